Source: an optimization exercise on an open RTL-to-GDS flow (aim: small area). Production flows keep margins and buffers that such runs may drop.
In this exercise RTL edits were held to simulation tests only and were not proved equivalent to the original.
Order is by start time. A run may have started before the one above it ended, and the first run may already hold edits.
Not every run is shown, and edits may drop behaviour that the tests do not exercise.
In runs 11 to 13 the design's own scripts or RTL, not TritonCTS, make the clock network.
The clock port is modelled as an ideal driver, which makes a skipped or thinned clock tree look cheaper than it is; a real chip needs a root buffer or a tree.
No activity file was given, so power comes from the tool's default toggle rates.

**run.sh**
```bash
#!/bin/bash
# synth_recipe.tcl (not shown) runs the flow's synth.tcl, then flattens the netlist and writes it again
# the make line also repeats each setting of config.mk as NAME=value (left out here)
make -C /OpenROAD-flow-scripts/flow DESIGN_CONFIG=/design/flow/config.mk WORK_HOME=/design/flow/orfs CLKGATE_MAP_FILE= SYNTH_SCRIPT=/design/flow/synth_recipe.tcl finish
```
**config.mk**
```make
export PLATFORM = sky130hd
export DESIGN_NAME = TOP_Final
export DESIGN_NICKNAME = TOP_Final
export VERILOG_FILES = /design/flow/design.v
export SDC_FILE = /design/flow/constraint.sdc
export NUM_CORES = 4
export LEC_CHECK = 0
export CAP_MARGIN = 20
export CORE_MARGIN = 2
export CORE_UTILIZATION = 40
export SLEW_MARGIN = 20
```
**constraint.sdc**
```tcl
create_clock -name core_clock -period 100.0 [get_ports {i_clk}]
set_input_delay 20.0000 -clock core_clock [delete_from_list [all_inputs] [get_ports {i_clk}]]
set_output_delay 20.0000 -clock core_clock [all_outputs]
set_load 0.01 [all_outputs]
```
**design.v**
```verilog
`timescale 1ns / 1ps
module clock_divider_1kHz(
    input i_clk,
    input i_reset,
    output o_clk
    );
    reg r_clk;
    reg[31:0] r_counter;
    assign o_clk = (r_counter == 4 - 1) & ~r_clk;
    always @(posedge i_clk or posedge i_reset) begin
        if(i_reset) begin
            r_clk <= 0;
            r_counter <= 0;
        end
        else begin
            if(r_counter == 4 - 1) begin  
                r_counter <= 0;
                r_clk <= ~r_clk;
            end
            else begin
                r_counter <= r_counter + 1;
            end
        end
    end
endmodule
`timescale 1ns / 1ps
module clock_divider_10Hz(
    input i_clk,
    input i_reset,
    output o_clk
    );
    reg r_clk;
    reg[31:0] r_counter;
    assign o_clk = (r_counter == 100 - 1) & ~r_clk;
    always @(posedge i_clk or posedge i_reset) begin
        if(i_reset) begin
            r_clk <= 0;
            r_counter <= 0;
        end
        else begin
            if(r_counter == 100 - 1) begin  
                r_counter <= 0;
                r_clk <= ~r_clk;
            end
            else begin
                r_counter <= r_counter + 1;
            end
        end
    end
endmodule
`timescale 1ns / 1ps
module counter_FND(
    input i_clk,
    input i_reset,
    input i_en,
    output[1:0] o_counter
    );
    reg[1:0] r_counter;
    assign o_counter = r_counter;
    always @(posedge i_clk or posedge i_reset)begin
        if(i_reset)begin
            r_counter <= 0;
        end
        else if(i_en) begin
            r_counter <= r_counter + 1;
        end
    end
endmodule
`timescale 1ns / 1ps
module counter_data(
    input i_clk,
    input i_reset,
    input i_en,
    output[13:0] o_counter
    );
    reg[13:0] r_counter;
    assign o_counter = r_counter;
    always @(posedge i_clk or posedge i_reset)begin
        if(i_reset)begin
            r_counter <= 0;
        end
        else if(i_en) begin
            r_counter <= r_counter + 1;
        end
    end
endmodule
`timescale 1ns / 1ps
module decoder_2x4(
    input[1:0] i_digitSelect,
    output[3:0] o_digit
    );
    reg[3:0] r_digit;
    assign o_digit = r_digit;
    always @(i_digitSelect) begin
        r_digit = 4'b1111;
        case(i_digitSelect)
            2'h0 : r_digit = 4'b1110;
            2'h1 : r_digit = 4'b1101;
            2'h2 : r_digit = 4'b1011;
            2'h3 : r_digit = 4'b0111;
        endcase
    end
endmodule
`timescale 1ns / 1ps
module digit_divider(
    input[13:0] i_value,   
    output[3:0] o_1000, o_100, o_10, o_1
    );
    assign o_1    = i_value % 10;
    assign o_10   = i_value / 10 % 10;
    assign o_100  = i_value / 100 % 10;
    assign o_1000 = i_value / 1000 % 10;
endmodule
`timescale 1ns / 1ps
module mux_4x1(
    input [3:0] i_1000, i_100, i_10, i_1,
    input [1:0] i_counter,
    output [3:0] o_value
    );
    reg [3:0] r_value;
    assign o_value = r_value;
    always @(*) begin
        case(i_counter)
            2'h0 : r_value = i_1;
            2'h1 : r_value = i_10;
            2'h2 : r_value = i_100;
            2'h3 : r_value = i_1000;
        endcase
    end
endmodule
`timescale 1ns / 1ps
module BCD_to_FND_decoder(
    input [3:0] i_value,
    output [7:0] o_font
    );
    reg[7:0] r_font;
    assign o_font = r_font;
    always @(i_value) begin
        case(i_value)
            4'h0 : r_font = 8'hc0;
            4'h1 : r_font = 8'hf9;
            4'h2 : r_font = 8'ha4;
            4'h3 : r_font = 8'hb0;
            4'h4 : r_font = 8'h99;
            4'h5 : r_font = 8'h92;
            4'h6 : r_font = 8'h82;
            4'h7 : r_font = 8'hf8;
            4'h8 : r_font = 8'h80;
            4'h9 : r_font = 8'h90;
            4'ha : r_font = 8'h7f;
            default : r_font = 8'hff;
        endcase
    end
endmodule
`timescale 1ns / 1ps
module TOP_Final(
    input i_clk,
    input i_reset,
    output[3:0] o_digit,
    output [7:0] o_font
    );
    wire w_clk_to_counter_FND;   
    wire [1:0] w_counter_to_2_4_decoder;   
    wire w_clk_to_counter_data;   
    wire [13:0] w_counter_to_digit_divider;   
    wire [3:0] w_1000, w_100, w_10, w_1;   
    wire [3:0] w_MUX_to_BCD_to_decoder;   
    clock_divider_1kHz clock_divider_1kHz_dut(
        .i_clk(i_clk),
        .i_reset(i_reset),
        .o_clk(w_clk_to_counter_FND)   
    );
    counter_FND counter_FND_dut(
        .i_clk(i_clk),
        .i_en(w_clk_to_counter_FND),
        .i_reset(i_reset),
        .o_counter(w_counter_to_2_4_decoder)   
    );    
    decoder_2x4 decoder_2x4_dut(
        .i_digitSelect(w_counter_to_2_4_decoder),   
        .o_digit(o_digit)
    );
    clock_divider_10Hz clock_divider_10Hz_dut(
        .i_clk(i_clk),
        .i_reset(i_reset),
        .o_clk(w_clk_to_counter_data)   
    );
    counter_data counter_data_dut(
        .i_clk(i_clk),
        .i_en(w_clk_to_counter_data),
        .i_reset(i_reset),
        .o_counter(w_counter_to_digit_divider)   
    );
    digit_divider digit_divider_dut(
        .i_value(w_counter_to_digit_divider),   
        .o_1000(w_1000),   
        .o_100(w_100),
        .o_10(w_10),
        .o_1(w_1)
    );
    mux_4x1 mux_4x1_dut(
        .i_1000(w_1000),  
        .i_100(w_100), 
        .i_10(w_10),
        .i_1(w_1),
        .i_counter(w_counter_to_2_4_decoder),   
        .o_value(w_MUX_to_BCD_to_decoder)   
    );
    BCD_to_FND_decoder BCD_to_FND_decoder_dut(
        .i_value(w_MUX_to_BCD_to_decoder),   
        .o_font(o_font)
    );
endmodule
```
==> notes.md, run 1 <==
drt wl/cell=between 15 and 20 um; Post-synth top cells=nor2_1 (405), nand2_1 (343), a21oi_1 (266); Worst path slowest cell=o311ai_2; drt first pass iters=6; largest net degree at the start of global routing=70; Die Y=roughly 270 um; worst stage delay on the critical path=750 ps; Data required, critical path=around 80,000 ps; GP Congestion=a little under 1; Fillers=roughly 7,000; Die W=between 200 and 300 um; Remaining DRCs=0; Hold EP=clock_divider_1kHz_dut.r_clk; final setup fails=0; Clock Sinks=82; ranking of synthesized cells by area=ha_1 (11%), dfrtp_1 (7.5%), xnor2_1 (7.4%); Antenna diodes=0; sequential element share of the synthesized area=0.0753; post-synth top area share=0.107; # nets final=4,053; clk_skew=between 20 and 25 ps; setup TNS=0 ps; asr flop ratio synth=1.00; number of global-route vias before repair=~27,000; Total GRT Usage=0.247; Worst-Margin Slew=~1100 ps; crit path DAT=74,010 ps; netlist area before placement=approximately 27,000 um2; WHS Path Cells=1; syn avg cell area=between 7 and 8 um2; Via Count=roughly 30,000; initial antenna violation count=1; DPL Wire Length=a little over 70 mm; Min-Delay Path Class=flop to flop; Die Footprint=70,200 um2; leading area contributor after synthesis=ha_1; Warnings, synthesis=7; CTS tree=done; Clock Root Buffer=clkbuf_16; routed vias/inst=6.29; EDFF count, synth=0; Area Growth Syn to Fin=5.21%; max_cap viols=0; clock slew seen by the registers of the worst setup and hold paths=about 90 ps; cell with the most instances after synthesis=nor2_1; Tcrit/Tclk final=0.940; final WL=89.5 mm; Non-Filler Instances=about 4,700; Final Slew Violations=0; Min Clock Period, post-route=about 94,000 ps; Reg2Reg Depth=13; Starting Density=0.405; type of element launching the critical path=flop; CTS buffer count=9; Hold Vio Cnt, Final=0; Ports=14; kind of end point of the critical path=output pin; critical path's most frequent cell=ha_1; H-tree Lvls=3; # port buffers=13; Reg-to-Reg Start=clock_divider_10Hz_dut.r_counter[6]; status=no timing/DRC/antenna violations; Routed Antenna Nets=0; Fmax=~11 MHz; dpl cells=approximately 4,700; CORE AREA=67,300 um2; row cnt=95; Yosys cell types=149; min-delay src=clock_divider_1kHz_dut.r_clk; Mapped Cells=roughly 3,900; critical path peak fanout=37; share of layout cells above drive strength 1=0.0782; ys flop type=dfrtp_1; GRT overflow=0; latest clock arrival within the worst-skew pair=380 ps; reg2reg end=clock_divider_10Hz_dut.r_counter[31]; relative slew slack=0.270; Initial DRC Count=about 2,400; Clock Tree Buf Depth=2; R2R Setup Slk=97,010 ps; global-route wire length before repair=144 mm; Worst Path Class, Setup=flop to output pin; flops & latches, synth=82
-- area by class of cell --
type / instances / area, um2 / area share
Clock buffer: 9 / 225 / 0.00785
Sequential cell: 82 / 2050 / 0.0716
Clock inverter: 7 / 71.3 / 0.00249
Tap cell: 873 / 1090 / 0.0381
Inverter: 114 / 432 / 0.0151
Timing Repair Buffer: 49 / 429 / 0.0150
Multi-Input combinational cell: 3561 / 24400 / 0.850
-- layer usage --
metal	part of all wire	wire [um]	GRT usage
met5	0.00012	11	0
met4	0.022	1950	0.0644
met3	0.066	5950	0.0239
met2	0.44	39700	0.400
met1	0.47	41900	0.348
-- worst max-delay path: cells and delay by family, from the launching register on --
kind / cells / cell delay [ps]
adders and majority gates: 31 / 9700
xor gates and xnor gates: 1 / 220
muxes: 18 / 5810
DFF: 1 / 420
AOI/OAI and AO/OA: 115 / 26450
buffers and inverters: 17 / 3330
and+or+nand+nor: 116 / 27540
-- logic make-up (layout without fill, tap and decap cells) --
family	after synthesis	after routing	synth area share
and+or+nand+nor	1676	1676	0.321
AOI/OAI and AO/OA	1194	1194	0.307
xor gates and xnor gates	306	306	0.0986
adders and majority gates	239	239	0.109
buffers and inverters	233	179	0.0368
muxes	128	128	0.0510
DFF	82	82	0.0753
other	1	18	0.000138
-- flip-flops by register name, summed over array words and instances, names as in the netlist --
register                          flops
clock_divider_10Hz_dut.r_counter     32
counter_FND_dut.r_counter             2
clock_divider_10Hz_dut.r_clk          1
counter_data_dut.r_counter           14
clock_divider_1kHz_dut.r_clk          1
clock_divider_1kHz_dut.r_counter     32
-- stage by stage --
stage                     hold slack [ps]  area [um2]  worst slack [ps]   util
after CTS                             477       28500              3130  0.424
after global routing                  505       28700             -8.52  0.426
final                                 473       28700              5990  0.426
after floorplan                       443       27300             15900      -
after detailed placement              465       28200              3730  0.419
after global placement                458       28200              5420  0.419
-- timing repair --
action	CTS	global route
setup buffers	0	7
setup endpoints to repair	0	8
gates resized for setup	0	21
hold buffers	0	0
-- cell usage in the layout, fill, tap and decap left out, drive strengths merged, types with 27 or more instances in the layout --
master	Yosys	final
nor2	410	410
nand2	345	345
a21oi	267	267
o21ai	265	265
ha	234	234
xnor2	230	230
nand3	156	156
nor3	154	154
inv	113	116
dfrtp	82	82
o21a	82	82
nand2b	80	80
xor2	76	76
nand4	75	75
mux2i	75	75
nor4	63	63
or3	59	59
a211oi	58	58
a21o	57	57
nor2b	56	56
mux2	53	53
o211ai	52	52
or2	51	51
and2	47	47
and3	46	46
o31ai	44	44
a31oi	40	40
or4	38	38
buf	53	36
o21bai	30	30
o211a	27	27
-- how the worst max path moves through the flow --
| stage | start | to | cells after the start |
|---|---|---|---|
| detailed placement | counter_FND_dut.r_counter[1] | o_font[4] | 292 |
| global route | counter_FND_dut.r_counter[1] | o_font[4] | 300 |
| CTS | counter_FND_dut.r_counter[1] | o_font[4] | 292 |
| floorplan | counter_FND_dut.r_counter[0] | o_font[4] | 319 |
| global placement | counter_FND_dut.r_counter[1] | o_font[4] | 293 |
| finish | counter_FND_dut.r_counter[0] | o_font[4] | 298 |
Power of run 1 is not shown: the default activity estimate is doubtful for this run.
==> run 2: changes to the inputs <==
==> design.v (replaced) <==
`timescale 1ns / 1ps
module TOP_Final(
    input i_clk,
    input i_reset,
    output [3:0] o_digit,
    output [7:0] o_font
    );
    reg [4:0] u;
    reg [4:0] x;
    reg [3:0] d0, d1, d2, d3;
    reg       f;
    wire blk  = &u[2:0];
    wire inc  = blk & (x == 5'd24);
    wire c1   = inc & (d0 == 4'd9);
    wire c2   = c1 & (d1 == 4'd9);
    wire c3   = c2 & (d2 == 4'd9);
    wire c4   = c3 & (d3 == 4'd9);
    wire wrap = inc & f & (d3 == 4'd6) & (d2 == 4'd3) & (d1 == 4'd8) & (d0 == 4'd3);
    always @(posedge i_clk or posedge i_reset) begin
        if (i_reset) begin
            u  <= 5'd4;
            x  <= 5'd0;
            d0 <= 4'd0;
            d1 <= 4'd0;
            d2 <= 4'd0;
            d3 <= 4'd0;
            f  <= 1'b0;
        end else begin
            u <= u + 5'd1;
            x <= (x == 5'd24) ? 5'd0 : x + 5'd1;
            if (wrap) begin
                d0 <= 4'd0;
                d1 <= 4'd0;
                d2 <= 4'd0;
                d3 <= 4'd0;
                f  <= 1'b0;
            end else begin
                if (inc) d0 <= c1 ? 4'd0 : d0 + 4'd1;
                if (c1)  d1 <= c2 ? 4'd0 : d1 + 4'd1;
                if (c2)  d2 <= c3 ? 4'd0 : d2 + 4'd1;
                if (c3)  d3 <= c4 ? 4'd0 : d3 + 4'd1;
                if (c4)  f  <= 1'b1;
            end
        end
    end
    wire [1:0] s = u[4:3];
    assign o_digit = ~(4'b0001 << s);
    reg [3:0] dig;
    always @(*) begin
        case (s)
            2'd0: dig = d0;
            2'd1: dig = d1;
            2'd2: dig = d2;
            default: dig = d3;
        endcase
    end
    reg [7:0] font;
    always @(*) begin
        case (dig)
            4'd0: font = 8'hc0;
            4'd1: font = 8'hf9;
            4'd2: font = 8'ha4;
            4'd3: font = 8'hb0;
            4'd4: font = 8'h99;
            4'd5: font = 8'h92;
            4'd6: font = 8'h82;
            4'd7: font = 8'hf8;
            4'd8: font = 8'h80;
            4'd9: font = 8'h90;
            default: font = 8'hff;
        endcase
    end
    assign o_font = font;
endmodule
==> run 2 against run 1 <==
Against the previous run: area after synthesis down 93%; sequential share of layout area up 26 points; clock-buffer cell count down 5; clock skew down 17 ps; highest routed layer is now met4.
==> notes.md, run 2 <==
CORE AREA=~4400 um2; Worst Slack Setup Final=about 77,000 ps; setup TNS=0 ps; Reg-to-Reg Start=x[0]; CP bufs+invs=2; initial antenna violation count=0; Clock Root Buffer=clkbuf_8; Min Clock Period, post-route=between 20,000 and 25,000 ps; Yosys cell types=48; Fmax=43.9 MHz; clock slew seen by the registers of the worst setup and hold paths=around 90 ps; final setup fails=0; final WL=3.68 mm; Initial DRC Count=38; clk_skew=4.11 ps; Most Crowded Layer GR=met2; worst stage delay on the critical path=approximately 760 ps; Die Y=between 70 and 80 um; post_cts resized=0; CTS tree=done; ys flop type=dfrtp_1; Mapped Cells=~190; CP Cell Sequence=mux4_1 -> inv_1 -> ha_1 -> nor2_1 -> o21ai_2 -> o21a_1 -> clkdlybuf4s50_1; R2R Setup Slk=97,880 ps; Tcrit/Tclk final=0.228; Worst path slowest cell=mux4_1; most frequent cells in the layout=dfrtp_1 (26), ha_1 (19), nand2_1 (16), inv_1 (15), nand3_1 (14); grt met2 use=0.263; critical path peak fanout=11; Ports=14; Hold WS=around 460 ps; type of element launching the critical path=flop; Final Slew Violations=0; post-synth top area share=0.351; # nets final=220; drt wl/cell=around 15 um; Worst-Margin Slew=~580 ps; GR Layer Usage met3=0.0208; postcts setup bufs=0; DPL Wire Length=between 2 and 3 mm; max_cap viols=0; row cnt=24; M1 GR Usage=0.199; H-tree Lvls=1; relative slew slack=0.613; status=no timing/DRC/antenna violations; reg2reg end=d3[2]; Starting Density=0.420; syn avg cell area=9.80 um2; Clock Tree Buf Depth=2; Min-Delay Path Class=flop to flop; Routed Antenna Nets=0; Die W=slightly above 70 um; Hold EP=u[0]; ranking of synthesized cells by area=dfrtp_1 (35%), ha_1 (13%), mux4_1 (4.3%); share of layout cells above drive strength 1=0.0707; setup slack at placement=between 70,000 and 80,000 ps; drt first pass iters=4; min-delay src=u[0]; Post-synth top cells=dfrtp_1 (26), ha_1 (19), inv_1 (16), nand2_1 (16), nand3_1 (14); latest clock arrival within the worst-skew pair=280 ps; EDFF count, synth=0; Hold Vio Cnt, Final=0; largest net degree at the start of global routing=28; CTS buffer count=3; Reg2Reg Depth=6; leading area contributor after synthesis=dfrtp_1; fin util=0.462; global-route wire length before repair=approximately 6.5 mm; Data required, critical path=roughly 80,000 ps; WHS Path Cells=1; kind of end point of the critical path=output pin; Die Footprint=about 5200 um2; sequential element share of the synthesized area=0.365; CP top delay family=multiplexers; number of global-route vias before repair=1,446; Largest regs=u: 5 flops, x: 5 flops; crit path DAT=~2800 ps; # port buffers=12; most common cell after layout, fill and taps aside=dfrtp_1; GP Congestion=0.840; Total GRT Usage=0.158; Antenna diodes=0; Worst Path Class, Setup=flop to output pin; Warnings, synthesis=1; Via Count=between 1,000 and 1,500; netlist area before placement=1850 um2; routed vias/inst=5.59; flops & latches, synth=27; cts hold-fix bufs=0; Clock Sinks=27; RSZ-0062 raised after global routing=no; Remaining DRCs=0; cell with the most instances after synthesis=dfrtp_1; Area Growth Syn to Fin=9.99%; GRT overflow=0; asr flop ratio synth=1.00
run 2: cell count changes after synthesis, moves of 139 or more:
cell / previous run / this run
nor2_1: 405 / 10
nand2_1: 343 / 16
a21oi_1: 266 / 13
xnor2_1: 230 / 2
o21ai_0: 229 / 9
ha_1: 234 / 19
nor3_1: 145 / 0
nand3_1: 153 / 14
run 2: worst register-to-register path: cells and delay by family (launching register included):
kind / cells / cell delay [ps]
and+or+nand+nor: 3 / 1200
buffers and inverters: 1 / 70
adders and majority gates: 1 / 200
DFF: 1 / 420
AOI/OAI and AO/OA: 1 / 160
run 2: per-layer routing:
metal  vias to the layer above  wire length, um
met5                         -                0
met4                         0               78
met3                         7              117
met2                        28             1760
met1                       674             1720
li1                        689                -
run 2: area by class of cell:
class                      count  area (um2)
clock buffer                   4        45.0
sequential                    27         677
multi-input combinational    139        1070
fill                         408        2380
inverter                      16        60.1
tap                           52        65.1
timing repair buffer          12         120
run 2: kinds of logic (layout without fill, tap and decap cells):
logic type                 count (synthesis)  count (layout)  synth area share
DFF                                       27              27             0.365
AOI/OAI and AO/OA                         37              37             0.128
muxes                                     10              10            0.0878
adders and majority gates                 19              19             0.128
xor gates and xnor gates                   3               3            0.0142
and+or+nand+nor                           69              69             0.218
other                                      1               1           0.00202
buffers and inverters                     23              32            0.0567
run 2: worst max-delay path by stage:
stage | start | end | cells past startpoint
final | u[3] | o_font[0] | 7
after detailed placement | u[3] | o_font[0] | 7
after CTS | u[3] | o_font[0] | 7
after global placement | u[3] | o_font[0] | 7
after global routing | u[3] | o_font[0] | 7
after floorplan | u[3] | o_font[1] | 5
run 2: through the flow:
step / instances / area, um2
floorplan: 189 / 1850
global placement: 246 / 1990
detailed placement: 246 / 1990
CTS: 250 / 2040
global route: 250 / 2040
finish: 250 / 2040
Power of run 2 is not shown: the default activity estimate is doubtful for this run.
==> run 3: changes to the inputs <==
==> design.v (replaced) <==
`timescale 1ns / 1ps
module TOP_Final(
    input i_clk,
    input i_reset,
    output [3:0] o_digit,
    output [7:0] o_font
    );
    reg [2:0] b;
    reg [1:0] s;
    reg [4:0] x;
    reg [3:0] d0, d1, d2, d3;
    reg       f;
    wire t   = ~b[1] & b[0];
    wire e   = t & b[2];
    wire inc = e & x[0] & x[2] & x[4];
    reg fx;
    always @(*) begin
        case ({x[4], x[3], x[2], x[1]})
            4'b0010, 4'b0100, 4'b1000, 4'b1001, 4'b1011,
            4'b1101, 4'b1110, 4'b1111: fx = 1'b1;
            default: fx = 1'b0;
        endcase
    end
    wire a0 = inc & d0[0];
    wire c1 = a0 & d0[3];
    wire a1 = c1 & d1[0];
    wire c2 = a1 & d1[3];
    wire a2 = c2 & d2[0];
    wire c3 = a2 & d2[3];
    wire a3 = c3 & d3[0];
    wire c4 = a3 & d3[3];
    wire wrap = a0 & d0[1] & f & d3[2] & d3[1] & d2[1] & d2[0] & d1[3];
    always @(posedge i_clk or posedge i_reset) begin
        if (i_reset) begin
            b  <= 3'b000;
            s  <= 2'd0;
            x  <= 5'b01010;
            d0 <= 4'd0;
            d1 <= 4'd0;
            d2 <= 4'd0;
            d3 <= 4'd0;
            f  <= 1'b0;
        end else begin
            b <= {b[1:0], ~(b[2] ^ t)};
            s <= {s[1] ^ (s[0] & e), s[0] ^ e};
            x <= {x[3:0], fx};
            d0[0] <= d0[0] ^ inc;
            d0[1] <= d0[1] ^ (a0 & ~d0[3]);
            d0[2] <= d0[2] ^ (a0 & d0[1] & ~wrap);
            d0[3] <= a0 ? (d0[1] & d0[2]) : d0[3];
            d1[0] <= d1[0] ^ c1;
            d1[1] <= d1[1] ^ (a1 & ~d1[3]);
            d1[2] <= d1[2] ^ (a1 & d1[1]);
            d1[3] <= a1 ? (d1[1] & d1[2]) : (d1[3] & ~wrap);
            d2[0] <= (d2[0] ^ c2) & ~wrap;
            d2[1] <= (d2[1] ^ (a2 & ~d2[3])) & ~wrap;
            d2[2] <= d2[2] ^ (a2 & d2[1]);
            d2[3] <= a2 ? (d2[1] & d2[2]) : d2[3];
            d3[0] <= d3[0] ^ c3;
            d3[1] <= (d3[1] ^ (a3 & ~d3[3])) & ~wrap;
            d3[2] <= (d3[2] ^ (a3 & d3[1])) & ~wrap;
            d3[3] <= a3 ? (d3[1] & d3[2]) : d3[3];
            f <= f ? ~wrap : c4;
        end
    end
    assign o_digit = {~(s[1] & s[0]), ~(s[1] & ~s[0]), ~(~s[1] & s[0]), ~(~s[1] & ~s[0])};
    reg [3:0] q;
    always @(*) begin
        case (s)
            2'd0: q = d0;
            2'd1: q = d1;
            2'd2: q = d2;
            default: q = d3;
        endcase
    end
    wire one  = ~q[3] & ~q[2] & ~q[1] & q[0];
    wire four = q[2] & ~q[1] & ~q[0];
    assign o_font[0] = one | four;
    assign o_font[1] = q[2] & (q[1] ^ q[0]);
    assign o_font[2] = ~q[2] & q[1] & ~q[0];
    assign o_font[3] = one | four | (q[2] & q[1] & q[0]);
    assign o_font[4] = q[0] | (q[2] & ~q[1]);
    assign o_font[5] = (~q[2] & q[1]) | (~q[3] & ~q[2] & q[0]) | (q[1] & q[0]);
    assign o_font[6] = (~q[3] & ~q[2] & ~q[1]) | (q[2] & q[1] & q[0]);
    assign o_font[7] = 1'b1;
endmodule
--- a/config.mk
+++ b/config.mk
@@ -9,3 +9,6 @@
 export CORE_MARGIN = 2
 export CORE_UTILIZATION = 40
+export CTS_BUF_LIST = sky130_fd_sc_hd__clkbuf_16
+export CTS_CLUSTER_DIAMETER = 200
+export CTS_CLUSTER_SIZE = 40
 export SLEW_MARGIN = 20
==> run 3 against run 2 <==
Against the previous run: global-route usage decreased by 1.2 points; critical path type unchanged; critical endpoint is now o_font[3]; die area shrank 29%; synthesized cell count decreased by 42%; register-to-register slack worse by 700 ps; critical path depth shrank 2; clock-buffer cell count shrank 1; via count decreased by 41%; area after synthesis down 31%; cell area decreased by 26%.
==> notes.md, run 3 <==
Reg2Reg Depth=13; GRT overflow=0; main combinational cell family by area after synthesis=simple AND/OR/NAND/NOR gates; setup slack at placement=around 78,000 ps; flops & latches, synth=27; CP Capture Point=o_font[3]; sequential element share of the synthesized area=0.529; postcts setup bufs=0; Fmax=44.7 MHz; most frequent cells in the layout=dfrtp_1 (25), clkdlybuf4s50_1 (12), nor2_1 (8), inv_1 (8), ha_1 (8); dpl cell area=1430 um2; syn avg cell area=about 12 um2; mux cell area share after synthesis=0.0811; Worst Path Class, Setup=flop to output pin; Reg-to-Reg Start=b[0]; relative slew slack=0.522; status=no timing/DRC/antenna violations; setup TNS=0 ps; H-tree Lvls=1; Worst-Margin Slew=712 ps; R2R Setup Slk=a little under 100,000 ps; Largest Register=x; global-route wire length before repair=3.82 mm; asr flop ratio synth=1.00; Die W=~61 um; Starting Density=0.420; area of the multi-input gates=~550 um2; # port buffers=12; CTS tree=done; complex-gate fraction of the synthesized area=0.0488; Routed Antenna Nets=0; initial antenna violation count=0; most common cell after layout, fill and taps aside=dfrtp_1; row cnt=20; Yosys cell types=31; max_cap viols=0; final WL=between 2 and 2.5 mm; RSZ-0062 raised after global routing=no; cell with the most instances after synthesis=dfrtp_1; Leakage=just over 0.0007 uW; Pwr Density=between 10 and 15 nW/um2; share of layout cells above drive strength 1=0.0894; Synth Area in Adders=0.0781; Final Slew Violations=0; DPL Wire Length=~1.7 mm; crit path DAT=between 2000 and 2500 ps; drt wl/cell=13.2 um; Clock Root Buffer=clkbuf_16; Warnings, synthesis=1; IR drop worst, VDD=~8.4 uV; Data required, critical path=80,000 ps; EDFF count, synth=0; Tcrit/Tclk final=0.224; reg2reg end=d3[1]; Remaining DRCs=0; Post-synth top cells=dfrtp_1 (25), ha_1 (8), inv_1 (8), nor2_1 (8); critical path peak fanout=9; CORE AREA=3050 um2; GP Congestion=a little under 0.8; type of element launching the critical path=flop; Initial DRC Count=20; Hold WS=roughly 370 ps; leading area contributor after synthesis=dfrtp_1; Mapped Cells=110; post-synth top area share=0.488; clk_skew=1.29 ps; Worst Slack Setup Final=approximately 78,000 ps; max reg flops=5; kind of end point of the critical path=output pin; Min-Delay Path Class=flop to flop; Antenna diodes=0; # nets final=approximately 130; Die Footprint=~3700 um2; total power=approximately 20 uW; Storage cell area=678 um2; Min Clock Period, post-route=~22,000 ps; netlist area before placement=between 1000 and 1500 um2; drt first pass iters=4; post_cts resized=0; Hold Vio Cnt, Final=0; Final Cell Area=1510 um2; Clock Sinks=27; final setup fails=0; Fillers=309; number of global-route vias before repair=811; fraction of the mapped netlist area in simple logic gates=0.143; largest net degree at the start of global routing=28; post-synthesis xor/xnor area fraction=0.0752; ranking of synthesized cells by area=dfrtp_1 (49%), ha_1 (7.8%), mux4_2 (5.3%); latest clock arrival within the worst-skew pair=roughly 260 ps; CTS buffer count=3; Die Y=a little over 60 um; routed vias/inst=~4.9; Total GRT Usage=0.146; Ports=14; Clock Tree Buf Depth=2; beginning of the critical path=s[1]; cts hold-fix bufs=0; clock slew seen by the registers of the worst setup and hold paths=60 ps; Area Growth Syn to Fin=18.0%; Via Count=between 800 and 900; ys flop type=dfrtp_1
## run 3: final cells by class
cell class              count  share of cell area
multi-input cells          72               0.363
clock buffers               3              0.0497
inverters                   8              0.0199
clock inverters             1             0.00248
flip-flops and latches     27               0.449
well taps                  44              0.0364
repair buffers             12              0.0795
## run 3: cells by family (layout without fill, tap and decap cells)
group,count (synthesis),in the layout
DFF,27,27
and+or+nand+nor,36,36
muxes,5,5
buffers and inverters,11,24
AOI/OAI and AO/OA,11,11
adders and majority gates,8,8
other,1,1
xor gates and xnor gates,11,11
## run 3: per-layer routing
layer,vias to the layer above,wire (um),track usage
li1,394,-,-
met1,399,974,0.187
met2,17,1070,0.226
met3,9,74,0.0320
met4,0,86,0.0901
met5,-,0,0
## run 3: power by group
group | total (uW) | switching [uW] | internal (uW)
logic | 0.260 | 0.222 | 0.0378
clock network | 8.84 | 3.49 | 5.35
registers | 10.9 | 0 | 10.9
total | 20.0 | 3.71 | 16.3
## run 3: how the worst min path moves through the flow
stage | from | endpoint | cells past startpoint
floorplan | b[0] | b[1] | 0
global placement | b[0] | b[1] | 0
detailed placement | x[0] | x[1] | 0
CTS | b[0] | b[1] | 0
global route | b[0] | b[1] | 0
finish | b[0] | b[1] | 0
## run 3: worst max-delay path, cell delays in order, from the launching register on
cell and delay [ps]:
dfrtp_1 530, mux4_2 640, nor2_1 130, mux2i_1 100
o21ai_1 150, clkdlybuf4s50_1 560
## run 3: metrics by stage
step	utilization	cells
floorplan	-	110
global placement	0.469	163
detailed placement	0.469	163
CTS	0.495	167
global route	0.495	167
finish	0.495	167
==> run 4: changes to the inputs <==
--- a/config.mk
+++ b/config.mk
@@ -9,6 +9,4 @@
 export CORE_MARGIN = 2
 export CORE_UTILIZATION = 40
-export CTS_BUF_LIST = sky130_fd_sc_hd__clkbuf_16
-export CTS_CLUSTER_DIAMETER = 200
-export CTS_CLUSTER_SIZE = 40
+export CTS_BUF_LIST = sky130_fd_sc_hd__clkbuf_8
 export SLEW_MARGIN = 20
==> run 4 against run 3 <==
Against the previous run: sequential share of layout area grew 1.0 points; critical path depth is the same; register-to-register slack gained 30 ps; cell area shrank 2.2%; via count shrank 2.3%; worst hold slack gained 5.6 ps; critical path type unchanged; largest power group unchanged; highest routed layer unchanged.
==> notes.md, run 4 <==
Clock Tree Buf Depth=2; dpl cells=between 150 and 200; Fmax=~45 MHz; routed vias/inst=4.79; Remaining DRCs=0; Fillers=between 300 and 400; Ports=14; ys flop type=dfrtp_1; Largest Register=x; cts hold-fix bufs=0; GP Congestion=around 0.79; EDFF count, synth=0; status=no timing/DRC/antenna violations; Die Footprint=between 3000 and 4000 um2; Worst Path Class, Setup=flop to output pin; final WL=2.17 mm; Total GRT Usage=0.141; Data required, critical path=approximately 80,000 ps; Worst-Margin Slew=around 700 ps; initial antenna violation count=0; Mapped Cells=110; max_cap viols=0; # nets final=134; Post-synth top cells=dfrtp_1 (25), ha_1 (8), inv_1 (8), nor2_1 (8); final setup fails=0; share of layout cells above drive strength 1=0.0894; relative slew slack=0.524; asr flop ratio synth=1.00; Warnings, synthesis=1; Non-Filler Instances=between 150 and 200; drt wl/cell=13.0 um; Pwr Density=around 12 nW/um2; CTS buffer count=3; leading area contributor after synthesis=dfrtp_1; Area Growth Syn to Fin=15.3%; netlist area before placement=roughly 1300 um2; flops & latches, synth=27; ranking of synthesized cells by area=dfrtp_1 (49%), ha_1 (7.8%), mux4_2 (5.3%); dpl cell area=around 1400 um2; crit path DAT=2390 ps; H-tree Lvls=1; Die Y=around 61 um; global-route wire length before repair=around 3.7 mm; Via Count=800; Clock Root Buffer=clkbuf_8; IR drop worst, VDD=7.87 uV; critical path peak fanout=9; Clock Sinks=27; largest net degree at the start of global routing=28; # port buffers=12; kind of end point of the critical path=output pin; post-synth top area share=0.488; Final Cell Area=between 1000 and 1500 um2; Min Clock Period, post-route=between 20,000 and 25,000 ps; Hold Vio Cnt, Final=0; clk_skew=approximately 1.4 ps; row cnt=20; cell with the most instances after synthesis=dfrtp_1; Starting Density=0.420; setup TNS=0 ps; CTS tree=done; number of global-route vias before repair=793; Final Slew Violations=0; type of element launching the critical path=flop; Tcrit/Tclk final=0.224; CORE AREA=between 3000 and 4000 um2; sequential element share of the synthesized area=0.529; DPL Wire Length=1.65 mm; Min-Delay Path Class=flop to flop; most frequent cells in the layout=dfrtp_1 (25), clkdlybuf4s50_1 (12), nor2_1 (8), inv_1 (8), ha_1 (8); Yosys cell types=31; Antenna diodes=0; clock slew seen by the registers of the worst setup and hold paths=~90 ps; Leakage=between 0.0007 and 0.0008 uW; Initial DRC Count=22; Routed Antenna Nets=0; Die W=60.6 um; GRT overflow=0; RSZ-0062 raised after global routing=no; most common cell after layout, fill and taps aside=dfrtp_1; post_cts resized=0; syn avg cell area=~12 um2; postcts setup bufs=0; latest clock arrival within the worst-skew pair=between 200 and 300 ps; drt first pass iters=4; max reg flops=5
## run 4: cell counts after synthesis
Identical to the previous run, type by type.
## run 4: layout make-up
type                       count  area [um2]  share of cell area
clock inverter                 1        3.75             0.00254
clock buffer                   3        41.3              0.0279
multi-input combinational     72         549               0.372
tap                           44        55.1              0.0373
inverter                       8        30.0              0.0203
sequential                    27         678               0.459
timing repair buffer          12         120              0.0813
## run 4: worst paths after layout
path | to | start | cells past startpoint | slack, ps
min in group asynchronous | x[4] | i_reset | 2 | 20100
hold / removal | b[1] | b[0] | 0 | 380
setup reg to reg | d3[1] | b[0] | 13 | 97210
hold reg to reg | b[1] | b[0] | 0 | 380
max in group asynchronous | x[1] | i_reset | 2 | 79530
setup / recovery | o_font[3] | s[1] | 5 | 77610
## run 4: metrics by stage
stage	hold slack (ps)	total power, uW	setup slack, ps	util
2_1_floorplan	347	11.3	78470	-
3_3_place_gp	358	11.4	77950	0.469
3_5_place_dp	359	11.4	77890	0.469
4_1_cts	386	17.3	77590	0.484
5_1_grt	399	17.8	77480	0.484
6_report	379	17.1	77610	0.484
## run 4: metal layers
metal | routed length, um | GRT usage | part of all wire
met1 | 973 | 0.185 | 0.45
met2 | 1110 | 0.229 | 0.51
met3 | 72 | 0.0256 | 0.033
met4 | 19 | 0.0652 | 0.0087
met5 | 0 | 0 | 0
## run 4: critical path: stages (launching register included)
cell and delay [ps]:
dfrtp_1 540, mux4_1 660, nor2_1 110, mux2i_1 100, o21ai_1 150, clkdlybuf4s50_1 560
## run 4: cell families after synthesis
family / count (synthesis) / share of synthesized area
other: 1 / 0.00293
adder cells (fa/ha/maj): 8 / 0.0781
buffers and inverters: 11 / 0.0420
AND/OR/NAND/NOR: 36 / 0.143
multiplexers: 5 / 0.0811
XOR/XNOR: 11 / 0.0752
AO/OA/AOI/OAI: 11 / 0.0488
flip-flops: 27 / 0.529
## run 4: power by group
part	total [uW]	switching [uW]	internal, uW
clock	5.93	3.19	2.75
sequential	10.9	0	10.9
combinational	0.264	0.226	0.0378
==> run 5: changes to the inputs <==
==> flow/run.sh (new file) <==
#!/bin/bash
# The standard ORFS layout (standard.sh), with the port buffers made of the
# smallest buffer cell instead of the one buffer_ports picks by default.
set -euo pipefail
cd "$(dirname "$0")/.."
bash standard.sh "BUFFER_PORTS_ARGS=-buffer_cell sky130_fd_sc_hd__buf_1" finish > standard_flow.log 2>&1
==> standard.sh (new file) <==
#!/bin/bash
# synth_recipe.tcl (not shown) runs the flow's synth.tcl, then flattens the netlist and writes it again
# the make line also repeats each setting of config.mk as NAME=value (left out here)
make -C /OpenROAD-flow-scripts/flow DESIGN_CONFIG=/design/flow/config.mk WORK_HOME=/design/flow/orfs CLKGATE_MAP_FILE= SYNTH_SCRIPT=/design/flow/synth_recipe.tcl "${@:-finish}"
removed: run.sh
==> run 5 against run 4 <==
Against the previous run: largest cell class unchanged; non-clock buffer count unchanged; cell count did not move; via count is 2.3% higher; sequential power is essentially flat; setup slack gained 320 ps; still clean; critical endpoint is now o_font[1]; clock skew rose by 2.8 ps; register-to-register slack got worse by 50 ps; global-route usage grew 0.89 points; clock power is 3% higher.
==> notes.md, run 5 <==
share of layout cells above drive strength 1=0.0894; DPL Wire Length=between 1.5 and 2 mm; clk_skew=between 4 and 5 ps; flops & latches, synth=27; Final Slew Violations=0; type of element launching the critical path=flop; CP Cell Sequence=mux4_2 -> ha_1 -> and2_2 -> buf_1; Final Cell Area=between 1000 and 1500 um2; Reg2Reg Depth=13; Hold Vio Cnt, Final=0; final setup fails=0; Worst path slowest cell=mux4_2; Worst Slack Setup Final=77,930 ps; Data required, critical path=80,000 ps; Hold EP=b[1]; relative slew slack=0.525; drt wl/cell=around 13 um; Clock Sinks=27; Clock Root Buffer=clkbuf_8; most frequent cells in the layout=dfrtp_1 (25), buf_1 (12), nor2_1 (8), inv_1 (8), ha_1 (8); Yosys cell types=31; largest net degree at the start of global routing=28; IR drop worst, VDD=about 6.6 uV; Largest Register=x; Die Y=~60 um; Antenna diodes=0; CTS tree=done; Remaining DRCs=0; setup TNS=0 ps; post_cts resized=0; most common cell after layout, fill and taps aside=dfrtp_1; Die Footprint=between 3000 and 4000 um2; Worst Path Class, Setup=flop to output pin; Clock Tree Buf Depth=2; Starting Density=0.420; Min Clock Period, post-route=22,070 ps; drt first pass iters=4; Gate power share=0.014; # nets final=roughly 130; Fmax=45.3 MHz; critical path peak fanout=9; fin util=0.459; CP top delay family=multiplexers; clock slew seen by the registers of the worst setup and hold paths=90 ps; Ports=14; GP Congestion=0.764; beginning of the critical path=s[1]; CORE AREA=between 3000 and 4000 um2; # port buffers=12; row cnt=20; postcts setup bufs=0; final WL=approximately 2.2 mm; Clk network pwr share=0.354; cell with the most instances after synthesis=dfrtp_1; leading area contributor after synthesis=dfrtp_1; kind of end point of the critical path=output pin; Pwr Density=~12 nW/um2; syn avg cell area=between 10 and 15 um2; Worst-Margin Slew=about 700 ps; EDFF count, synth=0; max reg flops=5; dpl cell area=around 1400 um2; GRT overflow=0; routed vias/inst=slightly below 5; Tcrit/Tclk final=0.221; Reg-to-Reg Start=b[0]; ranking of synthesized cells by area=dfrtp_1 (49%), ha_1 (7.8%), mux4_2 (5.3%); RSZ-0062 raised after global routing=no; max_cap viols=0; H-tree Lvls=1; Initial DRC Count=27; post-synth top area share=0.488; global-route wire length before repair=around 3.9 mm; P_sw=about 3.6 uW; reg2reg end=d3[1]; P_int=approximately 14 uW; worst stage delay on the critical path=around 630 ps; Sw Ratio=0.207; min-delay src=b[0]; asr flop ratio synth=1.00; Routed Antenna Nets=0; WHS Path Cells=0; latest clock arrival within the worst-skew pair=270 ps; Total GRT Usage=0.150; number of global-route vias before repair=between 800 and 900; setup slack at placement=78,220 ps; Min-Delay Path Class=flop to flop; cts hold-fix bufs=0; Via Count=818; Area Growth Syn to Fin=9.47%; netlist area before placement=1280 um2; Leakage=0.000679 uW; ys flop type=dfrtp_1; Hold WS=380 ps; crit path DAT=about 2100 ps; CP bufs+invs=1; Fillers=313; status=no timing/DRC/antenna violations; Warnings, synthesis=1; CTS buffer count=3; Seq pwr share=0.632; Post-synth top cells=dfrtp_1 (25), ha_1 (8), inv_1 (8), nor2_1 (8); Die W=between 60 and 70 um; Mapped Cells=110; initial antenna violation count=0; R2R Setup Slk=a little under 100,000 ps; sequential element share of the synthesized area=0.529
==> run 5: changes by cell type in the layout (fill, tap and decap cells not counted), sizes merged <==
cell / previous run / this run
clkdlybuf4s50: 12 / 0
buf: 0 / 12
==> run 5: kinds of logic after synthesis <==
kind of cell | count (synthesis) | share of synthesized area
AO/OA/AOI/OAI | 11 | 0.0488
XOR/XNOR | 11 | 0.0752
adder cells (fa/ha/maj) | 8 | 0.0781
buffers and inverters | 11 | 0.0420
flip-flops | 27 | 0.529
multiplexers | 5 | 0.0811
other | 1 | 0.00293
AND/OR/NAND/NOR | 36 | 0.143
==> run 5: power groups by stage <==
stage	sequential, uW	combinational (uW)	clock [uW]
global route	10.9	0.300	6.66
floorplan	11.1	0.207	0
finish	10.9	0.238	6.11
CTS	10.9	0.253	6.19
detailed placement	11.1	0.252	0
global placement	11.1	0.243	0
==> run 5: per-stage QoR <==
stage          total power [uW]  cells
2_1_floorplan              11.3    110
3_3_place_gp               11.4    163
3_5_place_dp               11.4    163
4_1_cts                    17.4    167
5_1_grt                    17.9    167
6_report                   17.3    167
==> run 5: worst reg2reg max path, stage by stage (launching register included) <==
cell and delay, ps:
dfrtp_1 380, nor2b_1 130, ha_1 210, and4_1 210, ha_1 250, and2_1 190
ha_1 230, and2_1 180, ha_1 220, and2_1 170, ha_1 200, nor2b_1 140
xnor2_1 130, nor2_1 50
==> run 5: worst max path at each step <==
| stage | end | cells past startpoint | slack [ps] |
|---|---|---|---|
| 5_1_grt | o_font[1] | 4 | 77830 |
| 6_report | o_font[1] | 4 | 77930 |
| 3_5_place_dp | o_font[1] | 4 | 78220 |
| 2_1_floorplan | o_font[1] | 4 | 78470 |
| 4_1_cts | o_font[1] | 4 | 77920 |
| 3_3_place_gp | o_font[1] | 4 | 78300 |
==> run 5: per-layer routing <==
layer | up-vias | share of wire | track usage
li1 | 393 | - | -
met3 | 5 | 0.045 | 0.0362
met4 | 0 | 0.017 | 0.0652
met1 | 401 | 0.46 | 0.187
met2 | 19 | 0.48 | 0.249
met5 | - | 0 | 0
==> run 5: layout make-up <==
cell class	count	area, um2	area share
Timing Repair Buffer	12	45.0	0.0321
Clock buffer	3	41.3	0.0294
Inverter	8	30.0	0.0214
Multi-Input combinational cell	72	549	0.392
Clock inverter	1	3.75	0.00268
Tap cell	44	55.1	0.0393
Sequential cell	27	678	0.483
==> run 6: changes to the inputs <==
==> design.v (replaced) <==
`timescale 1ns / 1ps
module TOP_Final(
    input i_clk,
    input i_reset,
    output [3:0] o_digit,
    output [7:0] o_font
    );
    reg [2:0] b;
    reg [1:0] s;
    reg [4:0] x;
    reg [3:0] d0, d1, d2, d3;
    reg       f;
    wire [2:0] b_n;
    wire [1:0] s_n;
    wire [3:0] d0_n, d1_n, d2_n, d3_n;
    wire       f_n;
    wire       fx;
    always @(posedge i_clk or posedge i_reset) begin
        if (i_reset) begin
            b  <= 3'b000;
            s  <= 2'b00;
            x  <= 5'b01010;
            d0 <= 4'd0;
            d1 <= 4'd0;
            d2 <= 4'd0;
            d3 <= 4'd0;
            f  <= 1'b0;
        end else begin
            b  <= b_n;
            s  <= s_n;
            x  <= {x[3:0], fx};
            d0 <= d0_n;
            d1 <= d1_n;
            d2 <= d2_n;
            d3 <= d3_n;
            f  <= f_n;
        end
    end
    wire t, e, k, inc, fu, fv;
    g_nor2b  g_t  (.a(b[1]), .bn(b[0]), .y(t));           
    g_xnor2  g_b0 (.a(b[2]), .b(t), .y(b_n[0]));
    assign b_n[2:1] = b[1:0];
    g_and2   g_e  (.a(b[2]), .b(t), .y(e));               
    g_xor2   g_s0 (.a(s[0]), .b(e), .y(s_n[0]));
    g_nand2  g_k  (.a(s[0]), .b(e), .y(k));
    g_xnor2  g_s1 (.a(s[1]), .b(k), .y(s_n[1]));
    g_a21oi  g_fu (.a1(x[2]), .a2(x[3]), .b1(x[1]), .y(fu));
    g_o21ai  g_fv (.a1(x[2]), .a2(x[3]), .b1(fu), .y(fv));
    g_xnor2  g_fx (.a(x[4]), .b(fv), .y(fx));
    g_and4   g_in (.a(e), .b(x[0]), .c(x[2]), .d(x[4]), .y(inc));
    g_or2    g_o0 (.a(s[1]), .b(s[0]), .y(o_digit[0]));
    g_nand2b g_o1 (.an(s[1]), .b(s[0]), .y(o_digit[1]));
    g_nand2b g_o2 (.an(s[0]), .b(s[1]), .y(o_digit[2]));
    g_nand2  g_o3 (.a(s[1]), .b(s[0]), .y(o_digit[3]));
    wire a0, w1, w2, wrap, wrap_b;
    g_nand4  g_w1 (.a(a0), .b(d0[1]), .c(f), .d(d3[2]), .y(w1));
    g_nand4  g_w2 (.a(d3[1]), .b(d2[1]), .c(d2[0]), .d(d1[3]), .y(w2));
    g_nor2   g_w  (.a(w1), .b(w2), .y(wrap));
    g_inv    g_wb (.a(wrap), .y(wrap_b));
    wire h01, k02, p0, cb1;
    g_ha     g_00 (.a(d0[0]), .b(inc), .s(d0_n[0]), .co(a0));
    g_xnor2  g_01 (.a(d0[1]), .b(a0), .y(h01));
    g_nor2   g_02 (.a(h01), .b(d0[3]), .y(d0_n[1]));
    g_nand3  g_03 (.a(a0), .b(d0[1]), .c(wrap_b), .y(k02));
    g_xnor2  g_04 (.a(d0[2]), .b(k02), .y(d0_n[2]));
    g_nor2b  g_05 (.a(k02), .bn(d0[2]), .y(p0));
    g_nand2  g_06 (.a(a0), .b(d0[3]), .y(cb1));           
    g_a21o   g_07 (.a1(d0[3]), .a2(cb1), .b1(p0), .y(d0_n[3]));
    wire a1, h11, k12, p1, cb2;
    g_xnor2  g_10 (.a(d1[0]), .b(cb1), .y(d1_n[0]));
    g_nor2b  g_1a (.a(cb1), .bn(d1[0]), .y(a1));
    g_xnor2  g_11 (.a(d1[1]), .b(a1), .y(h11));
    g_nor2   g_12 (.a(h11), .b(d1[3]), .y(d1_n[1]));
    g_nand2  g_13 (.a(a1), .b(d1[1]), .y(k12));
    g_xnor2  g_14 (.a(d1[2]), .b(k12), .y(d1_n[2]));
    g_nor2b  g_15 (.a(k12), .bn(d1[2]), .y(p1));
    g_nand2  g_16 (.a(a1), .b(d1[3]), .y(cb2));
    g_a31o   g_17 (.a1(d1[3]), .a2(cb2), .a3(wrap_b), .b1(p1), .y(d1_n[3]));
    wire a2, h20, h21, k22, p2, cb3;
    g_xor2   g_20 (.a(d2[0]), .b(cb2), .y(h20));
    g_nor2   g_2w (.a(h20), .b(wrap), .y(d2_n[0]));
    g_nor2b  g_2a (.a(cb2), .bn(d2[0]), .y(a2));
    g_xnor2  g_21 (.a(d2[1]), .b(a2), .y(h21));
    g_nor3   g_22 (.a(h21), .b(d2[3]), .c(wrap), .y(d2_n[1]));
    g_nand2  g_23 (.a(a2), .b(d2[1]), .y(k22));
    g_xnor2  g_24 (.a(d2[2]), .b(k22), .y(d2_n[2]));
    g_nor2b  g_25 (.a(k22), .bn(d2[2]), .y(p2));
    g_nand2  g_26 (.a(a2), .b(d2[3]), .y(cb3));
    g_a21o   g_27 (.a1(d2[3]), .a2(cb3), .b1(p2), .y(d2_n[3]));
    wire a3, h31, k32, h32, p3, cb4, fb;
    g_xnor2  g_30 (.a(d3[0]), .b(cb3), .y(d3_n[0]));
    g_nor2b  g_3a (.a(cb3), .bn(d3[0]), .y(a3));
    g_xnor2  g_31 (.a(d3[1]), .b(a3), .y(h31));
    g_nor3   g_32 (.a(h31), .b(d3[3]), .c(wrap), .y(d3_n[1]));
    g_nand2  g_33 (.a(a3), .b(d3[1]), .y(k32));
    g_xor2   g_34 (.a(d3[2]), .b(k32), .y(h32));
    g_nor2   g_3w (.a(h32), .b(wrap), .y(d3_n[2]));
    g_nor2b  g_35 (.a(k32), .bn(d3[2]), .y(p3));
    g_nand2  g_36 (.a(a3), .b(d3[3]), .y(cb4));
    g_a21o   g_37 (.a1(d3[3]), .a2(cb4), .b1(p3), .y(d3_n[3]));
    g_nand2  g_f0 (.a(f), .b(wrap_b), .y(fb));
    g_nand2  g_f1 (.a(fb), .b(cb4), .y(f_n));
    wire [3:0] m;
    g_mux4 g_m0 (.a0(d0[0]), .a1(d1[0]), .a2(d2[0]), .a3(d3[0]), .s0(s[0]), .s1(s[1]), .y(m[0]));
    g_mux4 g_m1 (.a0(d0[1]), .a1(d1[1]), .a2(d2[1]), .a3(d3[1]), .s0(s[0]), .s1(s[1]), .y(m[1]));
    g_mux4 g_m2 (.a0(d0[2]), .a1(d1[2]), .a2(d2[2]), .a3(d3[2]), .s0(s[0]), .s1(s[1]), .y(m[2]));
    g_mux4 g_m3 (.a0(d0[3]), .a1(d1[3]), .a2(d2[3]), .a3(d3[3]), .s0(s[0]), .s1(s[1]), .y(m[3]));
    wire n0, n1, n2, n3, n4, n5, n6, n7, n8;
    g_inv    g_d0 (.a(m[0]), .y(n0));
    g_inv    g_d1 (.a(m[1]), .y(n1));
    g_nor2   g_d2 (.a(n0), .b(n1), .y(n2));
    g_o21ai  g_d3 (.a1(m[0]), .a2(m[1]), .b1(m[2]), .y(n3));
    g_nor2   g_d4 (.a(n3), .b(n2), .y(o_font[1]));
    g_nor2   g_d5 (.a(m[2]), .b(m[0]), .y(n4));
    g_nor2   g_d6 (.a(m[2]), .b(n1), .y(n5));
    g_nor4   g_d7 (.a(m[3]), .b(n4), .c(n5), .d(o_font[1]), .y(o_font[3]));
    g_nor2   g_d8 (.a(m[2]), .b(m[3]), .y(n6));
    g_inv    g_d9 (.a(n6), .y(n7));
    g_nor3   g_da (.a(m[0]), .b(n1), .c(n7), .y(o_font[2]));
    g_a211oi g_db (.a1(n7), .a2(m[0]), .b1(m[1]), .c1(n4), .y(o_font[0]));
    g_nor2   g_dc (.a(n6), .b(n2), .y(n8));
    g_nor2   g_dd (.a(n5), .b(n8), .y(o_font[6]));
    g_a21oi  g_de (.a1(n0), .a2(n1), .b1(n8), .y(o_font[5]));
    g_a21oi  g_df (.a1(n0), .a2(m[1]), .b1(n4), .y(o_font[4]));
    assign o_font[7] = 1'b1;
endmodule
module g_inv   (input a, output y);                 assign y = ~a;                 endmodule
module g_nand2 (input a, input b, output y);        assign y = ~(a & b);           endmodule
module g_nor2  (input a, input b, output y);        assign y = ~(a | b);           endmodule
module g_and2  (input a, input b, output y);        assign y = a & b;              endmodule
module g_or2   (input a, input b, output y);        assign y = a | b;              endmodule
module g_xor2  (input a, input b, output y);        assign y = a ^ b;              endmodule
module g_xnor2 (input a, input b, output y);        assign y = ~(a ^ b);           endmodule
module g_nor2b (input a, input bn, output y);       assign y = ~a & bn;            endmodule
module g_nand2b(input an, input b, output y);       assign y = an | ~b;            endmodule
module g_nand3 (input a, input b, input c, output y); assign y = ~(a & b & c);     endmodule
module g_nor3  (input a, input b, input c, output y); assign y = ~(a | b | c);     endmodule
module g_nand4 (input a, input b, input c, input d, output y); assign y = ~(a & b & c & d); endmodule
module g_nor4  (input a, input b, input c, input d, output y); assign y = ~(a | b | c | d); endmodule
module g_and4  (input a, input b, input c, input d, output y); assign y = a & b & c & d;    endmodule
module g_a21o  (input a1, input a2, input b1, output y);  assign y = (a1 & a2) | b1;        endmodule
module g_a31o  (input a1, input a2, input a3, input b1, output y); assign y = (a1 & a2 & a3) | b1; endmodule
module g_a21oi (input a1, input a2, input b1, output y);  assign y = ~((a1 & a2) | b1);     endmodule
module g_o21ai (input a1, input a2, input b1, output y);  assign y = ~((a1 | a2) & b1);     endmodule
module g_a211oi(input a1, input a2, input b1, input c1, output y); assign y = ~((a1 & a2) | b1 | c1); endmodule
module g_ha    (input a, input b, output s, output co); assign s = a ^ b; assign co = a & b; endmodule
module g_mux4  (input a0, input a1, input a2, input a3, input s0, input s1, output y);
    assign y = s1 ? (s0 ? a3 : a2) : (s0 ? a1 : a0);
endmodule
==> flow/run.sh (replaced) <==
#!/bin/bash
# The standard ORFS layout (standard.sh) with three changes:
#  - before floorplanning, every logic cell is set to the smallest drive of its own
#    family (flow/downsize.tcl); the resizer later upsizes any cell that needs it;
#  - the port buffers use the smallest buffer cell;
#  - after clock tree synthesis the tree's root buffer is removed, so the clock port
#    drives the leaf clock buffers directly (flow/post_cts.tcl).
set -euo pipefail
cd "$(dirname "$0")/.."
W="$PWD"
bash standard.sh "BUFFER_PORTS_ARGS=-buffer_cell sky130_fd_sc_hd__buf_1" \
  "PRE_FLOORPLAN_TCL=$W/flow/downsize.tcl" "POST_CTS_TCL=$W/flow/post_cts.tcl" \
  finish > "$W/standard_flow.log" 2>&1
==> flow/downsize.tcl (new file) <==
# Replace every cell by the smallest-area cell of its own family (same name but the drive suffix).
proc ds_downsize {} {
  set n 0; set saved 0.0
  foreach inst [get_cells *] {
    set lc [get_lib_cells -of_objects $inst]
    set name [get_name $lc]
    if {![regexp {^(sky130_fd_sc_hd__[a-z0-9]+)_([0-9]+)$} $name -> base drv]} continue
    if {[regexp {__(df|sdf|edf|sedf|dl)} $base] || [string match "*clkbuf*" $base] || [string match "*clkinv*" $base] || [string match "*tap*" $base] || [string match "*fill*" $base] || [string match "*decap*" $base] || [string match "*conb*" $base]} continue
    set best $name; set barea [get_property $lc area]
    foreach c [get_lib_cells ${base}_*] {
      set cn [get_name $c]
      if {![regexp "^${base}_\[0-9\]+\$" $cn]} continue
      if {[get_property $c dont_use]} continue
      set a [get_property $c area]
      if {$a < $barea - 1e-6} { set best $cn; set barea $a }
    }
    if {$best ne $name} {
      set saved [expr {$saved + [get_property $lc area] - $barea}]
      replace_cell $inst [get_lib_cells $best]
      incr n
    }
  }
  puts "downsize: replaced $n cells, saved $saved um2"
}

ds_downsize
==> flow/post_cts.tcl (new file) <==
# Remove the clock tree's root buffer: the clock port then drives the few leaf clock
# buffers directly (the leaf buffers still drive every register).
proc pc_remove_root {} {
  set block [ord::get_db_block]
  set clk [$block findNet i_clk]
  set roots {}
  foreach it [$clk getITerms] {
    set inst [$it getInst]
    if {[string match "sky130_fd_sc_hd__clkbuf_*" [[$inst getMaster] getName]]} { lappend roots $inst }
  }
  if {[llength $roots] != 1} { puts "post_cts: [llength $roots] buffers on i_clk, nothing removed"; return }
  set root [lindex $roots 0]
  set out [[$root findITerm X] getNet]
  set loads {}
  foreach it [$out getITerms] {
    if {[$it getInst] ne $root} { lappend loads $it }
  }
  if {[llength $loads] > 4} { puts "post_cts: root drives [llength $loads] pins, nothing removed"; return }
  foreach it $loads { $it disconnect; $it connect $clk }
  odb::dbInst_destroy $root
  odb::dbNet_destroy $out
  puts "post_cts: removed root clock buffer, i_clk now drives [llength $loads] pins"
}
pc_remove_root
--- a/config.mk
+++ b/config.mk
@@ -8,5 +8,7 @@
 export CAP_MARGIN = 20
 export CORE_MARGIN = 2
-export CORE_UTILIZATION = 40
+export CORE_UTILIZATION = 30
 export CTS_BUF_LIST = sky130_fd_sc_hd__clkbuf_8
 export SLEW_MARGIN = 20
+export SYNTH_HIERARCHICAL = 1
+export SYNTH_MINIMUM_KEEP_SIZE = 0
==> run 6 against run 5 <==
Against the previous run: still clean; sequential power is essentially flat; die area grew 24%; non-clock buffer count is the same; clock-buffer cell count shrank 1; maximum frequency grew 0.15%; worst hold slack gained 2.4 ps; first-iteration DRC count grew 48%; synthesized cell count shrank 2.7%; setup slack gained 34 ps; power shrank 5.4%; global-route usage shrank 4.1 points.
==> notes.md, run 6 <==
status=no timing/DRC/antenna violations; Die W=approximately 68 um; Mapped Cells=between 100 and 150; CP top delay family=multiplexers; clock slew seen by the registers of the worst setup and hold paths=100 ps; Data required, critical path=~80,000 ps; Warnings, synthesis=7; Hold WS=roughly 380 ps; Final Slew Violations=0; routed vias/inst=between 4 and 5; Initial DRC Count=40; global-route wire length before repair=3.74 mm; # nets final=around 130; clk_skew=about 2.9 ps; Worst path slowest cell=mux4_2; Routed Antenna Nets=0; row cnt=23; crit path DAT=around 2000 ps; Seq pwr share=0.669; Fmax=approximately 45 MHz; relative slew slack=0.375; Worst-Margin Slew=slightly above 900 ps; Clock Sinks=27; GP Congestion=~0.84; Pwr Density=approximately 12 nW/um2; number of global-route vias before repair=767; setup slack at placement=just under 80,000 ps; drt wl/cell=around 13 um; P_int=13.0 uW; drt first pass iters=4; Hold Vio Cnt, Final=0; Sw Ratio=0.204; DPL Wire Length=1.75 mm; kind of end point of the critical path=output pin; largest net degree at the start of global routing=28; setup TNS=0 ps; P_sw=3.33 uW; Leakage=a little under 0.0006 uW; Remaining DRCs=0; R2R Setup Slk=97,160 ps; Total GRT Usage=0.109; most frequent cells in the layout=dfrtp_1 (25), xnor2_1 (12), nor2_1 (12), buf_1 (12), nand2_1 (11); share of layout cells above drive strength 1=0.0744; initial antenna violation count=0; Min-Delay Path Class=flop to flop; Largest Register=x; IR drop worst, VDD=4.86 uV; Ports=14; Tcrit/Tclk final=0.220; GRT overflow=0; Final Cell Area=1350 um2; Die Y=between 60 and 70 um; critical path peak fanout=10; most common cell after layout, fill and taps aside=dfrtp_1; Worst Path Class, Setup=flop to output pin; CP Cell Sequence=mux4_2 -> o21ai_1 -> nor2_1 -> nor4_1 -> buf_1; Fillers=roughly 380; CTS tree=done; Die Footprint=4560 um2; max reg flops=5; worst stage delay on the critical path=roughly 610 ps; Starting Density=0.307; Min Clock Period, post-route=between 20,000 and 25,000 ps; CORE AREA=roughly 3900 um2; final WL=between 2 and 2.5 mm; final setup fails=0; dpl cell area=approximately 1300 um2; Antenna diodes=0; type of element launching the critical path=flop; Via Count=around 810; latest clock arrival within the worst-skew pair=approximately 150 ps; RSZ-0062 raised after global routing=no; Gate power share=0.014; # port buffers=12; max_cap viols=0; CP bufs+invs=1; Clk network pwr share=0.317; Worst Slack Setup Final=between 70,000 and 80,000 ps
[run 6: layer usage]
metal | vias to the layer above | track usage | part of all wire | routed length [um]
met3 | 5 | 0.0300 | 0.038 | 86
met2 | 15 | 0.179 | 0.48 | 1110
met5 | - | 0 | 0 | 0
met4 | 0 | 0.0408 | 0.021 | 48
li1 | 382 | - | - | -
met1 | 410 | 0.138 | 0.46 | 1040
[run 6: area by class of cell]
type,count,area [um2],share of cell area
sequential,27,678,0.502
timing repair buffer,12,45.0,0.0333
clock inverter,1,8.76,0.00648
tap,50,62.6,0.0463
multi-input combinational,74,510,0.378
clock buffer,2,27.5,0.0204
inverter,5,18.8,0.0139
[run 6: worst paths after layout]
kind,end,from,cells after the start
max reg2reg,d3[2],b[1],13
min reg2reg,b[1],b[0],0
max in group asynchronous,d3[3],i_reset,2
min,b[1],b[0],0
min in group asynchronous,x[4],i_reset,2
max,o_font[3],s[0],5
[run 6: through the flow]
stage | std cells | util | total power (uW)
3_5_place_dp | 168 | 0.334 | 11.4
5_1_grt | 171 | 0.343 | 16.9
2_1_floorplan | 107 | - | 11.3
6_report | 171 | 0.343 | 16.3
3_3_place_gp | 168 | 0.334 | 11.4
[run 6: power by group through the flow]
stage	Combinational (uW)	Sequential, uW	Clock (uW)
2_1_floorplan	0.190	11.1	0
3_3_place_gp	0.235	11.1	0
3_5_place_dp	0.254	11.1	0
5_1_grt	0.280	10.9	5.75
6_report	0.232	10.9	5.17
==> run 7: changes to the inputs <==
--- a/design.v
+++ b/design.v
@@ -6,9 +6,16 @@
     output [7:0] o_font
     );
-    reg [2:0] b;
+    reg       b0, b2;
     reg [1:0] s;
-    reg [4:0] x;
-    reg [3:0] d0, d1, d2, d3;
-    reg       f;
+    reg       x0, x2, x4;
+    reg [3:0] d0;
+    reg       d1_0, d1_2, d1_3, d2_2, d2_3, d3_0, d3_3;
+    reg       b1, x1, x3;
+    reg       d1_1, d2_0, d2_1, d3_1, d3_2, f;
+    wire [2:0] b = {b2, b1, b0};
+    wire [4:0] x = {x4, x3, x2, x1, x0};
+    wire [3:0] d1 = {d1_3, d1_2, d1_1, d1_0};
+    wire [3:0] d2 = {d2_3, d2_2, d2_1, d2_0};
+    wire [3:0] d3 = {d3_3, d3_2, d3_1, d3_0};
     wire [2:0] b_n;
     wire [1:0] s_n;
@@ -18,27 +25,49 @@
     always @(posedge i_clk or posedge i_reset) begin
         if (i_reset) begin
-            b  <= 3'b000;
+            b0 <= 1'b0;
+            b2 <= 1'b0;
             s  <= 2'b00;
-            x  <= 5'b01010;
+            x0 <= 1'b0;
+            x2 <= 1'b1;
+            x4 <= 1'b1;
             d0 <= 4'd0;
-            d1 <= 4'd0;
-            d2 <= 4'd0;
-            d3 <= 4'd0;
-            f  <= 1'b0;
+            d1_0 <= 1'b0;
+            d1_2 <= 1'b0;
+            d1_3 <= 1'b0;
+            d2_2 <= 1'b0;
+            d2_3 <= 1'b0;
+            d3_0 <= 1'b0;
+            d3_3 <= 1'b0;
         end else begin
-            b  <= b_n;
+            b0 <= b_n[0];
+            b2 <= b1;
             s  <= s_n;
-            x  <= {x[3:0], fx};
+            x0 <= fx;
+            x2 <= x1;
+            x4 <= x3;
             d0 <= d0_n;
-            d1 <= d1_n;
-            d2 <= d2_n;
-            d3 <= d3_n;
-            f  <= f_n;
+            d1_0 <= d1_n[0];
+            d1_2 <= d1_n[2];
+            d1_3 <= d1_n[3];
+            d2_2 <= d2_n[2];
+            d2_3 <= d2_n[3];
+            d3_0 <= d3_n[0];
+            d3_3 <= d3_n[3];
         end
+    end
+    always @(posedge i_clk) begin
+        b1   <= b0;
+        x1   <= x0;
+        x3   <= x2;
+        d1_1 <= d1_n[1];
+        d2_0 <= d2_n[0];
+        d2_1 <= d2_n[1];
+        d3_1 <= d3_n[1];
+        d3_2 <= d3_n[2];
+        f    <= f_n;
     end
     wire t, e, k, inc, fu, fv;
     g_nor2b  g_t  (.a(b[1]), .bn(b[0]), .y(t));           
     g_xnor2  g_b0 (.a(b[2]), .b(t), .y(b_n[0]));
-    assign b_n[2:1] = b[1:0];
     g_and2   g_e  (.a(b[2]), .b(t), .y(e));               
     g_xor2   g_s0 (.a(s[0]), .b(e), .y(s_n[0]));
@@ -48,14 +77,14 @@
     g_o21ai  g_fv (.a1(x[2]), .a2(x[3]), .b1(fu), .y(fv));
     g_xnor2  g_fx (.a(x[4]), .b(fv), .y(fx));
-    g_and4   g_in (.a(e), .b(x[0]), .c(x[2]), .d(x[4]), .y(inc));
+    g_and4   g_in (.a(e), .b(x[1]), .c(x[2]), .d(x[3]), .y(inc));
     g_or2    g_o0 (.a(s[1]), .b(s[0]), .y(o_digit[0]));
     g_nand2b g_o1 (.an(s[1]), .b(s[0]), .y(o_digit[1]));
     g_nand2b g_o2 (.an(s[0]), .b(s[1]), .y(o_digit[2]));
     g_nand2  g_o3 (.a(s[1]), .b(s[0]), .y(o_digit[3]));
-    wire a0, w1, w2, wrap, wrap_b;
+    wire a0, w1, w2, clr, wrap_b;
     g_nand4  g_w1 (.a(a0), .b(d0[1]), .c(f), .d(d3[2]), .y(w1));
     g_nand4  g_w2 (.a(d3[1]), .b(d2[1]), .c(d2[0]), .d(d1[3]), .y(w2));
-    g_nor2   g_w  (.a(w1), .b(w2), .y(wrap));
-    g_inv    g_wb (.a(wrap), .y(wrap_b));
+    g_or2    g_wb (.a(w1), .b(w2), .y(wrap_b));
+    g_o21bai g_cl (.a1(w1), .a2(w2), .b1n(i_reset), .y(clr));
     wire h01, k02, p0, cb1;
     g_ha     g_00 (.a(d0[0]), .b(inc), .s(d0_n[0]), .co(a0));
@@ -71,5 +100,5 @@
     g_nor2b  g_1a (.a(cb1), .bn(d1[0]), .y(a1));
     g_xnor2  g_11 (.a(d1[1]), .b(a1), .y(h11));
-    g_nor2   g_12 (.a(h11), .b(d1[3]), .y(d1_n[1]));
+    g_nor3   g_12 (.a(h11), .b(d1[3]), .c(i_reset), .y(d1_n[1]));
     g_nand2  g_13 (.a(a1), .b(d1[1]), .y(k12));
     g_xnor2  g_14 (.a(d1[2]), .b(k12), .y(d1_n[2]));
@@ -79,8 +108,8 @@
     wire a2, h20, h21, k22, p2, cb3;
     g_xor2   g_20 (.a(d2[0]), .b(cb2), .y(h20));
-    g_nor2   g_2w (.a(h20), .b(wrap), .y(d2_n[0]));
+    g_nor2   g_2w (.a(h20), .b(clr), .y(d2_n[0]));
     g_nor2b  g_2a (.a(cb2), .bn(d2[0]), .y(a2));
     g_xnor2  g_21 (.a(d2[1]), .b(a2), .y(h21));
-    g_nor3   g_22 (.a(h21), .b(d2[3]), .c(wrap), .y(d2_n[1]));
+    g_nor3   g_22 (.a(h21), .b(d2[3]), .c(clr), .y(d2_n[1]));
     g_nand2  g_23 (.a(a2), .b(d2[1]), .y(k22));
     g_xnor2  g_24 (.a(d2[2]), .b(k22), .y(d2_n[2]));
@@ -92,13 +121,13 @@
     g_nor2b  g_3a (.a(cb3), .bn(d3[0]), .y(a3));
     g_xnor2  g_31 (.a(d3[1]), .b(a3), .y(h31));
-    g_nor3   g_32 (.a(h31), .b(d3[3]), .c(wrap), .y(d3_n[1]));
+    g_nor3   g_32 (.a(h31), .b(d3[3]), .c(clr), .y(d3_n[1]));
     g_nand2  g_33 (.a(a3), .b(d3[1]), .y(k32));
     g_xor2   g_34 (.a(d3[2]), .b(k32), .y(h32));
-    g_nor2   g_3w (.a(h32), .b(wrap), .y(d3_n[2]));
+    g_nor2   g_3w (.a(h32), .b(clr), .y(d3_n[2]));
     g_nor2b  g_35 (.a(k32), .bn(d3[2]), .y(p3));
     g_nand2  g_36 (.a(a3), .b(d3[3]), .y(cb4));
     g_a21o   g_37 (.a1(d3[3]), .a2(cb4), .b1(p3), .y(d3_n[3]));
     g_nand2  g_f0 (.a(f), .b(wrap_b), .y(fb));
-    g_nand2  g_f1 (.a(fb), .b(cb4), .y(f_n));
+    g_a21oi  g_f1 (.a1(fb), .a2(cb4), .b1(i_reset), .y(f_n));
     wire [3:0] m;
     g_mux4 g_m0 (.a0(d0[0]), .a1(d1[0]), .a2(d2[0]), .a3(d3[0]), .s0(s[0]), .s1(s[1]), .y(m[0]));
@@ -144,4 +173,5 @@
 module g_o21ai (input a1, input a2, input b1, output y);  assign y = ~((a1 | a2) & b1);     endmodule
 module g_a211oi(input a1, input a2, input b1, input c1, output y); assign y = ~((a1 & a2) | b1 | c1); endmodule
+module g_o21bai(input a1, input a2, input b1n, output y); assign y = ~((a1 | a2) & ~b1n); endmodule
 module g_ha    (input a, input b, output s, output co); assign s = a ^ b; assign co = a & b; endmodule
 module g_mux4  (input a0, input a1, input a2, input a3, input s0, input s1, output y);
==> run 7 against run 6 <==
Against the previous run: worst hold slack worse by 54 ps; global-route usage is 0.12 points lower; critical path depth stayed put; cell count is 1.2% lower; first-iteration DRC count is 35% lower; sequential share of layout area is 1.8 points lower; die area is 2.8% lower; cell area is 3.1% lower; clock-buffer cell count stayed put; critical path type unchanged; critical endpoint unchanged.
==> notes.md, run 7 <==
status=no timing/DRC/antenna violations; GRT overflow=0; Largest regs=d0: 4 flops, s: 2 flops; Total GRT Usage=0.108; share of layout cells above drive strength 1=0.0744; row cnt=22; critical path peak fanout=10; Hold WS=329 ps; RSZ-0062 raised after global routing=no; drt wl/cell=approximately 12 um; Antenna diodes=0; clock slew seen by the registers of the worst setup and hold paths=approximately 90 ps; Routed Antenna Nets=0; fin util=0.352; DPL Wire Length=approximately 1.7 mm; Final Slew Violations=0; Die Y=approximately 67 um; Die W=about 67 um; max_cap viols=0; DRT met1 WL=about 970 um; Tcrit/Tclk final=0.220; Data required, critical path=80,000 ps; CORE AREA=about 3700 um2; type of element launching the critical path=flop; kind of end point of the critical path=output pin; Storage cell area=633 um2; most frequent cells in the layout=dfrtp_1 (16), xnor2_1 (12), buf_1 (12), nor2_1 (10), nand2_1 (10); max reg flops=4; Hold Vio Cnt, Final=0; CTS tree=done; Worst Path Class, Setup=flop to output pin; Starting Density=0.316; relative slew slack=0.546; number of global-route vias before repair=~790; Worst-Margin Slew=a little under 700 ps; initial antenna violation count=0; Min Clock Period, post-route=roughly 22,000 ps; Initial DRC Count=26; Clock Sinks=27; WL met2=~1000 um; Via Count=773; Min-Delay Path Class=flop to flop; crit path DAT=~2000 ps; DR WL met3=between 40 and 50 um; DR top layer=met4; most common cell after layout, fill and taps aside=dfrtp_1; setup TNS=0 ps; largest net degree at the start of global routing=19; Remaining DRCs=0; Fillers=about 380; drt first pass iters=2; final WL=about 2.1 mm; # nets final=about 130; Reg2Reg Depth=13; latest clock arrival within the worst-skew pair=about 150 ps; Fmax=between 40 and 50 MHz; Warnings, synthesis=7; final setup fails=0; GP Congestion=0.807; # port buffers=12; Die Footprint=4430 um2; clk_skew=~3.4 ps; Ports=14; routed vias/inst=4.57; WHS Path Cells=0; global-route wire length before repair=between 3 and 4 mm; Largest Register=d0; Mapped Cells=107; area of the multi-input gates=about 520 um2
## run 7: critical path, stage by stage (launching register included)
cell and delay (ps):
dfrtp_1 590, mux4_2 610, o21ai_1 150, nor2_1 80
nor4_1 260, buf_1 180
## run 7: layout make-up
cell class                 count  area share
clock inverter                 1     0.00382
timing repair buffer          12      0.0344
multi-input combinational     75       0.400
inverter                       4      0.0115
tap                           48      0.0459
sequential                    27       0.484
clock buffer                   2      0.0210
## run 7: per-stage QoR
| stage | setup slack [ps] | cells | instance area [um2] |
|---|---|---|---|
| after global routing | 77790 | 169 | 1310 |
| final | 77980 | 169 | 1310 |
| after floorplan | 78250 | 107 | 1170 |
| after global placement | 78240 | 166 | 1280 |
| after detailed placement | 78150 | 166 | 1280 |
## run 7: path summary, 6_finish.rpt
kind                            startpoint        end  slack [ps]
worst max-delay path                  s[0]  o_font[3]       77980
worst min-delay path                    x1         x2         330
worst max register to register          b0       d3_2       97130
worst min register to register          x1         x2         330
max in group asynchronous          i_reset       d2_2       79590
min in group asynchronous          i_reset       d1_2       19980
## run 7: per-layer routing
metal,global-route usage,vias to the layer above
met5,0,-
met4,0.0612,0
met3,0.0101,3
met2,0.191,11
met1,0.128,371
li1,-,388
Power of run 7 is not shown: the default activity estimate is doubtful for this run.
==> run 8: changes to the inputs <==
==> design.v (replaced) <==
`timescale 1ns / 1ps
module TOP_Final(
    input i_clk,
    input i_reset,
    output [3:0] o_digit,
    output [7:0] o_font
    );
    reg       b0, b2;
    reg [1:0] s;
    reg       x0, x2, x4;
    reg [3:0] d0;
    reg       d1_0, d1_2, d1_3, d2_2, d2_3, d3_0, d3_3;
    reg       b1, x1, x3;
    reg       d1_1, d2_0, d2_1, d3_1, d3_2, f;
    wire n__000_, n__001_, n__002_, n__003_, n__004_, n__005_, n__006_, n__007_, n__008_, n__009_, n__010_, n__011_, n__012_, n__013_, n__014_, n__015_, n__016_, n__017_, n__018_, n__019_, n__020_, n__021_, n__022_, n__023_, n__024_, n__025_, n__026_, n__027_, n__028_, n__029_, n__030_, n__031_, n__032_, n__033_, n__034_, n__035_, n__036_, n__037_, n__038_, n__039_, n__040_, n__041_, n__042_, n__043_, n__044_, n__045_, n__046_, n__047_, n__048_, n__049_, n__050_, n__051_, n__052_, n__053_, n__054_, n__055_, n__056_, n__057_, n__058_, n__059_, n__060_, n__061_, n__062_, n__063_, n__064_, n__065_, n__066_, n__067_, n__068_, n__069_, n__070_, n__071_, n__072_, n__073_, n__074_, n__075_, n__076_, n__077_, n__078_, n__079_, n__080_, n__081_, n_f_n, n_fx;
    always @(posedge i_clk or posedge i_reset) begin
        if (i_reset) begin
            b0 <= 1'b0;
            b2 <= 1'b0;
            s[0] <= 1'b0;
            s[1] <= 1'b0;
            x0 <= 1'b0;
            x2 <= 1'b1;
            x4 <= 1'b1;
            d0[0] <= 1'b0;
            d0[1] <= 1'b0;
            d0[2] <= 1'b0;
            d0[3] <= 1'b0;
            d1_0 <= 1'b0;
            d1_2 <= 1'b0;
            d1_3 <= 1'b0;
            d2_2 <= 1'b0;
            d2_3 <= 1'b0;
            d3_0 <= 1'b0;
            d3_3 <= 1'b0;
        end else begin
            b0 <= n__010_;
            b2 <= b1;
            s[0] <= n__009_;
            s[1] <= n__007_;
            x0 <= n_fx;
            x2 <= x1;
            x4 <= x3;
            d0[0] <= n__003_;
            d0[1] <= n__002_;
            d0[2] <= n__019_;
            d0[3] <= n__012_;
            d1_0 <= n__008_;
            d1_2 <= n__001_;
            d1_3 <= n__005_;
            d2_2 <= n__014_;
            d2_3 <= n__015_;
            d3_0 <= n__017_;
            d3_3 <= n__011_;
        end
    end
    always @(posedge i_clk) begin
        b1 <= b0;
        x1 <= x0;
        x3 <= x2;
        d1_1 <= n__004_;
        d2_0 <= n__006_;
        d2_1 <= n__013_;
        d3_1 <= n__018_;
        d3_2 <= n__016_;
        f <= n_f_n;
    end
    g_clkinv c1 (.A(d0[3]), .Y(n__053_));
    g_clkinv c2 (.A(d2_3), .Y(n__054_));
    g_clkinv c3 (.A(d3_3), .Y(n__055_));
    g_clkinv c4 (.A(i_reset), .Y(n__000_));
    g_clkinv c5 (.A(f), .Y(n__056_));
    g_clkinv c6 (.A(b1), .Y(n__057_));
    g_or2 c7 (.A(s[0]), .B(s[1]), .X(o_digit[0]));
    g_nand2b c8 (.A_N(s[0]), .B(s[1]), .Y(o_digit[2]));
    g_o22ai c9 (.A1(d0[0]), .A2(o_digit[0]), .B1(o_digit[2]), .B2(d2_0), .Y(n__058_));
    g_nand2 c10 (.A(s[0]), .B(s[1]), .Y(o_digit[3]));
    g_clkinv c11 (.A(o_digit[3]), .Y(n__059_));
    g_nand2b c12 (.A_N(s[1]), .B(s[0]), .Y(o_digit[1]));
    g_o22ai c13 (.A1(d3_0), .A2(o_digit[3]), .B1(o_digit[1]), .B2(d1_0), .Y(n__060_));
    g_or2 c14 (.A(n__058_), .B(n__060_), .X(n__061_));
    g_nor2 c15 (.A(d2_1), .B(o_digit[2]), .Y(n__062_));
    g_o22ai c16 (.A1(d3_1), .A2(o_digit[3]), .B1(o_digit[1]), .B2(d1_1), .Y(n__063_));
    g_nor2 c17 (.A(n__062_), .B(n__063_), .Y(n__064_));
    g_o21ai c18 (.A1(d0[1]), .A2(o_digit[0]), .B1(n__064_), .Y(n__065_));
    g_and2 c19 (.A(n__061_), .B(n__065_), .X(n__066_));
    g_o22ai c20 (.A1(d2_2), .A2(o_digit[2]), .B1(o_digit[3]), .B2(d3_2), .Y(n__067_));
    g_o22ai c21 (.A1(d0[2]), .A2(o_digit[0]), .B1(o_digit[1]), .B2(d1_2), .Y(n__068_));
    g_nor2 c22 (.A(n__067_), .B(n__068_), .Y(n__069_));
    g_nand2 c23 (.A(n__066_), .B(n__069_), .Y(n__070_));
    g_o22ai c24 (.A1(d3_3), .A2(o_digit[3]), .B1(o_digit[1]), .B2(d1_3), .Y(n__071_));
    g_o22ai c25 (.A1(d0[3]), .A2(o_digit[0]), .B1(o_digit[2]), .B2(d2_3), .Y(n__072_));
    g_nor2 c26 (.A(n__071_), .B(n__072_), .Y(n__073_));
    g_nor2 c27 (.A(n__069_), .B(n__073_), .Y(n__074_));
    g_nand2 c28 (.A(n__065_), .B(n__074_), .Y(n__075_));
    g_nand2 c29 (.A(n__061_), .B(n__070_), .Y(o_font[4]));
    g_nand2 c30 (.A(n__070_), .B(n__075_), .Y(n__076_));
    g_nand2 c31 (.A(o_font[4]), .B(n__076_), .Y(n__077_));
    g_clkinv c32 (.A(n__077_), .Y(o_font[0]));
    g_nand2b c33 (.A_N(n__066_), .B(n__074_), .Y(n__078_));
    g_nor2b c34 (.A(n__078_), .B_N(n__061_), .Y(o_font[2]));
    g_nor2 c35 (.A(n__061_), .B(n__065_), .Y(n__079_));
    g_nor3b c36 (.A(n__066_), .B(n__079_), .C_N(n__069_), .Y(o_font[1]));
    g_nand2 c37 (.A(n__069_), .B(n__079_), .Y(n__080_));
    g_a21oi c38 (.A1(n__077_), .A2(n__080_), .B1(n__073_), .Y(o_font[3]));
    g_and3 c39 (.A(n__057_), .B(b0), .C(b2), .X(n__081_));
    g_and2 c40 (.A(x2), .B(x3), .X(n__020_));
    g_and4 c41 (.A(d0[0]), .B(x1), .C(n__081_), .D(n__020_), .X(n__021_));
    g_nand2 c42 (.A(d0[1]), .B(n__021_), .Y(n__022_));
    g_nand2 c43 (.A(d1_3), .B(d2_0), .Y(n__023_));
    g_nand4 c44 (.A(d3_2), .B(d2_1), .C(d3_1), .D(f), .Y(n__024_));
    g_nor2 c45 (.A(n__023_), .B(n__024_), .Y(n__025_));
    g_nand3 c46 (.A(d0[1]), .B(n__021_), .C(n__025_), .Y(n__026_));
    g_nand2 c47 (.A(n__000_), .B(n__026_), .Y(n__027_));
    g_and3 c48 (.A(d0[3]), .B(d1_0), .C(n__021_), .X(n__028_));
    g_nor2b c49 (.A(n__023_), .B_N(n__028_), .Y(n__029_));
    g_and3 c50 (.A(d2_3), .B(d3_0), .C(n__029_), .X(n__030_));
    g_nand3 c51 (.A(d3_3), .B(n__000_), .C(n__030_), .Y(n__031_));
    g_o21ai c52 (.A1(n__056_), .A2(n__027_), .B1(n__031_), .Y(n_f_n));
    g_nand3 c53 (.A(d3_2), .B(d3_1), .C(n__030_), .Y(n__032_));
    g_o21ai c54 (.A1(n__055_), .A2(n__030_), .B1(n__032_), .Y(n__011_));
    g_a21oi c55 (.A1(d3_1), .A2(n__030_), .B1(d3_2), .Y(n__033_));
    g_nor3b c56 (.A(n__033_), .B(n__027_), .C_N(n__032_), .Y(n__016_));
    g_xnor2 c57 (.A(d3_1), .B(n__030_), .Y(n__034_));
    g_nor3 c58 (.A(d3_3), .B(n__027_), .C(n__034_), .Y(n__018_));
    g_a21oi c59 (.A1(d2_3), .A2(n__029_), .B1(d3_0), .Y(n__035_));
    g_nor2 c60 (.A(n__030_), .B(n__035_), .Y(n__017_));
    g_nand2 c61 (.A(d2_1), .B(n__029_), .Y(n__036_));
    g_nand3 c62 (.A(d2_2), .B(d2_1), .C(n__029_), .Y(n__037_));
    g_o21ai c63 (.A1(n__054_), .A2(n__029_), .B1(n__037_), .Y(n__015_));
    g_xnor2 c64 (.A(d2_2), .B(n__036_), .Y(n__014_));
    g_o21ai c65 (.A1(d2_1), .A2(n__029_), .B1(n__054_), .Y(n__038_));
    g_nor3b c66 (.A(n__027_), .B(n__038_), .C_N(n__036_), .Y(n__013_));
    g_a21oi c67 (.A1(d1_3), .A2(n__028_), .B1(d2_0), .Y(n__039_));
    g_nor3 c68 (.A(n__027_), .B(n__029_), .C(n__039_), .Y(n__006_));
    g_nand2 c69 (.A(d1_1), .B(n__028_), .Y(n__040_));
    g_nand3 c70 (.A(d1_2), .B(d1_1), .C(n__028_), .Y(n__041_));
    g_nand2 c71 (.A(d1_3), .B(n__026_), .Y(n__042_));
    g_o21ai c72 (.A1(n__028_), .A2(n__042_), .B1(n__041_), .Y(n__005_));
    g_xnor2 c73 (.A(d1_2), .B(n__040_), .Y(n__001_));
    g_o21ai c74 (.A1(d1_1), .A2(n__028_), .B1(n__000_), .Y(n__043_));
    g_nor3b c75 (.A(d1_3), .B(n__043_), .C_N(n__040_), .Y(n__004_));
    g_a21oi c76 (.A1(d0[3]), .A2(n__021_), .B1(d1_0), .Y(n__044_));
    g_nor2 c77 (.A(n__028_), .B(n__044_), .Y(n__008_));
    g_nor2 c78 (.A(n__022_), .B(n__025_), .Y(n__045_));
    g_nand2 c79 (.A(d0[2]), .B(n__045_), .Y(n__046_));
    g_o21ai c80 (.A1(n__053_), .A2(n__021_), .B1(n__046_), .Y(n__012_));
    g_xor2 c81 (.A(d0[2]), .B(n__045_), .X(n__019_));
    g_o21ai c82 (.A1(d0[1]), .A2(n__021_), .B1(n__053_), .Y(n__047_));
    g_a21oi c83 (.A1(d0[1]), .A2(n__021_), .B1(n__047_), .Y(n__002_));
    g_nor2 c84 (.A(x2), .B(x3), .Y(n__048_));
    g_nor3 c85 (.A(x1), .B(n__020_), .C(n__048_), .Y(n__049_));
    g_xor2 c86 (.A(x4), .B(n__049_), .X(n_fx));
    g_a21oi c87 (.A1(s[0]), .A2(n__081_), .B1(s[1]), .Y(n__050_));
    g_a21oi c88 (.A1(n__059_), .A2(n__081_), .B1(n__050_), .Y(n__007_));
    g_a21oi c89 (.A1(n__057_), .A2(b0), .B1(b2), .Y(n__051_));
    g_or2 c90 (.A(n__081_), .B(n__051_), .X(n__010_));
    g_nand2 c91 (.A(n__075_), .B(n__080_), .Y(o_font[6]));
    g_o21ai c92 (.A1(n__061_), .A2(n__065_), .B1(n__078_), .Y(o_font[5]));
    g_a31oi c93 (.A1(x1), .A2(n__081_), .A3(n__020_), .B1(d0[0]), .Y(n__052_));
    g_nor2 c94 (.A(n__021_), .B(n__052_), .Y(n__003_));
    g_xor2 c95 (.A(s[0]), .B(n__081_), .X(n__009_));
    assign o_font[7] = 1'h1;
endmodule
module g_a21oi(input A1, input A2, input B1, output Y); assign Y = (~A1&~B1) | (~A2&~B1); endmodule
module g_a31oi(input A1, input A2, input A3, input B1, output Y); assign Y = (~A1&~B1) | (~A2&~B1) | (~A3&~B1); endmodule
module g_and2(input A, input B, output X); assign X = (A&B); endmodule
module g_and3(input A, input B, input C, output X); assign X = (A&B&C); endmodule
module g_and4(input A, input B, input C, input D, output X); assign X = (A&B&C&D); endmodule
module g_clkinv(input A, output Y); assign Y = (~A); endmodule
module g_nand2(input A, input B, output Y); assign Y = (~A) | (~B); endmodule
module g_nand2b(input A_N, input B, output Y); assign Y = (A_N) | (~B); endmodule
module g_nand3(input A, input B, input C, output Y); assign Y = (~A) | (~B) | (~C); endmodule
module g_nand4(input A, input B, input C, input D, output Y); assign Y = (~A) | (~B) | (~C) | (~D); endmodule
module g_nor2(input A, input B, output Y); assign Y = (~A&~B); endmodule
module g_nor2b(input A, input B_N, output Y); assign Y = (~A&B_N); endmodule
module g_nor3(input A, input B, input C, output Y); assign Y = (~A&~B&~C); endmodule
module g_nor3b(input A, input B, input C_N, output Y); assign Y = (~A&~B&C_N); endmodule
module g_o21ai(input A1, input A2, input B1, output Y); assign Y = (~A1&~A2) | (~B1); endmodule
module g_o22ai(input A1, input A2, input B1, input B2, output Y); assign Y = (~B1&~B2) | (~A1&~A2); endmodule
module g_or2(input A, input B, output X); assign X = (A) | (B); endmodule
module g_xnor2(input A, input B, output Y); assign Y = (~A&~B) | (A&B); endmodule
module g_xor2(input A, input B, output X); assign X = (A&~B) | (~A&B); endmodule
==> run 8 against run 7 <==
Against the previous run: register-to-register slack better by 360 ps; clock skew up 2.3 ps; flip-flop and latch count stayed put; synthesized cell count grew 17%; die area is 2.8% lower.
==> notes.md, run 8 <==
Routed Antenna Nets=0; dpl cell area=1240 um2; most common cell after layout, fill and taps aside=dfrtp_1; largest net degree at the start of global routing=19; Seq pwr share=0.679; RSZ-0062 raised after global routing=no; number of global-route vias before repair=893; WL met2=about 1.1 mm; Hold Vio Cnt, Final=0; # port buffers=12; Mapped Cells=125; DPL Wire Length=about 1.8 mm; global-route wire length before repair=between 4 and 5 mm; DRT met1 WL=1.15 mm; Gate power share=0.015; GP Congestion=~0.76; total power=16.0 uW; Remaining DRCs=0; IR drop worst, VDD=around 6.2 uV; Worst Path Class, Setup=flop to output pin; clk_skew=approximately 5.7 ps; Sw Ratio=0.196; Min-Delay Path Class=flop to flop; Die Footprint=4310 um2; min-delay src=x3; DR WL met3=~87 um; DR top layer=met4; final setup fails=0; CTS tree=done; crit path DAT=around 2000 ps; Via Count=between 900 and 1,000; Largest regs=d0: 4 flops, s: 2 flops; Pwr Density=12.5 nW/um2; Die Y=around 66 um; Fmax=~46 MHz; Leakage=0.000552 uW; Total GRT Usage=0.120; Reg-to-Reg Start=x2; Final Slew Violations=0; Initial DRC Count=58; Warnings, synthesis=7; Data required, critical path=around 80,000 ps; row cnt=22; Die W=approximately 66 um; status=no timing/DRC/antenna violations; P_sw=around 3.1 uW; Worst-Margin Slew=a little under 700 ps; Tcrit/Tclk final=0.220; # nets final=142; Starting Density=0.311; max reg flops=4; Min Clock Period, post-route=~22,000 ps; Largest Register=d0; GRT overflow=0; setup TNS=0 ps; share of layout cells above drive strength 1=0.0360; Final Cell Area=1280 um2; relative slew slack=0.536; kind of end point of the critical path=output pin; drt first pass iters=4; type of element launching the critical path=flop; P_int=~13 uW; routed vias/inst=~5.0; Clock Sinks=27; Antenna diodes=0; Ports=14; initial antenna violation count=0; critical path peak fanout=6; Clk network pwr share=0.306; final WL=between 2 and 2.5 mm; latest clock arrival within the worst-skew pair=about 150 ps; most frequent cells in the layout=dfrtp_1 (16), nand2_1 (15), nor2_1 (12), buf_1 (12), o21ai_1 (10); beginning of the critical path=s[0]; CORE AREA=roughly 3700 um2; clock slew seen by the registers of the worst setup and hold paths=90 ps; max_cap viols=0; drt wl/cell=~13 um
## run 8: metal layers
metal,up-vias,track usage
met2,19,0.203
met4,0,0.0104
met3,4,0.0274
met1,450,0.161
met5,-,0
li1,455,-
## run 8: critical path, stage by stage (launching register included)
cell	delay (ps)
dfrtp_1	440
or2_1	310
o22ai_1	130
or2_1	190
and2_1	190
nand2_1	80
nand2_1	100
nand2_1	80
a21oi_1	120
buf_1	160
## run 8: worst paths after layout
| kind | end | slack (ps) | cells past startpoint |
|---|---|---|---|
| max | o_font[3] | 78050 | 9 |
| min | x4 | 330 | 0 |
| max reg2reg | d3_2 | 97490 | 7 |
| min reg2reg | x4 | 330 | 0 |
| max in group asynchronous | d2_3 | 79630 | 2 |
| min in group asynchronous | d3_0 | 19930 | 2 |
## run 8: metrics by stage
stage               std cells  utilization  setup WS [ps]  hold WS [ps]
floorplan                 125            -          78370           305
global placement          184        0.339          78290           312
detailed placement        184        0.339          78240           321
global route              187        0.349          77790           346
finish                    187        0.349          78050           331
## run 8: area by class of cell
cell class	count	area, um2
flip-flops and latches	27	633
multi-input cells	88	469
fillers	372	2380
repair buffers	12	45.0
well taps	48	60.1
clock inverters	1	7.51
clock buffers	2	27.5
inverters	9	33.8
## run 8: power by group through the flow
stage	logic, uW	clock network, uW	registers (uW)
floorplan	0.179	0	11.1
global route	0.293	5.62	10.9
global placement	0.241	0	11.1
detailed placement	0.254	0	11.1
finish	0.237	4.89	10.9
==> run 9: changes to the inputs <==
==> design.v (replaced) <==
`timescale 1ns / 1ps
module TOP_Final(
    input i_clk,
    input i_reset,
    output [3:0] o_digit,
    output [7:0] o_font
    );
    reg       b0, b2;
    reg [1:0] s;
    reg       x0, x2, x4;
    reg [3:0] d0;
    reg       d1_0, d1_2, d1_3, d2_2, d2_3, d3_0, d3_3;
    reg       b1, x1, x3;
    reg       d1_1, d2_0, d2_1, d3_1, d3_2, f;
    wire n__000_, n__001_, n__002_, n__003_, n__004_, n__005_, n__006_, n__007_, n__008_, n__009_, n__010_, n__011_, n__012_, n__013_, n__014_, n__015_, n__016_, n__017_, n__018_, n__019_, n__020_, n__021_, n__022_, n__023_, n__024_, n__025_, n__026_, n__027_, n__028_, n__029_, n__030_, n__031_, n__032_, n__033_, n__034_, n__035_, n__036_, n__037_, n__038_, n__039_, n__040_, n__041_, n__042_, n__043_, n__044_, n__045_, n__046_, n__047_, n__048_, n__049_, n__050_, n__051_, n__052_, n__053_, n__054_, n__055_, n__056_, n__057_, n__058_, n__059_, n__060_, n__061_, n__062_, n__063_, n__064_, n__065_, n__066_, n__067_, n__068_, n__069_, n__070_, n__071_, n__072_, n__073_, n__074_, n__075_, n__076_, n__077_, n__078_, n_f_n, n_fx;
    always @(posedge i_clk or posedge i_reset) begin
        if (i_reset) begin
            b0 <= 1'b0;
            b2 <= 1'b0;
            s[0] <= 1'b0;
            s[1] <= 1'b0;
            x0 <= 1'b0;
            x2 <= 1'b1;
            x4 <= 1'b1;
            d0[0] <= 1'b0;
            d0[1] <= 1'b0;
            d0[2] <= 1'b0;
            d0[3] <= 1'b0;
            d1_0 <= 1'b0;
            d1_2 <= 1'b0;
            d1_3 <= 1'b0;
            d2_2 <= 1'b0;
            d2_3 <= 1'b0;
            d3_0 <= 1'b0;
            d3_3 <= 1'b0;
        end else begin
            b0 <= n__010_;
            b2 <= b1;
            s[0] <= n__009_;
            s[1] <= n__007_;
            x0 <= n_fx;
            x2 <= x1;
            x4 <= x3;
            d0[0] <= n__003_;
            d0[1] <= n__002_;
            d0[2] <= n__019_;
            d0[3] <= n__012_;
            d1_0 <= n__008_;
            d1_2 <= n__001_;
            d1_3 <= n__005_;
            d2_2 <= n__014_;
            d2_3 <= n__015_;
            d3_0 <= n__017_;
            d3_3 <= n__011_;
        end
    end
    always @(posedge i_clk) begin
        b1 <= b0;
        x1 <= x0;
        x3 <= x2;
        d1_1 <= n__004_;
        d2_0 <= n__006_;
        d2_1 <= n__013_;
        d3_1 <= n__018_;
        d3_2 <= n__016_;
        f <= n_f_n;
    end
    g_clkinv c1 (.A(s[0]), .Y(n__051_));
    g_clkinv c2 (.A(d0[3]), .Y(n__052_));
    g_clkinv c3 (.A(d2_3), .Y(n__053_));
    g_clkinv c4 (.A(d3_3), .Y(n__054_));
    g_clkinv c5 (.A(i_reset), .Y(n__000_));
    g_clkinv c6 (.A(f), .Y(n__055_));
    g_nand2 c7 (.A(n__051_), .B(s[1]), .Y(o_digit[2]));
    g_or2 c8 (.A(s[0]), .B(s[1]), .X(o_digit[0]));
    g_o22ai c9 (.A1(d2_0), .A2(o_digit[2]), .B1(o_digit[0]), .B2(d0[0]), .Y(n__056_));
    g_nand2b c10 (.A_N(s[1]), .B(s[0]), .Y(o_digit[1]));
    g_nand2 c11 (.A(s[0]), .B(s[1]), .Y(o_digit[3]));
    g_o22ai c12 (.A1(d1_0), .A2(o_digit[1]), .B1(o_digit[3]), .B2(d3_0), .Y(n__057_));
    g_nor2 c13 (.A(n__056_), .B(n__057_), .Y(n__058_));
    g_o22ai c14 (.A1(d1_1), .A2(o_digit[1]), .B1(o_digit[3]), .B2(d3_1), .Y(n__059_));
    g_o22ai c15 (.A1(d2_1), .A2(o_digit[2]), .B1(o_digit[0]), .B2(d0[1]), .Y(n__060_));
    g_nor2 c16 (.A(n__059_), .B(n__060_), .Y(n__061_));
    g_nor2 c17 (.A(n__058_), .B(n__061_), .Y(n__062_));
    g_o22ai c18 (.A1(d2_2), .A2(o_digit[2]), .B1(o_digit[3]), .B2(d3_2), .Y(n__063_));
    g_o22ai c19 (.A1(d0[2]), .A2(o_digit[0]), .B1(o_digit[1]), .B2(d1_2), .Y(n__064_));
    g_nor2 c20 (.A(n__063_), .B(n__064_), .Y(n__065_));
    g_nand2 c21 (.A(n__062_), .B(n__065_), .Y(n__066_));
    g_o22ai c22 (.A1(d1_3), .A2(o_digit[1]), .B1(o_digit[3]), .B2(d3_3), .Y(n__067_));
    g_o22ai c23 (.A1(d2_3), .A2(o_digit[2]), .B1(o_digit[0]), .B2(d0[3]), .Y(n__068_));
    g_nor2 c24 (.A(n__067_), .B(n__068_), .Y(n__069_));
    g_o22ai c25 (.A1(n__063_), .A2(n__064_), .B1(n__067_), .B2(n__068_), .Y(n__070_));
    g_nor2 c26 (.A(n__061_), .B(n__070_), .Y(n__071_));
    g_nand2 c27 (.A(n__058_), .B(n__071_), .Y(n__072_));
    g_o21ai c28 (.A1(n__056_), .A2(n__057_), .B1(n__066_), .Y(o_font[4]));
    g_nand2 c29 (.A(n__066_), .B(n__072_), .Y(o_font[0]));
    g_nand2 c30 (.A(n__058_), .B(n__061_), .Y(n__073_));
    g_o21ai c31 (.A1(n__062_), .A2(n__070_), .B1(n__073_), .Y(o_font[5]));
    g_nor4 c32 (.A(n__058_), .B(n__059_), .C(n__060_), .D(n__070_), .Y(o_font[2]));
    g_nand2 c33 (.A(n__065_), .B(n__073_), .Y(n__074_));
    g_nor2 c34 (.A(n__062_), .B(n__074_), .Y(o_font[1]));
    g_nand3 c35 (.A(n__058_), .B(n__061_), .C(n__065_), .Y(n__075_));
    g_a31oi c36 (.A1(n__066_), .A2(n__072_), .A3(n__075_), .B1(n__069_), .Y(o_font[3]));
    g_nand2 c37 (.A(x2), .B(x3), .Y(n__076_));
    g_nor2b c38 (.A(b1), .B_N(b0), .Y(n__077_));
    g_nand2 c39 (.A(b2), .B(n__077_), .Y(n__078_));
    g_nor2 c40 (.A(n__076_), .B(n__078_), .Y(n__020_));
    g_and3 c41 (.A(d0[0]), .B(x1), .C(n__020_), .X(n__021_));
    g_nand2 c42 (.A(d0[1]), .B(n__021_), .Y(n__022_));
    g_nand2 c43 (.A(d1_3), .B(d2_0), .Y(n__023_));
    g_nand3 c44 (.A(d3_2), .B(d2_1), .C(d3_1), .Y(n__024_));
    g_nor3 c45 (.A(n__055_), .B(n__023_), .C(n__024_), .Y(n__025_));
    g_nand3 c46 (.A(d0[1]), .B(n__021_), .C(n__025_), .Y(n__026_));
    g_nand2 c47 (.A(n__000_), .B(n__026_), .Y(n__027_));
    g_and3 c48 (.A(d0[3]), .B(d1_0), .C(n__021_), .X(n__028_));
    g_nor2b c49 (.A(n__023_), .B_N(n__028_), .Y(n__029_));
    g_and3 c50 (.A(d2_3), .B(d3_0), .C(n__029_), .X(n__030_));
    g_nand3 c51 (.A(d3_3), .B(n__000_), .C(n__030_), .Y(n__031_));
    g_o21ai c52 (.A1(n__055_), .A2(n__027_), .B1(n__031_), .Y(n_f_n));
    g_nand3 c53 (.A(d3_2), .B(d3_1), .C(n__030_), .Y(n__032_));
    g_o21ai c54 (.A1(n__054_), .A2(n__030_), .B1(n__032_), .Y(n__011_));
    g_a21oi c55 (.A1(d3_1), .A2(n__030_), .B1(d3_2), .Y(n__033_));
    g_nor3b c56 (.A(n__033_), .B(n__027_), .C_N(n__032_), .Y(n__016_));
    g_xnor2 c57 (.A(d3_1), .B(n__030_), .Y(n__034_));
    g_nor3 c58 (.A(d3_3), .B(n__027_), .C(n__034_), .Y(n__018_));
    g_a21oi c59 (.A1(d2_3), .A2(n__029_), .B1(d3_0), .Y(n__035_));
    g_nor2 c60 (.A(n__030_), .B(n__035_), .Y(n__017_));
    g_nand2 c61 (.A(d2_1), .B(n__029_), .Y(n__036_));
    g_nand3 c62 (.A(d2_2), .B(d2_1), .C(n__029_), .Y(n__037_));
    g_o21ai c63 (.A1(n__053_), .A2(n__029_), .B1(n__037_), .Y(n__015_));
    g_xnor2 c64 (.A(d2_2), .B(n__036_), .Y(n__014_));
    g_o21ai c65 (.A1(d2_1), .A2(n__029_), .B1(n__053_), .Y(n__038_));
    g_nor3b c66 (.A(n__027_), .B(n__038_), .C_N(n__036_), .Y(n__013_));
    g_a21oi c67 (.A1(d1_3), .A2(n__028_), .B1(d2_0), .Y(n__039_));
    g_nor3 c68 (.A(n__027_), .B(n__029_), .C(n__039_), .Y(n__006_));
    g_nand2 c69 (.A(d1_3), .B(n__026_), .Y(n__040_));
    g_and2 c70 (.A(d1_1), .B(n__028_), .X(n__041_));
    g_o2bb2ai c71 (.A1_N(d1_2), .A2_N(n__041_), .B1(n__040_), .B2(n__028_), .Y(n__005_));
    g_xor2 c72 (.A(d1_2), .B(n__041_), .X(n__001_));
    g_o21ai c73 (.A1(d1_1), .A2(n__028_), .B1(n__000_), .Y(n__042_));
    g_nor3 c74 (.A(d1_3), .B(n__041_), .C(n__042_), .Y(n__004_));
    g_a21oi c75 (.A1(d0[3]), .A2(n__021_), .B1(d1_0), .Y(n__043_));
    g_nor2 c76 (.A(n__028_), .B(n__043_), .Y(n__008_));
    g_nor2 c77 (.A(n__022_), .B(n__025_), .Y(n__044_));
    g_nand2 c78 (.A(d0[2]), .B(n__044_), .Y(n__045_));
    g_o21ai c79 (.A1(n__052_), .A2(n__021_), .B1(n__045_), .Y(n__012_));
    g_xor2 c80 (.A(d0[2]), .B(n__044_), .X(n__019_));
    g_o21ai c81 (.A1(d0[1]), .A2(n__021_), .B1(n__052_), .Y(n__046_));
    g_a21oi c82 (.A1(d0[1]), .A2(n__021_), .B1(n__046_), .Y(n__002_));
    g_a21oi c83 (.A1(x2), .A2(x3), .B1(x1), .Y(n__047_));
    g_o21ai c84 (.A1(x2), .A2(x3), .B1(n__047_), .Y(n__048_));
    g_xnor2 c85 (.A(x4), .B(n__048_), .Y(n_fx));
    g_o21ai c86 (.A1(n__051_), .A2(n__078_), .B1(s[1]), .Y(n__049_));
    g_o21ai c87 (.A1(o_digit[1]), .A2(n__078_), .B1(n__049_), .Y(n__007_));
    g_xnor2 c88 (.A(b2), .B(n__077_), .Y(n__010_));
    g_o21ai c89 (.A1(n__061_), .A2(n__070_), .B1(n__075_), .Y(o_font[6]));
    g_a21oi c90 (.A1(x1), .A2(n__020_), .B1(d0[0]), .Y(n__050_));
    g_nor2 c91 (.A(n__021_), .B(n__050_), .Y(n__003_));
    g_xnor2 c92 (.A(s[0]), .B(n__078_), .Y(n__009_));
    assign o_font[7] = 1'h1;
endmodule
module g_a21oi(input A1, input A2, input B1, output Y); assign Y = (~A1&~B1) | (~A2&~B1); endmodule
module g_a31oi(input A1, input A2, input A3, input B1, output Y); assign Y = (~A1&~B1) | (~A2&~B1) | (~A3&~B1); endmodule
module g_and2(input A, input B, output X); assign X = (A&B); endmodule
module g_and3(input A, input B, input C, output X); assign X = (A&B&C); endmodule
module g_clkinv(input A, output Y); assign Y = (~A); endmodule
module g_nand2(input A, input B, output Y); assign Y = (~A) | (~B); endmodule
module g_nand2b(input A_N, input B, output Y); assign Y = (A_N) | (~B); endmodule
module g_nand3(input A, input B, input C, output Y); assign Y = (~A) | (~B) | (~C); endmodule
module g_nor2(input A, input B, output Y); assign Y = (~A&~B); endmodule
module g_nor2b(input A, input B_N, output Y); assign Y = (~A&B_N); endmodule
module g_nor3(input A, input B, input C, output Y); assign Y = (~A&~B&~C); endmodule
module g_nor3b(input A, input B, input C_N, output Y); assign Y = (~A&~B&C_N); endmodule
module g_nor4(input A, input B, input C, input D, output Y); assign Y = (~A&~B&~C&~D); endmodule
module g_o21ai(input A1, input A2, input B1, output Y); assign Y = (~A1&~A2) | (~B1); endmodule
module g_o22ai(input A1, input A2, input B1, input B2, output Y); assign Y = (~B1&~B2) | (~A1&~A2); endmodule
module g_o2bb2ai(input A1_N, input A2_N, input B1, input B2, output Y); assign Y = (~B1&~B2) | (A1_N&A2_N); endmodule
module g_or2(input A, input B, output X); assign X = (A) | (B); endmodule
module g_xnor2(input A, input B, output Y); assign Y = (~A&~B) | (A&B); endmodule
module g_xor2(input A, input B, output X); assign X = (A&~B) | (~A&B); endmodule
==> run 9 against run 8 <==
Against the previous run: synthesized cell count fell by 2.4%; cell count decreased by 1.6%; largest cell class unchanged; global-route usage hardly changed; setup slack better by 37 ps; critical path type unchanged; clock skew decreased by 2.9 ps.
==> notes.md, run 9 <==
Ports=14; Reg2Reg Depth=9; DPL Wire Length=between 1.5 and 2 mm; routed vias/inst=approximately 4.8; Hold Vio Cnt, Final=0; final WL=2.27 mm; most common cell after layout, fill and taps aside=dfrtp_1; drt first pass iters=4; # port buffers=12; largest net degree at the start of global routing=19; Tcrit/Tclk final=0.219; Reg-to-Reg Start=b0; clk_skew=2.79 ps; Worst Path Class, Setup=flop to output pin; max_cap viols=0; R2R Setup Slk=97,340 ps; final setup fails=0; RSZ-0062 raised after global routing=no; Largest Register=d0; Clock Sinks=27; Fillers=between 300 and 400; clock slew seen by the registers of the worst setup and hold paths=80 ps; Die W=approximately 65 um; critical path peak fanout=5; Die Y=~65 um; latest clock arrival within the worst-skew pair=between 100 and 150 ps; Worst path slowest cell=dfrtp_1; worst stage delay on the critical path=roughly 430 ps; CORE AREA=~3600 um2; max reg flops=4; relative slew slack=0.548; GRT overflow=0; min-delay src=x3; Largest regs=d0: 4 flops, s: 2 flops; Via Count=between 800 and 900; Die Footprint=about 4200 um2; # nets final=~140; number of global-route vias before repair=a little over 900; initial antenna violation count=0; CP Cell Sequence=or2_1 -> o22ai_1 -> nor2_1 -> nor2_1 -> nand2_1 -> a31oi_1 -> buf_1; kind of end point of the critical path=output pin; Hold EP=x4; Final Slew Violations=0; Mapped Cells=122; Antenna diodes=0; Min-Delay Path Class=flop to flop; critical path's most frequent cell=nor2_1; row cnt=22; Min Clock Period, post-route=approximately 22,000 ps; most frequent cells in the layout=dfrtp_1 (16), nand2_1 (15), o21ai_1 (13), nor2_1 (12), buf_1 (12); setup TNS=0 ps; WHS Path Cells=0; Fmax=between 40 and 50 MHz; global-route wire length before repair=~4 mm; dpl cells=around 180; type of element launching the critical path=flop; crit path DAT=approximately 1900 ps; fin util=0.345; status=no timing/DRC/antenna violations; Routed Antenna Nets=0; Initial DRC Count=45; reg2reg end=d3_2; drt wl/cell=around 12 um; Worst-Margin Slew=about 680 ps; Remaining DRCs=0; Total GRT Usage=0.120; Non-Filler Instances=184; share of layout cells above drive strength 1=0.0294; CTS tree=done; Data required, critical path=roughly 80,000 ps; Starting Density=0.309; Warnings, synthesis=7; GP Congestion=0.866
-- run 9: area by class of cell --
class / instances / area [um2] / area share
Timing Repair Buffer: 12 / 45.0 / 0.0359
Clock inverter: 1 / 3.75 / 0.00299
Tap cell: 48 / 60.1 / 0.0479
Multi-Input combinational cell: 87 / 459 / 0.366
Clock buffer: 2 / 27.5 / 0.0219
Inverter: 7 / 26.3 / 0.0209
Sequential cell: 27 / 633 / 0.504
-- run 9: worst max-delay path, delay by kind of cell (launching register included) --
| kind | cells | cell delay, ps |
|---|---|---|
| AND/OR/NAND/NOR | 4 | 770 |
| flip-flops | 1 | 430 |
| buffers and inverters | 1 | 170 |
| AO/OA/AOI/OAI | 2 | 410 |
-- run 9: how the worst max path moves through the flow --
| stage | start | end | slack, ps | cells past startpoint |
|---|---|---|---|---|
| after floorplan | s[0] | o_font[3] | 78510 | 6 |
| after global placement | s[0] | o_font[3] | 78450 | 7 |
| after detailed placement | s[0] | o_font[3] | 78260 | 7 |
| after global routing | s[0] | o_font[3] | 77910 | 7 |
| final | s[0] | o_font[3] | 78090 | 7 |
-- run 9: layer usage --
layer / up-vias / global-route usage / part of all wire
li1: 449 / - / -
met1: 417 / 0.144 / 0.47
met2: 23 / 0.210 / 0.47
met3: 3 / 0.0171 / 0.038
met4: 0 / 0.0547 / 0.021
met5: - / 0 / 0
-- run 9: metrics by stage --
stage | setup slack [ps] | cell area (um2) | hold slack (ps)
2_1_floorplan | 78510 | 1120 | 317
3_3_place_gp | 78450 | 1220 | 327
3_5_place_dp | 78260 | 1220 | 334
5_1_grt | 77910 | 1250 | 362
6_report | 78090 | 1250 | 347
Power of run 9 is not shown: the default activity estimate is doubtful for this run.
==> run 10: changes to the inputs <==
==> design.v (replaced) <==
`timescale 1ns / 1ps
module TOP_Final(
    input i_clk,
    input i_reset,
    output [3:0] o_digit,
    output [7:0] o_font
    );
    reg       b0, b2;
    reg [1:0] s;
    reg       x0, x2, x4;
    reg [3:0] d0;
    reg       b1, x1, x3;
    reg       d1_1, d2_0, d2_1, d3_1, d3_2, f;
    reg       d1_0, d1_2, d1_3, d2_2, d2_3, d3_0, d3_3;
    wire n__000_, n__001_, n__002_, n__003_, n__004_, n__005_, n__006_, n__007_, n__008_, n__009_, n__010_, n__011_, n__012_, n__013_, n__014_, n__015_, n__016_, n__017_, n__018_, n__019_, n__020_, n__021_, n__022_, n__023_, n__024_, n__025_, n__026_, n__027_, n__028_, n__029_, n__030_, n__031_, n__032_, n__033_, n__034_, n__035_, n__036_, n__037_, n__038_, n__039_, n__040_, n__041_, n__042_, n__043_, n__044_, n__045_, n__046_, n__047_, n__048_, n__049_, n__050_, n__051_, n__052_, n__053_, n__054_, n__055_, n__056_, n__057_, n__058_, n__059_, n__060_, n__061_, n__062_, n__063_, n__064_, n__065_, n__066_, n__067_, n__068_, n__069_, n__070_, n__071_, n__072_, n__073_, n__074_, n__075_, n__076_, n__077_, n__078_, n__079_, n__080_, n__081_, n_f_n, n_fx;
    always @(posedge i_clk or posedge i_reset) begin
        if (i_reset) begin
            b0 <= 1'b0;
            b2 <= 1'b0;
            s[0] <= 1'b0;
            s[1] <= 1'b0;
            x0 <= 1'b0;
            x2 <= 1'b1;
            x4 <= 1'b1;
            d0[0] <= 1'b0;
            d0[1] <= 1'b0;
            d0[2] <= 1'b0;
            d0[3] <= 1'b0;
        end else begin
            b0 <= n__016_;
            b2 <= b1;
            s[0] <= n__014_;
            s[1] <= n__013_;
            x0 <= n_fx;
            x2 <= x1;
            x4 <= x3;
            d0[0] <= n__011_;
            d0[1] <= n__010_;
            d0[2] <= n__008_;
            d0[3] <= n__017_;
        end
    end
    always @(posedge i_clk) begin
        b1 <= b0;
        x1 <= x0;
        x3 <= x2;
        d1_1 <= n__009_;
        d2_0 <= n__012_;
        d2_1 <= n__015_;
        d3_1 <= n__019_;
        d3_2 <= n__018_;
        f <= n_f_n;
        d1_0 <= n__000_;
        d1_2 <= n__001_;
        d1_3 <= n__002_;
        d2_2 <= n__003_;
        d2_3 <= n__004_;
        d3_0 <= n__005_;
        d3_3 <= n__006_;
    end
    g_clkinv c1 (.A(s[0]), .Y(n__052_));
    g_clkinv c2 (.A(d0[3]), .Y(n__053_));
    g_clkinv c3 (.A(i_reset), .Y(n__007_));
    g_clkinv c4 (.A(f), .Y(n__054_));
    g_nand2 c5 (.A(s[0]), .B(s[1]), .Y(o_digit[3]));
    g_or2 c6 (.A(s[0]), .B(s[1]), .X(o_digit[0]));
    g_o22ai c7 (.A1(d3_1), .A2(o_digit[3]), .B1(o_digit[0]), .B2(d0[1]), .Y(n__055_));
    g_nand2 c8 (.A(n__052_), .B(s[1]), .Y(o_digit[2]));
    g_nand2b c9 (.A_N(s[1]), .B(s[0]), .Y(o_digit[1]));
    g_o22ai c10 (.A1(d2_1), .A2(o_digit[2]), .B1(o_digit[1]), .B2(d1_1), .Y(n__056_));
    g_nor2 c11 (.A(n__055_), .B(n__056_), .Y(n__057_));
    g_o22ai c12 (.A1(d0[0]), .A2(o_digit[0]), .B1(o_digit[1]), .B2(d1_0), .Y(n__058_));
    g_o22ai c13 (.A1(d3_0), .A2(o_digit[3]), .B1(o_digit[2]), .B2(d2_0), .Y(n__059_));
    g_nor2 c14 (.A(n__058_), .B(n__059_), .Y(n__060_));
    g_nand2 c15 (.A(n__057_), .B(n__060_), .Y(n__061_));
    g_nor2 c16 (.A(n__057_), .B(n__060_), .Y(n__062_));
    g_o22ai c17 (.A1(d0[2]), .A2(o_digit[0]), .B1(o_digit[2]), .B2(d2_2), .Y(n__063_));
    g_o22ai c18 (.A1(d3_2), .A2(o_digit[3]), .B1(o_digit[1]), .B2(d1_2), .Y(n__064_));
    g_nor2 c19 (.A(n__063_), .B(n__064_), .Y(n__065_));
    g_nand2 c20 (.A(n__061_), .B(n__065_), .Y(n__066_));
    g_nor2 c21 (.A(n__062_), .B(n__066_), .Y(o_font[1]));
    g_o22ai c22 (.A1(d3_3), .A2(o_digit[3]), .B1(o_digit[1]), .B2(d1_3), .Y(n__067_));
    g_o22ai c23 (.A1(d0[3]), .A2(o_digit[0]), .B1(o_digit[2]), .B2(d2_3), .Y(n__068_));
    g_nor2 c24 (.A(n__067_), .B(n__068_), .Y(n__069_));
    g_nand3 c25 (.A(n__057_), .B(n__060_), .C(n__065_), .Y(n__070_));
    g_nand2 c26 (.A(n__062_), .B(n__065_), .Y(n__071_));
    g_o22ai c27 (.A1(n__063_), .A2(n__064_), .B1(n__067_), .B2(n__068_), .Y(n__072_));
    g_nor2 c28 (.A(n__057_), .B(n__072_), .Y(n__073_));
    g_nand2 c29 (.A(n__060_), .B(n__073_), .Y(n__074_));
    g_o21ai c30 (.A1(n__058_), .A2(n__059_), .B1(n__071_), .Y(o_font[4]));
    g_nand2 c31 (.A(n__071_), .B(n__074_), .Y(o_font[0]));
    g_a31oi c32 (.A1(n__070_), .A2(n__071_), .A3(n__074_), .B1(n__069_), .Y(o_font[3]));
    g_nand2 c33 (.A(x2), .B(x3), .Y(n__075_));
    g_nor2b c34 (.A(b1), .B_N(b0), .Y(n__076_));
    g_nand2 c35 (.A(b2), .B(n__076_), .Y(n__077_));
    g_nor2 c36 (.A(n__075_), .B(n__077_), .Y(n__078_));
    g_and3 c37 (.A(d0[0]), .B(x1), .C(n__078_), .X(n__079_));
    g_nand2 c38 (.A(d0[1]), .B(n__079_), .Y(n__080_));
    g_nand2 c39 (.A(d2_0), .B(d1_3), .Y(n__081_));
    g_nand4 c40 (.A(d2_1), .B(d3_1), .C(d3_2), .D(f), .Y(n__020_));
    g_nor2 c41 (.A(n__081_), .B(n__020_), .Y(n__021_));
    g_o31ai c42 (.A1(n__080_), .A2(n__081_), .A3(n__020_), .B1(n__007_), .Y(n__022_));
    g_and3 c43 (.A(d0[3]), .B(d1_0), .C(n__079_), .X(n__023_));
    g_nor2b c44 (.A(n__081_), .B_N(n__023_), .Y(n__024_));
    g_and3 c45 (.A(d3_0), .B(d2_3), .C(n__024_), .X(n__025_));
    g_nand2 c46 (.A(d3_3), .B(n__007_), .Y(n__026_));
    g_nand3 c47 (.A(d3_3), .B(n__007_), .C(n__025_), .Y(n__027_));
    g_o21ai c48 (.A1(n__054_), .A2(n__022_), .B1(n__027_), .Y(n_f_n));
    g_a21oi c49 (.A1(d3_1), .A2(n__025_), .B1(d3_2), .Y(n__028_));
    g_and3 c50 (.A(d3_1), .B(d3_2), .C(n__025_), .X(n__029_));
    g_nor3 c51 (.A(n__022_), .B(n__028_), .C(n__029_), .Y(n__018_));
    g_xnor2 c52 (.A(d3_1), .B(n__025_), .Y(n__030_));
    g_nor3 c53 (.A(d3_3), .B(n__022_), .C(n__030_), .Y(n__019_));
    g_and2 c54 (.A(d2_1), .B(n__024_), .X(n__031_));
    g_nor2 c55 (.A(d2_1), .B(n__024_), .Y(n__032_));
    g_nor4 c56 (.A(d2_3), .B(n__022_), .C(n__031_), .D(n__032_), .Y(n__015_));
    g_a21oi c57 (.A1(d1_3), .A2(n__023_), .B1(d2_0), .Y(n__033_));
    g_nor3 c58 (.A(n__022_), .B(n__024_), .C(n__033_), .Y(n__012_));
    g_and2 c59 (.A(d1_1), .B(n__023_), .X(n__034_));
    g_o21ai c60 (.A1(d1_1), .A2(n__023_), .B1(n__007_), .Y(n__035_));
    g_nor3 c61 (.A(d1_3), .B(n__034_), .C(n__035_), .Y(n__009_));
    g_nor2 c62 (.A(n__080_), .B(n__021_), .Y(n__036_));
    g_nand2 c63 (.A(d0[2]), .B(n__036_), .Y(n__037_));
    g_o21ai c64 (.A1(n__053_), .A2(n__079_), .B1(n__037_), .Y(n__017_));
    g_xor2 c65 (.A(d0[2]), .B(n__036_), .X(n__008_));
    g_o21ai c66 (.A1(d0[1]), .A2(n__079_), .B1(n__053_), .Y(n__038_));
    g_a21oi c67 (.A1(d0[1]), .A2(n__079_), .B1(n__038_), .Y(n__010_));
    g_a21oi c68 (.A1(x2), .A2(x3), .B1(x1), .Y(n__039_));
    g_o21ai c69 (.A1(x2), .A2(x3), .B1(n__039_), .Y(n__040_));
    g_xnor2 c70 (.A(x4), .B(n__040_), .Y(n_fx));
    g_o21ai c71 (.A1(n__052_), .A2(n__077_), .B1(s[1]), .Y(n__041_));
    g_o21ai c72 (.A1(o_digit[1]), .A2(n__077_), .B1(n__041_), .Y(n__013_));
    g_xnor2 c73 (.A(b2), .B(n__076_), .Y(n__016_));
    g_o21ai c74 (.A1(n__057_), .A2(n__072_), .B1(n__070_), .Y(o_font[6]));
    g_o21ai c75 (.A1(n__062_), .A2(n__072_), .B1(n__061_), .Y(o_font[5]));
    g_a21oi c76 (.A1(x1), .A2(n__078_), .B1(d0[0]), .Y(n__042_));
    g_nor2 c77 (.A(n__079_), .B(n__042_), .Y(n__011_));
    g_xnor2 c78 (.A(s[0]), .B(n__077_), .Y(n__014_));
    g_a21oi c79 (.A1(d0[3]), .A2(n__079_), .B1(d1_0), .Y(n__043_));
    g_nor3 c80 (.A(i_reset), .B(n__023_), .C(n__043_), .Y(n__000_));
    g_nand2 c81 (.A(d1_2), .B(n__034_), .Y(n__044_));
    g_o21ai c82 (.A1(d1_2), .A2(n__034_), .B1(n__007_), .Y(n__045_));
    g_a21oi c83 (.A1(d1_2), .A2(n__034_), .B1(n__045_), .Y(n__001_));
    g_nor2 c84 (.A(n__022_), .B(n__023_), .Y(n__046_));
    g_nand2 c85 (.A(d1_3), .B(n__046_), .Y(n__047_));
    g_o21ai c86 (.A1(i_reset), .A2(n__044_), .B1(n__047_), .Y(n__002_));
    g_nand2 c87 (.A(d2_2), .B(n__031_), .Y(n__048_));
    g_xnor2 c88 (.A(d2_2), .B(n__031_), .Y(n__049_));
    g_nor2 c89 (.A(i_reset), .B(n__049_), .Y(n__003_));
    g_nand2b c90 (.A_N(n__024_), .B(d2_3), .Y(n__050_));
    g_a21oi c91 (.A1(n__048_), .A2(n__050_), .B1(i_reset), .Y(n__004_));
    g_a21oi c92 (.A1(d2_3), .A2(n__024_), .B1(d3_0), .Y(n__051_));
    g_nor3 c93 (.A(i_reset), .B(n__025_), .C(n__051_), .Y(n__005_));
    g_o2bb2ai c94 (.A1_N(n__007_), .A2_N(n__029_), .B1(n__025_), .B2(n__026_), .Y(n__006_));
    g_nor2b c95 (.A(n__060_), .B_N(o_font[5]), .Y(o_font[2]));
    assign o_font[7] = 1'h1;
endmodule
module g_a21oi(input A1, input A2, input B1, output Y); assign Y = (~A1&~B1) | (~A2&~B1); endmodule
module g_a31oi(input A1, input A2, input A3, input B1, output Y); assign Y = (~A1&~B1) | (~A2&~B1) | (~A3&~B1); endmodule
module g_and2(input A, input B, output X); assign X = (A&B); endmodule
module g_and3(input A, input B, input C, output X); assign X = (A&B&C); endmodule
module g_clkinv(input A, output Y); assign Y = (~A); endmodule
module g_nand2(input A, input B, output Y); assign Y = (~A) | (~B); endmodule
module g_nand2b(input A_N, input B, output Y); assign Y = (A_N) | (~B); endmodule
module g_nand3(input A, input B, input C, output Y); assign Y = (~A) | (~B) | (~C); endmodule
module g_nand4(input A, input B, input C, input D, output Y); assign Y = (~A) | (~B) | (~C) | (~D); endmodule
module g_nor2(input A, input B, output Y); assign Y = (~A&~B); endmodule
module g_nor2b(input A, input B_N, output Y); assign Y = (~A&B_N); endmodule
module g_nor3(input A, input B, input C, output Y); assign Y = (~A&~B&~C); endmodule
module g_nor4(input A, input B, input C, input D, output Y); assign Y = (~A&~B&~C&~D); endmodule
module g_o21ai(input A1, input A2, input B1, output Y); assign Y = (~A1&~A2) | (~B1); endmodule
module g_o22ai(input A1, input A2, input B1, input B2, output Y); assign Y = (~B1&~B2) | (~A1&~A2); endmodule
module g_o2bb2ai(input A1_N, input A2_N, input B1, input B2, output Y); assign Y = (~B1&~B2) | (A1_N&A2_N); endmodule
module g_o31ai(input A1, input A2, input A3, input B1, output Y); assign Y = (~A1&~A2&~A3) | (~B1); endmodule
module g_or2(input A, input B, output X); assign X = (A) | (B); endmodule
module g_xnor2(input A, input B, output Y); assign Y = (~A&~B) | (A&B); endmodule
module g_xor2(input A, input B, output X); assign X = (A&~B) | (~A&B); endmodule
==> run 10 against run 9 <==
Against the previous run: setup slack improved by 72 ps; highest routed layer is now met3; first-iteration DRC count rose by 38%; critical endpoint unchanged; cell area fell by 1.6%; cell count rose by 1.6%; routed wire length fell by 1.4%; worst hold slack barely moved.
==> notes.md, run 10 <==
status=no timing/DRC/antenna violations; Clock Sinks=27; area of the multi-input gates=480 um2; Ports=14; CP Cell Sequence=or2_1 -> o22ai_1 -> nor2_1 -> nor2_1 -> nand2_1 -> a31oi_1 -> buf_1; # port buffers=12; number of global-route vias before repair=~900; type of element launching the critical path=flop; worst stage delay on the critical path=about 430 ps; Routed Antenna Nets=0; crit path DAT=1840 ps; CORE AREA=between 3000 and 4000 um2; Fillers=between 300 and 400; global-route wire length before repair=3.95 mm; Storage cell area=around 600 um2; clock slew seen by the registers of the worst setup and hold paths=80 ps; Hold Vio Cnt, Final=0; max reg flops=4; row cnt=22; latest clock arrival within the worst-skew pair=150 ps; Die Y=64.6 um; Pwr Density=~13 nW/um2; Warnings, synthesis=7; Tcrit/Tclk final=0.218; relative slew slack=0.507; dpl cell area=approximately 1200 um2; largest net degree at the start of global routing=16; CP top delay family=simple AND/OR/NAND/NOR gates; Final Cell Area=1230 um2; Total GRT Usage=0.116; max_cap viols=0; Final Slew Violations=0; GRT overflow=0; GP Congestion=about 0.76; clk_skew=~4.4 ps; CTS tree=done; critical path peak fanout=5; Worst path slowest cell=dfrtp_1; share of layout cells above drive strength 1=0.0360; Die Footprint=4170 um2; drt wl/cell=approximately 12 um; Initial DRC Count=62; final setup fails=0; critical path's most frequent cell=nor2_1; DPL Wire Length=between 1.5 and 2 mm; drt first pass iters=4; total power=roughly 16 uW; IR drop worst, VDD=roughly 9.6 uV; initial antenna violation count=0; Data required, critical path=roughly 80,000 ps; Antenna diodes=0; routed vias/inst=just under 5; Largest Register=d0; Fmax=about 46 MHz; Worst Slack Setup Final=between 70,000 and 80,000 ps; CP bufs+invs=1; RSZ-0062 raised after global routing=no; Die W=approximately 65 um; Starting Density=0.305; Remaining DRCs=0; Hold WS=347 ps; Worst-Margin Slew=~730 ps; setup TNS=0 ps; setup slack at placement=roughly 78,000 ps; Min-Delay Path Class=flop to flop; kind of end point of the critical path=output pin; Leakage=between 0.0004 and 0.0005 uW; most frequent cells in the layout=nand2_1 (16), dfxtp_1 (16), nor2_1 (14), o21ai_1 (12), buf_1 (12); Via Count=907; Min Clock Period, post-route=21,840 ps; Worst Path Class, Setup=flop to output pin; Mapped Cells=around 130; final WL=2.24 mm; Largest regs=d0: 4 flops, s: 2 flops; # nets final=around 140
run 10: metrics by stage:
stage,util,cells
floorplan,-,125
global placement,0.333,184
detailed placement,0.333,184
global route,0.342,187
finish,0.342,187
run 10: final cells by class:
class / count / share of cell area
tap: 48 / 0.0486
sequential: 27 / 0.484
multi-input combinational: 92 / 0.389
inverter: 5 / 0.0152
clock inverter: 1 / 0.00405
clock buffer: 2 / 0.0223
timing repair buffer: 12 / 0.0365
run 10: worst paths after layout:
kind                         start   endpoint  slack, ps  cells after the start
max reg2reg                     b0       d3_2      97420                      9
min                             x0         x1        350                      0
min in group asynchronous  i_reset         x0      19990                      2
min reg2reg                     x0         x1        350                      0
max                           s[0]  o_font[3]      78160                      7
max in group asynchronous  i_reset         x2      79690                      2
run 10: per-layer routing:
layer / vias up / global-route usage / share of wire
met1: 437 / 0.144 / 0.47
met4: 0 / 0.00798 / 0
met5: - / 0 / 0
li1: 460 / - / -
met3: 0 / 0.0313 / 0.038
met2: 10 / 0.208 / 0.50
run 10: report_power, final:
part	internal [uW]	switching, uW
clock network	1.93	2.69
registers	10.8	0.00000000000000520
logic	0.0293	0.222
==> run 11: changes to the inputs <==
==> design.v (replaced) <==
`timescale 1ns / 1ps
module TOP_Final(
    input i_clk,
    input i_reset,
    output [3:0] o_digit,
    output [7:0] o_font
    );
    reg       b0, b2;
    reg [1:0] s;
    reg       x0, x2, x4;
    reg [3:0] d0;
    reg       b1, x1, x3;
    reg       d1_1, d2_0, d2_1, d3_1, d3_2, f;
    reg       d1_0, d1_2, d1_3, d2_2, d2_3, d3_0, d3_3;
    wire n__000_, n__001_, n__002_, n__003_, n__004_, n__005_, n__006_, n__007_, n__008_, n__009_, n__010_, n__011_, n__012_, n__013_, n__014_, n__015_, n__016_, n__017_, n__018_, n__019_, n__020_, n__021_, n__022_, n__023_, n__024_, n__025_, n__026_, n__027_, n__028_, n__029_, n__030_, n__031_, n__032_, n__033_, n__034_, n__035_, n__036_, n__037_, n__038_, n__039_, n__040_, n__041_, n__042_, n__043_, n__044_, n__045_, n__046_, n__047_, n__048_, n__049_, n__050_, n__051_, n__052_, n__053_, n__054_, n__055_, n__056_, n__057_, n__058_, n__059_, n__060_, n__061_, n__062_, n__063_, n__064_, n__065_, n__066_, n__067_, n__068_, n__069_, n__070_, n__071_, n__072_, n__073_, n__074_, n__075_, n__076_, n__077_, n__078_, n_f_n, n_fx;
    always @(posedge i_clk or posedge i_reset) begin
        if (i_reset) begin
            b0 <= 1'b0;
            b2 <= 1'b0;
            s[0] <= 1'b0;
            s[1] <= 1'b0;
            x0 <= 1'b0;
            x2 <= 1'b1;
            x4 <= 1'b1;
            d0[0] <= 1'b0;
            d0[1] <= 1'b0;
            d0[2] <= 1'b0;
            d0[3] <= 1'b0;
        end else begin
            b0 <= n__016_;
            b2 <= b1;
            s[0] <= n__014_;
            s[1] <= n__013_;
            x0 <= n_fx;
            x2 <= x1;
            x4 <= x3;
            d0[0] <= n__011_;
            d0[1] <= n__010_;
            d0[2] <= n__008_;
            d0[3] <= n__017_;
        end
    end
    always @(posedge i_clk) begin
        b1 <= b0;
        x1 <= x0;
        x3 <= x2;
        d1_1 <= n__009_;
        d2_0 <= n__012_;
        d2_1 <= n__015_;
        d3_1 <= n__019_;
        d3_2 <= n__018_;
        f <= n_f_n;
        d1_0 <= n__000_;
        d1_2 <= n__001_;
        d1_3 <= n__002_;
        d2_2 <= n__003_;
        d2_3 <= n__004_;
        d3_0 <= n__005_;
        d3_3 <= n__006_;
    end
    g_clkinv c1 (.A(s[0]), .Y(n__049_));
    g_clkinv c2 (.A(d0[3]), .Y(n__050_));
    g_clkinv c3 (.A(i_reset), .Y(n__007_));
    g_clkinv c4 (.A(f), .Y(n__051_));
    g_or2 c5 (.A(s[0]), .B(s[1]), .X(o_digit[0]));
    g_nand2 c6 (.A(s[0]), .B(s[1]), .Y(o_digit[3]));
    g_o22ai c7 (.A1(d0[1]), .A2(o_digit[0]), .B1(o_digit[3]), .B2(d3_1), .Y(n__052_));
    g_nand2b c8 (.A_N(s[1]), .B(s[0]), .Y(o_digit[1]));
    g_nand2 c9 (.A(n__049_), .B(s[1]), .Y(o_digit[2]));
    g_o22ai c10 (.A1(d1_1), .A2(o_digit[1]), .B1(o_digit[2]), .B2(d2_1), .Y(n__053_));
    g_nor2 c11 (.A(n__052_), .B(n__053_), .Y(n__054_));
    g_o22ai c12 (.A1(d3_0), .A2(o_digit[3]), .B1(o_digit[2]), .B2(d2_0), .Y(n__055_));
    g_o22ai c13 (.A1(d0[0]), .A2(o_digit[0]), .B1(o_digit[1]), .B2(d1_0), .Y(n__056_));
    g_nor2 c14 (.A(n__055_), .B(n__056_), .Y(n__057_));
    g_nand2 c15 (.A(n__054_), .B(n__057_), .Y(n__058_));
    g_nor2 c16 (.A(n__054_), .B(n__057_), .Y(n__059_));
    g_o22ai c17 (.A1(d3_2), .A2(o_digit[3]), .B1(o_digit[2]), .B2(d2_2), .Y(n__060_));
    g_o22ai c18 (.A1(d0[2]), .A2(o_digit[0]), .B1(o_digit[1]), .B2(d1_2), .Y(n__061_));
    g_nor2 c19 (.A(n__060_), .B(n__061_), .Y(n__062_));
    g_nand2 c20 (.A(n__058_), .B(n__062_), .Y(n__063_));
    g_nor2 c21 (.A(n__059_), .B(n__063_), .Y(o_font[1]));
    g_o22ai c22 (.A1(d0[3]), .A2(o_digit[0]), .B1(o_digit[2]), .B2(d2_3), .Y(n__064_));
    g_o22ai c23 (.A1(d3_3), .A2(o_digit[3]), .B1(o_digit[1]), .B2(d1_3), .Y(n__065_));
    g_nor2 c24 (.A(n__064_), .B(n__065_), .Y(n__066_));
    g_nand3 c25 (.A(n__054_), .B(n__057_), .C(n__062_), .Y(n__067_));
    g_nand2 c26 (.A(n__059_), .B(n__062_), .Y(n__068_));
    g_o22ai c27 (.A1(n__060_), .A2(n__061_), .B1(n__064_), .B2(n__065_), .Y(n__069_));
    g_nor2 c28 (.A(n__054_), .B(n__069_), .Y(n__070_));
    g_nand2 c29 (.A(n__057_), .B(n__070_), .Y(n__071_));
    g_o21ai c30 (.A1(n__055_), .A2(n__056_), .B1(n__068_), .Y(o_font[4]));
    g_nand2 c31 (.A(n__068_), .B(n__071_), .Y(o_font[0]));
    g_a31oi c32 (.A1(n__067_), .A2(n__068_), .A3(n__071_), .B1(n__066_), .Y(o_font[3]));
    g_nand2 c33 (.A(x2), .B(x3), .Y(n__072_));
    g_nor2b c34 (.A(b1), .B_N(b0), .Y(n__073_));
    g_nand2 c35 (.A(b2), .B(n__073_), .Y(n__074_));
    g_nor2 c36 (.A(n__072_), .B(n__074_), .Y(n__075_));
    g_and3 c37 (.A(d0[0]), .B(x1), .C(n__075_), .X(n__076_));
    g_nand2 c38 (.A(d0[1]), .B(n__076_), .Y(n__077_));
    g_nand3 c39 (.A(d2_0), .B(d2_1), .C(d1_3), .Y(n__078_));
    g_nand3 c40 (.A(d3_1), .B(d3_2), .C(f), .Y(n__020_));
    g_nor2 c41 (.A(n__078_), .B(n__020_), .Y(n__021_));
    g_o31ai c42 (.A1(n__077_), .A2(n__078_), .A3(n__020_), .B1(n__007_), .Y(n__022_));
    g_and3 c43 (.A(d0[3]), .B(d1_0), .C(n__076_), .X(n__023_));
    g_and3 c44 (.A(d2_0), .B(d1_3), .C(n__023_), .X(n__024_));
    g_and3 c45 (.A(d3_0), .B(d2_3), .C(n__024_), .X(n__025_));
    g_nand3 c46 (.A(d3_3), .B(n__007_), .C(n__025_), .Y(n__026_));
    g_o21ai c47 (.A1(n__051_), .A2(n__022_), .B1(n__026_), .Y(n_f_n));
    g_a21oi c48 (.A1(d3_1), .A2(n__025_), .B1(d3_2), .Y(n__027_));
    g_nand3 c49 (.A(d3_1), .B(d3_2), .C(n__025_), .Y(n__028_));
    g_nor3b c50 (.A(n__022_), .B(n__027_), .C_N(n__028_), .Y(n__018_));
    g_xnor2 c51 (.A(d3_1), .B(n__025_), .Y(n__029_));
    g_nor3 c52 (.A(d3_3), .B(n__022_), .C(n__029_), .Y(n__019_));
    g_xnor2 c53 (.A(d2_1), .B(n__024_), .Y(n__030_));
    g_nor3 c54 (.A(d2_3), .B(n__022_), .C(n__030_), .Y(n__015_));
    g_a21oi c55 (.A1(d1_3), .A2(n__023_), .B1(d2_0), .Y(n__031_));
    g_nor3 c56 (.A(n__022_), .B(n__024_), .C(n__031_), .Y(n__012_));
    g_o21ai c57 (.A1(d1_1), .A2(n__023_), .B1(n__007_), .Y(n__032_));
    g_a211oi c58 (.A1(d1_1), .A2(n__023_), .B1(n__032_), .C1(d1_3), .Y(n__009_));
    g_nor2 c59 (.A(n__077_), .B(n__021_), .Y(n__033_));
    g_nand2 c60 (.A(d0[2]), .B(n__033_), .Y(n__034_));
    g_o21ai c61 (.A1(n__050_), .A2(n__076_), .B1(n__034_), .Y(n__017_));
    g_xor2 c62 (.A(d0[2]), .B(n__033_), .X(n__008_));
    g_o21ai c63 (.A1(d0[1]), .A2(n__076_), .B1(n__050_), .Y(n__035_));
    g_a21oi c64 (.A1(d0[1]), .A2(n__076_), .B1(n__035_), .Y(n__010_));
    g_a21oi c65 (.A1(x2), .A2(x3), .B1(x1), .Y(n__036_));
    g_o21ai c66 (.A1(x2), .A2(x3), .B1(n__036_), .Y(n__037_));
    g_xnor2 c67 (.A(x4), .B(n__037_), .Y(n_fx));
    g_o21ai c68 (.A1(n__049_), .A2(n__074_), .B1(s[1]), .Y(n__038_));
    g_o21ai c69 (.A1(o_digit[1]), .A2(n__074_), .B1(n__038_), .Y(n__013_));
    g_xnor2 c70 (.A(b2), .B(n__073_), .Y(n__016_));
    g_o21ai c71 (.A1(n__054_), .A2(n__069_), .B1(n__067_), .Y(o_font[6]));
    g_o21ai c72 (.A1(n__059_), .A2(n__069_), .B1(n__058_), .Y(o_font[5]));
    g_a21oi c73 (.A1(x1), .A2(n__075_), .B1(d0[0]), .Y(n__039_));
    g_nor2 c74 (.A(n__076_), .B(n__039_), .Y(n__011_));
    g_xnor2 c75 (.A(s[0]), .B(n__074_), .Y(n__014_));
    g_a21oi c76 (.A1(d0[3]), .A2(n__076_), .B1(d1_0), .Y(n__040_));
    g_nor3 c77 (.A(i_reset), .B(n__023_), .C(n__040_), .Y(n__000_));
    g_and3 c78 (.A(d1_1), .B(d1_2), .C(n__023_), .X(n__041_));
    g_a21oi c79 (.A1(d1_1), .A2(n__023_), .B1(d1_2), .Y(n__042_));
    g_nor3 c80 (.A(i_reset), .B(n__041_), .C(n__042_), .Y(n__001_));
    g_nor2 c81 (.A(n__022_), .B(n__023_), .Y(n__043_));
    g_a22o c82 (.A1(n__007_), .A2(n__041_), .B1(n__043_), .B2(d1_3), .X(n__002_));
    g_and3 c83 (.A(d2_1), .B(d2_2), .C(n__024_), .X(n__044_));
    g_a21oi c84 (.A1(d2_1), .A2(n__024_), .B1(d2_2), .Y(n__045_));
    g_nor3 c85 (.A(i_reset), .B(n__044_), .C(n__045_), .Y(n__003_));
    g_nor2b c86 (.A(n__024_), .B_N(d2_3), .Y(n__046_));
    g_o21a c87 (.A1(n__044_), .A2(n__046_), .B1(n__007_), .X(n__004_));
    g_a21oi c88 (.A1(d2_3), .A2(n__024_), .B1(d3_0), .Y(n__047_));
    g_nor3 c89 (.A(i_reset), .B(n__025_), .C(n__047_), .Y(n__005_));
    g_nand2b c90 (.A_N(n__025_), .B(d3_3), .Y(n__048_));
    g_a21oi c91 (.A1(n__028_), .A2(n__048_), .B1(i_reset), .Y(n__006_));
    g_nor2b c92 (.A(n__057_), .B_N(o_font[5]), .Y(o_font[2]));
    assign o_font[7] = 1'h1;
endmodule
module g_a211oi(input A1, input A2, input B1, input C1, output Y); assign Y = (~A1&~B1&~C1) | (~A2&~B1&~C1); endmodule
module g_a21oi(input A1, input A2, input B1, output Y); assign Y = (~A1&~B1) | (~A2&~B1); endmodule
module g_a22o(input A1, input A2, input B1, input B2, output X); assign X = (B1&B2) | (A1&A2); endmodule
module g_a31oi(input A1, input A2, input A3, input B1, output Y); assign Y = (~A1&~B1) | (~A2&~B1) | (~A3&~B1); endmodule
module g_and3(input A, input B, input C, output X); assign X = (A&B&C); endmodule
module g_clkinv(input A, output Y); assign Y = (~A); endmodule
module g_nand2(input A, input B, output Y); assign Y = (~A) | (~B); endmodule
module g_nand2b(input A_N, input B, output Y); assign Y = (A_N) | (~B); endmodule
module g_nand3(input A, input B, input C, output Y); assign Y = (~A) | (~B) | (~C); endmodule
module g_nor2(input A, input B, output Y); assign Y = (~A&~B); endmodule
module g_nor2b(input A, input B_N, output Y); assign Y = (~A&B_N); endmodule
module g_nor3(input A, input B, input C, output Y); assign Y = (~A&~B&~C); endmodule
module g_nor3b(input A, input B, input C_N, output Y); assign Y = (~A&~B&C_N); endmodule
module g_o21a(input A1, input A2, input B1, output X); assign X = (A1&B1) | (A2&B1); endmodule
module g_o21ai(input A1, input A2, input B1, output Y); assign Y = (~A1&~A2) | (~B1); endmodule
module g_o22ai(input A1, input A2, input B1, input B2, output Y); assign Y = (~B1&~B2) | (~A1&~A2); endmodule
module g_o31ai(input A1, input A2, input A3, input B1, output Y); assign Y = (~A1&~A2&~A3) | (~B1); endmodule
module g_or2(input A, input B, output X); assign X = (A) | (B); endmodule
module g_xnor2(input A, input B, output Y); assign Y = (~A&~B) | (A&B); endmodule
module g_xor2(input A, input B, output X); assign X = (A&~B) | (~A&B); endmodule
==> flow/run.sh (replaced) <==
#!/bin/bash
# The standard ORFS layout (standard.sh) with three changes:
#  - before floorplanning, every logic cell is set to the smallest drive of its own
#    family (flow/downsize.tcl); the resizer later upsizes any cell that needs it;
#  - the port buffers use the smallest buffer cell;
#  - after clock tree synthesis its buffers are replaced by three clkbuf_4, each driving
#    an equal share of the registers nearest to it, all fed by the clock port
#    (flow/clock_buffers.tcl; CTS dummy loads are removed), then the placement is
#    legalised again.
set -euo pipefail
cd "$(dirname "$0")/.."
W="$PWD"
export PC2_NBUF=3 PC2_BUF=sky130_fd_sc_hd__clkbuf_4
bash standard.sh "BUFFER_PORTS_ARGS=-buffer_cell sky130_fd_sc_hd__buf_1" \
  "PRE_FLOORPLAN_TCL=$W/flow/downsize.tcl" "POST_CTS_TCL=$W/flow/clock_buffers.tcl" \
  finish > "$W/standard_flow.log" 2>&1
==> flow/clock_buffers.tcl (new file) <==
# Replace the clock tree made by CTS with a few buffers of one type, each driving the
# registers nearest to it (k-means on register positions), all driven by the clock port.
proc pc2_rebuild {nbuf bufname} {
  set block [ord::get_db_block]
  set db [ord::get_db]
  set clk [$block findNet i_clk]
  # delete the CTS buffers (every clkbuf whose input is on the clock tree)
  set todo [list $clk]
  set regs {}
  set others {}
  set dead {}
  while {[llength $todo]} {
    set net [lindex $todo 0]; set todo [lrange $todo 1 end]
    foreach it [$net getITerms] {
      if {[$it isOutputSignal]} continue
      set inst [$it getInst]
      set m [[$inst getMaster] getName]
      if {[string match "sky130_fd_sc_hd__clkbuf_*" $m] && [[$it getMTerm] getName] eq "A"} {
        set out [[$inst findITerm X] getNet]
        lappend todo $out
        lappend dead [list $inst $out]
      } elseif {[string match "sky130_fd_sc_hd__df*" $m]} {
        lappend regs $it
      } else {
        lappend others $inst
      }
    }
  }
  # CTS dummy loads (cells on the clock tree that are neither buffers nor registers and drive nothing)
  foreach inst [lsort -unique $others] {
    set drives 0
    foreach it [$inst getITerms] {
      if {[$it isOutputSignal] && [$it getNet] ne "NULL" && [$it getNet] ne ""} { incr drives }
    }
    if {$drives == 0} {
      puts "post_cts2: removing clock dummy load [$inst getName] ([[$inst getMaster] getName])"
      odb::dbInst_destroy $inst
    } else {
      error "post_cts2: [$inst getName] on the clock tree is neither a buffer nor a register"
    }
  }
  foreach d $dead {
    lassign $d inst out
    foreach it [$out getITerms] { if {[$it getInst] ne $inst} { $it disconnect } }
    odb::dbInst_destroy $inst
    odb::dbNet_destroy $out
  }
  # k-means of register clock pins
  set pts {}
  foreach it $regs { lassign [[$it getInst] getLocation] x y; lappend pts [list $x $y $it] }
  set n [llength $pts]
  set cs {}
  for {set k 0} {$k < $nbuf} {incr k} { set p [lindex $pts [expr {($k * $n) / $nbuf}]]; lappend cs [list [lindex $p 0] [lindex $p 1]] }
  for {set iter 0} {$iter < 30} {incr iter} {
    set cap [expr {($n + $nbuf - 1) / $nbuf}]
    set pairs {}
    set i 0
    foreach p $pts {
      for {set k 0} {$k < $nbuf} {incr k} {
        lassign [lindex $cs $k] cx cy
        lappend pairs [list [expr {pow([lindex $p 0]-$cx,2)+pow([lindex $p 1]-$cy,2)}] $i $k]
      }
      incr i
    }
    set pairs [lsort -real -index 0 $pairs]
    set asg [lrepeat $n -1]
    set cnt [lrepeat $nbuf 0]
    foreach pr $pairs {
      lassign $pr d i k
      if {[lindex $asg $i] >= 0 || [lindex $cnt $k] >= $cap} continue
      lset asg $i $k; lset cnt $k [expr {[lindex $cnt $k]+1}]
    }
    set new {}
    for {set k 0} {$k < $nbuf} {incr k} {
      set sx 0; set sy 0; set c 0
      foreach p $pts a $asg { if {$a == $k} { set sx [expr {$sx+[lindex $p 0]}]; set sy [expr {$sy+[lindex $p 1]}]; incr c } }
      if {$c} { lappend new [list [expr {$sx/$c}] [expr {$sy/$c}]] } else { lappend new [lindex $cs $k] }
    }
    set cs $new
  }
  set master [$db findMaster $bufname]
  for {set k 0} {$k < $nbuf} {incr k} {
    set inst [odb::dbInst_create $block $master "clkbuf_rebuilt_$k"]
    set net [odb::dbNet_create $block "clknet_rebuilt_$k"]
    $net setSigType CLOCK
    lassign [lindex $cs $k] cx cy
    $inst setLocation [expr {int($cx)}] [expr {int($cy)}]
    $inst setPlacementStatus PLACED
    [$inst findITerm A] connect $clk
    [$inst findITerm X] connect $net
    set c 0
    foreach p $pts a $asg { if {$a == $k} { [lindex $p 2] connect $net; incr c } }
    puts "post_cts2: buffer $k ($bufname) drives $c registers"
  }
  detailed_placement
  check_placement -verbose
}
pc2_rebuild $::env(PC2_NBUF) $::env(PC2_BUF)
removed: flow/post_cts.tcl
==> run 11 against run 10 <==
Against the previous run: synthesized cell count shrank 2.4%; critical path depth is the same; utilization grew 1.5 points; critical path type unchanged; critical endpoint unchanged.
==> notes.md, run 11 <==
# nets final=140; Data required, critical path=~80,000 ps; area of the multi-input gates=around 480 um2; CP top delay family=simple AND/OR/NAND/NOR gates; most frequent cells in the layout=dfxtp_1 (16), nor2_1 (12), buf_1 (12), nand2_1 (11); Die W=approximately 65 um; Worst-Margin Slew=a little under 800 ps; latest clock arrival within the worst-skew pair=about 160 ps; DPL Wire Length=1.66 mm; Warnings, synthesis=7; Storage cell area=about 600 um2; Tcrit/Tclk final=0.219; largest net degree at the start of global routing=12; Antenna diodes=0; Ports=14; Reg2Reg Depth=9; Worst Path Class, Setup=flop to output pin; share of layout cells above drive strength 1=0.0368; drt first pass iters=4; GP Congestion=roughly 0.85; CP Cell Sequence=or2_1 -> o22ai_1 -> nor2_1 -> nor2_1 -> nand2_1 -> a31oi_1 -> buf_1; max reg flops=4; Clock Sinks=27; Levels on crit path=7; Min-Delay Path Class=flop to flop; CP bufs+invs=1; critical path peak fanout=5; Via Count=roughly 940; CORE AREA=about 3400 um2; final WL=approximately 2.2 mm; Hold Vio Cnt, Final=0; kind of end point of the critical path=output pin; Total GRT Usage=0.116; setup TNS=0 ps; Routed Antenna Nets=0; GRT overflow=0; Die Footprint=roughly 4200 um2; Starting Density=0.322; Final Slew Violations=0; final setup fails=0; most common cell after layout, fill and taps aside=dfxtp_1; Fillers=365; type of element launching the critical path=flop; # port buffers=12; Fmax=45.7 MHz; worst stage delay on the critical path=420 ps; Min Clock Period, post-route=about 22,000 ps; Mapped Cells=between 100 and 150; Largest regs=d0: 4 flops, s: 2 flops; critical path's most frequent cell=nor2_1; Die Y=64.5 um; clock slew seen by the registers of the worst setup and hold paths=approximately 100 ps; initial antenna violation count=0; Worst path slowest cell=dfrtp_1; setup slack at placement=approximately 78,000 ps; clk_skew=a little over 9 ps; WHS Path Cells=0; drt wl/cell=about 12 um; max_cap viols=0; routed vias/inst=between 5 and 6; RSZ-0062 raised after global routing=no; number of global-route vias before repair=between 900 and 1,000; global-route wire length before repair=roughly 3.8 mm; crit path DAT=roughly 1900 ps; Worst Slack Setup Final=slightly below 80,000 ps; row cnt=21; Remaining DRCs=0; Largest Register=d0; status=no timing/DRC/antenna violations; relative slew slack=0.467; Initial DRC Count=60; Hold WS=about 340 ps
run 11: cell types whose count changed in the layout (fill, tap and decap cells not counted), sizes merged, moves of 2 or more:
cell	change
nand2	-5
nand3	+3
and2	-2
and3	+2
nor2	-2
o21ai	-2
run 11: worst paths after layout:
check,start,endpoint,slack (ps)
min,x3,x4,340
min in group asynchronous,i_reset,d0[2],19950
max,s[1],o_font[3],78130
max reg2reg,b0,d3_2,97360
max in group asynchronous,i_reset,x2,79730
min reg2reg,x3,x4,340
run 11: stage by stage:
| stage | instance area (um2) | util | instances |
|---|---|---|---|
| finish | 1220 | 0.358 | 182 |
| global route | 1220 | 0.358 | 182 |
| detailed placement | 1200 | 0.351 | 179 |
| global placement | 1200 | 0.351 | 179 |
| floorplan | 1100 | - | 122 |
run 11: layout make-up:
class	count	share of cell area
repair buffers	12	0.0369
inverters	5	0.0154
plain buffers	3	0.0184
flip-flops and latches	27	0.490
well taps	46	0.0471
multi-input cells	89	0.392
run 11: metal layers:
metal  part of all wire  track usage  vias to the layer above
met5                  0            0                        -
met4              0.030       0.0479                        0
met3              0.039       0.0313                       10
met2               0.47        0.190                       25
met1               0.46        0.145                      440
li1                   -            -                      461
Power of run 11 is not shown: the default activity estimate is doubtful for this run.
==> run 12: changes to the inputs <==
==> design.v (replaced) <==
`timescale 1ns / 1ps
module TOP_Final(
    input i_clk,
    input i_reset,
    output [3:0] o_digit,
    output [7:0] o_font
    );
    reg       b0, b2;
    reg [1:0] s;
    reg       x0, x2, x4;
    reg [3:0] d0;
    reg       b1, x1, x3;
    reg       d1_1, d2_0, d2_1, d3_1, d3_2, f;
    reg       d1_0, d1_2, d1_3, d2_2, d2_3, d3_0, d3_3;
    wire n__000_, n__001_, n__002_, n__003_, n__004_, n__005_, n__006_, n__007_, n__008_, n__009_, n__010_, n__011_, n__012_, n__013_, n__014_, n__015_, n__016_, n__017_, n__018_, n__019_, n__020_, n__021_, n__022_, n__023_, n__024_, n__025_, n__026_, n__027_, n__028_, n__029_, n__030_, n__031_, n__032_, n__033_, n__034_, n__035_, n__036_, n__037_, n__038_, n__039_, n__040_, n__041_, n__042_, n__043_, n__044_, n__045_, n__046_, n__047_, n__048_, n__049_, n__050_, n__051_, n__052_, n__053_, n__054_, n__055_, n__056_, n__057_, n__058_, n__059_, n__060_, n__061_, n__062_, n__063_, n__064_, n__065_, n__066_, n__067_, n__068_, n__069_, n__070_, n__071_, n__072_, n__073_, n__074_, n__075_, n__076_, n__077_, n_f_n, n_fx;
    always @(posedge i_clk or posedge i_reset) begin
        if (i_reset) begin
            b0 <= 1'b0;
            b2 <= 1'b0;
            s[0] <= 1'b0;
            s[1] <= 1'b0;
            x0 <= 1'b0;
            x2 <= 1'b0;
            x4 <= 1'b0;
            d0[0] <= 1'b0;
            d0[1] <= 1'b0;
            d0[2] <= 1'b0;
            d0[3] <= 1'b0;
        end else begin
            b0 <= n__015_;
            b2 <= b1;
            s[0] <= n__014_;
            s[1] <= n__013_;
            x0 <= n_fx;
            x2 <= x1;
            x4 <= x3;
            d0[0] <= n__010_;
            d0[1] <= n__009_;
            d0[2] <= n__008_;
            d0[3] <= n__018_;
        end
    end
    always @(posedge i_clk) begin
        b1 <= b0;
        x1 <= x0;
        x3 <= x2;
        d1_1 <= n__012_;
        d2_0 <= n__011_;
        d2_1 <= n__016_;
        d3_1 <= n__019_;
        d3_2 <= n__017_;
        f <= n_f_n;
        d1_0 <= n__000_;
        d1_2 <= n__001_;
        d1_3 <= n__002_;
        d2_2 <= n__003_;
        d2_3 <= n__004_;
        d3_0 <= n__005_;
        d3_3 <= n__006_;
    end
    g_clkinv c1 (.A(d0[3]), .Y(n__049_));
    g_clkinv c2 (.A(i_reset), .Y(n__007_));
    g_clkinv c3 (.A(f), .Y(n__050_));
    g_clkinv c4 (.A(b1), .Y(n__051_));
    g_or2 c5 (.A(s[0]), .B(s[1]), .X(o_digit[0]));
    g_nand2 c6 (.A(s[0]), .B(s[1]), .Y(o_digit[3]));
    g_clkinv c7 (.A(o_digit[3]), .Y(n__052_));
    g_o22ai c8 (.A1(d0[0]), .A2(o_digit[0]), .B1(o_digit[3]), .B2(d3_0), .Y(n__053_));
    g_nand2b c9 (.A_N(s[0]), .B(s[1]), .Y(o_digit[2]));
    g_nand2b c10 (.A_N(s[1]), .B(s[0]), .Y(o_digit[1]));
    g_o22ai c11 (.A1(d2_0), .A2(o_digit[2]), .B1(o_digit[1]), .B2(d1_0), .Y(n__054_));
    g_nor2 c12 (.A(n__053_), .B(n__054_), .Y(n__055_));
    g_o22ai c13 (.A1(d0[1]), .A2(o_digit[0]), .B1(o_digit[2]), .B2(d2_1), .Y(n__056_));
    g_o22ai c14 (.A1(d3_1), .A2(o_digit[3]), .B1(o_digit[1]), .B2(d1_1), .Y(n__057_));
    g_nor2 c15 (.A(n__056_), .B(n__057_), .Y(n__058_));
    g_clkinv c16 (.A(n__058_), .Y(n__059_));
    g_o21ai c17 (.A1(n__053_), .A2(n__054_), .B1(n__059_), .Y(n__060_));
    g_o22ai c18 (.A1(d3_2), .A2(o_digit[3]), .B1(o_digit[1]), .B2(d1_2), .Y(n__061_));
    g_o22ai c19 (.A1(d0[2]), .A2(o_digit[0]), .B1(o_digit[2]), .B2(d2_2), .Y(n__062_));
    g_nor2 c20 (.A(n__061_), .B(n__062_), .Y(n__063_));
    g_nand2 c21 (.A(n__055_), .B(n__058_), .Y(n__064_));
    g_and3 c22 (.A(n__060_), .B(n__063_), .C(n__064_), .X(o_font[1]));
    g_o22ai c23 (.A1(d2_3), .A2(o_digit[2]), .B1(o_digit[1]), .B2(d1_3), .Y(n__065_));
    g_o22ai c24 (.A1(d0[3]), .A2(o_digit[0]), .B1(o_digit[3]), .B2(d3_3), .Y(n__066_));
    g_nor2 c25 (.A(n__065_), .B(n__066_), .Y(n__067_));
    g_a21o c26 (.A1(n__059_), .A2(n__063_), .B1(n__055_), .X(o_font[4]));
    g_o21ai c27 (.A1(n__063_), .A2(n__067_), .B1(n__064_), .Y(n__068_));
    g_o21a c28 (.A1(n__059_), .A2(n__063_), .B1(n__068_), .X(o_font[6]));
    g_o31ai c29 (.A1(n__053_), .A2(n__054_), .A3(o_font[6]), .B1(o_font[4]), .Y(n__069_));
    g_nor2 c30 (.A(n__067_), .B(n__069_), .Y(o_font[3]));
    g_nor4b c31 (.A(x3), .B(x1), .C(x0), .D_N(x4), .Y(n__070_));
    g_and3 c32 (.A(n__051_), .B(b0), .C(b2), .X(n__071_));
    g_and3 c33 (.A(d0[0]), .B(n__070_), .C(n__071_), .X(n__072_));
    g_nand2 c34 (.A(d0[1]), .B(n__072_), .Y(n__073_));
    g_nand2 c35 (.A(d2_0), .B(d1_3), .Y(n__074_));
    g_nand4 c36 (.A(d2_1), .B(d3_1), .C(d3_2), .D(f), .Y(n__075_));
    g_nor2 c37 (.A(n__074_), .B(n__075_), .Y(n__076_));
    g_o31ai c38 (.A1(n__073_), .A2(n__074_), .A3(n__075_), .B1(n__007_), .Y(n__077_));
    g_and3 c39 (.A(d1_0), .B(d0[3]), .C(n__072_), .X(n__020_));
    g_nor2b c40 (.A(n__074_), .B_N(n__020_), .Y(n__021_));
    g_and3 c41 (.A(d3_0), .B(d2_3), .C(n__021_), .X(n__022_));
    g_nand3 c42 (.A(d3_3), .B(n__007_), .C(n__022_), .Y(n__023_));
    g_o21ai c43 (.A1(n__050_), .A2(n__077_), .B1(n__023_), .Y(n_f_n));
    g_a21oi c44 (.A1(d3_1), .A2(n__022_), .B1(d3_2), .Y(n__024_));
    g_nand3 c45 (.A(d3_1), .B(d3_2), .C(n__022_), .Y(n__025_));
    g_nor3b c46 (.A(n__077_), .B(n__024_), .C_N(n__025_), .Y(n__017_));
    g_xnor2 c47 (.A(d3_1), .B(n__022_), .Y(n__026_));
    g_nor3 c48 (.A(d3_3), .B(n__077_), .C(n__026_), .Y(n__019_));
    g_and2 c49 (.A(d2_1), .B(n__021_), .X(n__027_));
    g_nor2 c50 (.A(d2_1), .B(n__021_), .Y(n__028_));
    g_nor4 c51 (.A(d2_3), .B(n__077_), .C(n__027_), .D(n__028_), .Y(n__016_));
    g_a21oi c52 (.A1(d1_3), .A2(n__020_), .B1(d2_0), .Y(n__029_));
    g_nor3 c53 (.A(n__077_), .B(n__021_), .C(n__029_), .Y(n__011_));
    g_and2 c54 (.A(d1_1), .B(n__020_), .X(n__030_));
    g_o21ai c55 (.A1(d1_1), .A2(n__020_), .B1(n__007_), .Y(n__031_));
    g_nor3 c56 (.A(d1_3), .B(n__030_), .C(n__031_), .Y(n__012_));
    g_nor2 c57 (.A(n__073_), .B(n__076_), .Y(n__032_));
    g_nand2 c58 (.A(d0[2]), .B(n__032_), .Y(n__033_));
    g_o21ai c59 (.A1(n__049_), .A2(n__072_), .B1(n__033_), .Y(n__018_));
    g_xor2 c60 (.A(d0[2]), .B(n__032_), .X(n__008_));
    g_o21ai c61 (.A1(d0[1]), .A2(n__072_), .B1(n__049_), .Y(n__034_));
    g_a21oi c62 (.A1(d0[1]), .A2(n__072_), .B1(n__034_), .Y(n__009_));
    g_a21oi c63 (.A1(s[0]), .A2(n__071_), .B1(s[1]), .Y(n__035_));
    g_a21oi c64 (.A1(n__052_), .A2(n__071_), .B1(n__035_), .Y(n__013_));
    g_a21oi c65 (.A1(n__051_), .A2(b0), .B1(b2), .Y(n__036_));
    g_or2 c66 (.A(n__071_), .B(n__036_), .X(n__015_));
    g_and2 c67 (.A(n__060_), .B(n__068_), .X(o_font[5]));
    g_a21oi c68 (.A1(n__070_), .A2(n__071_), .B1(d0[0]), .Y(n__037_));
    g_nor2 c69 (.A(n__072_), .B(n__037_), .Y(n__010_));
    g_o211ai c70 (.A1(x3), .A2(x0), .B1(x2), .C1(x4), .Y(n__038_));
    g_o21ai c71 (.A1(x4), .A2(x2), .B1(n__038_), .Y(n_fx));
    g_xor2 c72 (.A(s[0]), .B(n__071_), .X(n__014_));
    g_a21oi c73 (.A1(d0[3]), .A2(n__072_), .B1(d1_0), .Y(n__039_));
    g_nor3 c74 (.A(i_reset), .B(n__020_), .C(n__039_), .Y(n__000_));
    g_nand2 c75 (.A(d1_2), .B(n__030_), .Y(n__040_));
    g_o21ai c76 (.A1(d1_2), .A2(n__030_), .B1(n__007_), .Y(n__041_));
    g_a21oi c77 (.A1(d1_2), .A2(n__030_), .B1(n__041_), .Y(n__001_));
    g_nor2 c78 (.A(n__077_), .B(n__020_), .Y(n__042_));
    g_nand2 c79 (.A(d1_3), .B(n__042_), .Y(n__043_));
    g_o21ai c80 (.A1(i_reset), .A2(n__040_), .B1(n__043_), .Y(n__002_));
    g_o21ai c81 (.A1(d2_2), .A2(n__027_), .B1(n__007_), .Y(n__044_));
    g_a21oi c82 (.A1(d2_2), .A2(n__027_), .B1(n__044_), .Y(n__003_));
    g_nor2 c83 (.A(n__058_), .B(n__069_), .Y(o_font[0]));
    g_nor2b c84 (.A(n__021_), .B_N(d2_3), .Y(n__045_));
    g_a21oi c85 (.A1(d2_2), .A2(n__027_), .B1(n__045_), .Y(n__046_));
    g_nor2 c86 (.A(i_reset), .B(n__046_), .Y(n__004_));
    g_a21oi c87 (.A1(d2_3), .A2(n__021_), .B1(d3_0), .Y(n__047_));
    g_nor3 c88 (.A(i_reset), .B(n__022_), .C(n__047_), .Y(n__005_));
    g_nand2b c89 (.A_N(n__022_), .B(d3_3), .Y(n__048_));
    g_a21oi c90 (.A1(n__025_), .A2(n__048_), .B1(i_reset), .Y(n__006_));
    g_nor4 c91 (.A(n__055_), .B(n__059_), .C(n__063_), .D(n__067_), .Y(o_font[2]));
    assign o_font[7] = 1'h1;
endmodule
module g_a21o(input A1, input A2, input B1, output X); assign X = (A1&A2) | (B1); endmodule
module g_a21oi(input A1, input A2, input B1, output Y); assign Y = (~A1&~B1) | (~A2&~B1); endmodule
module g_and2(input A, input B, output X); assign X = (A&B); endmodule
module g_and3(input A, input B, input C, output X); assign X = (A&B&C); endmodule
module g_clkinv(input A, output Y); assign Y = (~A); endmodule
module g_nand2(input A, input B, output Y); assign Y = (~A) | (~B); endmodule
module g_nand2b(input A_N, input B, output Y); assign Y = (A_N) | (~B); endmodule
module g_nand3(input A, input B, input C, output Y); assign Y = (~A) | (~B) | (~C); endmodule
module g_nand4(input A, input B, input C, input D, output Y); assign Y = (~A) | (~B) | (~C) | (~D); endmodule
module g_nor2(input A, input B, output Y); assign Y = (~A&~B); endmodule
module g_nor2b(input A, input B_N, output Y); assign Y = (~A&B_N); endmodule
module g_nor3(input A, input B, input C, output Y); assign Y = (~A&~B&~C); endmodule
module g_nor3b(input A, input B, input C_N, output Y); assign Y = (~A&~B&C_N); endmodule
module g_nor4(input A, input B, input C, input D, output Y); assign Y = (~A&~B&~C&~D); endmodule
module g_nor4b(input A, input B, input C, input D_N, output Y); assign Y = (~A&~B&~C&D_N); endmodule
module g_o211ai(input A1, input A2, input B1, input C1, output Y); assign Y = (~A1&~A2) | (~B1) | (~C1); endmodule
module g_o21a(input A1, input A2, input B1, output X); assign X = (A1&B1) | (A2&B1); endmodule
module g_o21ai(input A1, input A2, input B1, output Y); assign Y = (~A1&~A2) | (~B1); endmodule
module g_o22ai(input A1, input A2, input B1, input B2, output Y); assign Y = (~B1&~B2) | (~A1&~A2); endmodule
module g_o31ai(input A1, input A2, input A3, input B1, output Y); assign Y = (~A1&~A2&~A3) | (~B1); endmodule
module g_or2(input A, input B, output X); assign X = (A) | (B); endmodule
module g_xnor2(input A, input B, output Y); assign Y = (~A&~B) | (A&B); endmodule
module g_xor2(input A, input B, output X); assign X = (A&~B) | (~A&B); endmodule
==> run 12 against run 11 <==
Against the previous run: still clean; critical path depth grew 2; via count decreased by 2.6%; maximum frequency decreased by 1.1%; flip-flop and latch count did not move; cell count down 0.55%; utilization shrank 0.18 points; register-to-register slack improved by 100 ps; clock skew hardly changed; first-iteration DRC count is 48% higher; routed wire length increased by 1.1%; die area decreased by 0.53%; critical endpoint unchanged.
==> notes.md, run 12 <==
clk_skew=a little under 10 ps; Hold Vio Cnt, Final=0; row cnt=21; Ports=14; max reg flops=4; GP Congestion=approximately 0.77; DPL Wire Length=roughly 1.7 mm; R2R Setup Slk=97,460 ps; setup TNS=0 ps; WHS Path Cells=0; Die W=between 60 and 70 um; Largest Register=d0; Total GRT Usage=0.124; global-route wire length before repair=just over 4 mm; Data required, critical path=around 80,000 ps; Storage cell area=between 500 and 600 um2; RSZ-0062 raised after global routing=no; share of layout cells above drive strength 1=0.0222; most frequent cells in the layout=dfxtp_1 (16), a21oi_1 (13), nor2_1 (12), buf_1 (12), dfrtp_1 (11); # nets final=approximately 140; Die Footprint=around 4100 um2; max_cap viols=0; Min Clock Period, post-route=around 22,000 ps; # port buffers=12; Reg2Reg Depth=7; routed vias/inst=a little over 5; Worst-Margin Slew=around 740 ps; Clock Sinks=27; Largest regs=d0: 4 flops, s: 2 flops; relative slew slack=0.504; Initial DRC Count=89; kind of end point of the critical path=output pin; area of the multi-input gates=~470 um2; Tcrit/Tclk final=0.221; Warnings, synthesis=7; Starting Density=0.320; status=no timing/DRC/antenna violations; drt first pass iters=5; clock slew seen by the registers of the worst setup and hold paths=around 80 ps; number of global-route vias before repair=around 940; critical path peak fanout=6; Mapped Cells=between 100 and 150; largest net degree at the start of global routing=12; most common cell after layout, fill and taps aside=dfxtp_1; crit path DAT=2110 ps; initial antenna violation count=0; Fillers=~360; Die Y=between 60 and 70 um; final setup fails=0; Antenna diodes=0; Final Slew Violations=0; drt wl/cell=between 10 and 15 um; Worst Path Class, Setup=flop to output pin; latest clock arrival within the worst-skew pair=roughly 160 ps; type of element launching the critical path=flop; final WL=around 2.2 mm; Remaining DRCs=0; Via Count=slightly above 900; GRT overflow=0; Fmax=about 45 MHz; CORE AREA=roughly 3400 um2; Routed Antenna Nets=0; Min-Delay Path Class=flop to flop
[run 12: final timing paths]
kind,to,from
worst min register to register,b2,b1
min in group asynchronous,d0[2],i_reset
worst min-delay path,b2,b1
worst max register to register,d3_2,x0
max in group asynchronous,b0,i_reset
worst max-delay path,o_font[3],s[0]
[run 12: final cells by class]
class	instances	share of cell area
Timing Repair Buffer	12	0.0371
Sequential cell	27	0.490
Buffer	3	0.0185
Tap cell	46	0.0474
Multi-Input combinational cell	86	0.385
Inverter	7	0.0216
[run 12: per-layer routing]
metal | share of wire | global-route usage | vias to the layer above
met5 | 0 | 0 | -
met4 | 0.015 | 0.0319 | 0
met1 | 0.43 | 0.144 | 425
li1 | - | - | 460
met3 | 0.042 | 0.0317 | 6
met2 | 0.51 | 0.225 | 21
[run 12: worst max-delay path, cell delays in order, from the launching register on]
cell,delay [ps]
dfrtp_1,440
or2_1,290
o22ai_1,260
nor2_1,120
nand2_1,110
o21ai_1,80
o21a_1,130
o31ai_1,280
nor2_1,110
buf_1,140
[run 12: metrics by stage]
stage               instance area, um2  instances  worst slack, ps  utilization  hold slack, ps
floorplan                         1090        121            78340            -             332
global placement                  1190        178            78290        0.349             337
detailed placement                1190        178            78120        0.349             345
global route                      1210        181            77710        0.356             370
finish                            1210        181            77890        0.356             354
Power of run 12 is not shown: the default activity estimate is doubtful for this run.
==> run 13: changes to the inputs <==
==> design.v (replaced) <==
`timescale 1ns / 1ps
module TOP_Final(
    input i_clk,
    input i_reset,
    output [3:0] o_digit,
    output [7:0] o_font
    );
    reg       b0, b2;
    reg [1:0] s;
    reg       x0, x2, x4;
    reg [3:0] d0;
    reg       b1, x1, x3;
    reg       d1_1, d2_0, d2_1, d3_1, d3_2, f;
    reg       d1_0, d1_2, d1_3, d2_2, d2_3, d3_0, d3_3;
    wire n__000_, n__001_, n__002_, n__003_, n__004_, n__005_, n__006_, n__007_, n__008_, n__009_, n__010_, n__011_, n__012_, n__013_, n__014_, n__015_, n__016_, n__017_, n__018_, n__019_, n__020_, n__021_, n__022_, n__023_, n__024_, n__025_, n__026_, n__027_, n__028_, n__029_, n__030_, n__031_, n__032_, n__033_, n__034_, n__035_, n__036_, n__037_, n__038_, n__039_, n__040_, n__041_, n__042_, n__043_, n__044_, n__045_, n__046_, n__047_, n__048_, n__049_, n__050_, n__051_, n__052_, n__053_, n__054_, n__055_, n__056_, n__057_, n__058_, n_n__000_, n_n__001_, n_n__002_, n_n__003_, n_n__004_, n_n__005_, n_n__006_, n_n__008_, n_n__009_, n_n__010_, n_n__011_, n_n__012_, n_n__013_, n_n__014_, n_n__015_, n_n__016_, n_n__017_, n_n__018_, n_n__019_, n_n_f_n, n_n_fx;
    always @(posedge i_clk or posedge i_reset) begin
        if (i_reset) begin
            b0 <= 1'b0;
            b2 <= 1'b0;
            s[0] <= 1'b0;
            s[1] <= 1'b0;
            x0 <= 1'b0;
            x2 <= 1'b0;
            x4 <= 1'b0;
            d0[0] <= 1'b0;
            d0[1] <= 1'b0;
            d0[2] <= 1'b0;
            d0[3] <= 1'b0;
        end else begin
            b0 <= n_n__015_;
            b2 <= b1;
            s[0] <= n_n__014_;
            s[1] <= n_n__013_;
            x0 <= n_n_fx;
            x2 <= x1;
            x4 <= x3;
            d0[0] <= n_n__010_;
            d0[1] <= n_n__009_;
            d0[2] <= n_n__008_;
            d0[3] <= n_n__018_;
        end
    end
    always @(posedge i_clk) begin
        b1 <= b0;
        x1 <= x0;
        x3 <= x2;
        d1_1 <= n_n__012_;
        d2_0 <= n_n__011_;
        d2_1 <= n_n__016_;
        d3_1 <= n_n__019_;
        d3_2 <= n_n__017_;
        f <= n_n_f_n;
        d1_0 <= n_n__000_;
        d1_2 <= n_n__001_;
        d1_3 <= n_n__002_;
        d2_2 <= n_n__003_;
        d2_3 <= n_n__004_;
        d3_0 <= n_n__005_;
        d3_3 <= n_n__006_;
    end
    g_nor2 c1 (.A(i_reset), .B(n__017_), .Y(n_n__003_));
    g_a32o c2 (.A1(d3_3), .A2(n__000_), .A3(n__012_), .B1(n__005_), .B2(f), .X(n_n_f_n));
    g_a21oi c3 (.A1(d2_3), .A2(n__007_), .B1(d3_0), .Y(n__018_));
    g_nor3 c4 (.A(i_reset), .B(n__012_), .C(n__018_), .Y(n_n__005_));
    g_nor2 c5 (.A(n__052_), .B(n__009_), .Y(o_font[3]));
    g_nor3 c6 (.A(n__048_), .B(n__049_), .C(n__055_), .Y(o_font[1]));
    g_nand2 c7 (.A(d1_3), .B(n__005_), .Y(n__019_));
    g_nand3 c8 (.A(d1_1), .B(d1_2), .C(n__003_), .Y(n__020_));
    g_o22ai c9 (.A1(n__003_), .A2(n__019_), .B1(n__020_), .B2(i_reset), .Y(n_n__002_));
    g_nand2 c10 (.A(s[0]), .B(n__033_), .Y(n__021_));
    g_xnor2 c11 (.A(s[1]), .B(n__021_), .Y(n_n__013_));
    g_a21o c12 (.A1(d1_1), .A2(n__003_), .B1(d1_2), .X(n__022_));
    g_and3 c13 (.A(n__000_), .B(n__020_), .C(n__022_), .X(n_n__001_));
    g_a21oi c14 (.A1(d0[3]), .A2(n__034_), .B1(d1_0), .Y(n__023_));
    g_nor3 c15 (.A(i_reset), .B(n__003_), .C(n__023_), .Y(n_n__000_));
    g_a21oi c16 (.A1(n__030_), .A2(b0), .B1(b2), .Y(n__024_));
    g_or2 c17 (.A(n__033_), .B(n__024_), .X(n_n__015_));
    g_xor2 c18 (.A(s[0]), .B(n__033_), .X(n_n__014_));
    g_o211ai c19 (.A1(x3), .A2(x0), .B1(x2), .C1(x4), .Y(n__025_));
    g_o21ai c20 (.A1(x4), .A2(x2), .B1(n__025_), .Y(n_n_fx));
    g_a21oi c21 (.A1(n__032_), .A2(n__033_), .B1(d0[0]), .Y(n__026_));
    g_nor2 c22 (.A(n__034_), .B(n__026_), .Y(n_n__010_));
    g_nand2b c23 (.A_N(n__007_), .B(d2_3), .Y(n__027_));
    g_a21oi c24 (.A1(n__016_), .A2(n__027_), .B1(i_reset), .Y(n_n__004_));
    g_nor2b c25 (.A(n__012_), .B_N(d3_3), .Y(n__028_));
    g_a21oi c26 (.A1(d3_2), .A2(n__013_), .B1(n__028_), .Y(n__029_));
    g_nor2 c27 (.A(i_reset), .B(n__029_), .Y(n_n__006_));
    g_clkinv c28 (.A(b1), .Y(n__030_));
    g_clkinv c29 (.A(d0[3]), .Y(n__031_));
    g_clkinv c30 (.A(i_reset), .Y(n__000_));
    g_nor4b c31 (.A(x3), .B(x1), .C(x0), .D_N(x4), .Y(n__032_));
    g_and3 c32 (.A(n__030_), .B(b0), .C(b2), .X(n__033_));
    g_and3 c33 (.A(d0[0]), .B(n__032_), .C(n__033_), .X(n__034_));
    g_nand2 c34 (.A(d0[1]), .B(n__034_), .Y(n__035_));
    g_o21ai c35 (.A1(d0[1]), .A2(n__034_), .B1(n__031_), .Y(n__036_));
    g_a21oi c36 (.A1(d0[1]), .A2(n__034_), .B1(n__036_), .Y(n_n__009_));
    g_nand2 c37 (.A(s[0]), .B(s[1]), .Y(o_digit[3]));
    g_or2 c38 (.A(s[0]), .B(s[1]), .X(o_digit[0]));
    g_nand2b c39 (.A_N(s[1]), .B(s[0]), .Y(o_digit[1]));
    g_nand2b c40 (.A_N(s[0]), .B(s[1]), .Y(o_digit[2]));
    g_nor2 c41 (.A(d0[0]), .B(o_digit[0]), .Y(n__037_));
    g_o22ai c42 (.A1(d1_0), .A2(o_digit[1]), .B1(o_digit[2]), .B2(d2_0), .Y(n__038_));
    g_nor2 c43 (.A(n__037_), .B(n__038_), .Y(n__039_));
    g_o21ai c44 (.A1(d3_0), .A2(o_digit[3]), .B1(n__039_), .Y(n__040_));
    g_clkinv c45 (.A(n__040_), .Y(n__041_));
    g_o22ai c46 (.A1(d3_1), .A2(o_digit[3]), .B1(o_digit[1]), .B2(d1_1), .Y(n__042_));
    g_o22ai c47 (.A1(d0[1]), .A2(o_digit[0]), .B1(o_digit[2]), .B2(d2_1), .Y(n__043_));
    g_nor2 c48 (.A(n__042_), .B(n__043_), .Y(n__044_));
    g_o22ai c49 (.A1(d0[2]), .A2(o_digit[0]), .B1(o_digit[2]), .B2(d2_2), .Y(n__045_));
    g_nor2 c50 (.A(d1_2), .B(o_digit[1]), .Y(n__046_));
    g_nor2 c51 (.A(n__045_), .B(n__046_), .Y(n__047_));
    g_o21ai c52 (.A1(d3_2), .A2(o_digit[3]), .B1(n__047_), .Y(n__048_));
    g_o21ai c53 (.A1(n__044_), .A2(n__048_), .B1(n__040_), .Y(o_font[4]));
    g_nor3 c54 (.A(n__040_), .B(n__042_), .C(n__043_), .Y(n__049_));
    g_o22ai c55 (.A1(d0[3]), .A2(o_digit[0]), .B1(o_digit[1]), .B2(d1_3), .Y(n__050_));
    g_o22ai c56 (.A1(d3_3), .A2(o_digit[3]), .B1(o_digit[2]), .B2(d2_3), .Y(n__051_));
    g_nor2 c57 (.A(n__050_), .B(n__051_), .Y(n__052_));
    g_clkinv c58 (.A(n__052_), .Y(n__053_));
    g_a21oi c59 (.A1(n__048_), .A2(n__053_), .B1(n__049_), .Y(n__054_));
    g_nor2 c60 (.A(n__041_), .B(n__044_), .Y(n__055_));
    g_nor2 c61 (.A(n__054_), .B(n__055_), .Y(o_font[5]));
    g_nor3 c62 (.A(o_font[4]), .B(n__054_), .C(n__055_), .Y(o_font[2]));
    g_nand2 c63 (.A(d2_0), .B(d2_1), .Y(n__056_));
    g_nand4 c64 (.A(d3_1), .B(d3_2), .C(d1_3), .D(f), .Y(n__057_));
    g_nor2 c65 (.A(n__056_), .B(n__057_), .Y(n__058_));
    g_nor2 c66 (.A(n__035_), .B(n__058_), .Y(n__001_));
    g_nand2 c67 (.A(d0[2]), .B(n__001_), .Y(n__002_));
    g_xor2 c68 (.A(d0[2]), .B(n__001_), .X(n_n__008_));
    g_o21ai c69 (.A1(n__031_), .A2(n__034_), .B1(n__002_), .Y(n_n__018_));
    g_and3 c70 (.A(d0[3]), .B(d1_0), .C(n__034_), .X(n__003_));
    g_o21ai c71 (.A1(d1_1), .A2(n__003_), .B1(n__000_), .Y(n__004_));
    g_a211oi c72 (.A1(d1_1), .A2(n__003_), .B1(n__004_), .C1(d1_3), .Y(n_n__012_));
    g_a31oi c73 (.A1(d0[1]), .A2(n__034_), .A3(n__058_), .B1(i_reset), .Y(n__005_));
    g_o31ai c74 (.A1(n__035_), .A2(n__056_), .A3(n__057_), .B1(n__000_), .Y(n__006_));
    g_and3 c75 (.A(d2_0), .B(d1_3), .C(n__003_), .X(n__007_));
    g_a21oi c76 (.A1(d1_3), .A2(n__003_), .B1(d2_0), .Y(n__008_));
    g_nor3 c77 (.A(n__006_), .B(n__007_), .C(n__008_), .Y(n_n__011_));
    g_a21oi c78 (.A1(n__044_), .A2(n__048_), .B1(n__054_), .Y(o_font[6]));
    g_o21ai c79 (.A1(n__040_), .A2(o_font[6]), .B1(o_font[4]), .Y(n__009_));
    g_nor2 c80 (.A(n__044_), .B(n__009_), .Y(o_font[0]));
    g_and2 c81 (.A(d2_1), .B(n__007_), .X(n__010_));
    g_nor2 c82 (.A(d2_1), .B(n__007_), .Y(n__011_));
    g_nor4 c83 (.A(d2_3), .B(n__006_), .C(n__010_), .D(n__011_), .Y(n_n__016_));
    g_and3 c84 (.A(d3_0), .B(d2_3), .C(n__007_), .X(n__012_));
    g_and2 c85 (.A(d3_1), .B(n__012_), .X(n__013_));
    g_o21ai c86 (.A1(d3_1), .A2(n__012_), .B1(n__005_), .Y(n__014_));
    g_nor3 c87 (.A(d3_3), .B(n__013_), .C(n__014_), .Y(n_n__019_));
    g_o21ai c88 (.A1(d3_2), .A2(n__013_), .B1(n__005_), .Y(n__015_));
    g_a21oi c89 (.A1(d3_2), .A2(n__013_), .B1(n__015_), .Y(n_n__017_));
    g_nand2 c90 (.A(d2_2), .B(n__010_), .Y(n__016_));
    g_xnor2 c91 (.A(d2_2), .B(n__010_), .Y(n__017_));
    assign o_font[7] = 1'h1;
endmodule
module g_a211oi(input A1, input A2, input B1, input C1, output Y); assign Y = (~A1&~B1&~C1) | (~A2&~B1&~C1); endmodule
module g_a21o(input A1, input A2, input B1, output X); assign X = (A1&A2) | (B1); endmodule
module g_a21oi(input A1, input A2, input B1, output Y); assign Y = (~A1&~B1) | (~A2&~B1); endmodule
module g_a31oi(input A1, input A2, input A3, input B1, output Y); assign Y = (~A1&~B1) | (~A2&~B1) | (~A3&~B1); endmodule
module g_a32o(input A1, input A2, input A3, input B1, input B2, output X); assign X = (A1&A2&A3) | (B1&B2); endmodule
module g_and2(input A, input B, output X); assign X = (A&B); endmodule
module g_and3(input A, input B, input C, output X); assign X = (A&B&C); endmodule
module g_clkinv(input A, output Y); assign Y = (~A); endmodule
module g_nand2(input A, input B, output Y); assign Y = (~A) | (~B); endmodule
module g_nand2b(input A_N, input B, output Y); assign Y = (A_N) | (~B); endmodule
module g_nand3(input A, input B, input C, output Y); assign Y = (~A) | (~B) | (~C); endmodule
module g_nand4(input A, input B, input C, input D, output Y); assign Y = (~A) | (~B) | (~C) | (~D); endmodule
module g_nor2(input A, input B, output Y); assign Y = (~A&~B); endmodule
module g_nor2b(input A, input B_N, output Y); assign Y = (~A&B_N); endmodule
module g_nor3(input A, input B, input C, output Y); assign Y = (~A&~B&~C); endmodule
module g_nor4(input A, input B, input C, input D, output Y); assign Y = (~A&~B&~C&~D); endmodule
module g_nor4b(input A, input B, input C, input D_N, output Y); assign Y = (~A&~B&~C&D_N); endmodule
module g_o211ai(input A1, input A2, input B1, input C1, output Y); assign Y = (~A1&~A2) | (~B1) | (~C1); endmodule
module g_o21ai(input A1, input A2, input B1, output Y); assign Y = (~A1&~A2) | (~B1); endmodule
module g_o22ai(input A1, input A2, input B1, input B2, output Y); assign Y = (~B1&~B2) | (~A1&~A2); endmodule
module g_o31ai(input A1, input A2, input A3, input B1, output Y); assign Y = (~A1&~A2&~A3) | (~B1); endmodule
module g_or2(input A, input B, output X); assign X = (A) | (B); endmodule
module g_xnor2(input A, input B, output Y); assign Y = (~A&~B) | (A&B); endmodule
module g_xor2(input A, input B, output X); assign X = (A&~B) | (~A&B); endmodule
==> run 13 against run 12 <==
Against the previous run: die area shrank 0.22%; first-iteration DRC count decreased by 17%; flip-flop and latch count did not move; synthesized cell count stayed put; setup slack lost 84 ps; via count is 2.9% higher; maximum frequency fell by 0.38%; clock skew decreased by 2.0 ps; critical endpoint is now o_font[0].
==> notes.md, run 13 <==
status=no timing/DRC/antenna violations; Remaining DRCs=0; Worst Slack Setup Final=77,800 ps; Tcrit/Tclk final=0.222; latest clock arrival within the worst-skew pair=between 150 and 200 ps; Routed Antenna Nets=0; initial antenna violation count=0; Antenna diodes=0; Starting Density=0.319; Die Footprint=about 4100 um2; Largest Register=d0; largest net degree at the start of global routing=12; drt first pass iters=4; drt wl/cell=around 13 um; share of layout cells above drive strength 1=0.0222; Worst Path Class, Setup=flop to output pin; final setup fails=0; Hold Vio Cnt, Final=0; DPL Wire Length=1.71 mm; GRT overflow=0; Fmax=45.1 MHz; Die W=roughly 64 um; # port buffers=12; type of element launching the critical path=flop; critical path peak fanout=5; kind of end point of the critical path=output pin; Final Slew Violations=0; Initial DRC Count=74; most frequent cells in the layout=nor2_1 (16), dfxtp_1 (16), buf_1 (12), a21oi_1 (11), dfrtp_1 (11); # nets final=between 100 and 150; global-route wire length before repair=3.93 mm; Clock Sinks=27; Via Count=~940; Mapped Cells=121; RSZ-0062 raised after global routing=no; Min Clock Period, post-route=roughly 22,000 ps; routed vias/inst=between 5 and 6; Ports=14; max reg flops=4; final WL=~2.3 mm; clock slew seen by the registers of the worst setup and hold paths=~100 ps; Warnings, synthesis=7; Largest regs=d0: 4 flops, s: 2 flops; Total GRT Usage=0.118; row cnt=21; max_cap viols=0; CORE AREA=around 3400 um2; Data required, critical path=approximately 80,000 ps; setup TNS=0 ps; Die Y=approximately 64 um; GP Congestion=between 0.7 and 0.8; number of global-route vias before repair=900; Min-Delay Path Class=flop to flop; setup slack at placement=slightly below 80,000 ps; clk_skew=7.68 ps; crit path DAT=2200 ps
run 13: layout make-up:
class	instances	area [um2]
buffer	3	22.5
timing repair buffer	12	45.0
tap	46	57.6
multi-input combinational	87	469
fill	356	2200
sequential	27	596
inverter	6	22.5
run 13: final timing paths:
check                              from        end  slack, ps  cells past startpoint
worst max-delay path               s[1]  o_font[0]      77800                     10
worst min-delay path                 b1         b2        350                      0
worst max register to register       x0       d3_2      97450                      8
worst min register to register       b1         b2        350                      0
max in group asynchronous       i_reset         b0      79710                      2
min in group asynchronous       i_reset         x0      19990                      2
run 13: critical path, cell delays in order (launching register included):
cell      delay [ps]
dfrtp_1          420
nand2b_1         250
o22ai_1          120
nor2_1           110
o21ai_1          130
nor3_1           280
a21oi_1          120
a21oi_1          220
o21ai_1          130
nor2_1           120
buf_1            160
run 13: through the flow:
stage                     cells  instance area, um2   util  hold WS [ps]
final                       181                1210  0.355           347
after global routing        181                1210  0.355           359
after detailed placement    178                1190  0.348           339
after global placement      178                1190  0.348           338
after floorplan             121                1090      -           332
run 13: metal layers:
metal | share of wire | up-vias | global-route usage | wire length (um)
li1 | - | 461 | - | -
met3 | 0.062 | 5 | 0.0246 | 140
met1 | 0.44 | 438 | 0.144 | 996
met2 | 0.48 | 34 | 0.210 | 1100
met4 | 0.015 | 0 | 0.0319 | 33
met5 | 0 | - | 0 | 0
Power of run 13 is not shown: the default activity estimate is doubtful for this run.

## re-timing with driven ports
In the flow no input, the clock included, has a driving cell. The finished layouts below were timed again as built, in two steps. Step 1 assumes that a clkbuf_16 drives the clock port and a buf_2 every other input. Step 2 also shifts input and output timing later by t, the mid clock arrival at the registers, as if the neighbouring blocks saw the same clock. Slacks: no drivers / after step 1 / after step 2; pairs: no drivers / after step 1.
run	shift t [ns]	setup WS [ns]	worst register clock-pin slew, ns	worst data-port slew with drivers (ns)	cell pins on the clock port's net
run 1	0.428	5.989 / 5.931 / 6.360	0.09 / 0.09	0.03	1
run 2	0.300	77.212 / 77.186 / 77.486	0.09 / 0.09	0.03	1
run 3	0.284	77.629 / 77.601 / 77.885	0.06 / 0.06	0.03	1
run 4	0.286	77.612 / 77.588 / 77.875	0.09 / 0.09	0.03	1
run 5	0.294	77.930 / 77.906 / 78.200	0.09 / 0.09	0.03	1
run 6	0.186	77.964 / 77.929 / 78.115	0.10 / 0.10	0.03	2
run 7	0.180	77.977 / 77.941 / 78.121	0.09 / 0.09	0.03	2
run 8	0.181	78.050 / 78.017 / 78.198	0.09 / 0.09	0.03	2
run 9	0.175	78.086 / 78.052 / 78.228	0.08 / 0.08	0.03	2
run 10	0.174	78.158 / 78.127 / 78.301	0.09 / 0.09	0.03	2
run 11	0.188	78.130 / 78.097 / 78.284	0.10 / 0.10	0.03	3
run 12	0.183	77.887 / 77.855 / 78.038	0.09 / 0.09	0.03	3
run 13	0.189	77.803 / 77.770 / 77.959	0.10 / 0.10	0.03	3
After both steps setup and hold are still met in every run listed.
